Context: an optimization exercise on an open-source flow, tuned for small area. The choices shown serve that exercise and are no tape-out recipe.
RTL that was checked went through simulation tests only; none was proved equivalent to the original.
The runs stand in the order in which they began. Some may have run side by side, so a run need not build on the results above it, and the first need not be the original design.
The series may have gaps, and a smaller design here may also do less where the tests do not look.
Function not checked in runs 1 and 3 to 7: the RTL went through the layout flow alone.
Power figures rest on the tool's default switching activity, not on a simulated workload.

## design.v

```verilog
module gamma_oscillator #(
    parameter [8:0] CYCLE_LEN = 9'd256   
)(
    input  wire       clk,
    input  wire       rst_n,
    output reg  [7:0] phase_out,     
    output reg        cycle_start    
);
    always @(posedge clk or negedge rst_n) begin
        if (!rst_n) begin
            phase_out   <= 8'd0;
            cycle_start <= 1'b0;
        end
        else begin
            if (phase_out == CYCLE_LEN - 1) begin
                phase_out   <= 8'd0;
                cycle_start <= 1'b1;   
            end
            else begin
                phase_out   <= phase_out + 8'd1;
                cycle_start <= 1'b0;
            end
        end
    end
endmodule
module theta_oscillator #(
    parameter [2:0] GAMMA_PER_THETA = 3'd7   
)(
    input  wire       clk,
    input  wire       rst_n,
    input  wire       gamma_tick,    
    output reg  [2:0] gamma_cnt,     
    output reg        theta_tick,    
    output wire       episode_last   
);
    assign episode_last = (gamma_cnt == GAMMA_PER_THETA);
    always @(posedge clk or negedge rst_n) begin
        if (!rst_n) begin
            gamma_cnt  <= 3'd0;
            theta_tick <= 1'b0;
        end
        else begin
            theta_tick <= 1'b0;   
            if (gamma_tick) begin
                if (gamma_cnt >= GAMMA_PER_THETA) begin
                    gamma_cnt  <= 3'd0;
                    theta_tick <= 1'b1;
                end
                else begin
                    gamma_cnt <= gamma_cnt + 3'd1;
                end
            end
        end
    end
endmodule
module episode_memory (
    input  wire       clk,
    input  wire       rst_n,
    input  wire       gamma_tick,        
    input  wire       theta_tick,        
    input  wire [2:0] current_winner,    
    output reg  [2:0] episode_winner,    
    output reg  [3:0] episode_strength,  
    output reg        ep_valid           
);
    reg [3:0] vote_0, vote_1, vote_2, vote_3, vote_4, vote_5;
    reg  [2:0] max_idx;
    reg  [3:0] max_val;
    always @(*) begin
        max_idx = 3'd0; max_val = vote_0;
        if (vote_1 > max_val) begin max_val = vote_1; max_idx = 3'd1; end
        if (vote_2 > max_val) begin max_val = vote_2; max_idx = 3'd2; end
        if (vote_3 > max_val) begin max_val = vote_3; max_idx = 3'd3; end
        if (vote_4 > max_val) begin max_val = vote_4; max_idx = 3'd4; end
        if (vote_5 > max_val) begin max_val = vote_5; max_idx = 3'd5; end
    end
    always @(posedge clk or negedge rst_n) begin
        if (!rst_n) begin
            vote_0 <= 4'd0; vote_1 <= 4'd0; vote_2 <= 4'd0;
            vote_3 <= 4'd0; vote_4 <= 4'd0; vote_5 <= 4'd0;
            episode_winner   <= 3'd0;
            episode_strength <= 4'd0;
            ep_valid         <= 1'b0;
        end
        else if (theta_tick) begin
            episode_winner   <= max_idx;
            episode_strength <= max_val;
            ep_valid         <= 1'b1;
            vote_0 <= 4'd0; vote_1 <= 4'd0; vote_2 <= 4'd0;
            vote_3 <= 4'd0; vote_4 <= 4'd0; vote_5 <= 4'd0;
        end
        else if (gamma_tick) begin
            case (current_winner)
                3'd0: if (vote_0 < 4'd15) vote_0 <= vote_0 + 4'd1;
                3'd1: if (vote_1 < 4'd15) vote_1 <= vote_1 + 4'd1;
                3'd2: if (vote_2 < 4'd15) vote_2 <= vote_2 + 4'd1;
                3'd3: if (vote_3 < 4'd15) vote_3 <= vote_3 + 4'd1;
                3'd4: if (vote_4 < 4'd15) vote_4 <= vote_4 + 4'd1;
                3'd5: if (vote_5 < 4'd15) vote_5 <= vote_5 + 4'd1;
                default: ;
            endcase
        end
    end
endmodule
module metacognition #(
    parameter [3:0] EXPLOIT_THR    = 4'd6,
    parameter [3:0] EXPLORE_THR    = 4'd5,
    parameter [1:0] CONF_EXP_THR   = 2'd2,
    parameter [7:0] ERR_HIGH_THR   = 8'd50,   
    parameter [7:0] ERR_FORCE_WIN  = 8'd5     
)(
    input  wire       clk,
    input  wire       rst_n,
    input  wire       theta_tick,
    input  wire [3:0] ep_strength,
    input  wire       ep_valid,
    input  wire [7:0] pred_err,
    input  wire       cyc_start,
    input  wire       input_mismatch,   
    output reg        exploit_mode,
    output wire       explore_mode,
    output reg [1:0]  confidence_level,
    output wire       err_explore     
);
    reg [7:0] err_high_cnt;
    always @(posedge clk or negedge rst_n) begin
        if (!rst_n) begin
            err_high_cnt <= 8'd0;
        end
        else if (cyc_start) begin
            if (pred_err > ERR_HIGH_THR) begin
                if (err_high_cnt < ERR_FORCE_WIN)
                    err_high_cnt <= err_high_cnt + 8'd1;
            end
            else begin
                err_high_cnt <= 8'd0;   
            end
        end
    end
    wire err_forced = (err_high_cnt >= ERR_FORCE_WIN);
    assign err_explore  = err_forced;
    assign explore_mode = err_forced ||
                          input_mismatch ||            
                          (ep_valid &&
                           (ep_strength   <= EXPLORE_THR) &&
                           (confidence_level <= CONF_EXP_THR));
    always @(posedge clk or negedge rst_n) begin
        if (!rst_n) begin
            exploit_mode     <= 1'b0;
            confidence_level <= 2'd0;
        end
        else if (theta_tick && ep_valid) begin
            if (ep_strength >= EXPLOIT_THR) begin
                confidence_level <= 2'd3;
                exploit_mode     <= 1'b1;
            end
            else if (ep_strength <= EXPLORE_THR) begin
                if (confidence_level == 2'd3)
                    confidence_level <= 2'd2;
                else
                    confidence_level <= 2'd1;
                exploit_mode <= 1'b0;
            end
            else begin
                confidence_level <= 2'd2;
                exploit_mode     <= 1'b0;
            end
        end
    end
endmodule
module delta_oscillator #(
    parameter [2:0] THETA_PER_DELTA = 3'd4   
)(
    input  wire       clk,
    input  wire       rst_n,
    input  wire       theta_tick,     
    output reg  [2:0] theta_cnt,      
    output reg        delta_tick,     
    output wire       topic_last      
);
    assign topic_last = (theta_cnt == THETA_PER_DELTA);
    always @(posedge clk or negedge rst_n) begin
        if (!rst_n) begin
            theta_cnt  <= 3'd0;
            delta_tick <= 1'b0;
        end
        else begin
            delta_tick <= 1'b0;
            if (theta_tick) begin
                if (theta_cnt >= THETA_PER_DELTA) begin
                    theta_cnt  <= 3'd0;
                    delta_tick <= 1'b1;   
                end
                else begin
                    theta_cnt <= theta_cnt + 3'd1;
                end
            end
        end
    end
endmodule
module topic_memory #(
    parameter [2:0] TOPIC_STAB_THR = 3'd3   
)(
    input  wire       clk,
    input  wire       rst_n,
    input  wire       theta_tick,
    input  wire       delta_tick,
    input  wire [2:0] ep_winner,
    output reg  [2:0] topic_winner,
    output reg  [2:0] topic_strength,
    output reg        topic_valid
);
    reg [2:0] tvote_0, tvote_1, tvote_2, tvote_3, tvote_4, tvote_5;
    reg [2:0] tmax_idx;
    reg [2:0] tmax_val;
    always @(*) begin
        tmax_idx = 3'd0; tmax_val = tvote_0;
        if (tvote_1 > tmax_val) begin tmax_val = tvote_1; tmax_idx = 3'd1; end
        if (tvote_2 > tmax_val) begin tmax_val = tvote_2; tmax_idx = 3'd2; end
        if (tvote_3 > tmax_val) begin tmax_val = tvote_3; tmax_idx = 3'd3; end
        if (tvote_4 > tmax_val) begin tmax_val = tvote_4; tmax_idx = 3'd4; end
        if (tvote_5 > tmax_val) begin tmax_val = tvote_5; tmax_idx = 3'd5; end
    end
    always @(posedge clk or negedge rst_n) begin
        if (!rst_n) begin
            tvote_0 <= 3'd0; tvote_1 <= 3'd0; tvote_2 <= 3'd0;
            tvote_3 <= 3'd0; tvote_4 <= 3'd0; tvote_5 <= 3'd0;
            topic_winner   <= 3'd0;
            topic_strength <= 3'd0;
            topic_valid    <= 1'b0;
        end
        else if (delta_tick) begin
            if (tmax_val >= TOPIC_STAB_THR) begin
                topic_winner   <= tmax_idx;
                topic_strength <= tmax_val;
            end
            topic_strength <= tmax_val;
            topic_valid    <= 1'b1;
            tvote_0 <= 3'd0; tvote_1 <= 3'd0; tvote_2 <= 3'd0;
            tvote_3 <= 3'd0; tvote_4 <= 3'd0; tvote_5 <= 3'd0;
        end
        else if (theta_tick) begin
            case (ep_winner)
                3'd0: if (tvote_0 < 3'd7) tvote_0 <= tvote_0 + 3'd1;
                3'd1: if (tvote_1 < 3'd7) tvote_1 <= tvote_1 + 3'd1;
                3'd2: if (tvote_2 < 3'd7) tvote_2 <= tvote_2 + 3'd1;
                3'd3: if (tvote_3 < 3'd7) tvote_3 <= tvote_3 + 3'd1;
                3'd4: if (tvote_4 < 3'd7) tvote_4 <= tvote_4 + 3'd1;
                3'd5: if (tvote_5 < 3'd7) tvote_5 <= tvote_5 + 3'd1;
                default: ;
            endcase
        end
    end
endmodule
module phase_neuron #(
    parameter [7:0] THRESHOLD  = 8'd64,    
    parameter [7:0] LEAK       = 8'd8,     
    parameter [7:0] CYCLE_LEN  = 8'd255    
)(
    input  wire       clk,
    input  wire       rst_n,
    input  wire [7:0] global_phase,     
    input  wire       cycle_start,      
    input  wire [7:0] input_current,    
    output reg        spike_out,        
    output reg  [7:0] phase_lock,       
    output reg        fired_this_cycle  
);
    reg [7:0] v_mem;         
    reg       has_fired;     
    reg [8:0] v_next;        
    always @(posedge clk or negedge rst_n) begin
        if (!rst_n) begin
            v_mem           <= 8'd0;
            spike_out       <= 1'b0;
            phase_lock      <= 8'd255;   
            fired_this_cycle<= 1'b0;
            has_fired       <= 1'b0;
            v_next          <= 9'd0;
        end
        else begin
            spike_out <= 1'b0;   
            if (cycle_start) begin
                v_mem            <= 8'd0;
                has_fired        <= 1'b0;
                fired_this_cycle <= 1'b0;
            end
            else if (!has_fired) begin
                v_next = {1'b0, v_mem} + {1'b0, input_current};
                v_mem  <= v_next[8] ? 8'd255 : v_next[7:0];
                if (v_next[8] || v_next[7:0] >= THRESHOLD) begin
                    spike_out        <= 1'b1;
                    phase_lock       <= global_phase;
                    fired_this_cycle <= 1'b1;
                    has_fired        <= 1'b1;
                    v_mem            <= 8'd0;
                end
            end
        end
    end
endmodule
module coincidence_detector #(
    parameter [7:0] PHASE_TOL  = 8'd20,
    parameter [7:0] CYCLE_LEN  = 8'd255
)(
    input  wire       clk,
    input  wire       rst_n,
    input  wire       fired_a,
    input  wire       fired_b,
    input  wire [7:0] phase_a,
    input  wire [7:0] phase_b,
    input  wire       cycle_start,
    output reg  [7:0] relevance,
    output reg        coincident
);
    wire [8:0] pa = {1'b0, phase_a};
    wire [8:0] pb = {1'b0, phase_b};
    wire [8:0] diff_raw = (pa >= pb) ? (pa - pb) : (pb - pa);
    wire [8:0] diff_wrap = 9'd256 - diff_raw;
    wire [7:0] phase_diff = (diff_raw <= diff_wrap) ?
                             diff_raw[7:0] : diff_wrap[7:0];
    wire [7:0] rel_score = 8'd255 - phase_diff;
    always @(posedge clk or negedge rst_n) begin
        if (!rst_n) begin
            relevance  <= 8'd0;
            coincident <= 1'b0;
        end
        else if (cycle_start) begin
            if (fired_a && fired_b) begin
                relevance  <= rel_score;
                coincident <= (phase_diff <= PHASE_TOL) ? 1'b1 : 1'b0;
            end
            else begin
                relevance  <= 8'd0;
                coincident <= 1'b0;
            end
        end
    end
endmodule
module seq2_predictor #(
    parameter [7:0] SLOT_A_INIT = 8'd5,
    parameter [7:0] SLOT_B_INIT = 8'd50,
    parameter [7:0] ETA         = 8'd8
)(
    input  wire       clk,
    input  wire       rst_n,
    input  wire       cycle_start,
    input  wire [7:0] actual_phase,
    input  wire       fired,
    output reg  [7:0] force_pred,    
    output reg        force_valid,   
    output reg  [7:0] slot_A,
    output reg  [7:0] slot_B,
    output reg        last_winner,
    output reg  [7:0] error_out
);
    wire [7:0] rawA = actual_phase - slot_A;
    wire [7:0] invA = 8'd255 - rawA + 8'd1;
    wire [7:0] dA   = (rawA <= invA) ? rawA : invA;
    wire [7:0] rawB = actual_phase - slot_B;
    wire [7:0] invB = 8'd255 - rawB + 8'd1;
    wire [7:0] dB   = (rawB <= invB) ? rawB : invB;
    wire is_A = (dA <= dB);
    wire winner_changed = fired && (last_winner != (is_A ? 1'b0 : 1'b1));
    wire [7:0] winner_dist = is_A ? dA : dB;
    wire [7:0] curr_slot   = is_A ? slot_A : slot_B;
    wire [7:0] raw_dir     = actual_phase - curr_slot;
    wire       dn_dir      = (raw_dir[7] == 1'b1) && (raw_dir != 8'd0);
    wire       up_dir      = (raw_dir[7] == 1'b0) && (raw_dir != 8'd0);
    wire [7:0] step        = (winner_dist[7:2] > 8'd1) ? winner_dist[7:2] : 8'd1;
    reg [8:0]  slot_up;
    always @(posedge clk or negedge rst_n) begin
        if (!rst_n) begin
            slot_A      <= SLOT_A_INIT;
            slot_B      <= SLOT_B_INIT;
            last_winner <= 1'b0;
            force_pred  <= SLOT_B_INIT;
            force_valid <= 1'b0;
            error_out   <= 8'd0;
        end
        else if (cycle_start && fired) begin
            if (winner_dist > 8'd2) begin
                if (is_A) begin
                    if (dn_dir)
                        slot_A <= (slot_A >= step) ? slot_A - step : 8'd0;
                    else if (up_dir) begin
                        slot_up = {1'b0, slot_A} + {1'b0, step};
                        slot_A <= (slot_up > 9'd255) ? 8'd255 : slot_up[7:0];
                    end
                end else begin
                    if (dn_dir)
                        slot_B <= (slot_B >= step) ? slot_B - step : 8'd0;
                    else if (up_dir) begin
                        slot_up = {1'b0, slot_B} + {1'b0, step};
                        slot_B <= (slot_up > 9'd255) ? 8'd255 : slot_up[7:0];
                    end
                end
            end
            if (winner_changed) begin
                force_pred  <= is_A ? slot_A : slot_B;
                force_valid <= 1'b1;
            end else begin
                force_valid <= 1'b0;
            end
            error_out   <= winner_dist;
            last_winner <= is_A ? 1'b0 : 1'b1;
        end
        else if (cycle_start) begin
            force_valid <= 1'b0;
        end
    end
endmodule
module phase_stdp #(
    parameter [7:0] W_INIT   = 8'd128,   
    parameter [7:0] W_MAX    = 8'd255,   
    parameter [7:0] W_MIN    = 8'd1,     
    parameter [7:0] ETA_LTP  = 8'd4,     
    parameter [7:0] ETA_LTD  = 8'd3,     
    parameter [7:0] WINDOW   = 8'd30     
)(
    input  wire       clk,
    input  wire       rst_n,
    input  wire       cycle_start,       
    input  wire [7:0] phase_pre,         
    input  wire [7:0] phase_post,        
    input  wire       fired_pre,         
    input  wire       fired_post,        
    input  wire [7:0] eta_boost,
    output reg  [7:0] weight,            
    output reg        ltp_event,         
    output reg        ltd_event          
);
    wire [7:0] raw_diff = phase_pre - phase_post;   
    wire [7:0] inv_diff   = 8'd255 - raw_diff + 8'd1;  
    wire [7:0] diff_abs   = (raw_diff <= inv_diff) ? raw_diff : inv_diff;
    wire pre_first  = (raw_diff[7] == 1'b1) && (raw_diff != 8'd0);
    wire post_first = (raw_diff[7] == 1'b0) && (raw_diff != 8'd0);
    wire [8:0] dyn_ltp = {1'b0, ETA_LTP} + {1'b0, eta_boost};
    wire [8:0] dyn_ltd = {1'b0, ETA_LTD} + {1'b0, eta_boost};
    wire [7:0] eff_ltp = (dyn_ltp > 9'd255) ? 8'd255 : dyn_ltp[7:0];
    wire [7:0] eff_ltd = (dyn_ltd > 9'd255) ? 8'd255 : dyn_ltd[7:0];
    reg [8:0] w_next;
    always @(posedge clk or negedge rst_n) begin
        if (!rst_n) begin
            weight    <= W_INIT;
            ltp_event <= 1'b0;
            ltd_event <= 1'b0;
        end
        else if (cycle_start) begin
            ltp_event <= 1'b0;
            ltd_event <= 1'b0;
            if (fired_pre && fired_post && (diff_abs <= WINDOW)) begin
                if (pre_first) begin
                    w_next = {1'b0, weight} + {1'b0, eff_ltp};
                    weight    <= (w_next > {1'b0, W_MAX}) ? W_MAX : w_next[7:0];
                    ltp_event <= 1'b1;
                end
                else if (post_first) begin
                    if (weight > eff_ltd + W_MIN)
                        weight <= weight - eff_ltd;
                    else
                        weight <= W_MIN;
                    ltd_event <= 1'b1;
                end
            end
        end
    end
endmodule
module predictive_phase #(
    parameter [7:0] W_INIT    = 8'd128,
    parameter [7:0] ETA_LTP   = 8'd4,
    parameter [7:0] ETA_LTD   = 8'd3,
    parameter [7:0] WINDOW    = 8'd128,
    parameter [7:0] PRED_GAIN = 8'd1
)(
    input  wire       clk,
    input  wire       rst_n,
    input  wire       cycle_start,
    input  wire [7:0] actual_phase,
    input  wire       fired_actual,
    input  wire [7:0] pred_phase_in,    
    input  wire       pred_valid,       
    input  wire [7:0] eta_boost_in,     
    input  wire [7:0] force_pred,       
    input  wire       force_valid,      
    output reg  [7:0] error_mag,
    output reg        error_sign,
    output reg        error_valid,
    output reg  [7:0] pred_phase_out,
    output wire [7:0] weight,
    output wire [7:0] eta_boost_out     
);
    reg [7:0] my_pred;
    wire [9:0] eff_wide = ({2'b0, my_pred} + {2'b0, my_pred} +
                           {2'b0, my_pred} + {2'b0, pred_phase_in});
    wire [7:0] effective_pred = pred_valid ? eff_wide[9:2] : my_pred;
    wire [7:0] raw_err  = actual_phase - effective_pred;
    wire [7:0] inv_err  = 8'd255 - raw_err + 8'd1;
    wire [7:0] err_abs  = (raw_err <= inv_err) ? raw_err : inv_err;
    wire       act_fast = (raw_err[7] == 1'b1) && (raw_err != 8'd0);
    assign eta_boost_out = err_abs >> 2;    
    wire ltp_ev, ltd_ev;
    wire pred_err_valid = (err_abs > 8'd2);
    phase_stdp #(
        .W_INIT(W_INIT),
        .ETA_LTP(ETA_LTP),
        .ETA_LTD(ETA_LTD),
        .WINDOW(WINDOW)
    ) syn (
        .clk(clk), .rst_n(rst_n),
        .cycle_start(cycle_start),
        .phase_pre (act_fast ? actual_phase : effective_pred),
        .phase_post(act_fast ? effective_pred : actual_phase),
        .fired_pre (fired_actual && pred_err_valid),
        .fired_post(fired_actual && pred_err_valid),
        .eta_boost(eta_boost_in),     
        .weight(weight),
        .ltp_event(ltp_ev),
        .ltd_event(ltd_ev)
    );
    wire [7:0] adapt_base = (err_abs[7:2] > 8'd1) ? err_abs[7:2] : 8'd1;
    wire [8:0] adapt_wide = {1'b0, adapt_base} + {1'b0, eta_boost_in[7:2]};
    wire [7:0] adapt_step = (adapt_wide > 9'd255) ? 8'd255 : adapt_wide[7:0];
    reg  [8:0] pred_next;
    always @(posedge clk or negedge rst_n) begin
        if (!rst_n) begin
            my_pred        <= 8'd128;
            pred_phase_out <= 8'd128;
            error_mag      <= 8'd0;
            error_sign     <= 1'b0;
            error_valid    <= 1'b0;
        end
        else if (cycle_start && fired_actual) begin
            error_mag   <= err_abs;
            error_sign  <= ~act_fast;
            error_valid <= pred_err_valid;
            if (force_valid) begin
                my_pred <= force_pred;
            end else if (pred_err_valid) begin
                if (act_fast) begin
                    if (my_pred >= adapt_step)
                        my_pred <= my_pred - adapt_step;
                    else
                        my_pred <= 8'd0;
                end else begin
                    pred_next = {1'b0, my_pred} + {1'b0, adapt_step};
                    my_pred <= (pred_next > 9'd255) ? 8'd255 : pred_next[7:0];
                end
            end else if (pred_valid) begin
                if (pred_phase_in > my_pred)
                    my_pred <= my_pred + 8'd1;
                else if (pred_phase_in < my_pred && my_pred > 8'd0)
                    my_pred <= my_pred - 8'd1;
            end
            pred_phase_out <= force_valid ? force_pred : my_pred;
        end
        else if (cycle_start) begin
            error_valid <= 1'b0;
        end
    end
endmodule
module pst_brain_v2 #(
    parameter [7:0] THRESHOLD    = 8'd200,
    parameter [7:0] PHASE_TOL    = 8'd15,
    parameter [7:0] ETA_LTP      = 8'd4,
    parameter [7:0] ETA_LTD      = 8'd2,
    parameter [2:0] W_SHIFT      = 3'd2,
    parameter [7:0] DECAY_PERIOD = 8'd2,
    parameter [7:0] ERR_WIN      = 8'd3,
    parameter [7:0] ERR_THR      = 8'd5,
    parameter [3:0] EP_BIAS      = 4'd4,    
    parameter [3:0] TOPIC_BIAS   = 4'd2,    
    parameter [7:0] SLOT_A_INIT  = 8'd0,
    parameter [7:0] SLOT_B_INIT  = 8'd213
)(
    input  wire        clk,
    input  wire        rst_n,
    input  wire [7:0]  cur0, cur1, cur2, cur3,
    output wire [7:0]  phase0, phase1, phase2, phase3,
    output wire [2:0]  winner,
    output wire [7:0]  winner_score,
    output wire [7:0]  winner_rel,
    output wire [7:0]  w_ab, w_ac, w_ad, w_bc, w_bd, w_cd,
    output wire [7:0]  seq_slot_A, seq_slot_B,
    output wire        seq_force_valid,
    output wire [7:0]  seq_force_pred,
    output wire [7:0]  pred_out,
    output wire [7:0]  pred_err,
    output wire        reward_out,   
    output wire [2:0]  gamma_cnt,
    output wire        theta_tick,
    output wire        episode_last,
    output wire [2:0]  ep_winner,
    output wire [3:0]  ep_strength,
    output wire        ep_valid,
    output wire        exploit_mode,
    output wire        explore_mode,
    output wire [1:0]  confidence_level,
    output wire [2:0]  theta_cnt,       
    output wire        delta_tick,      
    output wire [2:0]  topic_winner,
    output wire [2:0]  topic_strength,
    output wire        topic_valid,
    output wire        err_explore      
);
    wire [7:0] gphase;
    wire       cyc_start;
    gamma_oscillator #(.CYCLE_LEN(9'd256)) osc (
        .clk(clk), .rst_n(rst_n),
        .phase_out(gphase), .cycle_start(cyc_start)
    );
    theta_oscillator #(.GAMMA_PER_THETA(3'd7)) theta (
        .clk(clk), .rst_n(rst_n),
        .gamma_tick(cyc_start),
        .gamma_cnt(gamma_cnt),
        .theta_tick(theta_tick),
        .episode_last(episode_last)
    );
    episode_memory ep_mem (
        .clk(clk), .rst_n(rst_n),
        .gamma_tick(cyc_start),
        .theta_tick(theta_tick),
        .current_winner(winner_w),
        .episode_winner(ep_winner),
        .episode_strength(ep_strength),
        .ep_valid(ep_valid)
    );
    metacognition #(.EXPLOIT_THR(4'd6), .EXPLORE_THR(4'd5), .CONF_EXP_THR(2'd2),
                    .ERR_HIGH_THR(8'd50), .ERR_FORCE_WIN(8'd5)) meta (
        .clk(clk), .rst_n(rst_n),
        .theta_tick(theta_tick),
        .ep_strength(ep_strength),
        .ep_valid(ep_valid),
        .pred_err(pred_err_w),
        .cyc_start(cyc_start),
        .input_mismatch(input_mismatch),   
        .exploit_mode(exploit_mode),
        .explore_mode(explore_mode),
        .confidence_level(confidence_level),
        .err_explore(err_explore_w)
    );
    delta_oscillator #(.THETA_PER_DELTA(3'd4)) delta (
        .clk(clk), .rst_n(rst_n),
        .theta_tick(theta_tick),
        .theta_cnt(theta_cnt),
        .delta_tick(delta_tick),
        .topic_last()
    );
    topic_memory topic (
        .clk(clk), .rst_n(rst_n),
        .theta_tick(theta_tick),
        .delta_tick(delta_tick),
        .ep_winner(ep_winner),
        .topic_winner(topic_winner),
        .topic_strength(topic_strength),
        .topic_valid(topic_valid)
    );
    wire fired0, fired1, fired2, fired3;
    phase_neuron #(.THRESHOLD(THRESHOLD),.LEAK(8'd0)) n0 (
        .clk(clk),.rst_n(rst_n),.global_phase(gphase),.cycle_start(cyc_start),
        .input_current(cur0),.spike_out(),.phase_lock(phase0),.fired_this_cycle(fired0));
    phase_neuron #(.THRESHOLD(THRESHOLD),.LEAK(8'd0)) n1 (
        .clk(clk),.rst_n(rst_n),.global_phase(gphase),.cycle_start(cyc_start),
        .input_current(cur1),.spike_out(),.phase_lock(phase1),.fired_this_cycle(fired1));
    phase_neuron #(.THRESHOLD(THRESHOLD),.LEAK(8'd0)) n2 (
        .clk(clk),.rst_n(rst_n),.global_phase(gphase),.cycle_start(cyc_start),
        .input_current(cur2),.spike_out(),.phase_lock(phase2),.fired_this_cycle(fired2));
    phase_neuron #(.THRESHOLD(THRESHOLD),.LEAK(8'd0)) n3 (
        .clk(clk),.rst_n(rst_n),.global_phase(gphase),.cycle_start(cyc_start),
        .input_current(cur3),.spike_out(),.phase_lock(phase3),.fired_this_cycle(fired3));
    wire [7:0] rel_ab, rel_ac, rel_ad, rel_bc, rel_bd, rel_cd;
    wire       coin_ab, coin_ac, coin_ad, coin_bc, coin_bd, coin_cd;
    coincidence_detector #(.PHASE_TOL(PHASE_TOL)) cd_ab (
        .clk(clk),.rst_n(rst_n),.cycle_start(cyc_start),
        .fired_a(fired0),.fired_b(fired1),.phase_a(phase0),.phase_b(phase1),
        .relevance(rel_ab),.coincident(coin_ab));
    coincidence_detector #(.PHASE_TOL(PHASE_TOL)) cd_ac (
        .clk(clk),.rst_n(rst_n),.cycle_start(cyc_start),
        .fired_a(fired0),.fired_b(fired2),.phase_a(phase0),.phase_b(phase2),
        .relevance(rel_ac),.coincident(coin_ac));
    coincidence_detector #(.PHASE_TOL(PHASE_TOL)) cd_ad (
        .clk(clk),.rst_n(rst_n),.cycle_start(cyc_start),
        .fired_a(fired0),.fired_b(fired3),.phase_a(phase0),.phase_b(phase3),
        .relevance(rel_ad),.coincident(coin_ad));
    coincidence_detector #(.PHASE_TOL(PHASE_TOL)) cd_bc (
        .clk(clk),.rst_n(rst_n),.cycle_start(cyc_start),
        .fired_a(fired1),.fired_b(fired2),.phase_a(phase1),.phase_b(phase2),
        .relevance(rel_bc),.coincident(coin_bc));
    coincidence_detector #(.PHASE_TOL(PHASE_TOL)) cd_bd (
        .clk(clk),.rst_n(rst_n),.cycle_start(cyc_start),
        .fired_a(fired1),.fired_b(fired3),.phase_a(phase1),.phase_b(phase3),
        .relevance(rel_bd),.coincident(coin_bd));
    coincidence_detector #(.PHASE_TOL(PHASE_TOL)) cd_cd (
        .clk(clk),.rst_n(rst_n),.cycle_start(cyc_start),
        .fired_a(fired2),.fired_b(fired3),.phase_a(phase2),.phase_b(phase3),
        .relevance(rel_cd),.coincident(coin_cd));
    wire [7:0] stdp_ab, stdp_ac, stdp_ad, stdp_bc, stdp_bd, stdp_cd;
    wire [2:0] winner_w;
    wire en_ab = (winner_w == 3'd0);
    wire en_ac = (winner_w == 3'd1);
    wire en_ad = (winner_w == 3'd2);
    wire en_bc = (winner_w == 3'd3);
    wire en_bd = (winner_w == 3'd4);
    wire en_cd = (winner_w == 3'd5);
    wire prot_any = topic_valid && !explore_mode;
    wire prot_ab = prot_any;
    wire prot_ac = prot_any;
    wire prot_ad = prot_any;
    wire prot_bc = prot_any;
    wire prot_bd = prot_any;
    wire prot_cd = prot_any;
    stdp_gated #(.W_INIT(8'd128),.ETA_LTP(ETA_LTP),.ETA_LTD(ETA_LTD),.DECAY_PERIOD(DECAY_PERIOD)) s_ab (
        .clk(clk),.rst_n(rst_n),.cycle_start(cyc_start),.enable(en_ab),.reward(internal_reward),.protect(prot_ab),
        .phase_pre(phase0),.fired_pre(fired0),
        .phase_post(phase1),.fired_post(fired1),
        .weight(stdp_ab));
    stdp_gated #(.W_INIT(8'd128),.ETA_LTP(ETA_LTP),.ETA_LTD(ETA_LTD),.DECAY_PERIOD(DECAY_PERIOD)) s_ac (
        .clk(clk),.rst_n(rst_n),.cycle_start(cyc_start),.enable(en_ac),.reward(internal_reward),.protect(prot_ac),
        .phase_pre(phase0),.fired_pre(fired0),
        .phase_post(phase2),.fired_post(fired2),
        .weight(stdp_ac));
    stdp_gated #(.W_INIT(8'd128),.ETA_LTP(ETA_LTP),.ETA_LTD(ETA_LTD),.DECAY_PERIOD(DECAY_PERIOD)) s_ad (
        .clk(clk),.rst_n(rst_n),.cycle_start(cyc_start),.enable(en_ad),.reward(internal_reward),.protect(prot_ad),
        .phase_pre(phase0),.fired_pre(fired0),
        .phase_post(phase3),.fired_post(fired3),
        .weight(stdp_ad));
    stdp_gated #(.W_INIT(8'd128),.ETA_LTP(ETA_LTP),.ETA_LTD(ETA_LTD),.DECAY_PERIOD(DECAY_PERIOD)) s_bc (
        .clk(clk),.rst_n(rst_n),.cycle_start(cyc_start),.enable(en_bc),.reward(internal_reward),.protect(prot_bc),
        .phase_pre(phase1),.fired_pre(fired1),
        .phase_post(phase2),.fired_post(fired2),
        .weight(stdp_bc));
    stdp_gated #(.W_INIT(8'd128),.ETA_LTP(ETA_LTP),.ETA_LTD(ETA_LTD),.DECAY_PERIOD(DECAY_PERIOD)) s_bd (
        .clk(clk),.rst_n(rst_n),.cycle_start(cyc_start),.enable(en_bd),.reward(internal_reward),.protect(prot_bd),
        .phase_pre(phase1),.fired_pre(fired1),
        .phase_post(phase3),.fired_post(fired3),
        .weight(stdp_bd));
    stdp_gated #(.W_INIT(8'd128),.ETA_LTP(ETA_LTP),.ETA_LTD(ETA_LTD),.DECAY_PERIOD(DECAY_PERIOD)) s_cd (
        .clk(clk),.rst_n(rst_n),.cycle_start(cyc_start),.enable(en_cd),.reward(internal_reward),.protect(prot_cd),
        .phase_pre(phase2),.fired_pre(fired2),
        .phase_post(phase3),.fired_post(fired3),
        .weight(stdp_cd));
    assign w_ab = stdp_ab; assign w_ac = stdp_ac; assign w_ad = stdp_ad;
    assign w_bc = stdp_bc; assign w_bd = stdp_bd; assign w_cd = stdp_cd;
    wire ctx_gate = force_valid_w | explore_mode | input_mismatch_ctx;
    wire [7:0] ep_b_ab    = (ep_valid    && (ep_winner    == 3'd0)) ? {4'd0, EP_BIAS}    : 8'd0;
    wire [7:0] ep_b_ac    = (ep_valid    && (ep_winner    == 3'd1)) ? {4'd0, EP_BIAS}    : 8'd0;
    wire [7:0] ep_b_ad    = (ep_valid    && (ep_winner    == 3'd2)) ? {4'd0, EP_BIAS}    : 8'd0;
    wire [7:0] ep_b_bc    = (ep_valid    && (ep_winner    == 3'd3)) ? {4'd0, EP_BIAS}    : 8'd0;
    wire [7:0] ep_b_bd    = (ep_valid    && (ep_winner    == 3'd4)) ? {4'd0, EP_BIAS}    : 8'd0;
    wire [7:0] ep_b_cd    = (ep_valid    && (ep_winner    == 3'd5)) ? {4'd0, EP_BIAS}    : 8'd0;
    wire [7:0] top_b_ab   = (topic_valid && (topic_winner == 3'd0)) ? {5'd0, TOPIC_BIAS} : 8'd0;
    wire [7:0] top_b_ac   = (topic_valid && (topic_winner == 3'd1)) ? {5'd0, TOPIC_BIAS} : 8'd0;
    wire [7:0] top_b_ad   = (topic_valid && (topic_winner == 3'd2)) ? {5'd0, TOPIC_BIAS} : 8'd0;
    wire [7:0] top_b_bc   = (topic_valid && (topic_winner == 3'd3)) ? {5'd0, TOPIC_BIAS} : 8'd0;
    wire [7:0] top_b_bd   = (topic_valid && (topic_winner == 3'd4)) ? {5'd0, TOPIC_BIAS} : 8'd0;
    wire [7:0] top_b_cd   = (topic_valid && (topic_winner == 3'd5)) ? {5'd0, TOPIC_BIAS} : 8'd0;
    wire [7:0] score_ab = rel_ab[7:1]
                        + (ctx_gate    ? 8'd0 : stdp_ab[7:2])    
                        + (explore_mode? 8'd0 : ep_b_ab)         
                        + (explore_mode? 8'd0 : top_b_ab);       
    wire [7:0] score_ac = rel_ac[7:1]
                        + (ctx_gate    ? 8'd0 : stdp_ac[7:2])
                        + (explore_mode? 8'd0 : ep_b_ac)
                        + (explore_mode? 8'd0 : top_b_ac);
    wire [7:0] score_ad = rel_ad[7:1]
                        + (ctx_gate    ? 8'd0 : stdp_ad[7:2])
                        + (explore_mode? 8'd0 : ep_b_ad)
                        + (explore_mode? 8'd0 : top_b_ad);
    wire [7:0] score_bc = rel_bc[7:1]
                        + (ctx_gate    ? 8'd0 : stdp_bc[7:2])
                        + (explore_mode? 8'd0 : ep_b_bc)
                        + (explore_mode? 8'd0 : top_b_bc);
    wire [7:0] score_bd = rel_bd[7:1]
                        + (ctx_gate    ? 8'd0 : stdp_bd[7:2])
                        + (explore_mode? 8'd0 : ep_b_bd)
                        + (explore_mode? 8'd0 : top_b_bd);
    wire [7:0] score_cd = rel_cd[7:1]
                        + (ctx_gate    ? 8'd0 : stdp_cd[7:2])
                        + (explore_mode? 8'd0 : ep_b_cd)
                        + (explore_mode? 8'd0 : top_b_cd);
    reg [2:0] w_comb;
    reg [7:0] ws_comb;   
    reg [7:0] wr_comb;   
    always @(*) begin
        w_comb=3'd0; ws_comb=score_ab; wr_comb=rel_ab;
        if (score_ac>ws_comb) begin w_comb=3'd1; ws_comb=score_ac; wr_comb=rel_ac; end
        if (score_ad>ws_comb) begin w_comb=3'd2; ws_comb=score_ad; wr_comb=rel_ad; end
        if (score_bc>ws_comb) begin w_comb=3'd3; ws_comb=score_bc; wr_comb=rel_bc; end
        if (score_bd>ws_comb) begin w_comb=3'd4; ws_comb=score_bd; wr_comb=rel_bd; end
        if (score_cd>ws_comb) begin w_comb=3'd5; ws_comb=score_cd; wr_comb=rel_cd; end
    end
    reg [7:0] wa_comb;   
    always @(*) begin
        wa_comb = 8'd0;
        if (w_comb != 3'd0 && rel_ab > wa_comb) wa_comb = rel_ab;
        if (w_comb != 3'd1 && rel_ac > wa_comb) wa_comb = rel_ac;
        if (w_comb != 3'd2 && rel_ad > wa_comb) wa_comb = rel_ad;
        if (w_comb != 3'd3 && rel_bc > wa_comb) wa_comb = rel_bc;
        if (w_comb != 3'd4 && rel_bd > wa_comb) wa_comb = rel_bd;
        if (w_comb != 3'd5 && rel_cd > wa_comb) wa_comb = rel_cd;
    end
    reg [2:0]  winner_r;
    reg [7:0]  winner_score_r, winner_rel_r, winner_alt_rel_r;
    always @(posedge clk or negedge rst_n) begin
        if (!rst_n) begin winner_r<=0; winner_score_r<=0; winner_rel_r<=0; winner_alt_rel_r<=0; end
        else if (cyc_start) begin
            winner_r       <= w_comb;
            winner_score_r <= ws_comb;
            winner_rel_r   <= wr_comb;
            winner_alt_rel_r <= wa_comb;
        end
    end
    assign winner_w     = winner_r;
    assign winner       = winner_r;
    assign winner_score = winner_score_r;
    assign winner_rel   = winner_rel_r;
    localparam [7:0] MISMATCH_DIF   = 8'd20;   
    localparam [7:0] STABLE_WIN     = 8'd10;   
    reg [2:0] prev_winner_r;
    reg [7:0] stable_cnt;
    always @(posedge clk or negedge rst_n) begin
        if (!rst_n) begin
            prev_winner_r <= 3'd0;
            stable_cnt    <= 8'd0;
        end
        else if (cyc_start) begin
            if (winner_r == prev_winner_r) begin
                if (stable_cnt < 8'd255) stable_cnt <= stable_cnt + 8'd1;
            end
            else begin
                stable_cnt <= 8'd0;   
            end
            prev_winner_r <= winner_r;
        end
    end
    wire winner_stable = (stable_cnt >= STABLE_WIN);
    wire input_mismatch = !winner_stable &&
                          (winner_alt_rel_r > winner_rel_r + MISMATCH_DIF);
    localparam [7:0] MISMATCH_CTX = 8'd40;
    wire input_mismatch_ctx = (winner_alt_rel_r > winner_rel_r + MISMATCH_CTX);
    reg [7:0] win_idx_mapped;
    always @(*) begin
        case (winner_r)
            3'd0: win_idx_mapped = 8'd0;
            3'd1: win_idx_mapped = 8'd43;
            3'd2: win_idx_mapped = 8'd85;
            3'd3: win_idx_mapped = 8'd128;
            3'd4: win_idx_mapped = 8'd170;
            3'd5: win_idx_mapped = 8'd213;
            default: win_idx_mapped = 8'd0;
        endcase
    end
    wire [7:0] force_pred_w, seq_err_w;
    wire       force_valid_w, seq_lw_w;
    reg win_fired_a_r, win_fired_b_r;
    always @(*) begin
        case (winner_r)
            3'd0: begin win_fired_a_r=fired0; win_fired_b_r=fired1; end
            3'd1: begin win_fired_a_r=fired0; win_fired_b_r=fired2; end
            3'd2: begin win_fired_a_r=fired0; win_fired_b_r=fired3; end
            3'd3: begin win_fired_a_r=fired1; win_fired_b_r=fired2; end
            3'd4: begin win_fired_a_r=fired1; win_fired_b_r=fired3; end
            3'd5: begin win_fired_a_r=fired2; win_fired_b_r=fired3; end
            default: begin win_fired_a_r=1'b0; win_fired_b_r=1'b0; end
        endcase
    end
    wire win_fired = win_fired_a_r | win_fired_b_r;
    seq2_predictor #(
        .SLOT_A_INIT(SLOT_A_INIT),
        .SLOT_B_INIT(SLOT_B_INIT),
        .ETA(8'd8)
    ) seq2 (
        .clk(clk), .rst_n(rst_n), .cycle_start(cyc_start),
        .actual_phase(win_idx_mapped),
        .fired(win_fired),
        .force_pred(force_pred_w),
        .force_valid(force_valid_w),
        .slot_A(seq_slot_A), .slot_B(seq_slot_B),
        .last_winner(seq_lw_w), .error_out(seq_err_w)
    );
    assign seq_force_valid = force_valid_w;
    assign seq_force_pred  = force_pred_w;
    wire pred_err_sign, pred_err_valid;
    wire [7:0] pred_boost_out;
    predictive_phase #(
        .W_INIT(8'd128),
        .ETA_LTP(ETA_LTP),
        .ETA_LTD(ETA_LTD),
        .WINDOW(8'd128)
    ) pred (
        .clk(clk), .rst_n(rst_n), .cycle_start(cyc_start),
        .actual_phase(win_idx_mapped),
        .fired_actual(win_fired),
        .pred_phase_in(8'd0),
        .pred_valid(1'b0),
        .eta_boost_in(8'd0),
        .force_pred(force_pred_w),
        .force_valid(force_valid_w),
        .error_mag(pred_err),
        .error_sign(pred_err_sign),
        .error_valid(pred_err_valid),
        .pred_phase_out(pred_out),
        .weight(),
        .eta_boost_out(pred_boost_out)
    );
    assign err_explore = err_explore_w;
    wire        pred_err_internal;
    wire [7:0]  pred_err_w;
    wire        err_explore_w;        
    assign pred_err_internal = pred_err;
    assign pred_err_w        = pred_err;
    reg [7:0] err_zero_cnt;    
    reg       internal_reward;
    always @(posedge clk or negedge rst_n) begin
        if (!rst_n) begin
            err_zero_cnt   <= 8'd0;
            internal_reward <= 1'b0;
        end
        else if (cyc_start) begin
            if (pred_err_w < ERR_THR) begin
                err_zero_cnt <= (err_zero_cnt < ERR_WIN) ? err_zero_cnt + 8'd1 : ERR_WIN;
                internal_reward <= (err_zero_cnt >= ERR_WIN - 8'd1) ? 1'b1 : 1'b0;
            end
            else begin
                err_zero_cnt   <= 8'd0;
                internal_reward <= 1'b0;
            end
        end
    end
    assign reward_out = internal_reward;
endmodule
module stdp_gated #(
    parameter [7:0] W_INIT       = 8'd128,
    parameter [7:0] W_MAX        = 8'd190,
    parameter [7:0] W_MIN        = 8'd80,
    parameter [7:0] ETA_LTP      = 8'd4,
    parameter [7:0] ETA_LTD      = 8'd2,
    parameter [7:0] WINDOW       = 8'd30,
    parameter [7:0] DECAY_PERIOD = 8'd2
)(
    input  wire       clk,
    input  wire       rst_n,
    input  wire       cycle_start,
    input  wire       enable,
    input  wire       reward,       
    input  wire       protect,      
    input  wire [7:0] phase_pre,
    input  wire       fired_pre,
    input  wire [7:0] phase_post,
    input  wire       fired_post,
    output reg  [7:0] weight
);
    wire [7:0] raw_diff = phase_pre - phase_post;
    wire [7:0] inv_diff = 8'd255 - raw_diff + 8'd1;
    wire [7:0] diff_abs = (raw_diff <= inv_diff) ? raw_diff : inv_diff;
    wire pre_first  = (raw_diff[7] == 1'b1) && (raw_diff != 8'd0);
    wire post_first = (raw_diff[7] == 1'b0) && (raw_diff != 8'd0);
    wire [7:0] eff_ltp = reward ? ((ETA_LTP << 1 > 8'd255) ? 8'd255 : ETA_LTP << 1)
                                : ETA_LTP;
    reg [7:0] decay_cnt;
    reg [8:0] w_next;
    always @(posedge clk or negedge rst_n) begin
        if (!rst_n) begin
            weight    <= W_INIT;
            decay_cnt <= 8'd0;
        end
        else if (cycle_start) begin
            if (decay_cnt >= DECAY_PERIOD - 1) begin
                decay_cnt <= 8'd0;
                if (!protect && weight > W_MIN) weight <= weight - 8'd1;
            end
            else begin
                decay_cnt <= decay_cnt + 8'd1;
                if (enable && fired_pre && fired_post && (diff_abs <= WINDOW)) begin
                    if (pre_first) begin
                        w_next = {1'b0, weight} + {1'b0, eff_ltp};
                        weight <= (w_next > {1'b0, W_MAX}) ? W_MAX : w_next[7:0];
                    end
                    else if (post_first && !protect) begin
                        if (weight > ETA_LTD + W_MIN)
                            weight <= weight - ETA_LTD;
                        else
                            weight <= W_MIN;
                    end
                end
            end
        end
    end
endmodule
```

## run.sh

```bash
#!/bin/bash
# synth_recipe.tcl (not shown) runs the flow's synth.tcl, then flattens the netlist and writes it again
# the make line also repeats each setting of config.mk as NAME=value (left out here)
make -C /OpenROAD-flow-scripts/flow DESIGN_CONFIG=/design/flow/config.mk WORK_HOME=/design/flow/orfs CLKGATE_MAP_FILE= SYNTH_SCRIPT=/design/flow/synth_recipe.tcl finish
```

## config.mk

```make
export PLATFORM = sky130hd
export DESIGN_NAME = pst_brain_v2
export DESIGN_NICKNAME = pst_brain_v2
export VERILOG_FILES = /design/flow/design.v
export SDC_FILE = /design/flow/constraint.sdc
export NUM_CORES = 4
export LEC_CHECK = 0
export CAP_MARGIN = 20
export CORE_MARGIN = 2
export CORE_UTILIZATION = 40
export SLEW_MARGIN = 20
```

## constraint.sdc

```tcl
create_clock -name core_clock -period 40.0 [get_ports {clk}]
set_input_delay 8.0000 -clock core_clock [delete_from_list [all_inputs] [get_ports {clk}]]
set_output_delay 8.0000 -clock core_clock [all_outputs]
set_load 0.01 [all_outputs]
```

==> metrics.cfg, run 1 <==
[detailed_routing]
wl_per_cell_um=20.3
drt_iter0_markers=2774
drc=0
dr.pass1.iters=6
vias_per_cell=5.68
routed_wirelength_mm=127
antenna_left=0
vias=35500

[global_route]
grt_antenna_before_repair=3
grt_pass1_wl_mm=199
grt_max_degree=113
grt.total_usage_pct=24.6
grt_pass1_vias=34200
grt_overflow_total=0

[setup_path]
endpoint_kind=register
cp.required_ns=40.57
r2r_cells=121
rr_endpoint=winner_alt_rel_r[1]
critPathSlowestCell=a311oi_1
reg2reg_from=winner_rel_r[4]
start_kind=register
crit_arrival_ns=27.03
slowest_delay_ns=0.91
crit_type=register to register
crit_fanout=32
r2r_slack_ns=13.54

[cells_and_area]
area_delta_synth_final_pct=12.9
fin_nets=5534
drive_gt1_share_pct=6.52
fin_util_pct=45.5

[timing]
rsz0062_at_grt=no
tightest_slew_ns=1.10
fin_skew_ns=0.0295
tns_ns=0
finalCritPeriodShare_pct=66.2
slew_viol_final=0
setup_violations=0
fin_ws_ns=13.54
hold_violations=0
period_needed_ns=26.46
fmax_mhz=37.8
slew-limit-headroom_pct=26.1

[hold_path]
holdPathEnd=n1.v_mem[5]
whs_path_depth=2
hold_path_class=register to register
hold_path_startpoint=n1.v_mem[5]

[yosys]
ys_types=93
ys_ff_latch=398
yosys-top-cells-area=dfrtp_1, ha_1, a21oi_1
yosys-top-cells-count=ha_1, nor2_1, a21oi_1, inv_1, dfrtp_1
syn-num-nets=5415
synth_seq_area_share_pct=25.4
synthCells=4795
yosys.area.top_type=dfrtp_1
ys_warn_count=13
synth_edf_count=0
syn_avg_cell_area_um2=8.24
netlist_area_mm2=0.0395
yosysMostFrequentCell=ha_1
synth.top_cell.area_share_pct=22.0
async_reset_ff_share_pct=100
synth_ff_type=dfrtp_1

[place]
numPortBuffers=203
globalplace.congestion=0.964
hpwlAfterDp_mm=97.6
pre_cts_slack_ns=14.07

[power]
internal_power_w=0.000752
clockPowerShare_pct=45.3
power.share.sequential_pct=38.6
pwr-share-comb_pct=16.1
peakVddDrop_mv=0.0296
leakage_nw=21.2
switchingPower_w=0.000307
switching_share_pct=29.0
power_per_cell_area_mw_per_mm2=23.7

[clock_tree]
path_clk_slew_ns=0.06
clock-root-buffer=clkbuf_16
post_cts_resized=0
cts_buffers=50
h-tree-depth=2
hold_buffers=0
cts_tree=built
cts_setup_buffers=0
numClockSinks=398
clkLatencyLatePin_ns=0.66
cts_buffer_depth=3

[floorplanning]
fp.coreArea_mm2=0.0981
dieWidth_um=318
start_util_pct=40.3
rows=115
die_h_um=318
die_area_mm2=0.101
io_pins=204

[run_status]
status=complete, no violations

[run]
drv_cap=0

[worst max-delay path, delay by kind of cell (launching register included)]
family	cells	cell delay, ns
buf+inv	12	2.33
flops	1	0.47
mux	4	1.31
fa+ha+maj	15	4.46
simple gates	31	5.56
compound gates	58	11.98
xor+xnor	1	0.13
[how the worst max path moves through the flow]
stage,from,depth (start not counted),slack [ns],to
5_1_grt,winner_rel_r[4],124,10.97,winner_alt_rel_r[0]
6_report,winner_rel_r[4],121,13.54,winner_alt_rel_r[1]
2_1_floorplan,winner_rel_r[4],131,17.66,winner_alt_rel_r[0]
4_1_cts,winner_rel_r[4],122,14.03,winner_alt_rel_r[1]
3_3_place_gp,winner_rel_r[4],122,14.71,winner_alt_rel_r[0]
3_5_place_dp,winner_rel_r[4],122,14.07,winner_alt_rel_r[1]
[cells in the final DEF, fill, tap and decap left out, drive strengths merged, types with 59 or more instances in the layout]
cell           instances
nand4                 59
mux2                  83
o21bai                73
ha                   536
clkdlybuf4s50        202
nor2                 466
nand3                123
dfrtp                348
mux2i                 93
xor2                  87
nor2b                 83
nor3                  91
inv                  413
nand2                307
clkbuf                71
a21o                 119
a21oi                456
xnor2                176
o21ai                317
[power groups by stage]
stage	registers [W]	logic, W	clock network (W)
6_report	0.000409	0.000170	0.000480
5_1_grt	0.000409	0.000188	0.000506
4_1_cts	0.000409	0.000170	0.000493
3_5_place_dp	0.000416	0.000169	0
3_3_place_gp	0.000416	0.000168	0
2_1_floorplan	0.000414	0.000113	0
[per-stage QoR]
stage          cells  total power (W)  cell area [µm²]  hold slack [ns]
6_report        6246          0.00106            44600            0.471
2_1_floorplan   4795         0.000528            39500            0.443
4_1_cts         6242          0.00107            44600            0.474
3_5_place_dp    6149         0.000585            42900            0.462
5_1_grt         6242          0.00110            44600            0.498
3_3_place_gp    6149         0.000584            42900            0.455
[final cells by class]
type | instances | area [µm²]
clock inverter | 22 | 229
multi-input combinational | 3812 | 27400
tap | 1287 | 1610
fill | 9859 | 53500
timing repair buffer | 242 | 2330
antenna | 4 | 10.0
inverter | 410 | 1540
sequential | 398 | 10000
clock buffer | 71 | 1490
[cell families (layout without fill, tap and decap cells)]
family / count (synthesis) / after routing / synth area share [%]
AO/OA/AOI/OAI: 1384 / 1384 / 21.9
XOR/XNOR: 263 / 263 / 5.83
AND/OR/NAND/NOR: 1400 / 1400 / 16.9
other: 0 / 4 / 0
multiplexers: 176 / 176 / 4.76
buffers and inverters: 585 / 745 / 5.59
adder cells (fa/ha/maj): 589 / 589 / 19.6
flip-flops: 398 / 398 / 25.4
[routing by layer]
metal  part of all wire [%]  track usage, %  vias up
li1                       -               -    17300
met1                     45            32.8    17100
met2                     46            40.3      873
met3                    6.7            4.89      160
met4                    2.5            7.13        0
met5                      0               0        -
==> inputs of run 2 (changes only) <==
==> design.v (replaced) <==
module pst_brain_v2 (
    input  wire        clk,
    input  wire        rst_n,
    input  wire [7:0]  cur0, cur1, cur2, cur3,
    output wire [7:0]  phase0, phase1, phase2, phase3,
    output wire [2:0]  winner,
    output wire [7:0]  winner_score,
    output wire [7:0]  winner_rel,
    output wire [7:0]  w_ab, w_ac, w_ad, w_bc, w_bd, w_cd,
    output wire [7:0]  seq_slot_A, seq_slot_B,
    output wire        seq_force_valid,
    output wire [7:0]  seq_force_pred,
    output wire [7:0]  pred_out,
    output wire [7:0]  pred_err,
    output wire        reward_out,
    output wire [2:0]  gamma_cnt,
    output wire        theta_tick,
    output wire        episode_last,
    output wire [2:0]  ep_winner,
    output wire [3:0]  ep_strength,
    output wire        ep_valid,
    output wire        exploit_mode,
    output wire        explore_mode,
    output wire [1:0]  confidence_level,
    output wire [2:0]  theta_cnt,
    output wire        delta_tick,
    output wire [2:0]  topic_winner,
    output wire [2:0]  topic_strength,
    output wire        topic_valid,
    output wire        err_explore
);
    integer i;
    function [8:0] addc;
        input [7:0] a;
        input [7:0] b;
        input       ci;
        integer k;
        reg c;
        begin
            c = ci;
            for (k = 0; k < 8; k = k + 1) begin
                addc[k] = a[k] ^ b[k] ^ c;
                c = (a[k] & b[k]) | (c & (a[k] ^ b[k]));
            end
            addc[8] = c;
        end
    endfunction
    function gt8;
        input [7:0] a;
        input [7:0] b;
        integer k;
        reg g;
        begin
            g = 1'b0;
            for (k = 0; k < 8; k = k + 1)
                g = a[k] ? (~b[k] | g) : (~b[k] & g);
            gt8 = g;
        end
    endfunction
    function [7:0] decr;
        input [7:0] r;
        input       dec;
        integer k;
        reg b;
        begin
            b = dec;
            for (k = 0; k < 8; k = k + 1) begin
                decr[k] = r[k] ^ b;
                b = b & ~r[k];
            end
        end
    endfunction
    function [7:0] cdist;
        input [7:0] r;
        integer k;
        reg c;
        reg [7:0] x;
        begin
            x = r ^ {8{r[7]}};
            c = r[7];
            for (k = 0; k < 8; k = k + 1) begin
                cdist[k] = x[k] ^ c;
                c = c & x[k];
            end
        end
    endfunction
    function [7:0] crel;
        input [7:0] r;
        begin
            crel = decr(r ^ {8{~r[7]}}, r[7]);
        end
    endfunction
    reg [7:0] gph;
    reg       cs;
    always @(posedge clk or negedge rst_n) begin
        if (!rst_n) begin
            gph <= 8'd0;
            cs  <= 1'b0;
        end else begin
            gph <= gph + 8'd1;
            cs  <= &gph;
        end
    end
    reg [2:0] gcnt;
    reg       tht;
    reg [2:0] tcnt;
    reg       dlt;
    always @(posedge clk or negedge rst_n) begin
        if (!rst_n) begin
            gcnt <= 3'd0;
            tht  <= 1'b0;
            tcnt <= 3'd0;
            dlt  <= 1'b0;
        end else begin
            tht <= cs & (&gcnt);
            if (cs) gcnt <= gcnt + 3'd1;
            dlt <= tht & tcnt[2];
            if (tht) tcnt <= tcnt[2] ? 3'd0 : tcnt + 3'd1;
        end
    end
    assign gamma_cnt    = gcnt;
    assign theta_tick   = tht;
    assign episode_last = &gcnt;
    assign theta_cnt    = tcnt;
    assign delta_tick   = dlt;
    wire [31:0] cur_all = {cur3, cur2, cur1, cur0};
    reg  [31:0] rem;
    reg  [31:0] ph;
    reg  [3:0]  fired;
    reg  [35:0] nd;
    always @(*) begin
        for (i = 0; i < 4; i = i + 1)
            nd[9*i +: 9] = addc(rem[8*i +: 8], ~cur_all[8*i +: 8], 1'b1);
    end
    always @(posedge clk or negedge rst_n) begin
        if (!rst_n) begin
            rem   <= {4{8'd199}};
            ph    <= {32{1'b1}};
            fired <= 4'd0;
        end else begin
            for (i = 0; i < 4; i = i + 1) begin
                rem[8*i +: 8] <= cs ? 8'd199 : nd[9*i +: 8];
                fired[i]      <= ~cs & (fired[i] | ~nd[9*i+8]);
                if (~cs & ~fired[i] & ~nd[9*i+8]) ph[8*i +: 8] <= gph;
            end
        end
    end
    assign phase0 = ph[7:0];
    assign phase1 = ph[15:8];
    assign phase2 = ph[23:16];
    assign phase3 = ph[31:24];
    reg [31:0] sp;
    reg [3:0]  sf;
    always @(posedge clk) begin
        if (cs) sp <= ph;
    end
    always @(posedge clk or negedge rst_n) begin
        if (!rst_n)  sf <= 4'd0;
        else if (cs) sf <= fired;
    end
    reg  [2:0] winner_r;
    reg  [7:0] wscore_r, wrel_r;
    reg        mm20_r, mm40_r, eq_r;
    reg  [3:0] stab;
    reg  [47:0] w;
    reg        dph;
    reg  [7:0] sA, sB, fpred, my_pred, pout, perr;
    reg        lw, fvalid;
    reg  [1:0] ezc;
    reg        reward;
    reg  [2:0] ehc;
    reg        exploit_r;
    reg  [1:0] conf;
    reg  [2:0] epw;
    reg  [3:0] eps;
    reg        epv;
    reg  [2:0] tw, ts;
    reg        tv;
    wire err_forced = (ehc >= 3'd5);
    wire in_mm      = ~(stab >= 4'd10) & mm20_r;
    wire explore    = err_forced | in_mm | (epv & (eps <= 4'd5) & (conf <= 2'd2));
    wire ctx_gate   = fvalid | explore | mm40_r;
    wire [2:0] si    = gph[2:0];
    wire       sact  = (&gph[7:4]) & ~(si[2] & si[1]);
    wire       spass = gph[3];
    reg [7:0] spa, spb;
    reg       sfa, sfb;
    reg [5:0] sw;
    always @(*) begin
        case (si)
            3'd0:    begin spa = sp[7:0];   sfa = sf[0]; spb = sp[15:8];  sfb = sf[1]; sw = w[7:2];   end
            3'd1:    begin spa = sp[7:0];   sfa = sf[0]; spb = sp[23:16]; sfb = sf[2]; sw = w[15:10]; end
            3'd2:    begin spa = sp[7:0];   sfa = sf[0]; spb = sp[31:24]; sfb = sf[3]; sw = w[23:18]; end
            3'd3:    begin spa = sp[15:8];  sfa = sf[1]; spb = sp[23:16]; sfb = sf[2]; sw = w[31:26]; end
            3'd4:    begin spa = sp[15:8];  sfa = sf[1]; spb = sp[31:24]; sfb = sf[3]; sw = w[39:34]; end
            default: begin spa = sp[23:16]; sfa = sf[2]; spb = sp[31:24]; sfb = sf[3]; sw = w[47:42]; end
        endcase
    end
    wire [8:0] sdiff = addc(spa, ~spb, 1'b1);
    wire [7:0] srel  = (sfa & sfb) ? crel(sdiff[7:0]) : 8'd0;
    wire       sb2   = ~explore & epv & (epw == si);
    wire       sb1   = ~explore & tv  & (tw  == si);
    wire [8:0] ssum1 = addc({1'b0, srel[7:1]}, {2'b0, (ctx_gate ? 6'd0 : sw)}, 1'b0);
    wire [8:0] sscore = addc(ssum1[7:0], {5'b0, sb2, sb1, 1'b0}, 1'b0);
    reg  [7:0] bs, brel;
    reg  [2:0] bi;
    reg        a20, a40;
    wire [8:0] brel20 = addc(brel, 8'd20, 1'b0);
    wire [8:0] brel40 = addc(brel, 8'd40, 1'b0);
    wire       sne    = (si != bi);
    wire       h20    = sne & gt8(srel, brel20[7:0]);
    wire       h40    = sne & gt8(srel, brel40[7:0]);
    wire       sfirst = (si == 3'd0);
    always @(posedge clk) begin
        if (sact & ~spass & (sfirst | gt8(sscore[7:0], bs))) begin
            bs   <= sscore[7:0];
            bi   <= si;
            brel <= srel;
        end
        if (sact & spass) begin
            a20 <= (~sfirst & a20) | h20;
            a40 <= (~sfirst & a40) | h40;
        end
    end
    always @(posedge clk or negedge rst_n) begin
        if (!rst_n) begin
            winner_r <= 3'd0;
            wscore_r <= 8'd0;
            wrel_r   <= 8'd0;
            mm20_r   <= 1'b0;
            mm40_r   <= 1'b0;
            eq_r     <= 1'b1;
            stab     <= 4'd0;
        end else if (cs) begin
            winner_r <= bi;
            wscore_r <= bs;
            wrel_r   <= brel;
            mm20_r   <= a20;
            mm40_r   <= a40;
            eq_r     <= (bi == winner_r);
            if (eq_r) stab <= (stab >= 4'd10) ? 4'd10 : stab + 4'd1;
            else      stab <= 4'd0;
        end
    end
    assign winner       = winner_r;
    assign winner_score = wscore_r;
    assign winner_rel   = wrel_r;
    reg [7:0] lpa, lpb, act;
    reg       lfa, lfb;
    reg [7:0] wsel;
    always @(*) begin
        case (winner_r)
            3'd0:    begin lpa = ph[7:0];   lfa = fired[0]; lpb = ph[15:8];  lfb = fired[1]; act = 8'd0;   wsel = w[7:0];   end
            3'd1:    begin lpa = ph[7:0];   lfa = fired[0]; lpb = ph[23:16]; lfb = fired[2]; act = 8'd43;  wsel = w[15:8];  end
            3'd2:    begin lpa = ph[7:0];   lfa = fired[0]; lpb = ph[31:24]; lfb = fired[3]; act = 8'd85;  wsel = w[23:16]; end
            3'd3:    begin lpa = ph[15:8];  lfa = fired[1]; lpb = ph[23:16]; lfb = fired[2]; act = 8'd128; wsel = w[31:24]; end
            3'd4:    begin lpa = ph[15:8];  lfa = fired[1]; lpb = ph[31:24]; lfb = fired[3]; act = 8'd170; wsel = w[39:32]; end
            default: begin lpa = ph[23:16]; lfa = fired[2]; lpb = ph[31:24]; lfb = fired[3]; act = 8'd213; wsel = w[47:40]; end
        endcase
    end
    wire       wf     = lfa | lfb;
    wire [8:0] ldiff  = addc(lpa, ~lpb, 1'b1);
    wire [7:0] lr     = ldiff[7:0];
    wire       lclose = lr[7] ? gt8(lr, 8'd225) : ~gt8(lr, 8'd30);
    wire       prot    = tv & ~explore;
    wire [8:0] ltp     = addc(wsel, {4'b0, reward, ~reward, 2'b0}, 1'b0);
    wire [7:0] ltpc    = gt8(ltp[7:0], 8'd190) ? 8'd190 : ltp[7:0];
    wire [8:0] ltdm    = addc(wsel, 8'hFD, 1'b1);
    wire [7:0] ltd     = gt8(wsel, 8'd82) ? ltdm[7:0] : 8'd80;
    wire       dolearn = lfa & lfb & lclose & (lr[7] | ((|lr) & ~prot));
    wire [7:0] lval    = lr[7] ? ltpc : ltd;
    always @(posedge clk or negedge rst_n) begin
        if (!rst_n) begin
            w   <= {6{8'd128}};
            dph <= 1'b0;
        end else if (cs) begin
            dph <= ~dph;
            for (i = 0; i < 6; i = i + 1) begin
                if (~dph & dolearn & (winner_r == i))
                    w[8*i +: 8] <= lval;
                else
                    w[8*i +: 8] <= decr(w[8*i +: 8], dph & ~prot & gt8(w[8*i +: 8], 8'd80));
            end
        end
    end
    assign w_ab = w[7:0];   assign w_ac = w[15:8];  assign w_ad = w[23:16];
    assign w_bc = w[31:24]; assign w_bd = w[39:32]; assign w_cd = w[47:40];
    wire [8:0] rawA  = addc(act, ~sA, 1'b1);
    wire [8:0] rawB  = addc(act, ~sB, 1'b1);
    wire [7:0] dA    = cdist(rawA[7:0]);
    wire [7:0] dB    = cdist(rawB[7:0]);
    wire       isA   = ~gt8(dA, dB);
    wire [7:0] sd    = isA ? dA : dB;
    wire       sdn   = isA ? rawA[7] : rawB[7];
    wire [7:0] scur  = isA ? sA : sB;
    wire [7:0] sstep = {2'b0, sd[7:3], sd[2] | ~(|sd[7:3])};
    wire [8:0] sres  = addc(scur, sstep ^ {8{sdn}}, sdn);
    wire [7:0] snext = (sdn ^ sres[8]) ? {8{~sdn}} : sres[7:0];
    wire       smove = (|sd[7:2]) | (&sd[1:0]);
    always @(posedge clk or negedge rst_n) begin
        if (!rst_n) begin
            sA     <= 8'd0;
            sB     <= 8'd213;
            lw     <= 1'b0;
            fpred  <= 8'd213;
            fvalid <= 1'b0;
        end else if (cs) begin
            if (wf) begin
                if (smove) begin
                    if (isA) sA <= snext;
                    else     sB <= snext;
                end
                if (lw == isA) fpred <= scur;
                fvalid <= (lw == isA);
                lw     <= ~isA;
            end else begin
                fvalid <= 1'b0;
            end
        end
    end
    assign seq_slot_A      = sA;
    assign seq_slot_B      = sB;
    assign seq_force_valid = fvalid;
    assign seq_force_pred  = fpred;
    wire [8:0] rawP  = addc(act, ~my_pred, 1'b1);
    wire       pdn   = rawP[7];
    wire [7:0] eP    = cdist(rawP[7:0]);
    wire [7:0] pstep = {2'b0, eP[7:3], eP[2] | ~(|eP[7:3])};
    wire [8:0] pres  = addc(my_pred, pstep ^ {8{pdn}}, pdn);
    wire [7:0] pnext = (pdn ^ pres[8]) ? {8{~pdn}} : pres[7:0];
    wire       pmove = (|eP[7:2]) | (&eP[1:0]);
    always @(posedge clk or negedge rst_n) begin
        if (!rst_n) begin
            my_pred <= 8'd128;
            pout    <= 8'd128;
            perr    <= 8'd0;
        end else if (cs & wf) begin
            perr <= eP;
            if (fvalid)     my_pred <= fpred;
            else if (pmove) my_pred <= pnext;
            pout <= fvalid ? fpred : my_pred;
        end
    end
    assign pred_out = pout;
    assign pred_err = perr;
    always @(posedge clk or negedge rst_n) begin
        if (!rst_n) begin
            ezc    <= 2'd0;
            reward <= 1'b0;
            ehc    <= 3'd0;
        end else if (cs) begin
            if (perr < 8'd5) begin
                ezc    <= (ezc == 2'd3) ? 2'd3 : ezc + 2'd1;
                reward <= ezc[1];
            end else begin
                ezc    <= 2'd0;
                reward <= 1'b0;
            end
            if (perr > 8'd50) begin
                if (ehc < 3'd5) ehc <= ehc + 3'd1;
            end else begin
                ehc <= 3'd0;
            end
        end
    end
    assign reward_out  = reward;
    assign err_explore = err_forced;
    always @(posedge clk or negedge rst_n) begin
        if (!rst_n) begin
            exploit_r <= 1'b0;
            conf      <= 2'd0;
        end else if (tht && epv) begin
            if (eps >= 4'd6) begin
                conf      <= 2'd3;
                exploit_r <= 1'b1;
            end else begin
                conf      <= (conf == 2'd3) ? 2'd2 : 2'd1;
                exploit_r <= 1'b0;
            end
        end
    end
    assign exploit_mode     = exploit_r;
    assign explore_mode     = explore;
    assign confidence_level = conf;
    reg [23:0] ev;
    reg [2:0]  emi;
    reg [3:0]  emv;
    always @(*) begin
        emi = 3'd0; emv = ev[3:0];
        for (i = 1; i < 6; i = i + 1)
            if (gt8({4'b0, ev[4*i +: 4]}, {4'b0, emv})) begin emi = i; emv = ev[4*i +: 4]; end
    end
    always @(posedge clk or negedge rst_n) begin
        if (!rst_n) begin
            ev  <= 24'd0;
            epw <= 3'd0;
            eps <= 4'd0;
            epv <= 1'b0;
        end else if (tht) begin
            epw <= emi;
            eps <= emv;
            epv <= 1'b1;
            ev  <= 24'd0;
        end else if (cs) begin
            for (i = 0; i < 6; i = i + 1)
                if (winner_r == i) ev[4*i +: 4] <= ev[4*i +: 4] + 4'd1;
        end
    end
    assign ep_winner   = epw;
    assign ep_strength = eps;
    assign ep_valid    = epv;
    reg [17:0] tvt;
    reg [2:0]  tmi, tmv;
    always @(*) begin
        tmi = 3'd0; tmv = tvt[2:0];
        for (i = 1; i < 6; i = i + 1)
            if (gt8({5'b0, tvt[3*i +: 3]}, {5'b0, tmv})) begin tmi = i; tmv = tvt[3*i +: 3]; end
    end
    always @(posedge clk or negedge rst_n) begin
        if (!rst_n) begin
            tvt <= 18'd0;
            tw  <= 3'd0;
            ts  <= 3'd0;
            tv  <= 1'b0;
        end else if (dlt) begin
            if (tmv >= 3'd3) tw <= tmi;
            ts  <= tmv;
            tv  <= 1'b1;
            tvt <= 18'd0;
        end else if (tht) begin
            for (i = 0; i < 6; i = i + 1)
                if (epw == i) tvt[3*i +: 3] <= tvt[3*i +: 3] + 3'd1;
        end
    end
    assign topic_winner   = tw;
    assign topic_strength = ts;
    assign topic_valid    = tv;
endmodule
==> metrics.cfg, run 2 <==
[yosys]
yosys-top-cells-area=dfrtp_1, dfstp_2, edfxtp_1
async_reset_ff_share_pct=84.1  ; -16 points
synth_ff_type=dfrtp_1
yosys-top-cells-count=dfrtp_1, inv_1, nand2_1, nor2_1, o21ai_0
ys_warn_count=1  ; -12
synth_edf_count=53  ; +53
yosys.area.top_type=dfrtp_1
syn-num-nets=2352  ; -57%
synth_seq_area_share_pct=40.4  ; +15 points
syn_avg_cell_area_um2=10.2  ; +23%
synthCells=2115  ; -56%
synth.top_cell.area_share_pct=24.3  ; +2.3 points
ys_ff_latch=333  ; -16%
netlist_area_mm2=0.0215  ; -46%
ys_types=100  ; +7.5%
yosysMostFrequentCell=dfrtp_1

[clock_tree]
clkLatencyLatePin_ns=0.58  ; -0.08 ns
numClockSinks=333  ; -16%
path_clk_slew_ns=0.06  ; about the same
h-tree-depth=2  ; unchanged
cts_setup_buffers=0  ; unchanged
cts_tree=built
cts_buffer_depth=3  ; unchanged
post_cts_resized=0  ; unchanged
cts_buffers=41  ; -18%
clock-root-buffer=clkbuf_16
hold_buffers=0  ; unchanged

[timing]
holdWs_ns=0.478  ; +0.00710 ns
slew-limit-headroom_pct=30.3  ; +4.2 points
hold_violations=0  ; unchanged
fmax_mhz=87.4  ; +130%
rsz0062_at_grt=no
fin_ws_ns=28.56  ; +15.02 ns
tns_ns=0  ; unchanged
finalCritPeriodShare_pct=28.6  ; -38 points
period_needed_ns=11.44  ; -15.02 ns
slew_viol_final=0  ; unchanged
fin_skew_ns=0.0221  ; -0.00736 ns
setup_violations=0  ; unchanged
tightest_slew_ns=1.05  ; -0.0549 ns

[place]
hpwlAfterDp_mm=45.1  ; -54%
dpl.cell_count=2935  ; -52%
numPortBuffers=203  ; unchanged
placed_cell_area_mm2=0.0242  ; -44%
globalplace.congestion=0.888  ; -7.9%
pre_cts_slack_ns=27.86  ; +13.78 ns

[hold_path]
hold_path_class=register to register

[detailed_routing]
drc=0  ; unchanged
drt_iter0_markers=963  ; -65%
antenna_left=0  ; unchanged
routed_wirelength_mm=61.4  ; -52%
vias=16500  ; -53%
dr.pass1.iters=5  ; -1
vias_per_cell=5.49  ; -3.4%
wl_per_cell_um=20.4  ; +0.51%

[setup_path]
critPathSlowestCell=a2111oi_2
r2r_cells=38  ; -69%
critPathBufInv=8  ; -4
crit_fanout=16  ; -50%
crit_top_cell=fa_1
endpoint_kind=register
critPathCapture=brel[0]
cp.required_ns=40.25  ; -0.32 ns
r2r_slack_ns=28.56  ; +15.02 ns
crit_type=register to register
start_kind=register
crit_family=adder cells
reg2reg_from=gph[1]
slowest_delay_ns=0.70  ; -0.21 ns
rr_endpoint=brel[0]
crit_cells=38  ; -69%
crit_start=gph[1]
crit_arrival_ns=11.70  ; -15.33 ns

[floorplanning]
rows=84  ; -27%
die_area_mm2=0.0556  ; -45%
die_h_um=236  ; -26%
start_util_pct=40.7  ; +0.40 points
io_pins=204  ; unchanged
fp.coreArea_mm2=0.0529  ; -46%
dieWidth_um=236  ; -26%

[cells_and_area]
final_cell_mix=dfrtp_1, inv_1, clkdlybuf4s50_1
drive_gt1_share_pct=12.8  ; +6.3 points
largest_register=w
area_delta_synth_final_pct=19.1
final_common_cell=dfrtp_1
stdcell_area_mm2=0.0256  ; -43%
n_antenna_cell=0  ; -4
fin_cells=3011  ; -52%
largest_register_ffs=48
fin_nets=2527  ; -54%
n_fill_cell=4852  ; -51%

[global_route]
grt_pass1_vias=16900  ; -51%
grt_overflow_total=0  ; unchanged
grt.total_usage_pct=22.2  ; -2.4 points
grt_pass1_wl_mm=97.5  ; -51%
grt_max_degree=169  ; +50%
grt_antenna_before_repair=1  ; -2

[run_status]
status=complete, no violations

[power]
peakVddDrop_mv=0.0260  ; -12%
power_per_cell_area_mw_per_mm2=37.2  ; +57%
leakage_nw=10.8  ; -49%

[run]
drv_cap=0  ; unchanged

[run 2: cell count changes in the layout (fill, tap and decap cells not counted), moves of 125 or more]
cell	before	now
dfrtp_1	346	205
xnor2_1	175	50
inv_1	407	203
ha_1	536	126
nor2_1	464	161
a21oi_1	452	88
o21ai_0	293	134
[run 2: how the worst min path moves through the flow]
stage,startpoint,to,slack (ns),cells past startpoint
after floorplan,brel[0],wrel_r[0],0.47,1
after global placement,pout[1],pout[1],0.47,2
after detailed placement,exploit_r,exploit_r,0.47,2
after CTS,pout[1],pout[1],0.49,2
after global routing,exploit_r,exploit_r,0.51,2
final,pout[1],pout[1],0.48,2
[run 2: tightest hold or removal path, cell delays in order, from the launching register on]
cell	delay (ns)
dfrtp_1	0.34
nand2_1	0.05
o21ai_0	0.06
[run 2: cell families (layout without fill, tap and decap cells)]
family / after synthesis / in the layout / synth area share [%]
compound gates: 482 / 482 / 15.5
xor+xnor: 101 / 101 / 4.11
fa+ha+maj: 224 / 224 / 15.5
buf+inv: 302 / 510 / 5.52
flops: 333 / 333 / 40.4
mux: 155 / 155 / 7.90
simple gates: 518 / 518 / 11.1
[run 2: per-stage QoR]
| stage | utilization [%] | power [W] |
|---|---|---|
| after global placement | 45.8 | 0.000568 |
| final | 48.4 | 0.000953 |
| after CTS | 48.4 | 0.000966 |
| after detailed placement | 45.8 | 0.000575 |
| after global routing | 48.4 | 0.00100 |
| after floorplan | - | 0.000499 |
[run 2: cell type report]
cell class	count	area (µm²)	area share [%]
timing repair buffer	229	2240	8.76
sequential	333	8690	34.0
tap	688	861	3.36
inverter	205	769	3.00
clock inverter	11	178	0.694
clock buffer	65	1200	4.67
multi-input combinational	1480	11700	45.6
[run 2: metal layers]
layer / vias up / GRT usage, % / wire, µm
met2: 436 / 37.5 / 29700
li1: 7754 / - / -
met5: - / 0 / 0
met1: 8225 / 28.2 / 26000
met3: 104 / 5.15 / 3970
met4: 0 / 6.81 / 1650
[run 2: report_power, final]
part	leakage, nW	switching, W	internal, W	total (W)
clock network	0.673	0.000152	0.000232	0.000384
registers	4.02	0.0000202	0.000382	0.000402
logic	6.12	0.0000942	0.0000725	0.000167
==> inputs of run 3 (changes only) <==
--- a/design.v
+++ b/design.v
@@ -165,2 +165,6 @@
     reg  [47:0] w;
+    reg  [23:0] ev;
+    reg  [17:0] tvt;
+    reg  [53:0] evn;
+    reg  [53:0] tvn;
     reg        dph;
@@ -182,5 +186,8 @@
     wire ctx_gate   = fvalid | explore | mm40_r;
-    wire [2:0] si    = gph[2:0];
-    wire       sact  = (&gph[7:4]) & ~(si[2] & si[1]);
+    reg  [7:0] bs, wa;
+    reg  [2:0] bi;
+    wire       sact  = (&gph[7:4]) & ~(gph[2] & gph[1]);
     wire       spass = gph[3];
+    wire [2:0] si    = sact ? gph[2:0] : bi;
+    wire       sfirst = (gph[2:0] == 3'd0);
     reg [7:0] spa, spb;
@@ -188,2 +195,4 @@
     reg [5:0] sw;
+    reg [3:0] sev;
+    reg [2:0] stv;
     always @(*) begin
@@ -197,2 +206,10 @@
         endcase
+        case (gph[2:0])
+            3'd0:    begin sev = ev[3:0];   stv = tvt[2:0];   end
+            3'd1:    begin sev = ev[7:4];   stv = tvt[5:3];   end
+            3'd2:    begin sev = ev[11:8];  stv = tvt[8:6];   end
+            3'd3:    begin sev = ev[15:12]; stv = tvt[11:9];  end
+            3'd4:    begin sev = ev[19:16]; stv = tvt[14:12]; end
+            default: begin sev = ev[23:20]; stv = tvt[17:15]; end
+        endcase
     end
@@ -204,22 +221,29 @@
     wire [8:0] sscore = addc(ssum1[7:0], {5'b0, sb2, sb1, 1'b0}, 1'b0);
-    reg  [7:0] bs, brel;
-    reg  [2:0] bi;
-    reg        a20, a40;
-    wire [8:0] brel20 = addc(brel, 8'd20, 1'b0);
-    wire [8:0] brel40 = addc(brel, 8'd40, 1'b0);
-    wire       sne    = (si != bi);
-    wire       h20    = sne & gt8(srel, brel20[7:0]);
-    wire       h40    = sne & gt8(srel, brel40[7:0]);
-    wire       sfirst = (si == 3'd0);
+    wire       sne   = (gph[2:0] != bi);
+    wire [8:0] sevp  = addc({4'b0, sev}, 8'd0, (winner_r == gph[2:0]));
+    wire [8:0] stvp  = addc({5'b0, stv}, 8'd0, (epw == gph[2:0]));
+    reg  [3:0] emv;
+    reg  [2:0] emi, tmi, tmv;
     always @(posedge clk) begin
-        if (sact & ~spass & (sfirst | gt8(sscore[7:0], bs))) begin
-            bs   <= sscore[7:0];
-            bi   <= si;
-            brel <= srel;
+        if (sact & ~spass) begin
+            if (sfirst | gt8(sscore[7:0], bs)) begin
+                bs <= sscore[7:0];
+                bi <= si;
+            end
+            if (sfirst | gt8({4'b0, sevp[3:0]}, {4'b0, emv})) begin
+                emv <= sevp[3:0];
+                emi <= gph[2:0];
+            end
+            if (sfirst | gt8({5'b0, stvp[2:0]}, {5'b0, tmv})) begin
+                tmv <= stvp[2:0];
+                tmi <= gph[2:0];
+            end
         end
         if (sact & spass) begin
-            a20 <= (~sfirst & a20) | h20;
-            a40 <= (~sfirst & a40) | h40;
+            if (sne & (sfirst | gt8(srel, wa))) wa <= srel;
+            else if (sfirst)                    wa <= 8'd0;
         end
     end
+    wire [8:0] srel20 = addc(srel, 8'd20, 1'b0);
+    wire [8:0] srel40 = addc(srel, 8'd40, 1'b0);
     always @(posedge clk or negedge rst_n) begin
@@ -235,6 +259,6 @@
             winner_r <= bi;
-            wscore_r <= bs;
-            wrel_r   <= brel;
-            mm20_r   <= a20;
-            mm40_r   <= a40;
+            wscore_r <= sscore[7:0];
+            wrel_r   <= srel;
+            mm20_r   <= gt8(wa, srel20[7:0]);
+            mm40_r   <= gt8(wa, srel40[7:0]);
             eq_r     <= (bi == winner_r);
@@ -275,9 +299,9 @@
             dph <= 1'b0;
-        end else if (cs) begin
-            dph <= ~dph;
+        end else begin
+            dph <= dph ^ cs;
             for (i = 0; i < 6; i = i + 1) begin
-                if (~dph & dolearn & (winner_r == i))
+                if (cs & ~dph & dolearn & (winner_r == i))
                     w[8*i +: 8] <= lval;
                 else
-                    w[8*i +: 8] <= decr(w[8*i +: 8], dph & ~prot & gt8(w[8*i +: 8], 8'd80));
+                    w[8*i +: 8] <= decr(w[8*i +: 8], cs & dph & ~prot & gt8(w[8*i +: 8], 8'd80));
             end
@@ -384,9 +408,7 @@
     assign confidence_level = conf;
-    reg [23:0] ev;
-    reg [2:0]  emi;
-    reg [3:0]  emv;
     always @(*) begin
-        emi = 3'd0; emv = ev[3:0];
-        for (i = 1; i < 6; i = i + 1)
-            if (gt8({4'b0, ev[4*i +: 4]}, {4'b0, emv})) begin emi = i; emv = ev[4*i +: 4]; end
+        for (i = 0; i < 6; i = i + 1) begin
+            evn[9*i +: 9] = addc({4'b0, ev[4*i +: 4]}, 8'd0, cs & (winner_r == i));
+            tvn[9*i +: 9] = addc({5'b0, tvt[3*i +: 3]}, 8'd0, tht & (epw == i));
+        end
     end
@@ -398,10 +420,10 @@
             epv <= 1'b0;
-        end else if (tht) begin
-            epw <= emi;
-            eps <= emv;
-            epv <= 1'b1;
-            ev  <= 24'd0;
-        end else if (cs) begin
+        end else begin
+            if (tht) begin
+                epw <= emi;
+                eps <= emv;
+                epv <= 1'b1;
+            end
             for (i = 0; i < 6; i = i + 1)
-                if (winner_r == i) ev[4*i +: 4] <= ev[4*i +: 4] + 4'd1;
+                ev[4*i +: 4] <= evn[9*i +: 4] & {4{~tht}};
         end
@@ -411,9 +433,2 @@
     assign ep_valid    = epv;
-    reg [17:0] tvt;
-    reg [2:0]  tmi, tmv;
-    always @(*) begin
-        tmi = 3'd0; tmv = tvt[2:0];
-        for (i = 1; i < 6; i = i + 1)
-            if (gt8({5'b0, tvt[3*i +: 3]}, {5'b0, tmv})) begin tmi = i; tmv = tvt[3*i +: 3]; end
-    end
     always @(posedge clk or negedge rst_n) begin
@@ -424,10 +439,10 @@
             tv  <= 1'b0;
-        end else if (dlt) begin
-            if (tmv >= 3'd3) tw <= tmi;
-            ts  <= tmv;
-            tv  <= 1'b1;
-            tvt <= 18'd0;
-        end else if (tht) begin
+        end else begin
+            if (dlt) begin
+                if (tmv >= 3'd3) tw <= tmi;
+                ts  <= tmv;
+                tv  <= 1'b1;
+            end
             for (i = 0; i < 6; i = i + 1)
-                if (epw == i) tvt[3*i +: 3] <= tvt[3*i +: 3] + 3'd1;
+                tvt[3*i +: 3] <= tvn[9*i +: 3] & {3{~dlt}};
         end
--- a/config.mk
+++ b/config.mk
@@ -7,2 +7,3 @@
 export LEC_CHECK = 0
+export ABC_AREA = 1
 export CAP_MARGIN = 20
@@ -10,2 +11,3 @@
 export CORE_UTILIZATION = 40
+export CTS_BUF_LIST = sky130_fd_sc_hd__clkbuf_2
 export SLEW_MARGIN = 20
==> metrics.cfg, run 3 <==
[setup_path]
endpoint_kind=output pin
rr_endpoint=sA[6]
crit_fanout=4  ; -12
start_kind=register
r2r_slack_ns=28.86  ; +0.30 ns
crit_arrival_ns=3.27  ; -8.43 ns
critPathCapture=explore_mode
crit_type=register to output pin
r2r_cells=53  ; +39%
cp.required_ns=32.00  ; -8.25 ns
reg2reg_from=winner_r[1]
crit_start=stab[0]

[timing]
setup_violations=0  ; unchanged
fmax_mhz=88.7  ; +1.5%
hold_violations=0  ; unchanged
slew_viol_final=0  ; unchanged
rsz0062_at_grt=no
slew-limit-headroom_pct=29.8  ; -0.47 points
finalCritPeriodShare_pct=28.2  ; -0.43 points
period_needed_ns=11.27  ; -0.173 ns
tightest_slew_ns=1.05  ; +0.00324 ns
fin_skew_ns=0.124  ; +0.102 ns
tns_ns=0  ; unchanged

[cells_and_area]
fin_nets=2728  ; +8.0%
multi_input_area_mm2=0.00969  ; -17%
fin_util_pct=47.7  ; -0.76 points
stdcell_area_mm2=0.0239  ; -6.6%
largest_register=w
fin_cells=3222  ; +7.0%
final_common_cell=nand2_1
largest_register_ffs=48  ; unchanged
final_cell_mix=nand2_1, inv_1, dfrtp_1
n_fill_cell=4867  ; +0.31%
register_area_mm2=0.00902  ; +3.8%
drive_gt1_share_pct=12.3  ; -0.50 points
area_delta_synth_final_pct=17.6

[yosys]
yosysMostFrequentCell=nand2_1
synth-simple-area-share_pct=15.2  ; +4.0 points
synth_seq_area_share_pct=44.3  ; +3.9 points
synth_mux_area_share_pct=0.215  ; -7.7 points
syn_avg_cell_area_um2=9.20  ; -9.5%
synth_ff_type=dfrtp_1
synthCells=2210  ; +4.5%
netlist_area_mm2=0.0203  ; -5.4%
synthAdderAreaFrac_pct=16.9  ; +1.4 points
synth_top_family_by_area=adder cells
yosys-top-cells-area=dfrtp_1, edfxtp_1, ha_1
synth_edf_count=64  ; +21%
yosys-top-cells-count=nand2_1, inv_1, dfrtp_1, o21ai_0, ha_1
synth_compound_area_share_pct=11.9  ; -3.5 points
ys_warn_count=1  ; unchanged
yosys.area.top_type=dfrtp_1
ys_types=69  ; -31%
synth.top_cell.area_share_pct=25.7  ; +1.4 points
synthXorXnorAreaFrac_pct=3.44  ; -0.67 points
async_reset_ff_share_pct=81.4  ; -2.7 points
syn-num-nets=2472  ; +5.1%
ys_ff_latch=344  ; +3.3%

[global_route]
grt_pass1_vias=16500  ; -2.2%
grt_pass1_wl_mm=93.9  ; -3.7%
grt.total_usage_pct=23.1  ; +0.90 points
grt_antenna_before_repair=1  ; unchanged
grt_max_degree=94  ; -44%
grt_overflow_total=0  ; unchanged

[detailed_routing]
drt_iter0_markers=1127  ; +17%
drc=0  ; unchanged
vias_per_cell=5.06  ; -7.8%
dr.pass1.iters=6  ; +1
vias=16300  ; -1.3%
wl_per_cell_um=18.6  ; -8.7%
routed_wirelength_mm=59.9  ; -2.3%
antenna_left=0  ; unchanged

[run]
drv_cap=0  ; unchanged

[power]
peakVddDrop_mv=0.0175  ; -33%
power_per_cell_area_mw_per_mm2=34.5  ; -7.4%
leakage_nw=11.3  ; +4.7%

[floorplanning]
die_area_mm2=0.0527  ; -5.3%
die_h_um=229  ; -2.7%
start_util_pct=40.5  ; -0.14 points
fp.coreArea_mm2=0.0502  ; -5.1%
dieWidth_um=229  ; -2.7%
rows=82  ; -2.4%
io_pins=204  ; unchanged

[clock_tree]
clkLatencyLatePin_ns=1.12  ; +0.54 ns
numClockSinks=344  ; +3.3%
path_clk_slew_ns=0.10  ; +0.04 ns
cts_buffer_depth=3  ; unchanged
cts_buffers=96  ; +130%
cts_tree=built
hold_buffers=0  ; unchanged
clock-root-buffer=clkbuf_2
post_cts_resized=0  ; unchanged
h-tree-depth=3  ; +1
cts_setup_buffers=0  ; unchanged

[place]
numPortBuffers=203  ; unchanged
hpwlAfterDp_mm=44.6  ; -1.3%
placed_cell_area_mm2=0.0230  ; -5.0%
globalplace.congestion=0.919  ; +3.5%
dpl.cell_count=3040  ; +3.6%

[run_status]
status=complete, no violations

[hold_path]
hold_path_class=register to register
hold_path_startpoint=emi[0]

run 3: cell types whose count changed after synthesis, sizes merged, moves of 25 or more:
cell    change
nand2     +289
inv       +149
mux2       -81
o21ai      +76
mux2i      -67
xnor2      -28
a21oi      -27
nand3      +27
clkbuf     -25
ha         +25
nand2b     -25
run 3: cell families after synthesis:
group           count (synthesis)
simple gates                  728
buf+inv                       414
compound gates                413
flops                         344
fa+ha+maj                     228
xor+xnor                       79
mux                             4
run 3: worst min-delay path by stage:
stage                   end  slack, ns  cells after the start
CTS                  ev[19]       0.47                      1
detailed placement   epw[0]       0.44                      2
floorplan            epw[0]       0.43                      2
global placement     epw[2]       0.44                      2
global route        tvt[14]       0.50                      1
finish               epw[0]       0.46                      2
run 3: critical path, cell delays in order, from the launching register on:
cell             delay (ns)
dfrtp_1                0.38
inv_1                  0.08
ha_1                   0.20
o31ai_1                0.40
nand2_1                0.18
o311ai_1               0.13
buf_4                  0.22
clkdlybuf4s50_1        0.57
run 3: through the flow:
stage                     hold WS (ns)  worst slack [ns]  total power, W
after detailed placement         0.443             28.38        0.000568
after global placement           0.438             28.52        0.000562
after CTS                        0.473             28.58        0.000837
final                            0.459             28.73        0.000825
after floorplan                  0.430             29.11        0.000502
after global routing             0.501             28.07        0.000877
run 3: final cells by class:
class / count / share of cell area, %
diodes: 2 / 0.0209
clock buffers: 136 / 2.85
clock inverters: 44 / 0.900
inverters: 357 / 5.62
multi-input cells: 1452 / 40.5
flip-flops and latches: 344 / 37.7
well taps: 672 / 3.51
repair buffers: 215 / 8.89
run 3: layer usage:
metal | global-route usage [%] | part of all wire [%] | vias up
met5 | 0 | 0 | -
met4 | 9.86 | 3.4 | 0
met3 | 6.21 | 8.2 | 119
met2 | 35.6 | 45 | 564
met1 | 30.6 | 44 | 7830
li1 | - | - | 7783
run 3: power breakdown:
group          internal, W  switching [W]
logic            0.0000607      0.0000897
registers         0.000393      0.0000182
clock network     0.000101       0.000163
total             0.000554       0.000271
==> inputs of run 4 (changes only) <==
--- a/config.mk
+++ b/config.mk
@@ -11,3 +11,4 @@
 export CORE_UTILIZATION = 40
-export CTS_BUF_LIST = sky130_fd_sc_hd__clkbuf_2
+export CTS_BUF_LIST = sky130_fd_sc_hd__clkbuf_4
+export CTS_CLUSTER_SIZE = 30
 export SLEW_MARGIN = 20
==> metrics.cfg, run 4 <==
[setup_path]
endpoint_kind=register
crit_top_cell=inv_1
cp.required_ns=40.71  ; +8.71 ns
critPathSlowestCell=dfrtp_1
crit_fanout=21  ; +17
slowest_delay_ns=0.57  ; about the same
start_kind=register
crit_type=register to register
crit_arrival_ns=11.88  ; +8.61 ns

[yosys]
synth_ff_type=dfrtp_1
syn-num-nets=2472  ; unchanged
yosysMostFrequentCell=nand2_1
ys_ff_latch=344  ; unchanged
synthCells=2210  ; unchanged
ys_types=69  ; unchanged
yosys-top-cells-count=nand2_1, inv_1, dfrtp_1, o21ai_0, ha_1
syn_avg_cell_area_um2=9.20  ; unchanged
synth.top_cell.area_share_pct=25.7  ; unchanged
ys_warn_count=1  ; unchanged
yosys.area.top_type=dfrtp_1
synth_edf_count=64  ; unchanged
async_reset_ff_share_pct=81.4  ; unchanged
yosys-top-cells-area=dfrtp_1, edfxtp_1, ha_1
netlist_area_mm2=0.0203  ; unchanged
synth_seq_area_share_pct=44.3  ; unchanged

[global_route]
grt_pass1_vias=16500  ; -0.36%
grt_pass1_wl_mm=93.7  ; -0.16%
grt_max_degree=94  ; unchanged
grt.total_usage_pct=23.1  ; about the same
grt_antenna_before_repair=1  ; unchanged
grt_overflow_total=0  ; unchanged

[detailed_routing]
routed_wirelength_mm=59.9  ; about the same
vias=16300  ; +0.27%
wl_per_cell_um=18.6  ; about the same
drc=0  ; unchanged
antenna_left=0  ; unchanged
drt_iter0_markers=1057  ; -6.2%
dr.pass1.iters=5  ; -1
vias_per_cell=5.07  ; +0.24%

[clock_tree]
post_cts_resized=0  ; unchanged
clkLatencyLatePin_ns=0.87  ; -0.25 ns
cts_buffers=97  ; +1.0%
cts_buffer_depth=3  ; unchanged
hold_buffers=0  ; unchanged
cts_tree=built
h-tree-depth=3  ; unchanged
numClockSinks=344  ; unchanged
path_clk_slew_ns=0.07  ; -0.03 ns
clock-root-buffer=clkbuf_4
cts_setup_buffers=0  ; unchanged

[cells_and_area]
drive_gt1_share_pct=13.1  ; +0.81 points
largest_register_ffs=48  ; unchanged
final_cell_mix=nand2_1, inv_1, dfrtp_1
final_common_cell=nand2_1
largest_register=w
area_delta_synth_final_pct=19.7
fin_util_pct=48.5  ; +0.84 points
fin_nets=2729  ; +0.037%

[power]
clockPowerShare_pct=38.0  ; +6.1 points
switchingPower_w=0.000268  ; -1.0%
power_per_cell_area_mw_per_mm2=37.2  ; +7.9%
internal_power_w=0.000638  ; +15%
pwr-share-comb_pct=16.6  ; -1.6 points
peakVddDrop_mv=0.0191  ; +9.0%
switching_share_pct=29.6  ; -3.2 points
leakage_nw=11.4  ; +1.1%
power.share.sequential_pct=45.4  ; -4.4 points

[floorplanning]
dieWidth_um=229  ; unchanged
die_area_mm2=0.0527  ; unchanged
die_h_um=229  ; unchanged
start_util_pct=40.5  ; unchanged
rows=82  ; unchanged
io_pins=204  ; unchanged
fp.coreArea_mm2=0.0502  ; unchanged

[timing]
tns_ns=0  ; unchanged
slew-limit-headroom_pct=27.2  ; -2.6 points
finalCritPeriodShare_pct=27.9  ; -0.27 points
fin_skew_ns=0.0823  ; -0.0417 ns
period_needed_ns=11.16  ; -0.107 ns
slew_viol_final=0  ; unchanged
tightest_slew_ns=1.09  ; +0.0375 ns
setup_violations=0  ; unchanged
fmax_mhz=89.6  ; +0.96%
hold_violations=0  ; unchanged
rsz0062_at_grt=no

[place]
numPortBuffers=203  ; unchanged
globalplace.congestion=0.919  ; unchanged
hpwlAfterDp_mm=44.6  ; unchanged

[hold_path]
hold_path_class=register to register

[run_status]
status=complete, no violations

[run]
drv_cap=0  ; unchanged

==> run 4: cell types whose count changed in the layout (fill, tap and decap cells not counted) <==
| cell | delta |
|---|---|
| inv_2 | +1 |
| clkbuf_4 | +156 |
| clkinv_1 | -19 |
| inv_6 | -1 |
| clkbuf_2 | -136 |
| diode_2 | -1 |
| clkinv_4 | +1 |
==> run 4: layer usage <==
layer  track usage, %  vias up  part of all wire [%]
li1                 -     7776                     -
met1             30.6     7864                    44
met2             35.8      592                    45
met3             6.31      108                   8.3
met4             9.25        0                   3.0
met5                0        -                     0
==> run 4: final timing paths <==
check                                 start      to  slack [ns]  depth (start not counted)
worst min-delay path                 emi[0]  epw[0]        0.47                          2
max in group asynchronous             rst_n   w[36]       30.55                          3
worst max register to register  winner_r[2]   sA[6]       28.84                         52
min in group asynchronous             rst_n  rem[3]        7.19                          1
worst max-delay path            winner_r[2]   sA[6]       28.84                         52
worst min register to register       emi[0]  epw[0]        0.47                          2
==> run 4: per-stage QoR <==
step / total power [W] / setup WS, ns / hold WS, ns / std cells / cell area (µm²)
final: 0.000906 / 28.84 / 0.470 / 3223 / 24300
after global routing: 0.000959 / 28.08 / 0.495 / 3223 / 24300
after CTS: 0.000919 / 28.84 / 0.464 / 3222 / 24300
after detailed placement: 0.000568 / 28.38 / 0.443 / 3040 / 23000
after global placement: 0.000562 / 28.52 / 0.438 / 3040 / 23000
after floorplan: 0.000502 / 29.11 / 0.430 / 2210 / 20300
==> run 4: worst max-delay path: cells and delay by family (launching register included) <==
family	cells	cell delay (ns)
adder cells (fa/ha/maj)	20	5.23
AND/OR/NAND/NOR	10	2.22
AO/OA/AOI/OAI	7	1.46
buffers and inverters	13	1.17
flip-flops	1	0.57
XOR/XNOR	2	0.31
==> run 4: power groups by stage <==
stage / sequential, W / clock, W / combinational, W
after detailed placement: 0.000418 / 0 / 0.000151
after CTS: 0.000412 / 0.000356 / 0.000152
after global routing: 0.000414 / 0.000374 / 0.000171
final: 0.000412 / 0.000344 / 0.000150
after global placement: 0.000417 / 0 / 0.000145
after floorplan: 0.000412 / 0 / 0.0000900
==> run 4: final cells by class <==
class	count	area, µm²
inverters	357	1340
fillers	4805	25800
flip-flops and latches	344	9020
clock inverters	26	148
clock buffers	156	1170
well taps	672	841
repair buffers	215	2130
diodes	1	2.50
multi-input cells	1452	9690
==> run 4: logic make-up (layout without fill, tap and decap cells) <==
family                     Yosys count  after routing  synth area share, %
other                                0              1                    0
muxes                                4              4                0.215
AOI/OAI and AO/OA                  413            413                 11.9
adders and majority gates          228            228                 16.9
buffers and inverters              414            754                 8.04
DFF                                344            344                 44.3
and+or+nand+nor                    728            728                 15.2
xor gates and xnor gates            79             79                 3.44
==> inputs of run 5 (changes only) <==
--- a/config.mk
+++ b/config.mk
@@ -11,4 +11,5 @@
 export CORE_UTILIZATION = 40
-export CTS_BUF_LIST = sky130_fd_sc_hd__clkbuf_4
-export CTS_CLUSTER_SIZE = 30
+export CTS_BUF_LIST = sky130_fd_sc_hd__clkbuf_8
+export CTS_CLUSTER_DIAMETER = 80
+export CTS_CLUSTER_SIZE = 16
 export SLEW_MARGIN = 20
==> metrics.cfg, run 5 <==
[run_status]
status=complete, no violations

[yosys]
syn_avg_cell_area_um2=9.20  ; unchanged
synth_seq_area_share_pct=44.3  ; unchanged
yosysMostFrequentCell=nand2_1
ys_types=69  ; unchanged
synth_ff_type=dfrtp_1
synthCells=2210  ; unchanged
ys_warn_count=1  ; unchanged
yosys.area.top_type=dfrtp_1
yosys-top-cells-count=nand2_1, inv_1, dfrtp_1, o21ai_0, ha_1
netlist_area_mm2=0.0203  ; unchanged
synth_edf_count=64  ; unchanged
yosys-top-cells-area=dfrtp_1, edfxtp_1, ha_1
synth.top_cell.area_share_pct=25.7  ; unchanged
async_reset_ff_share_pct=81.4  ; unchanged
ys_ff_latch=344  ; unchanged
syn-num-nets=2472  ; unchanged

[timing]
setup_violations=0  ; unchanged
hold_violations=0  ; unchanged
slew-limit-headroom_pct=28.6  ; +1.4 points
tightest_slew_ns=1.07  ; -0.0208 ns
fin_skew_ns=0.0287  ; -0.0535 ns
period_needed_ns=11.19  ; +0.0272 ns
fmax_mhz=89.4  ; -0.24%
finalCritPeriodShare_pct=28.0  ; +0.068 points
tns_ns=0  ; unchanged
slew_viol_final=0  ; unchanged
rsz0062_at_grt=no

[run]
drv_cap=0  ; unchanged

[cells_and_area]
stdcell_area_mm2=0.0236  ; -3.2%
largest_register_ffs=48  ; unchanged
final_common_cell=nand2_1
fin_nets=2660  ; -2.5%
area_delta_synth_final_pct=15.9
largest_register=w
final_cell_mix=nand2_1, inv_1, dfrtp_1
drive_gt1_share_pct=8.55  ; -4.5 points

[floorplanning]
die_h_um=229  ; unchanged
fp.coreArea_mm2=0.0502  ; unchanged
rows=82  ; unchanged
dieWidth_um=229  ; unchanged
die_area_mm2=0.0527  ; unchanged
start_util_pct=40.5  ; unchanged
io_pins=204  ; unchanged

[clock_tree]
path_clk_slew_ns=0.11  ; +0.04 ns
clock-root-buffer=clkbuf_8
cts_setup_buffers=0  ; unchanged
clkLatencyLatePin_ns=0.65  ; -0.22 ns
h-tree-depth=1  ; -2
post_cts_resized=0  ; unchanged
numClockSinks=344  ; unchanged
hold_buffers=0  ; unchanged
cts_tree=built
cts_buffer_depth=3  ; unchanged
cts_buffers=28  ; -71%

[setup_path]
crit_top_cell=inv_1
endpoint_kind=register
r2r_cells=53  ; +1.9%
rr_endpoint=sA[6]
crit_type=register to register
critPathSlowestCell=dfrtp_1
r2r_slack_ns=28.81  ; -0.03 ns
crit_fanout=21  ; unchanged
cp.required_ns=40.55  ; -0.16 ns
start_kind=register
reg2reg_from=winner_r[1]
slowest_delay_ns=0.73  ; +0.16 ns
critPathCapture=sA[6]
crit_arrival_ns=11.74  ; -0.14 ns
crit_start=winner_r[1]

[detailed_routing]
vias=15900  ; -2.9%
drt_iter0_markers=1190  ; +13%
vias_per_cell=5.13  ; +1.2%
antenna_left=0  ; unchanged
wl_per_cell_um=19.1  ; +2.5%
drc=0  ; unchanged
dr.pass1.iters=7  ; +2
routed_wirelength_mm=59.0  ; -1.6%

[place]
placed_cell_area_mm2=0.0230  ; unchanged
hpwlAfterDp_mm=44.6  ; unchanged
numPortBuffers=203  ; unchanged
globalplace.congestion=0.919  ; unchanged

[power]
leakage_nw=11.0  ; -4.1%
power_per_cell_area_mw_per_mm2=32.5  ; -13%
peakVddDrop_mv=0.0228  ; +20%

[global_route]
grt_pass1_wl_mm=92.3  ; -1.5%
grt_pass1_vias=15800  ; -3.9%
grt_antenna_before_repair=1  ; unchanged
grt_max_degree=94  ; unchanged
grt_overflow_total=0  ; unchanged
grt.total_usage_pct=22.5  ; -0.62 points

[hold_path]
hold_path_class=register to register

-- run 5: cell counts after synthesis --
No cell type changed its count.
-- run 5: routing by layer --
metal	global-route usage [%]	routed length, µm	up-vias
met1	30.7	26300	7725
met5	0	0	-
met3	4.96	4330	75
met2	35.9	26800	514
li1	-	-	7551
met4	6.17	1510	0
-- run 5: kinds of logic (layout without fill, tap and decap cells) --
family | count (synthesis) | count (layout) | share of synthesized area (%)
flip-flops | 344 | 344 | 44.3
buffers and inverters | 414 | 624 | 8.04
multiplexers | 4 | 4 | 0.215
AND/OR/NAND/NOR | 728 | 728 | 15.2
AO/OA/AOI/OAI | 413 | 413 | 11.9
XOR/XNOR | 79 | 79 | 3.44
other | 0 | 1 | 0
adder cells (fa/ha/maj) | 228 | 228 | 16.9
-- run 5: worst min path at each step --
stage | start | end | cells after the start
finish | emi[0] | epw[0] | 2
detailed placement | emi[0] | epw[0] | 2
global placement | emi[2] | epw[2] | 2
global route | tvt[14] | tvt[14] | 1
CTS | emi[0] | epw[0] | 2
floorplan | emi[0] | epw[0] | 2
-- run 5: critical path, delay by kind of cell, from the launching register on --
kind	cells	cell delay, ns
AND/OR/NAND/NOR	10	1.92
adder cells (fa/ha/maj)	19	5.14
AO/OA/AOI/OAI	8	1.57
buffers and inverters	14	1.41
XOR/XNOR	2	0.31
flip-flops	1	0.73
-- run 5: final cells by class --
cell class	instances	area [µm²]
Multi-Input combinational cell	1452	9690
Tap cell	672	841
Timing Repair Buffer	215	2130
Sequential cell	344	9020
Clock inverter	24	158
Inverter	357	1340
Fill cell	4795	26600
Antenna cell	1	2.50
Clock buffer	28	385
-- run 5: power breakdown --
group	switching (W)	total, W	internal [W]
sequential	0.0000182	0.000411	0.000393
combinational	0.0000899	0.000151	0.0000608
clock	0.000130	0.000205	0.0000751
-- run 5: metrics by stage --
stage | total power, W | util [%] | setup slack [ns] | std cells | hold WS (ns)
after floorplan | 0.000502 | - | 29.11 | 2210 | 0.430
after global placement | 0.000562 | 45.9 | 28.52 | 3040 | 0.438
after detailed placement | 0.000568 | 45.9 | 28.38 | 3040 | 0.443
after CTS | 0.000776 | 47.0 | 28.81 | 3092 | 0.469
after global routing | 0.000811 | 47.0 | 28.00 | 3093 | 0.502
final | 0.000767 | 47.0 | 28.81 | 3093 | 0.467
==> inputs of run 6 (changes only) <==
--- a/design.v
+++ b/design.v
@@ -92,2 +92,24 @@
     endfunction
+    function [3:0] pop8;
+        input [7:0] b;
+        reg sa, ca, sb, cb, sc, cc, cd, se, ce, cf;
+        begin
+            {ca, sa} = b[0] + b[1] + b[2];
+            {cb, sb} = b[3] + b[4] + b[5];
+            {cc, sc} = b[6] + b[7] + sa;
+            {cd, pop8[0]} = sb + sc;
+            {ce, se} = ca + cb + cc;
+            {cf, pop8[1]} = se + cd;
+            {pop8[3], pop8[2]} = ce + cf;
+        end
+    endfunction
+    function [2:0] pop5;
+        input [4:0] b;
+        reg sa, ca, cb;
+        begin
+            {ca, sa} = b[0] + b[1] + b[2];
+            {cb, pop5[0]} = b[3] + b[4] + sa;
+            {pop5[2], pop5[1]} = ca + cb;
+        end
+    endfunction
     reg [7:0] gph;
@@ -165,6 +187,4 @@
     reg  [47:0] w;
-    reg  [23:0] ev;
-    reg  [17:0] tvt;
-    reg  [53:0] evn;
-    reg  [53:0] tvn;
+    reg  [20:0] ews;
+    reg  [11:0] tws;
     reg        dph;
@@ -195,4 +215,2 @@
     reg [5:0] sw;
-    reg [3:0] sev;
-    reg [2:0] stv;
     always @(*) begin
@@ -206,10 +224,2 @@
         endcase
-        case (gph[2:0])
-            3'd0:    begin sev = ev[3:0];   stv = tvt[2:0];   end
-            3'd1:    begin sev = ev[7:4];   stv = tvt[5:3];   end
-            3'd2:    begin sev = ev[11:8];  stv = tvt[8:6];   end
-            3'd3:    begin sev = ev[15:12]; stv = tvt[11:9];  end
-            3'd4:    begin sev = ev[19:16]; stv = tvt[14:12]; end
-            default: begin sev = ev[23:20]; stv = tvt[17:15]; end
-        endcase
     end
@@ -222,4 +232,8 @@
     wire       sne   = (gph[2:0] != bi);
-    wire [8:0] sevp  = addc({4'b0, sev}, 8'd0, (winner_r == gph[2:0]));
-    wire [8:0] stvp  = addc({5'b0, stv}, 8'd0, (epw == gph[2:0]));
+    wire [2:0] vc = gph[2:0];
+    wire [7:0] em = {winner_r == vc, ews[20:18] == vc, ews[17:15] == vc, ews[14:12] == vc,
+                     ews[11:9] == vc, ews[8:6] == vc, ews[5:3] == vc, ews[2:0] == vc};
+    wire [4:0] tm = {epw == vc, tws[11:9] == vc, tws[8:6] == vc, tws[5:3] == vc, tws[2:0] == vc};
+    wire [3:0] sevp = pop8(em);
+    wire [2:0] stvp = pop5(tm);
     reg  [3:0] emv;
@@ -232,8 +246,8 @@
             end
-            if (sfirst | gt8({4'b0, sevp[3:0]}, {4'b0, emv})) begin
-                emv <= sevp[3:0];
+            if (sfirst | gt8({4'b0, sevp}, {4'b0, emv})) begin
+                emv <= sevp;
                 emi <= gph[2:0];
             end
-            if (sfirst | gt8({5'b0, stvp[2:0]}, {5'b0, tmv})) begin
-                tmv <= stvp[2:0];
+            if (sfirst | gt8({5'b0, stvp}, {5'b0, tmv})) begin
+                tmv <= stvp;
                 tmi <= gph[2:0];
@@ -408,7 +422,4 @@
     assign confidence_level = conf;
-    always @(*) begin
-        for (i = 0; i < 6; i = i + 1) begin
-            evn[9*i +: 9] = addc({4'b0, ev[4*i +: 4]}, 8'd0, cs & (winner_r == i));
-            tvn[9*i +: 9] = addc({5'b0, tvt[3*i +: 3]}, 8'd0, tht & (epw == i));
-        end
+    always @(posedge clk) begin
+        if (cs) ews <= {ews[17:0], winner_r};
     end
@@ -416,3 +427,2 @@
         if (!rst_n) begin
-            ev  <= 24'd0;
             epw <= 3'd0;
@@ -420,10 +430,6 @@
             epv <= 1'b0;
-        end else begin
-            if (tht) begin
-                epw <= emi;
-                eps <= emv;
-                epv <= 1'b1;
-            end
-            for (i = 0; i < 6; i = i + 1)
-                ev[4*i +: 4] <= evn[9*i +: 4] & {4{~tht}};
+        end else if (tht) begin
+            epw <= emi;
+            eps <= emv;
+            epv <= 1'b1;
         end
@@ -433,5 +439,7 @@
     assign ep_valid    = epv;
+    always @(posedge clk) begin
+        if (tht) tws <= {tws[8:0], epw};
+    end
     always @(posedge clk or negedge rst_n) begin
         if (!rst_n) begin
-            tvt <= 18'd0;
             tw  <= 3'd0;
@@ -439,10 +447,6 @@
             tv  <= 1'b0;
-        end else begin
-            if (dlt) begin
-                if (tmv >= 3'd3) tw <= tmi;
-                ts  <= tmv;
-                tv  <= 1'b1;
-            end
-            for (i = 0; i < 6; i = i + 1)
-                tvt[3*i +: 3] <= tvn[9*i +: 3] & {3{~dlt}};
+        end else if (dlt) begin
+            if (tmv >= 3'd3) tw <= tmi;
+            ts  <= tmv;
+            tv  <= 1'b1;
         end
==> flow/run.sh (new file) <==
#!/bin/bash
# Own layout flow: the standard layout (standard.sh, unchanged synthesis),
# with two layout choices changed:
#  - the port buffers that buffer_ports inserts use the smallest buffer cell
#  - the clock tree is built from clkbuf_4 clusters without dummy loads
# Each tool's output is kept in a log file in the work folder.
set -euo pipefail
export BUFFER_PORTS_ARGS="-buffer_cell sky130_fd_sc_hd__buf_1"
export CTS_ARGS="-sink_clustering_enable -repair_clock_nets -sink_clustering_size 12 -sink_clustering_max_diameter 60 -buf_list \"sky130_fd_sc_hd__clkbuf_4 sky130_fd_sc_hd__clkbuf_8\" -root_buf sky130_fd_sc_hd__clkbuf_16 -tree_buf sky130_fd_sc_hd__clkbuf_8 -dont_use_dummy_load"
bash standard.sh synth > synth.log 2>&1
bash standard.sh > layout.log 2>&1
==> standard.sh (new file) <==
#!/bin/bash
# synth_recipe.tcl (not shown) runs the flow's synth.tcl, then flattens the netlist and writes it again
# the make line also repeats each setting of config.mk as NAME=value (left out here)
make -C /OpenROAD-flow-scripts/flow DESIGN_CONFIG=/design/flow/config.mk WORK_HOME=/design/flow/orfs CLKGATE_MAP_FILE= SYNTH_SCRIPT=/design/flow/synth_recipe.tcl "${@:-finish}"
--- a/config.mk
+++ b/config.mk
@@ -11,5 +11,2 @@
 export CORE_UTILIZATION = 40
-export CTS_BUF_LIST = sky130_fd_sc_hd__clkbuf_8
-export CTS_CLUSTER_DIAMETER = 80
-export CTS_CLUSTER_SIZE = 16
 export SLEW_MARGIN = 20
removed: run.sh
==> metrics.cfg, run 6 <==
[cells_and_area]
final_cell_mix=nand2_1, inv_1, o21ai_0
final_common_cell=nand2_1
largest_register=w
fin_util_pct=44.3  ; -2.6 points
largest_register_ffs=48  ; unchanged
n_antenna_cell=0  ; -1
area_delta_synth_final_pct=10.3
fin_nets=2499  ; -6.1%
stdcell_area_mm2=0.0216  ; -8.5%
drive_gt1_share_pct=8.75  ; +0.20 points

[place]
numPortBuffers=203  ; unchanged
hpwlAfterDp_mm=41.5  ; -6.9%
pre_cts_slack_ns=28.21  ; -0.175 ns
placed_cell_area_mm2=0.0210  ; -8.8%
globalplace.congestion=0.962  ; +4.6%

[clock_tree]
cts_setup_buffers=0  ; unchanged
h-tree-depth=2  ; +1
cts_tree=built
post_cts_resized=0  ; unchanged
hold_buffers=0  ; unchanged
path_clk_slew_ns=0.08  ; -0.03 ns
cts_buffer_depth=3  ; unchanged
clkLatencyLatePin_ns=0.55  ; -0.10 ns
cts_buffers=38  ; +36%
numClockSinks=335  ; -2.6%
clock-root-buffer=clkbuf_16

[yosys]
synth_ff_type=dfrtp_1
ys_warn_count=1  ; unchanged
yosysMostFrequentCell=nand2_1
synthCells=2058  ; -6.9%
ys_ff_latch=335  ; -2.6%
netlist_area_mm2=0.0196  ; -3.8%
synth.top_cell.area_share_pct=21.4  ; -4.3 points
yosys-top-cells-count=nand2_1, inv_1, o21ai_0, dfrtp_1, ha_1
synth_edf_count=97  ; +52%
yosys-top-cells-area=dfrtp_1, edfxtp_1, dfstp_2
ys_types=60  ; -13%
syn_avg_cell_area_um2=9.50  ; +3.3%
yosys.area.top_type=dfrtp_1
async_reset_ff_share_pct=71.0  ; -10 points
syn-num-nets=2292  ; -7.3%
synth_seq_area_share_pct=45.8  ; +1.5 points

[run]
drv_cap=0  ; unchanged

[power]
peakVddDrop_mv=0.0204  ; -10%
power_per_cell_area_mw_per_mm2=35.2  ; +8.1%
leakage_nw=9.62  ; -12%

[setup_path]
crit_top_cell=fa_1
crit_type=register to register
critPathSlowestCell=dfrtp_1
cp.required_ns=40.14  ; -0.41 ns
endpoint_kind=register
crit_arrival_ns=11.97  ; +0.23 ns
crit_fanout=20  ; -4.8%
slowest_delay_ns=0.97  ; +0.24 ns
start_kind=register

[global_route]
grt_overflow_total=0  ; unchanged
grt_pass1_vias=15000  ; -5.1%
grt_antenna_before_repair=0  ; -1
grt.total_usage_pct=22.0  ; -0.43 points
grt_max_degree=80  ; -15%
grt_pass1_wl_mm=86.2  ; -6.6%

[timing]
hold_violations=0  ; unchanged
finalCritPeriodShare_pct=29.6  ; +1.6 points
tightest_slew_ns=1.06  ; -0.00314 ns
slew-limit-headroom_pct=29.1  ; +0.54 points
slew_viol_final=0  ; unchanged
tns_ns=0  ; unchanged
period_needed_ns=11.82  ; +0.632 ns
fmax_mhz=84.6  ; -5.3%
holdWs_ns=0.455  ; -0.0120 ns
rsz0062_at_grt=no
fin_skew_ns=0.0753  ; +0.0466 ns
fin_ws_ns=28.18  ; -0.632 ns
setup_violations=0  ; unchanged

[floorplanning]
die_h_um=225  ; -1.9%
fp.coreArea_mm2=0.0486  ; -3.0%
rows=81  ; -1.2%
die_area_mm2=0.0507  ; -3.8%
dieWidth_um=225  ; -1.9%
start_util_pct=40.2  ; -0.34 points
io_pins=204  ; unchanged

[hold_path]
hold_path_class=register to register

[detailed_routing]
vias_per_cell=5.19  ; +1.2%
vias=15000  ; -5.6%
routed_wirelength_mm=54.6  ; -7.4%
dr.pass1.iters=5  ; -2
drc=0  ; unchanged
wl_per_cell_um=18.9  ; -0.72%
drt_iter0_markers=1135  ; -4.6%
antenna_left=0  ; unchanged

[run_status]
status=complete, no violations

run 6: power breakdown:
group / switching (W) / leakage, nW / internal (W)
sequential: 0.0000166 / 3.70 / 0.000388
combinational: 0.0000854 / 5.62 / 0.0000535
clock: 0.000119 / 0.299 / 0.0000962
total: 0.000221 / 9.62 / 0.000538
run 6: worst max-delay path, delay by kind of cell (launching register included):
family | cells | cell delay [ns]
DFF | 1 | 0.97
adders and majority gates | 16 | 5.30
buffers and inverters | 8 | 0.98
AOI/OAI and AO/OA | 4 | 1.15
xor gates and xnor gates | 3 | 0.77
and+or+nand+nor | 10 | 2.20
run 6: path summary, 6_finish.rpt:
check                      startpoint    endpoint  slack, ns  depth (start not counted)
max                            gph[2]       bs[2]      28.18                         41
min                            emi[0]      epw[0]       0.46                          2
max reg2reg                    gph[2]       bs[2]      28.18                         41
min reg2reg                    emi[0]      epw[0]       0.46                          2
max in group asynchronous       rst_n  my_pred[1]      30.26                          3
min in group asynchronous       rst_n      epw[0]       7.47                          1
run 6: metal layers:
metal  up-vias  share of wire, %  global-route usage [%]
met5         -                 0                       0
met4         0               3.3                    7.65
met3       111               7.0                    4.65
met2       501                48                    37.0
met1      7264                42                    28.2
li1       7097                 -                       -
run 6: cells by family (layout without fill, tap and decap cells):
| kind of cell | after synthesis | in the layout | synth area share [%] |
|---|---|---|---|
| DFF | 335 | 335 | 45.8 |
| AOI/OAI and AO/OA | 376 | 376 | 11.2 |
| adders and majority gates | 200 | 200 | 16.0 |
| and+or+nand+nor | 665 | 665 | 14.4 |
| buffers and inverters | 365 | 570 | 7.16 |
| xor gates and xnor gates | 107 | 107 | 4.91 |
| muxes | 10 | 10 | 0.531 |
run 6: metrics by stage:
stage | cells | power (W)
6_report | 2885 | 0.000759
5_1_grt | 2885 | 0.000806
4_1_cts | 2884 | 0.000771
3_5_place_dp | 2846 | 0.000553
3_3_place_gp | 2846 | 0.000548
2_1_floorplan | 2058 | 0.000497
run 6: layout make-up:
type	instances	area [µm²]
sequential	335	8960
tap	622	778
multi-input combinational	1358	9200
inverter	314	1180
clock buffer	38	579
timing repair buffer	218	878
fill	4679	27100
==> inputs of run 7 (changes only) <==
--- a/flow/run.sh
+++ b/flow/run.sh
@@ -8,3 +8,3 @@
 export BUFFER_PORTS_ARGS="-buffer_cell sky130_fd_sc_hd__buf_1"
-export CTS_ARGS="-sink_clustering_enable -repair_clock_nets -sink_clustering_size 12 -sink_clustering_max_diameter 60 -buf_list \"sky130_fd_sc_hd__clkbuf_4 sky130_fd_sc_hd__clkbuf_8\" -root_buf sky130_fd_sc_hd__clkbuf_16 -tree_buf sky130_fd_sc_hd__clkbuf_8 -dont_use_dummy_load"
+export CTS_ARGS="-sink_clustering_enable -repair_clock_nets -sink_clustering_size 12 -sink_clustering_max_diameter 60 -buf_list sky130_fd_sc_hd__clkbuf_8 -dont_use_dummy_load"
 bash standard.sh synth > synth.log 2>&1
==> metrics.cfg, run 7 <==
[timing]
slew_viol_final=0  ; unchanged
finalCritPeriodShare_pct=29.7  ; +0.16 points
fin_ws_ns=28.11  ; -0.0658 ns
tns_ns=0  ; unchanged
tightest_slew_ns=1.07  ; +0.00933 ns
fin_skew_ns=0.107  ; +0.0314 ns
fmax_mhz=84.1  ; -0.55%
period_needed_ns=11.89  ; +0.0658 ns
slew-limit-headroom_pct=28.5  ; -0.62 points
setup_violations=0  ; unchanged
rsz0062_at_grt=no
hold_violations=0  ; unchanged

[yosys]
async_reset_ff_share_pct=71.0  ; unchanged
ys_types=60  ; unchanged
synth.top_cell.area_share_pct=21.4  ; unchanged
syn-num-nets=2292  ; unchanged
yosys.area.top_type=dfrtp_1
netlist_area_mm2=0.0196  ; unchanged
ys_ff_latch=335  ; unchanged
synth_edf_count=97  ; unchanged
yosys-top-cells-area=dfrtp_1, edfxtp_1, dfstp_2
yosys-top-cells-count=nand2_1, inv_1, o21ai_0, dfrtp_1, ha_1
syn_avg_cell_area_um2=9.50  ; unchanged
synthCells=2058  ; unchanged
synth_ff_type=dfrtp_1
ys_warn_count=1  ; unchanged
synth_seq_area_share_pct=45.8  ; unchanged
yosysMostFrequentCell=nand2_1

[setup_path]
slowest_delay_ns=0.97  ; about the same
crit_fanout=20  ; unchanged
crit_arrival_ns=12.11  ; +0.14 ns
start_kind=register
critPathBufInv=8  ; unchanged
critPathSlowestCell=dfrtp_1
reg2reg_from=gph[2]
endpoint_kind=register
crit_top_cell=fa_1
crit_family=adder cells
crit_start=gph[2]
crit_type=register to register
cp.required_ns=40.22  ; +0.08 ns

[place]
pre_cts_slack_ns=28.21  ; unchanged
hpwlAfterDp_mm=41.5  ; unchanged
globalplace.congestion=0.962  ; unchanged
numPortBuffers=203  ; unchanged

[clock_tree]
clkLatencyLatePin_ns=0.65  ; +0.10 ns
hold_buffers=0  ; unchanged
cts_buffers=38  ; unchanged
post_cts_resized=0  ; unchanged
clock-root-buffer=clkbuf_8
cts_setup_buffers=0  ; unchanged
path_clk_slew_ns=0.09  ; about the same
numClockSinks=335  ; unchanged
h-tree-depth=2  ; unchanged
cts_tree=built
cts_buffer_depth=3  ; unchanged

[run_status]
status=complete, no violations

[detailed_routing]
wl_per_cell_um=19.0  ; +0.13%
vias_per_cell=5.20  ; +0.13%
dr.pass1.iters=5  ; unchanged
vias=15000  ; +0.13%
antenna_left=0  ; unchanged
routed_wirelength_mm=54.7  ; +0.13%
drc=0  ; unchanged
drt_iter0_markers=1131  ; -0.35%

[floorplanning]
fp.coreArea_mm2=0.0486  ; unchanged
die_area_mm2=0.0507  ; unchanged
start_util_pct=40.2  ; unchanged
rows=81  ; unchanged
io_pins=204  ; unchanged
die_h_um=225  ; unchanged
dieWidth_um=225  ; unchanged

[cells_and_area]
largest_register=w
final_cell_mix=nand2_1, inv_1, o21ai_0
drive_gt1_share_pct=8.75  ; unchanged
final_common_cell=nand2_1
largest_register_ffs=48  ; unchanged
fin_util_pct=44.2  ; -0.12 points
n_antenna_cell=0  ; unchanged
area_delta_synth_final_pct=10.0
fin_nets=2499  ; unchanged

[power]
leakage_nw=9.59  ; -0.27%
switchingPower_w=0.000221  ; about the same
peakVddDrop_mv=0.0204  ; -0.11%
pwr-share-comb_pct=18.6  ; +0.3 points
power.share.sequential_pct=54.2  ; +0.9 points
clockPowerShare_pct=27.2  ; -1.2 points
switching_share_pct=29.6  ; +0.47 points
power_per_cell_area_mw_per_mm2=34.7  ; -1.2%
internal_power_w=0.000526  ; -2.1%

[hold_path]
hold_path_startpoint=emi[0]
hold_path_class=register to register

[global_route]
grt_antenna_before_repair=0  ; unchanged
grt.total_usage_pct=22.1  ; +0.040 points
grt_max_degree=80  ; unchanged
grt_pass1_wl_mm=86.3  ; about the same
grt_overflow_total=0  ; unchanged
grt_pass1_vias=15000  ; -0.086%

[run]
drv_cap=0  ; unchanged

-- run 7: cell type report --
type	count	area, µm²
fillers	4690	27100
multi-input cells	1358	9200
flip-flops and latches	335	8960
inverters	314	1180
repair buffers	218	878
well taps	622	778
clock buffers	38	523
-- run 7: path summary, 6_finish.rpt --
| path | endpoint | slack, ns | cells after the start |
|---|---|---|---|
| max reg2reg | bs[2] | 28.11 | 41 |
| min in group asynchronous | epw[0] | 7.37 | 1 |
| max in group asynchronous | my_pred[1] | 30.32 | 3 |
| min | epw[0] | 0.46 | 2 |
| max | bs[2] | 28.11 | 41 |
| min reg2reg | epw[0] | 0.46 | 2 |
-- run 7: cell families after synthesis --
| logic type | after synthesis | share of synthesized area (%) |
|---|---|---|
| AO/OA/AOI/OAI | 376 | 11.2 |
| XOR/XNOR | 107 | 4.91 |
| adder cells (fa/ha/maj) | 200 | 16.0 |
| buffers and inverters | 365 | 7.16 |
| flip-flops | 335 | 45.8 |
| multiplexers | 10 | 0.531 |
| AND/OR/NAND/NOR | 665 | 14.4 |
-- run 7: per-stage QoR --
step,cell area [µm²],std cells,total power [W],hold WS [ns]
2_1_floorplan,19600,2058,0.000497,0.426
3_3_place_gp,21000,2846,0.000548,0.430
3_5_place_dp,21000,2846,0.000553,0.438
4_1_cts,21500,2884,0.000758,0.457
5_1_grt,21500,2885,0.000793,0.459
6_report,21500,2885,0.000748,0.456
-- run 7: metal layers --
| metal | up-vias | routed length [µm] | track usage [%] |
|---|---|---|---|
| li1 | 7099 | - | - |
| met1 | 7299 | 23000 | 28.2 |
| met2 | 487 | 26300 | 37.2 |
| met3 | 107 | 3680 | 4.80 |
| met4 | 0 | 1700 | 7.14 |
| met5 | - | 0 | 0 |
-- run 7: tightest hold or removal path, cell delays in order, from the launching register on --
cell and delay [ns]:
edfxtp_1 0.32, nand2_1 0.05, nand2_1 0.05
-- run 7: power by group through the flow --
stage / registers [W] / logic, W / clock network [W]
5_1_grt: 0.000408 / 0.000162 / 0.000223
2_1_floorplan: 0.000407 / 0.0000902 / 0
3_5_place_dp: 0.000412 / 0.000141 / 0
4_1_cts: 0.000405 / 0.000142 / 0.000210
6_report: 0.000405 / 0.000139 / 0.000204
3_3_place_gp: 0.000411 / 0.000137 / 0
==> inputs of run 8 (changes only) <==
--- a/design.v
+++ b/design.v
@@ -260,4 +260,7 @@
     end
-    wire [8:0] srel20 = addc(srel, 8'd20, 1'b0);
-    wire [8:0] srel40 = addc(srel, 8'd40, 1'b0);
+    wire [8:0] wad    = addc(wa, ~srel, 1'b1);
+    wire       d20    = gt8(wad[7:0], 8'd20);
+    wire       d40    = gt8(wad[7:0], 8'd40);
+    wire       mm20   = gt8(srel, 8'd235) ? (wad[8] | d20) : (wad[8] & d20);
+    wire       mm40   = gt8(srel, 8'd215) ? (wad[8] | d40) : (wad[8] & d40);
     always @(posedge clk or negedge rst_n) begin
@@ -275,4 +278,4 @@
             wrel_r   <= srel;
-            mm20_r   <= gt8(wa, srel20[7:0]);
-            mm40_r   <= gt8(wa, srel40[7:0]);
+            mm20_r   <= mm20;
+            mm40_r   <= mm40;
             eq_r     <= (bi == winner_r);
@@ -423,3 +426,3 @@
     always @(posedge clk) begin
-        if (cs) ews <= {ews[17:0], winner_r};
+        ews <= {ews[17:0], (cs ? winner_r : ews[20:18])};
     end
--- a/flow/run.sh
+++ b/flow/run.sh
@@ -4,3 +4,3 @@
 #  - the port buffers that buffer_ports inserts use the smallest buffer cell
-#  - the clock tree is built from clkbuf_4 clusters without dummy loads
+#  - the clock tree is built from clkbuf_8 clusters without dummy loads
 # Each tool's output is kept in a log file in the work folder.
==> metrics.cfg, run 8 <==
[global_route]
grt_overflow_total=0  ; unchanged
grt_util_met1_pct=28.6  ; +0.39 points
grt.total_usage_pct=22.4  ; +0.37 points
top_usage_layer=met2
grtUsageMet3_pct=5.40  ; +0.60 points
grt_pass1_vias=15000  ; -0.26%
grt_pass1_wl_mm=86.6  ; +0.43%
met2_usage_pct=36.8  ; -0.47 points
grt_max_degree=78  ; -2.5%
grt_antenna_before_repair=0  ; unchanged

[timing]
fin_skew_ns=0.0780  ; -0.0287 ns
tightest_slew_ns=1.04  ; -0.0291 ns
fin_ws_ns=28.19  ; +0.0757 ns
finalCritPeriodShare_pct=29.5  ; -0.19 points
hold_violations=0  ; unchanged
fmax_mhz=84.7  ; +0.64%
tns_ns=0  ; unchanged
period_needed_ns=11.81  ; -0.0757 ns
slew-limit-headroom_pct=30.4  ; +1.9 points
slew_viol_final=0  ; unchanged
rsz0062_at_grt=no
setup_violations=0  ; unchanged

[cells_and_area]
final_cell_mix=nand2_1, inv_1, buf_1
largest_register=w
drive_gt1_share_pct=9.11  ; +0.36 points
largest_register_ffs=48  ; unchanged
fin_cells=2884  ; -0.035%
n_antenna_cell=0  ; unchanged
stdcell_area_mm2=0.0215  ; -0.22%
area_delta_synth_final_pct=9.68
fin_nets=2499  ; unchanged
final_common_cell=nand2_1

[setup_path]
crit_arrival_ns=12.29  ; +0.18 ns
cp.required_ns=40.48  ; +0.26 ns
critPathSlowestCell=a21oi_1
crit_top_cell=fa_1
crit_fanout=16  ; -20%
crit_type=register to register
r2r_cells=41  ; unchanged
endpoint_kind=register
slowest_delay_ns=0.87  ; -0.10 ns
start_kind=register
r2r_slack_ns=28.19  ; +0.08 ns

[yosys]
ys_warn_count=1  ; unchanged
synthCells=2063  ; +0.24%
syn-num-nets=2298  ; +0.26%
netlist_area_mm2=0.0196  ; +0.10%
yosys-top-cells-area=dfrtp_1, edfxtp_1, dfstp_2
synth_edf_count=76  ; -22%
synth_ff_type=dfrtp_1
synth.top_cell.area_share_pct=21.3  ; -0.022 points
yosys.area.top_type=dfrtp_1
async_reset_ff_share_pct=71.0  ; unchanged
ys_types=59  ; -1.7%
syn_avg_cell_area_um2=9.49  ; -0.14%
synth_seq_area_share_pct=44.7  ; -1.1 points
yosysMostFrequentCell=nand2_1
yosys-top-cells-count=nand2_1, inv_1, o21ai_0, dfrtp_1, nor2_1
ys_ff_latch=335  ; unchanged

[detailed_routing]
vias_per_cell=5.14  ; -1.1%
wl_per_cell_um=19.3  ; +2.1%
drt_iter0_markers=985  ; -13%
vias=14800  ; -1.1%
antenna_left=0  ; unchanged
drc=0  ; unchanged
dr.pass1.iters=5  ; unchanged
routed_wirelength_mm=55.8  ; +2.1%

[place]
numPortBuffers=203  ; unchanged
placed_cell_area_mm2=0.0209  ; -0.31%
pre_cts_slack_ns=28.10  ; -0.112 ns
dpl.cell_count=2845  ; -0.035%
globalplace.congestion=0.913  ; -5.1%
hpwlAfterDp_mm=42.8  ; +3.0%

[clock_tree]
cts_buffers=39  ; +2.6%
post_cts_resized=0  ; unchanged
clock-root-buffer=clkbuf_8
hold_buffers=0  ; unchanged
path_clk_slew_ns=0.08  ; about the same
numClockSinks=335  ; unchanged
clkLatencyLatePin_ns=0.62  ; -0.03 ns
cts_buffer_depth=3  ; unchanged
cts_tree=built
cts_setup_buffers=0  ; unchanged
h-tree-depth=2  ; unchanged

[power]
clockPowerShare_pct=27.8  ; +0.6 points
power.share.sequential_pct=54.6  ; +0.4 points
pwr-share-comb_pct=17.7  ; -0.9 points
switchingPower_w=0.000215  ; -2.9%
finalPower_w=0.000738  ; -1.3%
switching_share_pct=29.1  ; -0.50 points
power_per_cell_area_mw_per_mm2=34.4  ; -1.0%
leakage_nw=9.56  ; -0.32%
internal_power_w=0.000523  ; -0.55%
peakVddDrop_mv=0.0237  ; +16%

[floorplanning]
dieWidth_um=225  ; about the same
fp.coreArea_mm2=0.0486  ; unchanged
io_pins=204  ; unchanged
start_util_pct=40.2  ; +0.041 points
rows=81  ; unchanged
die_area_mm2=0.0507  ; +0.10%
die_h_um=225  ; about the same

[run_status]
status=complete, no violations

[hold_path]
whs_path_depth=0  ; -2
hold_path_class=register to register

[run]
drv_cap=0  ; unchanged

## run 8: area by class of cell
type	instances	area [µm²]
Tap cell	622	778
Inverter	301	1130
Sequential cell	335	8750
Timing Repair Buffer	215	860
Fill cell	4782	27200
Multi-Input combinational cell	1372	9410
Clock buffer	39	537
## run 8: cell families (layout without fill, tap and decap cells)
logic type | count (synthesis) | count (layout) | share of synthesized area, %
AO/OA/AOI/OAI | 366 | 366 | 10.9
AND/OR/NAND/NOR | 695 | 695 | 15.7
buffers and inverters | 356 | 555 | 7.26
multiplexers | 3 | 3 | 0.173
flip-flops | 335 | 335 | 44.7
adder cells (fa/ha/maj) | 201 | 201 | 16.3
XOR/XNOR | 107 | 107 | 4.96
## run 8: path summary, 6_finish.rpt
path | start | end
setup / recovery | winner_r[0] | my_pred[5]
hold / removal | ews[7] | ews[10]
setup reg to reg | winner_r[0] | my_pred[5]
hold reg to reg | ews[7] | ews[10]
max in group asynchronous | rst_n | tv
min in group asynchronous | rst_n | my_pred[1]
## run 8: routing by layer
metal,part of all wire [%],vias to the layer above
li1,-,7075
met1,42,7204
met2,47,422
met3,6.9,124
met4,3.9,0
met5,0,-
## run 8: critical path: cells and delay by family, from the launching register on
family | cells | cell delay [ns]
adders and majority gates | 19 | 6.29
DFF | 1 | 0.84
AOI/OAI and AO/OA | 5 | 1.41
and+or+nand+nor | 9 | 1.87
buffers and inverters | 6 | 0.96
xor gates and xnor gates | 2 | 0.34
## run 8: power groups by stage
stage / clock [W] / combinational, W / sequential (W)
after floorplan: 0 / 0.0000874 / 0.000404
after global routing: 0.000226 / 0.000153 / 0.000406
after detailed placement: 0 / 0.000133 / 0.000410
after CTS: 0.000214 / 0.000135 / 0.000403
final: 0.000205 / 0.000131 / 0.000403
after global placement: 0 / 0.000128 / 0.000408
## run 8: stage by stage
stage / hold WS, ns / util, %
after floorplan: 0.349 / -
after global placement: 0.352 / 43.0
after detailed placement: 0.355 / 43.0
after CTS: 0.344 / 44.1
after global routing: 0.342 / 44.1
final: 0.343 / 44.1
==> inputs of run 9 (changes only) <==
--- a/flow/run.sh
+++ b/flow/run.sh
@@ -8,3 +8,3 @@
 export BUFFER_PORTS_ARGS="-buffer_cell sky130_fd_sc_hd__buf_1"
-export CTS_ARGS="-sink_clustering_enable -repair_clock_nets -sink_clustering_size 12 -sink_clustering_max_diameter 60 -buf_list sky130_fd_sc_hd__clkbuf_8 -dont_use_dummy_load"
+export CTS_ARGS="-sink_clustering_enable -repair_clock_nets -sink_clustering_size 16 -sink_clustering_max_diameter 70 -buf_list sky130_fd_sc_hd__clkbuf_8 -dont_use_dummy_load"
 bash standard.sh synth > synth.log 2>&1
==> metrics.cfg, run 9 <==
[yosys]
synth_ff_type=dfrtp_1
syn_avg_cell_area_um2=9.49  ; unchanged
synth_seq_area_share_pct=44.7  ; unchanged
yosysMostFrequentCell=nand2_1
yosys.area.top_type=dfrtp_1
synth_compound_area_share_pct=10.9  ; unchanged
yosys-top-cells-area=dfrtp_1, edfxtp_1, dfstp_2
async_reset_ff_share_pct=71.0  ; unchanged
netlist_area_mm2=0.0196  ; unchanged
ys_warn_count=1  ; unchanged
synthXorXnorAreaFrac_pct=4.96  ; unchanged
synthAdderAreaFrac_pct=16.3  ; unchanged
synth-simple-area-share_pct=15.7  ; unchanged
synth_mux_area_share_pct=0.173  ; unchanged
synthCells=2063  ; unchanged
synth_edf_count=76  ; unchanged
ys_ff_latch=335  ; unchanged
synth.top_cell.area_share_pct=21.3  ; unchanged
yosys-top-cells-count=nand2_1, inv_1, o21ai_0, dfrtp_1, nor2_1
synth_top_family_by_area=adder cells
syn-num-nets=2298  ; unchanged
ys_types=59  ; unchanged

[detailed_routing]
antenna_left=0  ; unchanged
routed_wirelength_mm=55.5  ; -0.53%
dr.pass1.iters=5  ; unchanged
vias=14800  ; -0.12%
vias_per_cell=5.15  ; +0.23%
drc=0  ; unchanged
drt_iter0_markers=1040  ; +5.6%
wl_per_cell_um=19.3  ; -0.18%

[timing]
rsz0062_at_grt=no
slew_viol_final=0  ; unchanged
fin_skew_ns=0.0680  ; -0.0100 ns
fmax_mhz=85.1  ; +0.53%
setup_violations=0  ; unchanged
tightest_slew_ns=1.04  ; -0.00614 ns
finalCritPeriodShare_pct=29.4  ; -0.16 points
tns_ns=0  ; unchanged
hold_violations=0  ; unchanged
slew-limit-headroom_pct=30.9  ; +0.41 points
period_needed_ns=11.75  ; -0.0621 ns

[power]
peakVddDrop_mv=0.0242  ; +2.2%
pwr-share-comb_pct=18.4  ; +0.7 points
power_per_cell_area_mw_per_mm2=33.3  ; -3.2%
internal_power_w=0.000501  ; -4.3%
clockPowerShare_pct=24.9  ; -2.9 points
finalPower_w=0.000710  ; -3.9%
switching_share_pct=29.5  ; +0.33 points
power.share.sequential_pct=56.7  ; +2.1 points
switchingPower_w=0.000209  ; -2.8%
leakage_nw=9.49  ; -0.75%

[hold_path]
holdPathEnd=ews[9]
hold_path_startpoint=ews[6]
hold_path_class=register to register
whs_path_depth=0  ; unchanged

[setup_path]
crit_arrival_ns=12.31  ; +0.02 ns
rr_endpoint=my_pred[6]
critPathSlowestCell=a21oi_1
reg2reg_from=winner_r[0]
endpoint_kind=register
cp.required_ns=40.56  ; +0.08 ns
slowest_delay_ns=0.86  ; about the same
r2r_slack_ns=28.25  ; +0.06 ns
r2r_cells=41  ; unchanged
crit_fanout=16  ; unchanged
crit_type=register to register
crit_top_cell=fa_1
start_kind=register

[cells_and_area]
fin_nets=2489  ; -0.40%
largest_register=w
drive_gt1_share_pct=8.70  ; -0.40 points
final_common_cell=nand2_1
largest_register_ffs=48  ; unchanged
n_antenna_cell=0  ; unchanged
final_cell_mix=nand2_1, inv_1, buf_1
area_delta_synth_final_pct=8.97

[clock_tree]
numClockSinks=335  ; unchanged
cts_setup_buffers=0  ; unchanged
cts_buffer_depth=3  ; unchanged
path_clk_slew_ns=0.10  ; +0.02 ns
post_cts_resized=0  ; unchanged
cts_buffers=29  ; -26%
clock-root-buffer=clkbuf_8
h-tree-depth=1  ; -1
clkLatencyLatePin_ns=0.65  ; +0.03 ns
hold_buffers=0  ; unchanged
cts_tree=built

[floorplanning]
die_h_um=225  ; unchanged
die_area_mm2=0.0507  ; unchanged
io_pins=204  ; unchanged
fp.coreArea_mm2=0.0486  ; unchanged
start_util_pct=40.2  ; unchanged
dieWidth_um=225  ; unchanged
rows=81  ; unchanged

[global_route]
grt_overflow_total=0  ; unchanged
grt_antenna_before_repair=1  ; +1
grt_pass1_wl_mm=86.2  ; -0.46%
grt.total_usage_pct=22.1  ; -0.31 points
grt_max_degree=78  ; unchanged
grt_pass1_vias=14800  ; -1.1%

[place]
hpwlAfterDp_mm=42.8  ; unchanged
globalplace.congestion=0.913  ; unchanged
numPortBuffers=203  ; unchanged

[run_status]
status=complete, no violations

[run]
drv_cap=0  ; unchanged

==> run 9: cell counts after synthesis <==
No cell type changed its count.
==> run 9: final cells by class <==
cell class                      instances  area [µm²]
Fill cell                            4765       27300
Timing Repair Buffer                  215         860
Tap cell                              622         778
Inverter                              301        1130
Clock buffer                           29         399
Multi-Input combinational cell       1372        9410
Sequential cell                       335        8750
==> run 9: metal layers <==
layer / part of all wire [%] / GRT usage (%)
met1: 42 / 28.6
met2: 48 / 37.3
met3: 6.7 / 4.51
met4: 3.1 / 6.86
met5: 0.023 / 0
==> run 9: metrics by stage <==
stage | hold WS (ns) | utilization, % | setup slack (ns) | instance area [µm²] | std cells
2_1_floorplan | 0.349 | - | 29.11 | 19600 | 2063
3_5_place_dp | 0.355 | 43.0 | 28.10 | 20900 | 2845
3_3_place_gp | 0.352 | 43.0 | 28.34 | 20900 | 2845
6_report | 0.364 | 43.9 | 28.25 | 21300 | 2874
4_1_cts | 0.365 | 43.8 | 28.11 | 21300 | 2874
5_1_grt | 0.377 | 43.9 | 27.42 | 21300 | 2874
==> run 9: cells by family (layout without fill, tap and decap cells) <==
kind of cell / after synthesis / count (layout)
mux: 3 / 3
xor+xnor: 107 / 107
compound gates: 366 / 366
simple gates: 695 / 695
fa+ha+maj: 201 / 201
flops: 335 / 335
buf+inv: 356 / 545
==> run 9: critical path, delay by kind of cell, from the launching register on <==
| family | cells | cell delay, ns |
|---|---|---|
| buf+inv | 6 | 0.95 |
| simple gates | 9 | 1.96 |
| xor+xnor | 2 | 0.34 |
| fa+ha+maj | 19 | 6.29 |
| compound gates | 5 | 1.30 |
| flops | 1 | 0.84 |
==> run 9: how the worst max path moves through the flow <==
stage	startpoint	to	slack, ns	cells after the start
after global placement	winner_r[0]	my_pred[6]	28.34	41
after global routing	winner_r[0]	my_pred[1]	27.42	41
after detailed placement	winner_r[0]	my_pred[1]	28.10	41
final	winner_r[0]	my_pred[6]	28.25	41
after floorplan	cur1[0]	ph[13]	29.11	14
after CTS	winner_r[0]	my_pred[6]	28.11	41
==> run 9: power groups by stage <==
stage / sequential [W] / combinational, W / clock [W]
6_report: 0.000402 / 0.000131 / 0.000176
5_1_grt: 0.000406 / 0.000152 / 0.000195
4_1_cts: 0.000403 / 0.000135 / 0.000183
3_5_place_dp: 0.000410 / 0.000133 / 0
3_3_place_gp: 0.000408 / 0.000128 / 0
2_1_floorplan: 0.000404 / 0.0000874 / 0
==> inputs of run 10 (changes only) <==
--- a/flow/run.sh
+++ b/flow/run.sh
@@ -8,3 +8,3 @@
 export BUFFER_PORTS_ARGS="-buffer_cell sky130_fd_sc_hd__buf_1"
-export CTS_ARGS="-sink_clustering_enable -repair_clock_nets -sink_clustering_size 16 -sink_clustering_max_diameter 70 -buf_list sky130_fd_sc_hd__clkbuf_8 -dont_use_dummy_load"
+export CTS_ARGS="-sink_clustering_enable -repair_clock_nets -sink_clustering_size 30 -sink_clustering_max_diameter 100 -buf_list sky130_fd_sc_hd__clkbuf_16 -dont_use_dummy_load"
 bash standard.sh synth > synth.log 2>&1
--- a/config.mk
+++ b/config.mk
@@ -10,3 +10,3 @@
 export CORE_MARGIN = 2
-export CORE_UTILIZATION = 40
+export CORE_UTILIZATION = 60
 export SLEW_MARGIN = 20
==> metrics.cfg, run 10 <==
[setup_path]
crit_arrival_ns=11.87  ; -0.44 ns
crit_start=winner_r[0]
cp.required_ns=40.45  ; -0.11 ns
r2r_cells=42  ; +2.4%
crit_family=adder cells
r2r_slack_ns=28.58  ; +0.33 ns
start_kind=register
reg2reg_from=winner_r[0]
slowest_delay_ns=0.84  ; -0.02 ns
rr_endpoint=my_pred[2]
crit_type=register to register
endpoint_kind=register
crit_top_cell=fa_1
crit_fanout=16  ; unchanged
critPathSlowestCell=dfrtp_1
critPathBufInv=7  ; +1

[place]
numPortBuffers=203  ; unchanged
pre_cts_slack_ns=28.54  ; +0.440 ns
globalplace.congestion=0.945  ; +3.5%
hpwlAfterDp_mm=39.2  ; -8.3%
placed_cell_area_mm2=0.0207  ; -1.1%

[cells_and_area]
n_fill_cell=2758  ; -42%
largest_register_ffs=48  ; unchanged
largest_register=w
stdcell_area_mm2=0.0211  ; -1.2%
final_common_cell=nand2_1
drive_gt1_share_pct=8.09  ; -0.62 points
area_delta_synth_final_pct=7.68
fin_nets=2475  ; -0.56%
n_antenna_cell=0  ; unchanged
final_cell_mix=nand2_1, inv_1, buf_1

[timing]
period_needed_ns=11.42  ; -0.333 ns
tns_ns=0  ; unchanged
fin_skew_ns=0.0406  ; -0.0274 ns
hold_violations=0  ; unchanged
finalCritPeriodShare_pct=28.5  ; -0.83 points
setup_violations=0  ; unchanged
fin_ws_ns=28.58  ; +0.333 ns
tightest_slew_ns=1.04  ; +0.000942 ns
fmax_mhz=87.6  ; +2.9%
rsz0062_at_grt=no
slew-limit-headroom_pct=30.8  ; -0.063 points
slew_viol_final=0  ; unchanged

[yosys]
synth_edf_count=76  ; unchanged
netlist_area_mm2=0.0196  ; unchanged
synth_ff_type=dfrtp_1
yosys-top-cells-area=dfrtp_1, edfxtp_1, dfstp_2
synth_seq_area_share_pct=44.7  ; unchanged
ys_warn_count=1  ; unchanged
syn-num-nets=2298  ; unchanged
synth.top_cell.area_share_pct=21.3  ; unchanged
yosys.area.top_type=dfrtp_1
syn_avg_cell_area_um2=9.49  ; unchanged
yosysMostFrequentCell=nand2_1
yosys-top-cells-count=nand2_1, inv_1, o21ai_0, dfrtp_1, nor2_1
ys_ff_latch=335  ; unchanged
synthCells=2063  ; unchanged
async_reset_ff_share_pct=71.0  ; unchanged
ys_types=59  ; unchanged

[hold_path]
hold_path_class=register to register
whs_path_depth=0  ; unchanged
hold_path_startpoint=ews[16]
holdPathEnd=ews[19]

[clock_tree]
cts_setup_buffers=0  ; unchanged
clkLatencyLatePin_ns=0.53  ; -0.12 ns
path_clk_slew_ns=0.12  ; +0.02 ns
clock-root-buffer=clkbuf_16
h-tree-depth=1  ; unchanged
hold_buffers=0  ; unchanged
post_cts_resized=0  ; unchanged
cts_buffer_depth=3  ; unchanged
cts_buffers=15  ; -48%
cts_tree=built
numClockSinks=335  ; unchanged

[power]
peakVddDrop_mv=0.0329  ; +36%
leakage_nw=9.47  ; -0.23%
power_per_cell_area_mw_per_mm2=33.7  ; +1.2%

[floorplanning]
fp.coreArea_mm2=0.0324  ; -33%
dieWidth_um=185  ; -18%
die_area_mm2=0.0341  ; -33%
start_util_pct=60.5  ; +20 points
rows=66  ; -19%
io_pins=204  ; unchanged
die_h_um=185  ; -18%

[global_route]
grt_overflow_total=0  ; unchanged
grt.total_usage_pct=30.5  ; +8.4 points
grt_pass1_vias=14500  ; -2.4%
grt_pass1_wl_mm=80.6  ; -6.6%
grt_antenna_before_repair=0  ; -1
grt_max_degree=80  ; +2.6%

[run_status]
status=complete, no violations

[detailed_routing]
vias_per_cell=5.55  ; +7.8%
drc=0  ; unchanged
dr.pass1.iters=5  ; unchanged
routed_wirelength_mm=51.4  ; -7.5%
wl_per_cell_um=19.2  ; -0.78%
antenna_left=0  ; unchanged
vias=14900  ; +0.49%
drt_iter0_markers=1130  ; +8.7%

[run]
drv_cap=0  ; unchanged

==> run 10: cell counts after synthesis <==
Identical to the previous run, type by type.
==> run 10: power breakdown <==
part | internal [W] | switching [W]
clock | 0.0000683 | 0.000107
sequential | 0.000385 | 0.0000155
combinational | 0.0000520 | 0.0000828
==> run 10: layout make-up <==
cell class	instances	area [µm²]	share of cell area, %
Timing Repair Buffer	215	860	4.08
Sequential cell	335	8750	41.5
Multi-Input combinational cell	1372	9410	44.6
Tap cell	442	553	2.62
Inverter	301	1130	5.36
Clock buffer	15	375	1.78
==> run 10: worst max path at each step <==
stage               depth (start not counted)         end
floorplan                                  14      ph[13]
global placement                           41  my_pred[2]
detailed placement                         14      ph[28]
CTS                                        42  my_pred[4]
global route                               54       sA[1]
finish                                     42  my_pred[2]
==> run 10: kinds of logic (layout without fill, tap and decap cells) <==
| family | after synthesis | count (layout) | synth area share, % |
|---|---|---|---|
| and+or+nand+nor | 695 | 695 | 15.7 |
| AOI/OAI and AO/OA | 366 | 366 | 10.9 |
| buffers and inverters | 356 | 531 | 7.26 |
| DFF | 335 | 335 | 44.7 |
| adders and majority gates | 201 | 201 | 16.3 |
| xor gates and xnor gates | 107 | 107 | 4.96 |
| muxes | 3 | 3 | 0.173 |
==> run 10: worst reg2reg max path: cells and delay by family, from the launching register on <==
kind	cells	cell delay, ns
adders and majority gates	19	6.22
AOI/OAI and AO/OA	5	0.99
and+or+nand+nor	9	2.00
DFF	1	0.84
xor gates and xnor gates	2	0.32
buffers and inverters	7	1.01
==> run 10: layer usage <==
| layer | track usage (%) | wire, µm | part of all wire (%) | up-vias |
|---|---|---|---|---|
| met1 | 44.3 | 23200 | 45 | 7272 |
| met3 | 4.05 | 3180 | 6.2 | 76 |
| met5 | 0 | 0 | 0 | - |
| met4 | 7.81 | 1220 | 2.4 | 0 |
| li1 | - | - | - | 7040 |
| met2 | 48.9 | 23800 | 46 | 492 |
==> run 10: through the flow <==
stage / hold slack (ns) / power (W) / util (%) / std cells
final: 0.353 / 0.000710 / 65.1 / 2680
after CTS: 0.356 / 0.000716 / 65.1 / 2679
after floorplan: 0.349 / 0.000491 / - / 2063
after detailed placement: 0.354 / 0.000542 / 63.9 / 2664
after global routing: 0.362 / 0.000749 / 65.1 / 2680
after global placement: 0.352 / 0.000536 / 63.9 / 2663
==> inputs of run 11 (changes only) <==
--- a/design.v
+++ b/design.v
@@ -189,3 +189,3 @@
     reg  [11:0] tws;
-    reg        dph;
+    wire       dph = gcnt[0];           
     reg  [7:0] sA, sB, fpred, my_pred, pout, perr;
@@ -193,5 +193,3 @@
     reg  [1:0] ezc;
-    reg        reward;
     reg  [2:0] ehc;
-    reg        exploit_r;
     reg  [1:0] conf;
@@ -199,5 +197,5 @@
     reg  [3:0] eps;
-    reg        epv;
     reg  [2:0] tw, ts;
-    reg        tv;
+    wire epv = |eps;
+    wire tv  = |ts;
     wire err_forced = (ehc >= 3'd5);
@@ -306,3 +304,3 @@
     wire       prot    = tv & ~explore;
-    wire [8:0] ltp     = addc(wsel, {4'b0, reward, ~reward, 2'b0}, 1'b0);
+    wire [8:0] ltp     = addc(wsel, {4'b0, reward_out, ~reward_out, 2'b0}, 1'b0);
     wire [7:0] ltpc    = gt8(ltp[7:0], 8'd190) ? 8'd190 : ltp[7:0];
@@ -315,5 +313,3 @@
             w   <= {6{8'd128}};
-            dph <= 1'b0;
         end else begin
-            dph <= dph ^ cs;
             for (i = 0; i < 6; i = i + 1) begin
@@ -389,3 +385,2 @@
             ezc    <= 2'd0;
-            reward <= 1'b0;
             ehc    <= 3'd0;
@@ -394,6 +389,4 @@
                 ezc    <= (ezc == 2'd3) ? 2'd3 : ezc + 2'd1;
-                reward <= ezc[1];
             end else begin
                 ezc    <= 2'd0;
-                reward <= 1'b0;
             end
@@ -406,3 +399,3 @@
     end
-    assign reward_out  = reward;
+    assign reward_out  = &ezc;
     assign err_explore = err_forced;
@@ -410,3 +403,2 @@
         if (!rst_n) begin
-            exploit_r <= 1'b0;
             conf      <= 2'd0;
@@ -415,6 +407,4 @@
                 conf      <= 2'd3;
-                exploit_r <= 1'b1;
             end else begin
                 conf      <= (conf == 2'd3) ? 2'd2 : 2'd1;
-                exploit_r <= 1'b0;
             end
@@ -422,3 +412,3 @@
     end
-    assign exploit_mode     = exploit_r;
+    assign exploit_mode     = &conf;
     assign explore_mode     = explore;
@@ -432,3 +422,2 @@
             eps <= 4'd0;
-            epv <= 1'b0;
         end else if (tht) begin
@@ -436,3 +425,2 @@
             eps <= emv;
-            epv <= 1'b1;
         end
@@ -449,3 +437,2 @@
             ts  <= 3'd0;
-            tv  <= 1'b0;
         end else if (dlt) begin
@@ -453,3 +440,2 @@
             ts  <= tmv;
-            tv  <= 1'b1;
         end
--- a/flow/run.sh
+++ b/flow/run.sh
@@ -8,3 +8,3 @@
 export BUFFER_PORTS_ARGS="-buffer_cell sky130_fd_sc_hd__buf_1"
-export CTS_ARGS="-sink_clustering_enable -repair_clock_nets -sink_clustering_size 30 -sink_clustering_max_diameter 100 -buf_list sky130_fd_sc_hd__clkbuf_16 -dont_use_dummy_load"
+export CTS_ARGS="-sink_clustering_enable -repair_clock_nets -sink_clustering_size 16 -sink_clustering_max_diameter 70 -buf_list sky130_fd_sc_hd__clkbuf_8 -dont_use_dummy_load"
 bash standard.sh synth > synth.log 2>&1
--- a/config.mk
+++ b/config.mk
@@ -10,3 +10,3 @@
 export CORE_MARGIN = 2
-export CORE_UTILIZATION = 60
+export CORE_UTILIZATION = 40
 export SLEW_MARGIN = 20
==> metrics.cfg, run 11 <==
[timing]
hold_violations=0  ; unchanged
slew_viol_final=0  ; unchanged
slew-limit-headroom_pct=32.1  ; +1.3 points
rsz0062_at_grt=no
fin_skew_ns=0.116  ; +0.0749 ns
fmax_mhz=90.3  ; +3.1%
period_needed_ns=11.08  ; -0.342 ns
setup_violations=0  ; unchanged
tns_ns=0  ; unchanged
fin_ws_ns=28.92  ; +0.342 ns
tightest_slew_ns=1.02  ; -0.0188 ns
finalCritPeriodShare_pct=27.7  ; -0.85 points

[global_route]
grt_pass1_wl_mm=84.6  ; +5.0%
met2_usage_pct=36.3  ; -13 points
top_usage_layer=met2
grt_overflow_total=0  ; unchanged
grt.total_usage_pct=21.7  ; -8.8 points
grtUsageMet3_pct=4.17  ; +0.12 points
grt_max_degree=75  ; -6.3%
grt_util_met1_pct=28.5  ; -16 points
grt_pass1_vias=14800  ; +2.0%
grt_antenna_before_repair=0  ; unchanged

[setup_path]
critPathSlowestCell=dfrtp_1
crit_top_cell=fa_1
cp.required_ns=40.51  ; +0.06 ns
crit_family=adder cells
start_kind=register
crit_type=register to register
crit_fanout=24  ; +8
crit_arrival_ns=11.59  ; -0.28 ns
endpoint_kind=register
critPathBufInv=12  ; +5
slowest_delay_ns=0.73  ; -0.11 ns

[cells_and_area]
drive_gt1_share_pct=9.86  ; +1.8 points
fin_nets=2446  ; -1.2%
largest_register_ffs=48  ; unchanged
area_delta_synth_final_pct=9.40
n_antenna_cell=0  ; unchanged
stdcell_area_mm2=0.0211  ; +0.11%
final_common_cell=nand2_1
final_cell_mix=nand2_1, inv_1, buf_1
largest_register=w

[floorplanning]
start_util_pct=40.5  ; -20 points
rows=80  ; +21%
io_pins=204  ; unchanged
dieWidth_um=224  ; +21%
die_h_um=224  ; +21%
die_area_mm2=0.0500  ; +47%
fp.coreArea_mm2=0.0476  ; +47%

[yosys]
ys_types=61  ; +3.4%
synth_edf_count=76  ; unchanged
ys_ff_latch=330  ; -1.5%
netlist_area_mm2=0.0193  ; -1.5%
async_reset_ff_share_pct=70.6  ; -0.44 points
yosysMostFrequentCell=nand2_1
synth.top_cell.area_share_pct=21.0  ; -0.33 points
synth_ff_type=dfrtp_1
syn-num-nets=2252  ; -2.0%
synth_seq_area_share_pct=44.7  ; about the same
yosys-top-cells-count=nand2_1, inv_1, o21ai_0, dfrtp_1, ha_1
ys_warn_count=1  ; unchanged
yosys-top-cells-area=dfrtp_1, edfxtp_1, dfstp_2
yosys.area.top_type=dfrtp_1
syn_avg_cell_area_um2=9.55  ; +0.69%
synthCells=2019  ; -2.1%

[clock_tree]
cts_buffers=31  ; +16
clock-root-buffer=clkbuf_8
h-tree-depth=1  ; unchanged
cts_setup_buffers=0  ; unchanged
clkLatencyLatePin_ns=0.68  ; +0.15 ns
numClockSinks=330  ; -1.5%
path_clk_slew_ns=0.10  ; -0.02 ns
post_cts_resized=0  ; unchanged
cts_tree=built
cts_buffer_depth=3  ; unchanged
hold_buffers=0  ; unchanged

[place]
pre_cts_slack_ns=28.86  ; +0.320 ns
globalplace.congestion=0.924  ; -2.2%
numPortBuffers=203  ; unchanged
hpwlAfterDp_mm=41.7  ; +6.2%
placed_cell_area_mm2=0.0207  ; -0.12%

[detailed_routing]
dr.pass1.iters=5  ; unchanged
vias_per_cell=5.17  ; -6.9%
vias=14600  ; -1.9%
wl_per_cell_um=19.1  ; -0.44%
drt_iter0_markers=1000  ; -12%
routed_wirelength_mm=53.9  ; +5.0%
drc=0  ; unchanged
antenna_left=0  ; unchanged

[hold_path]
hold_path_class=register to register

[power]
leakage_nw=9.30  ; -1.8%
power_per_cell_area_mw_per_mm2=33.7  ; +0.13%
peakVddDrop_mv=0.0244  ; -26%

[run]
drv_cap=0  ; unchanged

[run_status]
status=complete, no violations

-- run 11: cell types whose count changed in the layout (fill, tap and decap cells not counted), sizes merged, moves of 9 or more --
cell,change
o21ai,+28
or2,-22
nor2,-10
nand3,-11
xnor2,-9
o22ai,-10
clkbuf,+16
nand2,-41
inv,+23
-- run 11: worst paths after layout --
kind / start / to / slack [ns] / cells past startpoint
worst max register to register: winner_r[2] / sB[4] / 28.92 / 52
min in group asynchronous: rst_n / wscore_r[4] / 7.27 / 1
worst min-delay path: ews[2] / ews[5] / 0.30 / 0
max in group asynchronous: rst_n / ehc[0] / 30.48 / 3
worst max-delay path: winner_r[2] / sB[4] / 28.92 / 52
worst min register to register: ews[2] / ews[5] / 0.30 / 0
-- run 11: logic make-up (layout without fill, tap and decap cells) --
logic type	after synthesis	count (layout)	share of synthesized area (%)
compound gates	391	391	11.9
flops	330	330	44.7
simple gates	609	609	14.2
buf+inv	376	568	7.52
xor+xnor	105	105	4.85
fa+ha+maj	199	199	16.4
mux	9	9	0.486
-- run 11: area by class of cell --
class                      count  area (µm²)
clock buffer                  31         427
fill                        4667       26500
inverter                     324        1220
multi-input combinational   1313        9220
sequential                   330        8630
tap                          615         769
timing repair buffer         213         838
-- run 11: worst reg2reg max path: cells and delay by family (launching register included) --
family	cells	cell delay, ns
xor+xnor	2	0.30
flops	1	0.73
fa+ha+maj	18	4.84
compound gates	10	1.76
buf+inv	12	1.18
simple gates	10	2.11
-- run 11: through the flow --
| step | utilization (%) | hold slack [ns] | std cells | total power (W) |
|---|---|---|---|---|
| after floorplan | - | 0.349 | 2019 | 0.000489 |
| after global placement | 43.4 | 0.352 | 2794 | 0.000534 |
| after detailed placement | 43.4 | 0.354 | 2794 | 0.000539 |
| after global routing | 44.3 | 0.304 | 2826 | 0.000755 |
| after CTS | 44.3 | 0.291 | 2825 | 0.000722 |
| final | 44.3 | 0.295 | 2826 | 0.000712 |
-- run 11: routing by layer --
metal,vias up,part of all wire (%),routed length (µm)
met5,-,0,0
met4,0,3.5,1890
met3,97,6.4,3450
li1,6938,-,-
met1,7150,43,23200
met2,416,47,25400
-- run 11: where the power goes --
| part | leakage [nW] | switching (W) | internal (W) | total, W |
|---|---|---|---|---|
| clock network | 0.223 | 0.000111 | 0.0000684 | 0.000179 |
| registers | 3.68 | 0.0000174 | 0.000380 | 0.000397 |
| logic | 5.40 | 0.0000829 | 0.0000520 | 0.000135 |
| total | 9.30 | 0.000211 | 0.000500 | 0.000712 |
==> inputs of run 12 (changes only) <==
--- a/flow/run.sh
+++ b/flow/run.sh
@@ -8,3 +8,3 @@
 export BUFFER_PORTS_ARGS="-buffer_cell sky130_fd_sc_hd__buf_1"
-export CTS_ARGS="-sink_clustering_enable -repair_clock_nets -sink_clustering_size 16 -sink_clustering_max_diameter 70 -buf_list sky130_fd_sc_hd__clkbuf_8 -dont_use_dummy_load"
+export CTS_ARGS="-sink_clustering_enable -repair_clock_nets -sink_clustering_size 10 -sink_clustering_max_diameter 50 -buf_list sky130_fd_sc_hd__clkbuf_4 -root_buf sky130_fd_sc_hd__clkbuf_16 -tree_buf sky130_fd_sc_hd__clkbuf_8 -sink_clustering_buffer sky130_fd_sc_hd__clkbuf_4 -dont_use_dummy_load"
 bash standard.sh synth > synth.log 2>&1
==> metrics.cfg, run 12 <==
[hold_path]
hold_path_class=register to register

[cells_and_area]
largest_register=w
area_delta_synth_final_pct=9.47  ; about the same
largest_register_ffs=48  ; unchanged
n_antenna_cell=0  ; unchanged
drive_gt1_share_pct=10.5  ; +0.65 points
fin_nets=2462  ; +0.65%
final_common_cell=nand2_1
final_cell_mix=nand2_1, inv_1, buf_1
stdcell_area_mm2=0.0211  ; about the same

[setup_path]
crit_type=register to register
cp.required_ns=40.45  ; -0.06 ns
crit_family=adder cells
crit_fanout=24  ; unchanged
critPathBufInv=12  ; unchanged
endpoint_kind=register
crit_arrival_ns=11.47  ; -0.12 ns
crit_top_cell=fa_1
slowest_delay_ns=0.72  ; about the same
start_kind=register
critPathSlowestCell=dfrtp_1

[yosys]
synthCells=2019  ; unchanged
yosys-top-cells-count=nand2_1, inv_1, o21ai_0, dfrtp_1, ha_1
yosysMostFrequentCell=nand2_1
syn_avg_cell_area_um2=9.55  ; unchanged
ys_ff_latch=330  ; unchanged
synth_top_family_by_area=adder cells
synth.top_cell.area_share_pct=21.0  ; unchanged
yosys.area.top_type=dfrtp_1
syn-num-nets=2252  ; unchanged
synthAdderAreaFrac_pct=16.4  ; unchanged
synth_edf_count=76  ; unchanged
netlist_area_mm2=0.0193  ; unchanged
ys_warn_count=1  ; unchanged
yosys-top-cells-area=dfrtp_1, edfxtp_1, dfstp_2
async_reset_ff_share_pct=70.6  ; unchanged
synthXorXnorAreaFrac_pct=4.85  ; unchanged
synth-simple-area-share_pct=14.2  ; unchanged
synth_ff_type=dfrtp_1
ys_types=61  ; unchanged
synth_mux_area_share_pct=0.486  ; unchanged
synth_compound_area_share_pct=11.9  ; unchanged
synth_seq_area_share_pct=44.7  ; unchanged

[place]
placed_cell_area_mm2=0.0207  ; unchanged
pre_cts_slack_ns=28.86  ; unchanged
hpwlAfterDp_mm=41.7  ; unchanged
globalplace.congestion=0.924  ; unchanged
numPortBuffers=203  ; unchanged

[detailed_routing]
routed_wirelength_mm=54.3  ; +0.76%
drt_iter0_markers=928  ; -7.2%
wl_per_cell_um=19.1  ; +0.20%
drc=0  ; unchanged
vias=14700  ; +0.48%
antenna_left=0  ; unchanged
vias_per_cell=5.16  ; about the same
dr.pass1.iters=5  ; unchanged

[floorplanning]
fp.coreArea_mm2=0.0476  ; unchanged
start_util_pct=40.5  ; unchanged
dieWidth_um=224  ; unchanged
die_area_mm2=0.0500  ; unchanged
die_h_um=224  ; unchanged
rows=80  ; unchanged
io_pins=204  ; unchanged

[clock_tree]
cts_buffers=47  ; +52%
path_clk_slew_ns=0.11  ; about the same
numClockSinks=330  ; unchanged
clock-root-buffer=clkbuf_16
cts_setup_buffers=0  ; unchanged
cts_tree=built
hold_buffers=0  ; unchanged
cts_buffer_depth=3  ; unchanged
clkLatencyLatePin_ns=0.57  ; -0.11 ns
h-tree-depth=2  ; +1
post_cts_resized=0  ; unchanged

[timing]
tightest_slew_ns=1.04  ; +0.0201 ns
slew_viol_final=0  ; unchanged
slew-limit-headroom_pct=30.7  ; -1.3 points
fmax_mhz=90.7  ; +0.47%
tns_ns=0  ; unchanged
holdWs_ns=0.314  ; +0.0186 ns
rsz0062_at_grt=no
setup_violations=0  ; unchanged
fin_ws_ns=28.98  ; +0.0522 ns
period_needed_ns=11.02  ; -0.0522 ns
finalCritPeriodShare_pct=27.6  ; -0.13 points
fin_skew_ns=0.0868  ; -0.0288 ns
hold_violations=0  ; unchanged

[power]
leakage_nw=9.33  ; +0.34%
finalPower_w=0.000720  ; +1.2%
peakVddDrop_mv=0.0183  ; -25%
power_per_cell_area_mw_per_mm2=34.1  ; +1.2%

[run]
drv_cap=0  ; unchanged

[global_route]
grt.total_usage_pct=22.1  ; +0.33 points
grt_pass1_vias=15000  ; +1.5%
grt_antenna_before_repair=0  ; unchanged
grt_max_degree=75  ; unchanged
grt_overflow_total=0  ; unchanged
grt_pass1_wl_mm=85.4  ; +0.99%

[run_status]
status=complete, no violations

==> run 12: stage by stage <==
step	cells	utilization, %
global route	2842	44.3
detailed placement	2794	43.4
CTS	2841	44.3
finish	2842	44.3
floorplan	2019	-
global placement	2794	43.4
==> run 12: cell type report <==
| cell class | instances | area (µm²) |
|---|---|---|
| clock buffer | 47 | 440 |
| fill | 4695 | 26500 |
| inverter | 324 | 1220 |
| multi-input combinational | 1313 | 9220 |
| sequential | 330 | 8630 |
| tap | 615 | 769 |
| timing repair buffer | 213 | 838 |
==> run 12: kinds of logic after synthesis <==
logic type               count (synthesis)
multiplexers                             9
AO/OA/AOI/OAI                          391
adder cells (fa/ha/maj)                199
XOR/XNOR                               105
buffers and inverters                  376
AND/OR/NAND/NOR                        609
flip-flops                             330
==> run 12: final timing paths <==
| path | startpoint | to | slack [ns] | depth (start not counted) |
|---|---|---|---|---|
| worst max register to register | winner_r[2] | sB[4] | 28.98 | 52 |
| min in group asynchronous | rst_n | wscore_r[4] | 7.39 | 1 |
| worst min register to register | ews[8] | ews[11] | 0.31 | 0 |
| max in group asynchronous | rst_n | perr[5] | 30.39 | 3 |
| worst min-delay path | ews[8] | ews[11] | 0.31 | 0 |
| worst max-delay path | winner_r[2] | sB[4] | 28.98 | 52 |
==> run 12: layer usage <==
metal | routed length (µm) | up-vias | global-route usage [%]
met5 | 0 | - | 0
met4 | 1940 | 0 | 8.58
met3 | 3840 | 111 | 4.46
met2 | 25600 | 475 | 36.4
met1 | 23000 | 7094 | 28.6
li1 | - | 6991 | -
==> run 12: report_power, final <==
part	switching, W	internal (W)	total, W
registers	0.0000174	0.000380	0.000397
clock network	0.000117	0.0000714	0.000188
logic	0.0000826	0.0000520	0.000135
total	0.000217	0.000503	0.000720
==> inputs of run 13 (changes only) <==
--- a/design.v
+++ b/design.v
@@ -304,8 +304,6 @@
     wire       prot    = tv & ~explore;
-    wire [8:0] ltp     = addc(wsel, {4'b0, reward_out, ~reward_out, 2'b0}, 1'b0);
-    wire [7:0] ltpc    = gt8(ltp[7:0], 8'd190) ? 8'd190 : ltp[7:0];
-    wire [8:0] ltdm    = addc(wsel, 8'hFD, 1'b1);
-    wire [7:0] ltd     = gt8(wsel, 8'd82) ? ltdm[7:0] : 8'd80;
+    wire [8:0] lsum    = addc(wsel, lr[7] ? {4'b0, reward_out, ~reward_out, 2'b0} : 8'hFE, 1'b0);
+    wire [7:0] lval    = lr[7] ? (gt8(lsum[7:0], 8'd190) ? 8'd190 : lsum[7:0])
+                               : (gt8(lsum[7:0], 8'd80)  ? lsum[7:0] : 8'd80);
     wire       dolearn = lfa & lfb & lclose & (lr[7] | ((|lr) & ~prot));
-    wire [7:0] lval    = lr[7] ? ltpc : ltd;
     always @(posedge clk or negedge rst_n) begin
--- a/flow/run.sh
+++ b/flow/run.sh
@@ -8,3 +8,3 @@
 export BUFFER_PORTS_ARGS="-buffer_cell sky130_fd_sc_hd__buf_1"
-export CTS_ARGS="-sink_clustering_enable -repair_clock_nets -sink_clustering_size 10 -sink_clustering_max_diameter 50 -buf_list sky130_fd_sc_hd__clkbuf_4 -root_buf sky130_fd_sc_hd__clkbuf_16 -tree_buf sky130_fd_sc_hd__clkbuf_8 -sink_clustering_buffer sky130_fd_sc_hd__clkbuf_4 -dont_use_dummy_load"
+export CTS_ARGS="-sink_clustering_enable -repair_clock_nets -sink_clustering_size 16 -sink_clustering_max_diameter 70 -buf_list sky130_fd_sc_hd__clkbuf_8 -dont_use_dummy_load"
 bash standard.sh synth > synth.log 2>&1
--- a/config.mk
+++ b/config.mk
@@ -10,3 +10,3 @@
 export CORE_MARGIN = 2
-export CORE_UTILIZATION = 40
+export CORE_UTILIZATION = 35
 export SLEW_MARGIN = 20
==> metrics.cfg, run 13 <==
[timing]
slew-limit-headroom_pct=33.1  ; +2.4 points
setup_violations=0  ; unchanged
rsz0062_at_grt=no
period_needed_ns=11.28  ; +0.256 ns
finalCritPeriodShare_pct=28.2  ; +0.64 points
fin_skew_ns=0.0600  ; -0.0268 ns
hold_violations=0  ; unchanged
slew_viol_final=0  ; unchanged
tns_ns=0  ; unchanged
fmax_mhz=88.7  ; -2.3%
holdWs_ns=0.351  ; +0.0375 ns
tightest_slew_ns=1.00  ; -0.0360 ns

[global_route]
grt_overflow_total=0  ; unchanged
grt_pass1_vias=14400  ; -3.6%
grt.total_usage_pct=19.4  ; -2.7 points
grt_antenna_before_repair=0  ; unchanged
grt_max_degree=73  ; -2.7%
grt_pass1_wl_mm=84.7  ; -0.90%

[yosys]
yosys-top-cells-count=nand2_1, inv_1, o21ai_0, dfrtp_1, nor2_1
yosys.area.top_type=dfrtp_1
async_reset_ff_share_pct=70.6  ; unchanged
yosysMostFrequentCell=nand2_1
ys_warn_count=1  ; unchanged
synth.top_cell.area_share_pct=21.4  ; +0.38 points
synth_edf_count=76  ; unchanged
synth_seq_area_share_pct=45.5  ; +0.80 points
syn_avg_cell_area_um2=9.55  ; about the same
netlist_area_mm2=0.0189  ; -1.8%
ys_ff_latch=330  ; unchanged
yosys-top-cells-area=dfrtp_1, edfxtp_1, fa_1
synthCells=1985  ; -1.7%
syn-num-nets=2214  ; -1.7%
ys_types=58  ; -4.9%
synth_ff_type=dfrtp_1

[floorplanning]
io_pins=204  ; unchanged
dieWidth_um=237  ; +5.8%
start_util_pct=35.3  ; -5.2 points
rows=85  ; +6.3%
die_area_mm2=0.0560  ; +12%
fp.coreArea_mm2=0.0537  ; +13%
die_h_um=237  ; +5.8%

[setup_path]
rr_endpoint=sB[4]
critPathCapture=sB[4]
crit_fanout=23  ; -4.2%
crit_arrival_ns=11.82  ; +0.35 ns
reg2reg_from=winner_r[0]
cp.required_ns=40.54  ; +0.09 ns
r2r_slack_ns=28.72  ; -0.26 ns
crit_start=winner_r[0]
critPathSlowestCell=dfrtp_1
crit_top_cell=fa_1
endpoint_kind=register
slowest_delay_ns=0.74  ; +0.02 ns
crit_type=register to register
start_kind=register
r2r_cells=48  ; -7.7%

[detailed_routing]
routed_wirelength_mm=54.2  ; -0.22%
antenna_left=0  ; unchanged
drt_iter0_markers=1076  ; +16%
dr.pass1.iters=5  ; unchanged
vias=14400  ; -2.1%
drc=0  ; unchanged
wl_per_cell_um=18.9  ; -1.3%
vias_per_cell=5.00  ; -3.2%

[clock_tree]
numClockSinks=330  ; unchanged
cts_buffer_depth=3  ; unchanged
post_cts_resized=0  ; unchanged
hold_buffers=0  ; unchanged
clock-root-buffer=clkbuf_8
h-tree-depth=1  ; -1
path_clk_slew_ns=0.10  ; about the same
cts_buffers=28  ; -40%
clkLatencyLatePin_ns=0.64  ; +0.07 ns
cts_tree=built
cts_setup_buffers=0  ; unchanged

[power]
power_per_cell_area_mw_per_mm2=34.8  ; +1.9%
finalPower_w=0.000724  ; +0.53%
peakVddDrop_mv=0.0257  ; +40%
leakage_nw=9.06  ; -2.9%

[cells_and_area]
largest_register=w
final_common_cell=nand2_1
fin_nets=2408  ; -2.2%
stdcell_area_mm2=0.0208  ; -1.3%
area_delta_synth_final_pct=9.96
n_antenna_cell=0  ; unchanged
drive_gt1_share_pct=8.08  ; -2.4 points
largest_register_ffs=48  ; unchanged
final_cell_mix=nand2_1, inv_1, buf_1

[place]
placed_cell_area_mm2=0.0204  ; -1.0%
globalplace.congestion=0.931  ; +0.80%
hpwlAfterDp_mm=42.1  ; +1.2%
numPortBuffers=203  ; unchanged

[hold_path]
hold_path_startpoint=ews[7]
hold_path_class=register to register

[run_status]
status=complete, no violations

[run]
drv_cap=0  ; unchanged

-- run 13: cell types whose count changed after synthesis, sizes merged, moves of 4 or more --
cell,change
a21oi,+7
nand2,-4
inv,-12
o221ai,-5
xor2,-7
o22ai,+9
nor2,-4
fa,+4
ha,-8
xnor2,+8
o21ai,-27
nand3,+7
-- run 13: worst max-delay path, delay by kind of cell, from the launching register on --
kind	cells	cell delay [ns]
buffers and inverters	7	0.62
AND/OR/NAND/NOR	12	2.63
flip-flops	1	0.74
XOR/XNOR	2	0.17
adder cells (fa/ha/maj)	20	5.51
AO/OA/AOI/OAI	7	1.52
-- run 13: worst min path at each step --
stage,end,depth (start not counted),slack [ns]
after floorplan,ews[10],0,0.35
after global placement,ews[9],0,0.35
after detailed placement,ews[17],0,0.36
after CTS,ews[10],0,0.36
after global routing,ews[10],0,0.37
final,ews[10],0,0.35
-- run 13: power by group --
group	leakage [nW]	switching [W]	internal, W	total, W
registers	3.68	0.0000173	0.000380	0.000397
clock network	0.201	0.000110	0.0000622	0.000172
logic	5.18	0.0000991	0.0000560	0.000155
total	9.06	0.000226	0.000498	0.000724
-- run 13: kinds of logic (layout without fill, tap and decap cells) --
| kind of cell | after synthesis | count (layout) | synth area share, % |
|---|---|---|---|
| simple gates | 605 | 605 | 13.5 |
| compound gates | 378 | 378 | 11.6 |
| buf+inv | 362 | 554 | 7.36 |
| flops | 330 | 330 | 45.5 |
| fa+ha+maj | 195 | 195 | 16.6 |
| xor+xnor | 106 | 106 | 4.90 |
| mux | 9 | 9 | 0.495 |
-- run 13: layout make-up --
type                       instances  area (µm²)
clock buffer                      28         385
fill                            5421       32900
inverter                         312        1170
multi-input combinational       1293        8940
sequential                       330        8620
tap                              696         871
timing repair buffer             214         848
-- run 13: metal layers --
layer	routed length (µm)	up-vias	track usage (%)	part of all wire (%)
li1	-	6855	-	-
met4	1380	0	5.22	2.6
met5	0	-	0	0
met3	3600	86	3.70	6.6
met1	23000	6993	25.4	42
met2	26200	429	32.8	48
-- run 13: through the flow --
| step | util (%) | setup slack (ns) | instances |
|---|---|---|---|
| 6_report | 38.8 | 28.72 | 2873 |
| 5_1_grt | 38.8 | 27.82 | 2873 |
| 4_1_cts | 38.8 | 28.73 | 2873 |
| 3_5_place_dp | 38.1 | 28.63 | 2845 |
| 3_3_place_gp | 38.1 | 28.71 | 2845 |
| 2_1_floorplan | - | 29.11 | 1985 |
==> inputs of run 14 (changes only) <==
--- a/design.v
+++ b/design.v
@@ -92,24 +92,2 @@
     endfunction
-    function [3:0] pop8;
-        input [7:0] b;
-        reg sa, ca, sb, cb, sc, cc, cd, se, ce, cf;
-        begin
-            {ca, sa} = b[0] + b[1] + b[2];
-            {cb, sb} = b[3] + b[4] + b[5];
-            {cc, sc} = b[6] + b[7] + sa;
-            {cd, pop8[0]} = sb + sc;
-            {ce, se} = ca + cb + cc;
-            {cf, pop8[1]} = se + cd;
-            {pop8[3], pop8[2]} = ce + cf;
-        end
-    endfunction
-    function [2:0] pop5;
-        input [4:0] b;
-        reg sa, ca, cb;
-        begin
-            {ca, sa} = b[0] + b[1] + b[2];
-            {cb, pop5[0]} = b[3] + b[4] + sa;
-            {pop5[2], pop5[1]} = ca + cb;
-        end
-    endfunction
     reg [7:0] gph;
@@ -231,7 +209,2 @@
     wire [2:0] vc = gph[2:0];
-    wire [7:0] em = {winner_r == vc, ews[20:18] == vc, ews[17:15] == vc, ews[14:12] == vc,
-                     ews[11:9] == vc, ews[8:6] == vc, ews[5:3] == vc, ews[2:0] == vc};
-    wire [4:0] tm = {epw == vc, tws[11:9] == vc, tws[8:6] == vc, tws[5:3] == vc, tws[2:0] == vc};
-    wire [3:0] sevp = pop8(em);
-    wire [2:0] stvp = pop5(tm);
     reg  [3:0] emv;
@@ -244,10 +217,2 @@
             end
-            if (sfirst | gt8({4'b0, sevp}, {4'b0, emv})) begin
-                emv <= sevp;
-                emi <= gph[2:0];
-            end
-            if (sfirst | gt8({5'b0, stvp}, {5'b0, tmv})) begin
-                tmv <= stvp;
-                tmi <= gph[2:0];
-            end
         end
@@ -258,2 +223,21 @@
     end
+    wire       ewin  = (gph[7:6] == 2'b10) & ~(gph[5] & gph[4]);
+    wire       twin  = (gph[7:6] == 2'b11) & ~(gph[5] & gph[4]);
+    wire [2:0] ec    = gph[5:3];
+    wire       vlast = (gph[2:0] == 3'd7);
+    wire       vtail = twin ? (tws[11:9] == ec) : (ews[20:18] == ec);
+    reg  [2:0] ecnt;
+    wire [8:0] etot  = addc({5'b0, ecnt}, 8'd0, twin ? (epw == ec) : (winner_r == ec));
+    always @(posedge clk) begin
+        if (gph[2:0] == 3'd0)                     ecnt <= {2'b0, vtail};
+        else if (ewin ? ~vlast : ~gph[2])         ecnt <= ecnt + {2'b0, vtail};
+        if (ewin & vlast & ((ec == 3'd0) | gt8({4'b0, etot[3:0]}, {4'b0, emv}))) begin
+            emv <= etot[3:0];
+            emi <= ec;
+        end
+        if (twin & vlast & ((ec == 3'd0) | gt8({5'b0, etot[2:0]}, {5'b0, tmv}))) begin
+            tmv <= etot[2:0];
+            tmi <= ec;
+        end
+    end
     wire [8:0] wad    = addc(wa, ~srel, 1'b1);
@@ -429,3 +413,3 @@
     always @(posedge clk) begin
-        if (tht) tws <= {tws[8:0], epw};
+        if (tht | twin) tws <= {tws[8:0], (tht ? epw : tws[11:9])};
     end
--- a/config.mk
+++ b/config.mk
@@ -10,3 +10,3 @@
 export CORE_MARGIN = 2
-export CORE_UTILIZATION = 35
+export CORE_UTILIZATION = 28
 export SLEW_MARGIN = 20
==> metrics.cfg, run 14 <==
[run_status]
status=complete, no violations

[clock_tree]
numClockSinks=333  ; +0.91%
cts_buffer_depth=3  ; unchanged
post_cts_resized=0  ; unchanged
clock-root-buffer=clkbuf_8
cts_setup_buffers=0  ; unchanged
h-tree-depth=1  ; unchanged
cts_tree=built
cts_buffers=29  ; +3.6%
path_clk_slew_ns=0.10  ; about the same
hold_buffers=0  ; unchanged
clkLatencyLatePin_ns=0.66  ; +0.02 ns

[yosys]
ys_warn_count=1  ; unchanged
async_reset_ff_share_pct=70.0  ; -0.64 points
synthAdderAreaFrac_pct=16.3  ; -0.32 points
yosys.area.top_type=dfrtp_1
synth_seq_area_share_pct=46.2  ; +0.72 points
synth_ff_type=dfrtp_1
synth-simple-area-share_pct=13.8  ; +0.32 points
synth_top_family_by_area=adder cells
synth_compound_area_share_pct=11.5  ; -0.15 points
syn-num-nets=2185  ; -1.3%
synth_mux_area_share_pct=1.46  ; +0.96 points
yosys-top-cells-area=dfrtp_1, edfxtp_1, dfstp_2
netlist_area_mm2=0.0188  ; -0.77%
yosysMostFrequentCell=nand2_1
synthCells=1960  ; -1.3%
synthXorXnorAreaFrac_pct=3.53  ; -1.4 points
ys_types=64  ; +10%
syn_avg_cell_area_um2=9.59  ; +0.50%
ys_ff_latch=333  ; +0.91%
synth.top_cell.area_share_pct=21.6  ; +0.17 points
yosys-top-cells-count=nand2_1, inv_1, o21ai_0, dfrtp_1
synth_edf_count=77  ; +1.3%

[global_route]
grt_max_degree=69  ; -5.5%
grt_overflow_total=0  ; unchanged
grt_pass1_wl_mm=85.7  ; +1.3%
grt_pass1_vias=13900  ; -3.8%
grt_antenna_before_repair=0  ; unchanged
grt.total_usage_pct=16.0  ; -3.3 points

[cells_and_area]
largest_register=w
final_cell_mix=nand2_1, inv_1, o21ai_0
largest_register_ffs=48  ; unchanged
area_delta_synth_final_pct=11.4
n_antenna_cell=0  ; unchanged
drive_gt1_share_pct=7.93  ; -0.16 points
fin_nets=2384  ; -1.0%
final_common_cell=nand2_1

[detailed_routing]
drt_iter0_markers=1174  ; +9.1%
drc=0  ; unchanged
routed_wirelength_mm=56.2  ; +3.7%
antenna_left=0  ; unchanged
wl_per_cell_um=18.5  ; -1.7%
dr.pass1.iters=6  ; +1
vias=14200  ; -1.2%
vias_per_cell=4.68  ; -6.4%

[power]
power_per_cell_area_mw_per_mm2=34.7  ; about the same
finalPower_w=0.000728  ; +0.50%
peakVddDrop_mv=0.0257  ; about the same
leakage_nw=9.08  ; +0.29%

[place]
globalplace.congestion=0.943  ; +1.2%
numPortBuffers=203  ; unchanged
hpwlAfterDp_mm=43.8  ; +4.0%

[setup_path]
crit_type=register to register
r2r_slack_ns=28.92  ; +0.20 ns
critPathSlowestCell=nor2_2
r2r_cells=51  ; +6.3%
crit_top_cell=fa_1
endpoint_kind=register
reg2reg_from=winner_r[2]
slowest_delay_ns=0.65  ; -0.09 ns
rr_endpoint=sA[3]
start_kind=register
crit_fanout=24  ; +4.3%
crit_arrival_ns=11.59  ; -0.23 ns
cp.required_ns=40.51  ; -0.03 ns

[floorplanning]
start_util_pct=28.1  ; -7.1 points
rows=95  ; +12%
die_h_um=263  ; +11%
die_area_mm2=0.0692  ; +24%
fp.coreArea_mm2=0.0668  ; +24%
dieWidth_um=263  ; +11%
io_pins=204  ; unchanged

[timing]
slew-limit-headroom_pct=28.8  ; -4.3 points
rsz0062_at_grt=no
finalCritPeriodShare_pct=27.7  ; -0.49 points
tns_ns=0  ; unchanged
hold_violations=0  ; unchanged
period_needed_ns=11.08  ; -0.195 ns
holdWs_ns=0.335  ; -0.0168 ns
fmax_mhz=90.2  ; +1.8%
fin_skew_ns=0.0695  ; +0.00943 ns
setup_violations=0  ; unchanged
tightest_slew_ns=1.06  ; +0.0527 ns
slew_viol_final=0  ; unchanged

[hold_path]
holdPathEnd=ews[8]
hold_path_startpoint=ews[5]
hold_path_class=register to register
whs_path_depth=0  ; unchanged

[run]
drv_cap=0  ; unchanged

[run 14: changes by cell type after synthesis, sizes merged, moves of 9 or more]
| cell | delta |
|---|---|
| buf | -10 |
| xor2 | -21 |
| mux2i | +18 |
| o21ai | +9 |
| a221oi | -12 |
| xnor2 | -11 |
[run 14: worst max path at each step]
stage          cells past startpoint   startpoint      to  slack (ns)
6_report                          51  winner_r[2]   sA[3]       28.92
5_1_grt                           54  winner_r[2]   sA[4]       28.20
4_1_cts                           51  winner_r[2]   sA[3]       28.92
3_5_place_dp                      14      cur1[0]  ph[15]       28.72
3_3_place_gp                       4        rst_n   sA[0]       28.82
2_1_floorplan                     14      cur1[0]  ph[13]       29.11
[run 14: power by group]
part	total [W]	internal, W	switching, W	leakage (nW)
logic	0.000150	0.0000541	0.0000958	5.14
clock network	0.000177	0.0000643	0.000113	0.209
registers	0.000401	0.000383	0.0000178	3.73
total	0.000728	0.000502	0.000226	9.08
[run 14: worst max-delay path, delay by kind of cell, from the launching register on]
family                   cells  cell delay, ns
flip-flops                   1            0.61
XOR/XNOR                     2            0.39
AND/OR/NAND/NOR             12            2.20
buffers and inverters       11            1.22
AO/OA/AOI/OAI                7            1.23
adder cells (fa/ha/maj)     19            5.30
[run 14: cell families (layout without fill, tap and decap cells)]
group	Yosys count	in the layout
compound gates	376	376
xor+xnor	74	74
fa+ha+maj	192	192
buf+inv	353	550
flops	333	333
mux	27	27
simple gates	605	605
[run 14: layer usage]
layer	global-route usage, %	up-vias	share of wire [%]	routed length [µm]
met1	20.9	6853	44	24600
met3	4.66	115	7.8	4390
met2	25.3	429	44	24900
li1	-	6788	-	-
met5	0	-	0	0
met4	5.78	0	4.1	2300
[run 14: final cells by class]
cell class              count  area [µm²]
flip-flops and latches    333        8700
repair buffers            214         848
multi-input cells        1274        8760
inverters                 307        1150
clock buffers              29         399
well taps                 873        1090
fillers                  7129       45900
[run 14: stage by stage]
stage	util, %	instances	area (µm²)	setup slack, ns
floorplan	-	1960	18800	29.11
CTS	31.4	3030	20900	28.92
global placement	30.8	3001	20500	28.82
detailed placement	30.8	3001	20500	28.72
finish	31.4	3030	20900	28.92
global route	31.4	3030	20900	28.20
==> inputs of run 15 (changes only) <==
--- a/config.mk
+++ b/config.mk
@@ -10,3 +10,3 @@
 export CORE_MARGIN = 2
-export CORE_UTILIZATION = 28
+export CORE_UTILIZATION = 35
 export SLEW_MARGIN = 20
==> metrics.cfg, run 15 <==
[run_status]
status=complete, no violations

[yosys]
ys_ff_latch=333  ; unchanged
synth.top_cell.area_share_pct=21.6  ; unchanged
netlist_area_mm2=0.0188  ; unchanged
ys_warn_count=1  ; unchanged
ys_types=64  ; unchanged
yosys-top-cells-count=nand2_1, inv_1, o21ai_0, dfrtp_1
async_reset_ff_share_pct=70.0  ; unchanged
synthCells=1960  ; unchanged
yosysMostFrequentCell=nand2_1
yosys-top-cells-area=dfrtp_1, edfxtp_1, dfstp_2
synth_edf_count=77  ; unchanged
synth_ff_type=dfrtp_1
syn-num-nets=2185  ; unchanged
synth_seq_area_share_pct=46.2  ; unchanged
yosys.area.top_type=dfrtp_1
syn_avg_cell_area_um2=9.59  ; unchanged

[timing]
tightest_slew_ns=1.04  ; -0.0195 ns
slew_viol_final=0  ; unchanged
fin_ws_ns=28.71  ; -0.210 ns
tns_ns=0  ; unchanged
fmax_mhz=88.5  ; -1.9%
hold_violations=0  ; unchanged
fin_skew_ns=0.100  ; +0.0306 ns
rsz0062_at_grt=no
setup_violations=0  ; unchanged
period_needed_ns=11.29  ; +0.210 ns
slew-limit-headroom_pct=30.2  ; +1.3 points
finalCritPeriodShare_pct=28.2  ; +0.52 points

[cells_and_area]
n_fill_cell=5322  ; -25%
multi_input_area_mm2=0.00877  ; +0.11%
largest_register=w
fin_util_pct=39.2  ; +7.8 points
register_area_mm2=0.00870  ; unchanged
area_delta_synth_final_pct=10.2
largest_register_ffs=48  ; unchanged
fin_nets=2382  ; -0.084%
final_common_cell=nand2_1
drive_gt1_share_pct=7.94  ; about the same
final_cell_mix=nand2_1, inv_1, o21ai_0

[global_route]
grt_pass1_vias=14400  ; +4.0%
grt_overflow_total=0  ; unchanged
grt_max_degree=70  ; +1.4%
grt.total_usage_pct=19.9  ; +3.8 points
grt_pass1_wl_mm=86.3  ; +0.60%
grt_antenna_before_repair=0  ; unchanged

[hold_path]
hold_path_class=register to register
whs_path_depth=0  ; unchanged
hold_path_startpoint=ews[3]
holdPathEnd=ews[6]

[setup_path]
slowest_delay_ns=0.55  ; -0.10 ns
cp.required_ns=40.56  ; +0.05 ns
crit_type=register to register
rr_endpoint=sA[2]
critPathSlowestCell=dfrtp_1
reg2reg_from=winner_r[0]
crit_fanout=24  ; unchanged
start_kind=register
r2r_cells=51  ; unchanged
endpoint_kind=register
crit_top_cell=fa_1
r2r_slack_ns=28.71  ; -0.21 ns
crit_arrival_ns=11.85  ; +0.26 ns

[clock_tree]
path_clk_slew_ns=0.11  ; about the same
clkLatencyLatePin_ns=0.67  ; about the same
numClockSinks=333  ; unchanged
h-tree-depth=1  ; unchanged
cts_buffer_depth=3  ; unchanged
post_cts_resized=0  ; unchanged
cts_setup_buffers=0  ; unchanged
cts_tree=built
clock-root-buffer=clkbuf_8
hold_buffers=0  ; unchanged
cts_buffers=30  ; +3.4%

[run]
drv_cap=0  ; unchanged

[power]
finalPower_w=0.000731  ; +0.46%
power_per_cell_area_mw_per_mm2=35.3  ; +1.6%
peakVddDrop_mv=0.0248  ; -3.4%
leakage_nw=9.08  ; -0.10%

[detailed_routing]
dr.pass1.iters=5  ; -1
drc=0  ; unchanged
vias=14500  ; +2.1%
antenna_left=0  ; unchanged
drt_iter0_markers=1001  ; -15%
vias_per_cell=5.09  ; +8.8%
routed_wirelength_mm=55.5  ; -1.2%
wl_per_cell_um=19.5  ; +5.2%

[place]
pre_cts_slack_ns=28.69  ; -0.0313 ns
hpwlAfterDp_mm=43.1  ; -1.7%
numPortBuffers=203  ; unchanged
globalplace.congestion=0.934  ; -0.91%

[floorplanning]
dieWidth_um=236  ; -10%
die_h_um=236  ; -10%
fp.coreArea_mm2=0.0529  ; -21%
start_util_pct=35.6  ; +7.4 points
io_pins=204  ; unchanged
die_area_mm2=0.0556  ; -20%
rows=84  ; -12%

run 15: cell counts after synthesis:
Identical to the previous run, type by type.
run 15: worst max path at each step:
stage | slack [ns] | endpoint | startpoint
2_1_floorplan | 29.11 | ph[13] | cur1[0]
3_3_place_gp | 28.88 | ph[8] | cur1[0]
3_5_place_dp | 28.69 | my_pred[0] | winner_r[2]
4_1_cts | 28.58 | my_pred[0] | winner_r[2]
5_1_grt | 27.86 | sB[5] | winner_r[0]
6_report | 28.71 | sA[2] | winner_r[0]
run 15: cells by family (layout without fill, tap and decap cells):
family | Yosys count | count (layout) | share of synthesized area [%]
other | 0 | 1 | 0
XOR/XNOR | 74 | 74 | 3.53
AND/OR/NAND/NOR | 605 | 605 | 13.8
flip-flops | 333 | 333 | 46.2
multiplexers | 27 | 27 | 1.46
buffers and inverters | 353 | 548 | 7.19
adder cells (fa/ha/maj) | 192 | 192 | 16.3
AO/OA/AOI/OAI | 376 | 376 | 11.5
run 15: per-stage QoR:
stage | cells | hold WS [ns] | cell area, µm²
CTS | 2843 | 0.313 | 20700
floorplan | 1960 | 0.310 | 18800
finish | 2844 | 0.309 | 20700
global placement | 2813 | 0.310 | 20300
global route | 2843 | 0.322 | 20700
detailed placement | 2813 | 0.312 | 20300
run 15: final cells by class:
class / instances / area share, %
Clock buffer: 30 / 1.99
Multi-Input combinational cell: 1274 / 42.3
Tap cell: 688 / 4.15
Timing Repair Buffer: 211 / 3.99
Inverter: 307 / 5.56
Sequential cell: 333 / 42.0
Antenna cell: 1 / 0.0121
run 15: critical path: cells and delay by family (launching register included):
family          cells  cell delay, ns
simple gates       12            2.50
xor+xnor            2            0.38
buf+inv            10            0.76
flops               1            0.55
compound gates      7            1.45
fa+ha+maj          20            5.53
run 15: routing by layer:
| layer | track usage (%) | routed length, µm | vias to the layer above |
|---|---|---|---|
| met3 | 4.12 | 3880 | 114 |
| met4 | 6.81 | 2120 | 0 |
| met1 | 26.4 | 23800 | 7091 |
| met2 | 32.4 | 25600 | 491 |
| met5 | 0 | 0 | - |
| li1 | - | - | 6786 |
run 15: power breakdown:
part	internal [W]	switching, W	leakage, nW
registers	0.000383	0.0000176	3.73
clock network	0.0000664	0.000114	0.216
logic	0.0000538	0.0000963	5.13
==> inputs of run 16 (changes only) <==
--- a/design.v
+++ b/design.v
@@ -306,14 +306,22 @@
     assign w_bc = w[31:24]; assign w_bd = w[39:32]; assign w_cd = w[47:40];
-    wire [8:0] rawA  = addc(act, ~sA, 1'b1);
-    wire [8:0] rawB  = addc(act, ~sB, 1'b1);
-    wire [7:0] dA    = cdist(rawA[7:0]);
-    wire [7:0] dB    = cdist(rawB[7:0]);
-    wire       isA   = ~gt8(dA, dB);
-    wire [7:0] sd    = isA ? dA : dB;
-    wire       sdn   = isA ? rawA[7] : rawB[7];
+    reg  [7:0] dAr, snr;
+    reg        isA, smr;
+    wire       u100 = (gph == 8'd253);
+    wire       u101 = (gph == 8'd254);
+    wire       u102 = &gph;
     wire [7:0] scur  = isA ? sA : sB;
-    wire [7:0] sstep = {2'b0, sd[7:3], sd[2] | ~(|sd[7:3])};
-    wire [8:0] sres  = addc(scur, sstep ^ {8{sdn}}, sdn);
-    wire [7:0] snext = (sdn ^ sres[8]) ? {8{~sdn}} : sres[7:0];
-    wire       smove = (|sd[7:2]) | (&sd[1:0]);
+    wire [7:0] ux    = u100 ? sA : u101 ? sB : u102 ? scur : my_pred;
+    wire [8:0] uraw  = addc(act, ~ux, 1'b1);
+    wire [7:0] ud    = cdist(uraw[7:0]);
+    wire       udn   = uraw[7];
+    wire [7:0] ustep = {2'b0, ud[7:3], ud[2] | ~(|ud[7:3])};
+    wire [8:0] ures  = addc(ux, ustep ^ {8{udn}}, udn);
+    wire [7:0] unext = (udn ^ ures[8]) ? {8{~udn}} : ures[7:0];
+    wire       umove = (|ud[7:2]) | (&ud[1:0]);
+    always @(posedge clk) begin
+        dAr <= ud;
+        if (u101) isA <= ~gt8(dAr, ud);
+        snr <= unext;
+        smr <= umove;
+    end
     always @(posedge clk or negedge rst_n) begin
@@ -327,5 +335,5 @@
             if (wf) begin
-                if (smove) begin
-                    if (isA) sA <= snext;
-                    else     sB <= snext;
+                if (smr) begin
+                    if (isA) sA <= snr;
+                    else     sB <= snr;
                 end
@@ -343,9 +351,2 @@
     assign seq_force_pred  = fpred;
-    wire [8:0] rawP  = addc(act, ~my_pred, 1'b1);
-    wire       pdn   = rawP[7];
-    wire [7:0] eP    = cdist(rawP[7:0]);
-    wire [7:0] pstep = {2'b0, eP[7:3], eP[2] | ~(|eP[7:3])};
-    wire [8:0] pres  = addc(my_pred, pstep ^ {8{pdn}}, pdn);
-    wire [7:0] pnext = (pdn ^ pres[8]) ? {8{~pdn}} : pres[7:0];
-    wire       pmove = (|eP[7:2]) | (&eP[1:0]);
     always @(posedge clk or negedge rst_n) begin
@@ -356,5 +357,5 @@
         end else if (cs & wf) begin
-            perr <= eP;
+            perr <= ud;
             if (fvalid)     my_pred <= fpred;
-            else if (pmove) my_pred <= pnext;
+            else if (umove) my_pred <= unext;
             pout <= fvalid ? fpred : my_pred;
==> metrics.cfg, run 16 <==
[clock_tree]
numClockSinks=351  ; +5.4%
h-tree-depth=1  ; unchanged
clock-root-buffer=clkbuf_8
path_clk_slew_ns=0.11  ; about the same
cts_tree=built
hold_buffers=0  ; unchanged
cts_buffers=31  ; +3.3%
cts_buffer_depth=3  ; unchanged
post_cts_resized=0  ; unchanged
clkLatencyLatePin_ns=0.67  ; about the same
cts_setup_buffers=0  ; unchanged

[power]
internal_power_w=0.000526  ; +4.5%
switchingPower_w=0.000238  ; +4.6%
peakVddDrop_mv=0.0241  ; -2.8%
power.share.sequential_pct=54.6  ; -0.2 points
pwr-share-comb_pct=21.0  ; +0.5 points
power_per_cell_area_mw_per_mm2=37.4  ; +6.1%
clockPowerShare_pct=24.4  ; -0.3 points
switching_share_pct=31.2  ; about the same
leakage_nw=8.75  ; -3.6%

[yosys]
async_reset_ff_share_pct=66.4  ; -3.6 points
synth_seq_area_share_pct=49.0  ; +2.8 points
syn_avg_cell_area_um2=9.73  ; +1.4%
netlist_area_mm2=0.0185  ; -1.7%
yosysMostFrequentCell=nand2_1
ys_types=63  ; -1.6%
synth_ff_type=dfrtp_1
yosys.area.top_type=dfrtp_1
ys_ff_latch=351  ; +5.4%
yosys-top-cells-area=dfrtp_1, edfxtp_1, dfstp_2
synthCells=1900  ; -3.1%
syn-num-nets=2092  ; -4.3%
synth_edf_count=78  ; +1.3%
synth.top_cell.area_share_pct=21.9  ; +0.37 points
ys_warn_count=1  ; unchanged
yosys-top-cells-count=nand2_1, inv_1, o21ai_0, dfrtp_1, nor2_1

[place]
numPortBuffers=203  ; unchanged
hpwlAfterDp_mm=41.3  ; -4.2%
placed_cell_area_mm2=0.0200  ; -1.6%
globalplace.congestion=0.913  ; -2.3%

[setup_path]
crit_fanout=12  ; -50%
crit_top_cell=inv_1
slowest_delay_ns=0.46  ; -0.09 ns
crit_start=gph[0]
reg2reg_from=gph[0]
crit_type=register to register
r2r_cells=49  ; -3.9%
r2r_slack_ns=28.87  ; +0.16 ns
start_kind=register
cp.required_ns=40.59  ; +0.03 ns
critPathSlowestCell=dfrtp_1
crit_arrival_ns=11.72  ; -0.13 ns
rr_endpoint=my_pred[2]
endpoint_kind=register

[detailed_routing]
drc=0  ; unchanged
vias_per_cell=5.13  ; +0.67%
vias=14300  ; -1.5%
wl_per_cell_um=19.4  ; -0.59%
dr.pass1.iters=7  ; +2
antenna_left=0  ; unchanged
drt_iter0_markers=1083  ; +8.2%
routed_wirelength_mm=54.0  ; -2.7%

[timing]
tns_ns=0  ; unchanged
fmax_mhz=89.8  ; +1.4%
rsz0062_at_grt=no
slew-limit-headroom_pct=39.4  ; +9.2 points
fin_skew_ns=0.0595  ; -0.0406 ns
setup_violations=0  ; unchanged
tightest_slew_ns=0.905  ; -0.132 ns
slew_viol_final=0  ; unchanged
hold_violations=0  ; unchanged
finalCritPeriodShare_pct=27.8  ; -0.40 points
period_needed_ns=11.13  ; -0.161 ns

[cells_and_area]
n_fill_cell=5234  ; -1.7%
multi_input_area_mm2=0.00811  ; -7.6%
fin_nets=2288  ; -3.9%
final_common_cell=nand2_1
stdcell_area_mm2=0.0204  ; -1.5%
area_delta_synth_final_pct=10.4
largest_register=w
largest_register_ffs=48  ; unchanged
drive_gt1_share_pct=9.65  ; +1.7 points
register_area_mm2=0.00907  ; +4.3%
final_cell_mix=nand2_1, inv_1, o21ai_0

[floorplanning]
rows=84  ; unchanged
die_area_mm2=0.0547  ; -1.6%
die_h_um=234  ; -0.82%
fp.coreArea_mm2=0.0524  ; -0.80%
io_pins=204  ; unchanged
start_util_pct=35.3  ; -0.31 points
dieWidth_um=234  ; -0.82%

[hold_path]
whs_path_depth=0  ; unchanged
hold_path_startpoint=ews[16]
holdPathEnd=ews[19]
hold_path_class=register to register

[global_route]
grt_pass1_wl_mm=83.4  ; -3.3%
grt_pass1_vias=14100  ; -2.3%
grt.total_usage_pct=19.9  ; about the same
grt_antenna_before_repair=1  ; +1
grt_overflow_total=0  ; unchanged
grt_max_degree=82  ; +17%

[run]
drv_cap=0  ; unchanged

[run_status]
status=complete, no violations

run 16: changes by cell type after synthesis, sizes merged, moves of 11 or more:
cell | previous run | this run
dfxtp | 23 | 40
fa | 88 | 71
ha | 103 | 87
inv | 305 | 294
mux2i | 24 | 8
nand2 | 385 | 366
xnor2 | 23 | 10
xor2 | 51 | 39
run 16: critical path: cells and delay by family (launching register included):
kind	cells	cell delay [ns]
compound gates	6	1.30
xor+xnor	1	0.22
fa+ha+maj	21	5.71
buf+inv	14	1.68
flops	1	0.46
simple gates	7	1.61
run 16: routing by layer:
layer	global-route usage (%)	up-vias	wire length (µm)
li1	-	6647	-
met2	32.8	455	25600
met3	4.46	82	4300
met4	5.08	0	1240
met5	0	-	0
met1	26.4	7082	22800
run 16: logic make-up after synthesis:
kind of cell | synth area share [%]
AOI/OAI and AO/OA | 12.6
xor gates and xnor gates | 2.32
adders and majority gates | 13.6
buffers and inverters | 7.18
DFF | 49.0
muxes | 0.616
and+or+nand+nor | 14.6
run 16: final cells by class:
| type | instances | area share [%] |
|---|---|---|
| Sequential cell | 351 | 44.4 |
| Antenna cell | 1 | 0.0123 |
| Clock buffer | 31 | 2.09 |
| Inverter | 298 | 5.52 |
| Timing Repair Buffer | 210 | 4.03 |
| Tap cell | 688 | 4.22 |
| Multi-Input combinational cell | 1204 | 39.7 |
run 16: how the worst max path moves through the flow:
stage	depth (start not counted)	slack, ns	to
floorplan	14	29.11	ph[13]
finish	49	28.87	my_pred[2]
detailed placement	14	28.68	ph[14]
global route	51	28.16	my_pred[2]
global placement	14	28.83	ph[9]
CTS	49	29.00	my_pred[2]
run 16: power groups by stage:
stage,clock (W),combinational (W),sequential [W]
2_1_floorplan,0,0.0000990,0.000420
3_3_place_gp,0,0.000152,0.000424
3_5_place_dp,0,0.000159,0.000425
4_1_cts,0.000194,0.000161,0.000418
5_1_grt,0.000207,0.000184,0.000420
6_report,0.000187,0.000160,0.000417
run 16: stage by stage:
stage          utilization [%]  hold WS (ns)  setup slack (ns)  total power [W]  std cells
2_1_floorplan                -         0.310             29.11         0.000519       1900
3_3_place_gp              38.1         0.311             28.83         0.000576       2751
3_5_place_dp              38.1         0.313             28.68         0.000584       2751
4_1_cts                   38.9         0.332             29.00         0.000772       2782
5_1_grt                   38.9         0.335             28.16         0.000811       2783
6_report                  38.9         0.329             28.87         0.000764       2783
==> inputs of run 17 (changes only) <==
--- a/design.v
+++ b/design.v
@@ -134,2 +134,10 @@
     end
+    reg  [3:0]  fired_d;
+    reg  [31:0] ph_d;
+    always @(*) begin
+        for (i = 0; i < 4; i = i + 1) begin
+            fired_d[i]     = ~cs & (fired[i] | ~nd[9*i+8]);
+            ph_d[8*i +: 8] = (~cs & ~fired[i] & ~nd[9*i+8]) ? gph : ph[8*i +: 8];
+        end
+    end
     always @(posedge clk or negedge rst_n) begin
@@ -142,5 +150,5 @@
                 rem[8*i +: 8] <= cs ? 8'd199 : nd[9*i +: 8];
-                fired[i]      <= ~cs & (fired[i] | ~nd[9*i+8]);
-                if (~cs & ~fired[i] & ~nd[9*i+8]) ph[8*i +: 8] <= gph;
             end
+            fired <= fired_d;
+            ph    <= ph_d;
         end
@@ -154,3 +162,3 @@
     always @(posedge clk) begin
-        if (cs) sp <= ph;
+        if (&gph) sp <= ph_d;
     end
@@ -158,3 +166,3 @@
         if (!rst_n)  sf <= 4'd0;
-        else if (cs) sf <= fired;
+        else if (&gph) sf <= fired_d;
     end
@@ -186,3 +194,3 @@
     wire       spass = gph[3];
-    wire [2:0] si    = sact ? gph[2:0] : bi;
+    wire [2:0] si    = sact ? gph[2:0] : cs ? winner_r : bi;
     wire       sfirst = (gph[2:0] == 3'd0);
@@ -247,2 +255,9 @@
     wire       mm40   = gt8(srel, 8'd215) ? (wad[8] | d40) : (wad[8] & d40);
+    reg  [7:0] brel;
+    reg        bm20, bm40;
+    always @(posedge clk) begin
+        brel <= srel;
+        bm20 <= mm20;
+        bm40 <= mm40;
+    end
     always @(posedge clk or negedge rst_n) begin
@@ -258,6 +273,6 @@
             winner_r <= bi;
-            wscore_r <= sscore[7:0];
-            wrel_r   <= srel;
-            mm20_r   <= mm20;
-            mm40_r   <= mm40;
+            wscore_r <= bs;
+            wrel_r   <= brel;
+            mm20_r   <= bm20;
+            mm40_r   <= bm40;
             eq_r     <= (bi == winner_r);
@@ -270,18 +285,29 @@
     assign winner_rel   = wrel_r;
-    reg [7:0] lpa, lpb, act;
-    reg       lfa, lfb;
-    reg [7:0] wsel;
+    reg [7:0] act;
+    always @(*) begin
+        case (winner_r)
+            3'd0:    act = 8'd0;
+            3'd1:    act = 8'd43;
+            3'd2:    act = 8'd85;
+            3'd3:    act = 8'd128;
+            3'd4:    act = 8'd170;
+            default: act = 8'd213;
+        endcase
+    end
+    wire       lfa    = sfa;
+    wire       lfb    = sfb;
+    wire       wf     = sfa | sfb;
+    wire [7:0] lr     = sdiff[7:0];
+    reg  [1:0] wsel_lo;
     always @(*) begin
         case (winner_r)
-            3'd0:    begin lpa = ph[7:0];   lfa = fired[0]; lpb = ph[15:8];  lfb = fired[1]; act = 8'd0;   wsel = w[7:0];   end
-            3'd1:    begin lpa = ph[7:0];   lfa = fired[0]; lpb = ph[23:16]; lfb = fired[2]; act = 8'd43;  wsel = w[15:8];  end
-            3'd2:    begin lpa = ph[7:0];   lfa = fired[0]; lpb = ph[31:24]; lfb = fired[3]; act = 8'd85;  wsel = w[23:16]; end
-            3'd3:    begin lpa = ph[15:8];  lfa = fired[1]; lpb = ph[23:16]; lfb = fired[2]; act = 8'd128; wsel = w[31:24]; end
-            3'd4:    begin lpa = ph[15:8];  lfa = fired[1]; lpb = ph[31:24]; lfb = fired[3]; act = 8'd170; wsel = w[39:32]; end
-            default: begin lpa = ph[23:16]; lfa = fired[2]; lpb = ph[31:24]; lfb = fired[3]; act = 8'd213; wsel = w[47:40]; end
+            3'd0:    wsel_lo = w[1:0];
+            3'd1:    wsel_lo = w[9:8];
+            3'd2:    wsel_lo = w[17:16];
+            3'd3:    wsel_lo = w[25:24];
+            3'd4:    wsel_lo = w[33:32];
+            default: wsel_lo = w[41:40];
         endcase
     end
-    wire       wf     = lfa | lfb;
-    wire [8:0] ldiff  = addc(lpa, ~lpb, 1'b1);
-    wire [7:0] lr     = ldiff[7:0];
+    wire [7:0] wsel   = {sw, wsel_lo};
     wire       lclose = lr[7] ? gt8(lr, 8'd225) : ~gt8(lr, 8'd30);
==> metrics.cfg, run 17 <==
[yosys]
ys_warn_count=1  ; unchanged
yosys.area.top_type=dfrtp_1
yosys-top-cells-count=nand2_1, inv_1, o21ai_0, dfrtp_1, nor2_1
synthCells=1891  ; -0.47%
synthAdderAreaFrac_pct=13.1  ; -0.49 points
syn-num-nets=2077  ; -0.72%
async_reset_ff_share_pct=64.5  ; -1.8 points
synth_seq_area_share_pct=50.9  ; +1.9 points
synth_top_family_by_area=simple AND/OR/NAND/NOR gates
netlist_area_mm2=0.0182  ; -1.6%
yosys-top-cells-area=dfrtp_1, edfxtp_1, dfstp_2
synth_compound_area_share_pct=11.1  ; -1.5 points
synth.top_cell.area_share_pct=22.3  ; +0.36 points
synthXorXnorAreaFrac_pct=2.17  ; -0.15 points
synth_edf_count=78  ; unchanged
yosysMostFrequentCell=nand2_1
synth_mux_area_share_pct=0.241  ; -0.38 points
ys_types=64  ; +1.6%
syn_avg_cell_area_um2=9.62  ; -1.1%
synth-simple-area-share_pct=14.9  ; +0.28 points
ys_ff_latch=361  ; +2.8%
synth_ff_type=dfrtp_1

[timing]
fmax_mhz=88.3  ; -1.6%
hold_violations=0  ; unchanged
period_needed_ns=11.32  ; +0.186 ns
tightest_slew_ns=1.05  ; +0.146 ns
rsz0062_at_grt=no
tns_ns=0  ; unchanged
finalCritPeriodShare_pct=28.3  ; +0.47 points
setup_violations=0  ; unchanged
fin_skew_ns=0.0706  ; +0.0111 ns
slew-limit-headroom_pct=29.7  ; -9.7 points
slew_viol_final=0  ; unchanged

[setup_path]
reg2reg_from=gph[4]
slowest_delay_ns=0.58  ; +0.12 ns
crit_arrival_ns=11.90  ; +0.18 ns
endpoint_kind=register
start_kind=register
crit_fanout=13  ; +1
crit_start=gph[4]
critPathSlowestCell=dfrtp_1
crit_type=register to register
cp.required_ns=40.58  ; about the same
crit_top_cell=inv_1

[floorplanning]
io_pins=204  ; unchanged
fp.coreArea_mm2=0.0513  ; -2.2%
die_area_mm2=0.0538  ; -1.6%
die_h_um=232  ; -0.80%
dieWidth_um=232  ; -0.80%
rows=83  ; -1.2%
start_util_pct=35.5  ; +0.20 points

[cells_and_area]
fin_nets=2270  ; -0.79%
largest_register=w
final_cell_mix=nand2_1, inv_1, o21ai_0
n_fill_cell=5201  ; -0.63%
final_common_cell=nand2_1
fin_util_pct=39.1  ; +0.15 points
largest_register_ffs=48  ; unchanged
drive_gt1_share_pct=8.74  ; -0.91 points
area_delta_synth_final_pct=10.2

[place]
numPortBuffers=203  ; unchanged
globalplace.congestion=0.902  ; -1.2%
hpwlAfterDp_mm=37.6  ; -8.8%

[global_route]
grt.total_usage_pct=18.3  ; -1.5 points
grt_max_degree=164  ; +100%
grt_antenna_before_repair=1  ; unchanged
grt_pass1_vias=13200  ; -6.3%
grt_pass1_wl_mm=76.4  ; -8.4%
grt_overflow_total=0  ; unchanged

[detailed_routing]
drc=0  ; unchanged
drt_iter0_markers=941  ; -13%
dr.pass1.iters=5  ; -2
antenna_left=0  ; unchanged
vias_per_cell=4.88  ; -4.8%
wl_per_cell_um=17.9  ; -7.7%
vias=13500  ; -5.5%
routed_wirelength_mm=49.5  ; -8.4%

[run]
drv_cap=0  ; unchanged

[run_status]
status=complete, no violations

[hold_path]
hold_path_startpoint=ews[8]
hold_path_class=register to register

[power]
peakVddDrop_mv=0.0196  ; -19%
leakage_nw=8.74  ; -0.11%
power_per_cell_area_mw_per_mm2=34.8  ; -7.1%

[clock_tree]
post_cts_resized=0  ; unchanged
cts_tree=built
cts_buffers=30  ; -3.2%
hold_buffers=0  ; unchanged
cts_setup_buffers=0  ; unchanged
clkLatencyLatePin_ns=0.65  ; -0.02 ns
clock-root-buffer=clkbuf_8
numClockSinks=361  ; +2.8%
cts_buffer_depth=3  ; unchanged
path_clk_slew_ns=0.11  ; about the same
h-tree-depth=1  ; unchanged

-- run 17: changes by cell type in the layout (fill, tap and decap cells not counted), moves of 9 or more --
| cell | previous run | this run |
|---|---|---|
| nand2_1 | 336 | 420 |
| xor2_1 | 39 | 30 |
| dfxtp_1 | 40 | 50 |
| o22ai_1 | 34 | 15 |
| a21oi_1 | 53 | 34 |
| nand3_1 | 52 | 34 |
| o221ai_1 | 15 | 6 |
| a221oi_1 | 12 | 3 |
| nor2_2 | 17 | 4 |
-- run 17: power breakdown --
part / switching (W) / total (W) / internal [W]
Combinational: 0.0000516 / 0.0000859 / 0.0000342
Clock: 0.000120 / 0.000187 / 0.0000666
Sequential: 0.0000125 / 0.000424 / 0.000412
-- run 17: final timing paths --
path	slack [ns]	end	cells after the start
worst max-delay path	28.68	my_pred[4]	55
worst min-delay path	0.32	ews[11]	0
worst max register to register	28.68	my_pred[4]	55
worst min register to register	0.32	ews[11]	0
max in group asynchronous	30.86	sA[7]	3
min in group asynchronous	7.54	rem[3]	2
-- run 17: cell families after synthesis --
group | Yosys count
simple gates | 634
fa+ha+maj | 152
flops | 361
buf+inv | 349
xor+xnor | 45
mux | 4
compound gates | 346
-- run 17: per-layer routing --
| layer | global-route usage, % | wire length (µm) |
|---|---|---|
| met4 | 5.49 | 1350 |
| met1 | 25.2 | 22400 |
| met3 | 3.19 | 2710 |
| met5 | 0 | 0 |
| met2 | 29.6 | 23000 |
-- run 17: final cells by class --
| cell class | instances | area [µm²] | area share (%) |
|---|---|---|---|
| Timing Repair Buffer | 209 | 823 | 4.11 |
| Clock buffer | 30 | 413 | 2.06 |
| Sequential cell | 361 | 9260 | 46.2 |
| Tap cell | 680 | 851 | 4.25 |
| Inverter | 301 | 1130 | 5.64 |
| Antenna cell | 1 | 2.50 | 0.0125 |
| Multi-Input combinational cell | 1181 | 7560 | 37.7 |
-- run 17: critical path: cells and delay by family, from the launching register on --
kind	cells	cell delay (ns)
AO/OA/AOI/OAI	7	1.79
XOR/XNOR	2	0.39
adder cells (fa/ha/maj)	20	5.23
buffers and inverters	15	1.06
flip-flops	1	0.58
AND/OR/NAND/NOR	11	2.21
-- run 17: through the flow --
| stage | instances | power (W) | cell area (µm²) | worst slack (ns) | hold WS (ns) |
|---|---|---|---|---|---|
| detailed placement | 2732 | 0.000519 | 19600 | 28.51 | 0.312 |
| CTS | 2762 | 0.000708 | 20000 | 28.66 | 0.325 |
| global route | 2763 | 0.000737 | 20000 | 27.71 | 0.321 |
| global placement | 2732 | 0.000515 | 19600 | 28.57 | 0.310 |
| floorplan | 1891 | 0.000484 | 18200 | 28.95 | 0.310 |
| finish | 2763 | 0.000697 | 20000 | 28.68 | 0.325 |
==> inputs of run 18 (changes only) <==
--- a/flow/run.sh
+++ b/flow/run.sh
@@ -8,3 +8,3 @@
 export BUFFER_PORTS_ARGS="-buffer_cell sky130_fd_sc_hd__buf_1"
-export CTS_ARGS="-sink_clustering_enable -repair_clock_nets -sink_clustering_size 16 -sink_clustering_max_diameter 70 -buf_list sky130_fd_sc_hd__clkbuf_8 -dont_use_dummy_load"
+export CTS_ARGS="-sink_clustering_enable -repair_clock_nets -sink_clustering_size 24 -sink_clustering_max_diameter 80 -buf_list sky130_fd_sc_hd__clkbuf_16 -dont_use_dummy_load"
 bash standard.sh synth > synth.log 2>&1
==> metrics.cfg, run 18 <==
[yosys]
ys_warn_count=1  ; unchanged
yosys-top-cells-area=dfrtp_1, edfxtp_1, dfstp_2
async_reset_ff_share_pct=64.5  ; unchanged
synthCells=1891  ; unchanged
netlist_area_mm2=0.0182  ; unchanged
syn-num-nets=2077  ; unchanged
yosys.area.top_type=dfrtp_1
yosys-top-cells-count=nand2_1, inv_1, o21ai_0, dfrtp_1, nor2_1
synth.top_cell.area_share_pct=22.3  ; unchanged
synth_edf_count=78  ; unchanged
synth_ff_type=dfrtp_1
ys_types=64  ; unchanged
yosysMostFrequentCell=nand2_1
syn_avg_cell_area_um2=9.62  ; unchanged
synth_seq_area_share_pct=50.9  ; unchanged
ys_ff_latch=361  ; unchanged

[global_route]
grtUsageMet3_pct=3.12  ; -0.074 points
grt_max_degree=164  ; unchanged
grt_pass1_vias=13200  ; +0.12%
grt_antenna_before_repair=0  ; -1
top_usage_layer=met2
grt_pass1_wl_mm=76.7  ; +0.37%
grt_overflow_total=0  ; unchanged
grt_util_met1_pct=25.3  ; +0.18 points
met2_usage_pct=29.6  ; about the same
grt.total_usage_pct=18.4  ; +0.051 points

[hold_path]
hold_path_startpoint=ews[14]
hold_path_class=register to register

[floorplanning]
die_h_um=232  ; unchanged
fp.coreArea_mm2=0.0513  ; unchanged
rows=83  ; unchanged
dieWidth_um=232  ; unchanged
io_pins=204  ; unchanged
start_util_pct=35.5  ; unchanged
die_area_mm2=0.0538  ; unchanged

[place]
hpwlAfterDp_mm=37.6  ; unchanged
numPortBuffers=203  ; unchanged
globalplace.congestion=0.902  ; unchanged

[timing]
hold_violations=0  ; unchanged
finalCritPeriodShare_pct=28.3  ; about the same
tns_ns=0  ; unchanged
fin_skew_ns=0.0421  ; -0.0286 ns
period_needed_ns=11.32  ; +0.00100 ns
rsz0062_at_grt=no
tightest_slew_ns=1.06  ; +0.00490 ns
slew_viol_final=0  ; unchanged
holdWs_ns=0.312  ; -0.0122 ns
fmax_mhz=88.3  ; about the same
slew-limit-headroom_pct=29.3  ; -0.33 points
setup_violations=0  ; unchanged

[setup_path]
crit_arrival_ns=11.83  ; -0.07 ns
critPathSlowestCell=dfrtp_1
slowest_delay_ns=0.58  ; about the same
cp.required_ns=40.51  ; -0.07 ns
reg2reg_from=gph[4]
endpoint_kind=register
crit_fanout=13  ; unchanged
crit_start=gph[4]
start_kind=register
crit_type=register to register
crit_top_cell=inv_1

[clock_tree]
cts_buffers=26  ; -13%
post_cts_resized=0  ; unchanged
hold_buffers=0  ; unchanged
clkLatencyLatePin_ns=0.58  ; -0.07 ns
path_clk_slew_ns=0.10  ; about the same
clock-root-buffer=clkbuf_16
cts_tree=built
cts_setup_buffers=0  ; unchanged
cts_buffer_depth=3  ; unchanged
h-tree-depth=1  ; unchanged
numClockSinks=361  ; unchanged

[power]
power_per_cell_area_mw_per_mm2=36.9  ; +6.3%
switching_share_pct=25.1  ; -1.3 points
pwr-share-comb_pct=11.5  ; -0.8 points
leakage_nw=8.84  ; +1.2%
internal_power_w=0.000561  ; +9.4%
switchingPower_w=0.000188  ; +2.3%
peakVddDrop_mv=0.0291  ; +48%
clockPowerShare_pct=31.9  ; +5.1 points
power.share.sequential_pct=56.7  ; -4.2 points

[detailed_routing]
routed_wirelength_mm=49.3  ; -0.26%
drt_iter0_markers=934  ; -0.74%
vias=13500  ; +0.022%
vias_per_cell=4.89  ; +0.20%
drc=0  ; unchanged
wl_per_cell_um=17.9  ; about the same
dr.pass1.iters=5  ; unchanged
antenna_left=0  ; unchanged

[cells_and_area]
fin_nets=2266  ; -0.18%
largest_register_ffs=48  ; unchanged
drive_gt1_share_pct=8.57  ; -0.18 points
fin_util_pct=39.5  ; +0.46 points
largest_register=w
n_antenna_cell=0  ; -1
final_common_cell=nand2_1
final_cell_mix=nand2_1, inv_1, o21ai_0
area_delta_synth_final_pct=11.5

[run]
drv_cap=0  ; unchanged

[run_status]
status=complete, no violations

==> run 18: power by group through the flow <==
stage                     clock, W  sequential (W)  combinational (W)
final                     0.000239        0.000424          0.0000858
after global routing      0.000262        0.000428           0.000102
after CTS                 0.000247        0.000425          0.0000886
after detailed placement         0        0.000432          0.0000869
after global placement           0        0.000431          0.0000836
after floorplan                  0        0.000430          0.0000535
==> run 18: stage by stage <==
stage | total power (W) | setup slack [ns] | instance area (µm²) | instances
3_5_place_dp | 0.000519 | 28.51 | 19600 | 2732
5_1_grt | 0.000792 | 27.71 | 20300 | 2758
4_1_cts | 0.000761 | 28.65 | 20300 | 2758
2_1_floorplan | 0.000484 | 28.95 | 18200 | 1891
3_3_place_gp | 0.000515 | 28.57 | 19600 | 2732
6_report | 0.000749 | 28.68 | 20300 | 2758
==> run 18: worst paths after layout <==
check	end	cells past startpoint	slack, ns
worst max-delay path	my_pred[6]	55	28.68
worst min-delay path	ews[17]	0	0.31
worst max register to register	my_pred[6]	55	28.68
worst min register to register	ews[17]	0	0.31
max in group asynchronous	lw	3	30.76
min in group asynchronous	rem[3]	2	7.59
==> run 18: worst max-delay path, delay by kind of cell (launching register included) <==
family / cells / cell delay [ns]
fa+ha+maj: 20 / 5.21
buf+inv: 15 / 1.05
flops: 1 / 0.58
xor+xnor: 2 / 0.39
simple gates: 11 / 2.23
compound gates: 7 / 1.79
==> run 18: area by class of cell <==
| class | instances | area [µm²] |
|---|---|---|
| sequential | 361 | 9260 |
| tap | 680 | 851 |
| timing repair buffer | 209 | 823 |
| fill | 5166 | 31000 |
| clock buffer | 26 | 651 |
| multi-input combinational | 1181 | 7560 |
| inverter | 301 | 1130 |
==> run 18: layer usage <==
layer	vias to the layer above	wire length [µm]
met2	376	22900
li1	6481	-
met1	6561	22300
met4	0	1320
met3	71	2840
met5	-	0
==> run 18: logic make-up (layout without fill, tap and decap cells) <==
group | Yosys count | after routing | share of synthesized area (%)
adders and majority gates | 152 | 152 | 13.1
muxes | 4 | 4 | 0.241
DFF | 361 | 361 | 50.9
xor gates and xnor gates | 45 | 45 | 2.17
AOI/OAI and AO/OA | 346 | 346 | 11.1
buffers and inverters | 349 | 536 | 7.54
and+or+nand+nor | 634 | 634 | 14.9
==> inputs of run 19 (changes only) <==
--- a/design.v
+++ b/design.v
@@ -190,3 +190,4 @@
     wire ctx_gate   = fvalid | explore | mm40_r;
-    reg  [7:0] bs, wa;
+    reg  [7:0] bs, brel;
+    reg        a20, a40;
     reg  [2:0] bi;
@@ -215,2 +216,7 @@
     wire [8:0] sscore = addc(ssum1[7:0], {5'b0, sb2, sb1, 1'b0}, 1'b0);
+    wire [8:0] wad   = addc(srel, ~brel, 1'b1);
+    wire       d20   = gt8(wad[7:0], 8'd20);
+    wire       d40   = gt8(wad[7:0], 8'd40);
+    wire       mm20  = gt8(brel, 8'd235) ? (wad[8] | d20) : (wad[8] & d20);
+    wire       mm40  = gt8(brel, 8'd215) ? (wad[8] | d40) : (wad[8] & d40);
     wire       sne   = (gph[2:0] != bi);
@@ -226,5 +232,6 @@
         end
+        if (gph == 8'd246) brel <= srel;
         if (sact & spass) begin
-            if (sne & (sfirst | gt8(srel, wa))) wa <= srel;
-            else if (sfirst)                    wa <= 8'd0;
+            a20 <= (~sfirst & a20) | (sne & mm20);
+            a40 <= (~sfirst & a40) | (sne & mm40);
         end
@@ -250,14 +257,2 @@
     end
-    wire [8:0] wad    = addc(wa, ~srel, 1'b1);
-    wire       d20    = gt8(wad[7:0], 8'd20);
-    wire       d40    = gt8(wad[7:0], 8'd40);
-    wire       mm20   = gt8(srel, 8'd235) ? (wad[8] | d20) : (wad[8] & d20);
-    wire       mm40   = gt8(srel, 8'd215) ? (wad[8] | d40) : (wad[8] & d40);
-    reg  [7:0] brel;
-    reg        bm20, bm40;
-    always @(posedge clk) begin
-        brel <= srel;
-        bm20 <= mm20;
-        bm40 <= mm40;
-    end
     always @(posedge clk or negedge rst_n) begin
@@ -275,4 +270,4 @@
             wrel_r   <= brel;
-            mm20_r   <= bm20;
-            mm40_r   <= bm40;
+            mm20_r   <= a20;
+            mm40_r   <= a40;
             eq_r     <= (bi == winner_r);
@@ -326,3 +321,3 @@
                 else
-                    w[8*i +: 8] <= decr(w[8*i +: 8], cs & dph & ~prot & gt8(w[8*i +: 8], 8'd80));
+                    w[8*i +: 8] <= decr(w[8*i +: 8], cs & dph & ~prot & (w[8*i +: 8] != 8'd80));
             end
--- a/flow/run.sh
+++ b/flow/run.sh
@@ -8,3 +8,3 @@
 export BUFFER_PORTS_ARGS="-buffer_cell sky130_fd_sc_hd__buf_1"
-export CTS_ARGS="-sink_clustering_enable -repair_clock_nets -sink_clustering_size 24 -sink_clustering_max_diameter 80 -buf_list sky130_fd_sc_hd__clkbuf_16 -dont_use_dummy_load"
+export CTS_ARGS="-sink_clustering_enable -repair_clock_nets -sink_clustering_size 16 -sink_clustering_max_diameter 70 -buf_list sky130_fd_sc_hd__clkbuf_8 -dont_use_dummy_load"
 bash standard.sh synth > synth.log 2>&1
==> metrics.cfg, run 19 <==
[run_status]
status=complete, no violations

[clock_tree]
cts_setup_buffers=0  ; unchanged
clock-root-buffer=clkbuf_8
clkLatencyLatePin_ns=0.64  ; +0.06 ns
post_cts_resized=0  ; unchanged
h-tree-depth=1  ; unchanged
cts_tree=built
hold_buffers=0  ; unchanged
cts_buffers=30  ; +15%
cts_buffer_depth=3  ; unchanged
numClockSinks=353  ; -2.2%
path_clk_slew_ns=0.10  ; about the same

[cells_and_area]
area_delta_synth_final_pct=10.1
fin_cells=2809  ; +1.8%
largest_register_ffs=48  ; unchanged
largest_register=w
n_fill_cell=5120  ; -0.89%
fin_nets=2317  ; +2.3%
final_common_cell=nand2_1
drive_gt1_share_pct=9.11  ; +0.55 points
final_cell_mix=nand2_1, inv_1, buf_1
n_antenna_cell=0  ; unchanged

[yosys]
synth_ff_type=dfrtp_1
async_reset_ff_share_pct=66.0  ; +1.5 points
synth.top_cell.area_share_pct=22.1  ; -0.21 points
syn-num-nets=2122  ; +2.2%
ys_types=64  ; unchanged
yosys.area.top_type=dfrtp_1
synthCells=1936  ; +2.4%
ys_warn_count=1  ; unchanged
netlist_area_mm2=0.0184  ; +0.96%
yosys-top-cells-area=dfrtp_1, edfxtp_1, dfstp_2
ys_ff_latch=353  ; -2.2%
synth_seq_area_share_pct=49.7  ; -1.2 points
synth_edf_count=80  ; +2.6%
synth_top_family_by_area=simple AND/OR/NAND/NOR gates
synthAdderAreaFrac_pct=13.0  ; -0.13 points
yosys-top-cells-count=nand2_1, inv_1, dfrtp_1, o21ai_0, nor2_1
yosysMostFrequentCell=nand2_1
synth_compound_area_share_pct=9.48  ; -1.6 points
synth-simple-area-share_pct=17.5  ; +2.6 points
syn_avg_cell_area_um2=9.49  ; -1.4%
synthXorXnorAreaFrac_pct=2.14  ; -0.027 points
synth_mux_area_share_pct=0.354  ; +0.11 points

[detailed_routing]
drt_iter0_markers=1023  ; +9.5%
wl_per_cell_um=18.3  ; +2.4%
drc=0  ; unchanged
vias_per_cell=4.90  ; +0.11%
routed_wirelength_mm=51.4  ; +4.3%
antenna_left=0  ; unchanged
vias=13800  ; +2.0%
dr.pass1.iters=5  ; unchanged

[setup_path]
reg2reg_from=gph[0]
crit_family=adder cells
endpoint_kind=register
start_kind=register
crit_type=register to register
crit_start=gph[0]
crit_cells=60  ; +9.1%
slowest_delay_ns=0.57  ; about the same
crit_arrival_ns=12.05  ; +0.22 ns
critPathBufInv=20  ; +5
critPathSlowestCell=and2_1
crit_top_cell=inv_1
cp.required_ns=40.49  ; -0.02 ns
crit_fanout=14  ; +1
r2r_cells=60  ; +9.1%

[timing]
slew_viol_final=0  ; unchanged
period_needed_ns=11.56  ; +0.240 ns
finalCritPeriodShare_pct=28.9  ; +0.60 points
hold_violations=0  ; unchanged
slew-limit-headroom_pct=45.1  ; +16 points
fin_skew_ns=0.0650  ; +0.0229 ns
rsz0062_at_grt=no
holdWs_ns=0.328  ; +0.0153 ns
fin_ws_ns=28.44  ; -0.240 ns
setup_violations=0  ; unchanged
tns_ns=0  ; unchanged
fmax_mhz=86.5  ; -2.1%
tightest_slew_ns=0.821  ; -0.236 ns

[power]
finalPower_w=0.000681  ; -9.1%
peakVddDrop_mv=0.0235  ; -19%
leakage_nw=9.52  ; +7.7%
power_per_cell_area_mw_per_mm2=33.7  ; -8.9%

[floorplanning]
die_h_um=233  ; +0.47%
io_pins=204  ; unchanged
die_area_mm2=0.0543  ; +0.95%
rows=83  ; unchanged
dieWidth_um=233  ; +0.47%
start_util_pct=35.6  ; +0.13 points
fp.coreArea_mm2=0.0516  ; +0.61%

[place]
hpwlAfterDp_mm=39.4  ; +4.8%
numPortBuffers=203  ; unchanged
globalplace.congestion=0.880  ; -2.4%
pre_cts_slack_ns=28.49  ; -0.0227 ns
dpl.cell_count=2779  ; +1.7%

[run]
drv_cap=0  ; unchanged

[global_route]
grt_pass1_wl_mm=79.3  ; +3.4%
grt.total_usage_pct=19.0  ; +0.61 points
grt_max_degree=74  ; -55%
grt_overflow_total=0  ; unchanged
grt_pass1_vias=13800  ; +4.4%
grt_antenna_before_repair=0  ; unchanged

[hold_path]
whs_path_depth=0  ; unchanged
hold_path_class=register to register
hold_path_startpoint=ews[14]

run 19: cell count changes after synthesis, moves of 7 or more:
cell,before,now
o21ai_0,204,131
nand2_1,420,475
inv_1,286,313
o21ai_1,12,25
a21oi_1,34,44
dfxtp_1,50,40
o21ai_2,3,13
nand3_1,34,43
nand3_2,2,11
xnor2_1,15,7
nor2_8,1,8
or2_2,15,8
run 19: where the power goes:
| group | total (W) | switching (W) | internal (W) |
|---|---|---|---|
| combinational | 0.0000856 | 0.0000512 | 0.0000344 |
| clock | 0.000182 | 0.000116 | 0.0000665 |
| sequential | 0.000413 | 0.00000993 | 0.000403 |
run 19: layout make-up:
class	instances	area [µm²]	area share (%)
Tap cell	680	851	4.21
Clock buffer	30	413	2.04
Multi-Input combinational cell	1214	7810	38.6
Inverter	322	1210	5.99
Sequential cell	353	9120	45.1
Timing Repair Buffer	210	822	4.06
run 19: through the flow:
stage	area, µm²	utilization [%]
floorplan	18400	-
global placement	19800	38.4
detailed placement	19800	38.4
CTS	20200	39.2
global route	20200	39.2
finish	20200	39.2
run 19: logic make-up after synthesis:
family | after synthesis
xor+xnor | 44
mux | 6
flops | 353
fa+ha+maj | 152
compound gates | 298
buf+inv | 369
simple gates | 714
run 19: final timing paths:
check	end	slack, ns
max	my_pred[2]	28.44
min	ews[17]	0.33
max reg2reg	my_pred[2]	28.44
min reg2reg	ews[17]	0.33
max in group asynchronous	my_pred[2]	30.51
min in group asynchronous	rem[11]	7.41
run 19: routing by layer:
| layer | up-vias | wire (µm) | global-route usage, % |
|---|---|---|---|
| li1 | 6562 | - | - |
| met1 | 6702 | 21800 | 24.3 |
| met2 | 387 | 24600 | 32.0 |
| met4 | 0 | 1820 | 6.15 |
| met5 | - | 0 | 0 |
| met3 | 103 | 3270 | 3.96 |
==> inputs of run 20 (changes only) <==
--- a/flow/run.sh
+++ b/flow/run.sh
@@ -8,3 +8,3 @@
 export BUFFER_PORTS_ARGS="-buffer_cell sky130_fd_sc_hd__buf_1"
-export CTS_ARGS="-sink_clustering_enable -repair_clock_nets -sink_clustering_size 16 -sink_clustering_max_diameter 70 -buf_list sky130_fd_sc_hd__clkbuf_8 -dont_use_dummy_load"
+export CTS_ARGS="-sink_clustering_enable -repair_clock_nets -sink_clustering_size 22 -sink_clustering_max_diameter 60 -buf_list sky130_fd_sc_hd__clkbuf_8 -dont_use_dummy_load"
 bash standard.sh synth > synth.log 2>&1
==> metrics.cfg, run 20 <==
[setup_path]
r2r_cells=58  ; -3.3%
r2r_slack_ns=28.49  ; +0.05 ns
start_kind=register
crit_fanout=14  ; unchanged
crit_arrival_ns=12.02  ; -0.03 ns
cp.required_ns=40.51  ; +0.02 ns
endpoint_kind=register
crit_top_cell=inv_1
slowest_delay_ns=0.57  ; about the same
critPathSlowestCell=and2_1
rr_endpoint=my_pred[1]
crit_type=register to register
reg2reg_from=gph[0]

[cells_and_area]
largest_register_ffs=48  ; unchanged
fin_cells=2815  ; +0.21%
stdcell_area_mm2=0.0203  ; +0.41%
final_common_cell=nand2_1
drive_gt1_share_pct=9.37  ; +0.26 points
largest_register=w
final_cell_mix=nand2_1, inv_1, buf_1
fin_util_pct=39.4  ; +0.16 points
area_delta_synth_final_pct=10.6
n_antenna_cell=0  ; unchanged
fin_nets=2323  ; +0.26%

[timing]
tightest_slew_ns=0.813  ; -0.00718 ns
tns_ns=0  ; unchanged
fin_skew_ns=0.126  ; +0.0610 ns
fin_ws_ns=28.49  ; +0.0505 ns
rsz0062_at_grt=no
fmax_mhz=86.9  ; +0.44%
slew_viol_final=0  ; unchanged
period_needed_ns=11.51  ; -0.0505 ns
hold_violations=0  ; unchanged
slew-limit-headroom_pct=45.6  ; +0.48 points
setup_violations=0  ; unchanged
finalCritPeriodShare_pct=28.8  ; -0.13 points

[global_route]
grt_overflow_total=0  ; unchanged
met2_usage_pct=32.0  ; about the same
grt.total_usage_pct=19.2  ; +0.19 points
grt_pass1_wl_mm=79.5  ; +0.20%
grt_util_met1_pct=24.1  ; -0.19 points
top_usage_layer=met2
grt_antenna_before_repair=0  ; unchanged
grt_pass1_vias=13800  ; +0.058%
grt_max_degree=74  ; unchanged
grtUsageMet3_pct=4.60  ; +0.65 points

[yosys]
syn_avg_cell_area_um2=9.49  ; unchanged
synth_ff_type=dfrtp_1
synthCells=1936  ; unchanged
synth_compound_area_share_pct=9.48  ; unchanged
synth.top_cell.area_share_pct=22.1  ; unchanged
yosysMostFrequentCell=nand2_1
synth_seq_area_share_pct=49.7  ; unchanged
syn-num-nets=2122  ; unchanged
ys_types=64  ; unchanged
ys_ff_latch=353  ; unchanged
synth_mux_area_share_pct=0.354  ; unchanged
ys_warn_count=1  ; unchanged
yosys.area.top_type=dfrtp_1
synthXorXnorAreaFrac_pct=2.14  ; unchanged
yosys-top-cells-count=nand2_1, inv_1, dfrtp_1, o21ai_0, nor2_1
synthAdderAreaFrac_pct=13.0  ; unchanged
synth_top_family_by_area=simple AND/OR/NAND/NOR gates
async_reset_ff_share_pct=66.0  ; unchanged
netlist_area_mm2=0.0184  ; unchanged
synth_edf_count=80  ; unchanged
yosys-top-cells-area=dfrtp_1, edfxtp_1, dfstp_2
synth-simple-area-share_pct=17.5  ; unchanged

[run]
drv_cap=0  ; unchanged

[place]
placed_cell_area_mm2=0.0198  ; unchanged
hpwlAfterDp_mm=39.4  ; unchanged
numPortBuffers=203  ; unchanged
globalplace.congestion=0.880  ; unchanged
pre_cts_slack_ns=28.49  ; unchanged
dpl.cell_count=2779  ; unchanged

[detailed_routing]
antenna_left=0  ; unchanged
routed_wirelength_mm=51.6  ; +0.34%
wl_per_cell_um=18.3  ; +0.13%
vias_per_cell=4.89  ; about the same
vias=13800  ; +0.15%
drc=0  ; unchanged
drt_iter0_markers=993  ; -2.9%
dr.pass1.iters=5  ; unchanged

[hold_path]
holdPathEnd=ews[4]
hold_path_class=register to register
hold_path_startpoint=ews[1]
whs_path_depth=0  ; unchanged

[clock_tree]
path_clk_slew_ns=0.12  ; +0.02 ns
cts_setup_buffers=0  ; unchanged
numClockSinks=353  ; unchanged
post_cts_resized=0  ; unchanged
cts_buffers=36  ; +20%
h-tree-depth=2  ; +1
hold_buffers=0  ; unchanged
cts_buffer_depth=3  ; unchanged
clock-root-buffer=clkbuf_8
clkLatencyLatePin_ns=0.65  ; about the same
cts_tree=built

[power]
peakVddDrop_mv=0.0164  ; -30%
leakage_nw=9.57  ; +0.45%
power_per_cell_area_mw_per_mm2=34.4  ; +2.3%

[run_status]
status=complete, no violations

[floorplanning]
fp.coreArea_mm2=0.0516  ; unchanged
io_pins=204  ; unchanged
rows=83  ; unchanged
die_area_mm2=0.0543  ; unchanged
start_util_pct=35.6  ; unchanged
dieWidth_um=233  ; unchanged
die_h_um=233  ; unchanged

run 20: cell counts after synthesis:
Identical to the previous run, type by type.
run 20: kinds of logic (layout without fill, tap and decap cells):
logic type      Yosys count  count (layout)
compound gates          298             298
flops                   353             353
mux                       6               6
xor+xnor                 44              44
fa+ha+maj               152             152
buf+inv                 369             568
simple gates            714             714
run 20: cell type report:
type | instances | area, µm²
clock buffers | 36 | 495
fillers | 5127 | 31300
inverters | 322 | 1210
multi-input cells | 1214 | 7810
flip-flops and latches | 353 | 9120
well taps | 680 | 851
repair buffers | 210 | 822
run 20: through the flow:
step | total power (W) | hold WS, ns
2_1_floorplan | 0.000474 | 0.310
3_3_place_gp | 0.000503 | 0.313
5_1_grt | 0.000740 | 0.247
4_1_cts | 0.000711 | 0.234
3_5_place_dp | 0.000507 | 0.313
6_report | 0.000699 | 0.259
run 20: worst max-delay path by stage:
stage                 start         end  slack, ns  depth (start not counted)
global route         gph[0]  my_pred[2]      27.52                         60
global placement    cur1[0]      sp[14]      28.55                         13
floorplan           cur0[0]       sp[0]      28.95                         13
finish               gph[0]  my_pred[1]      28.49                         58
CTS                  gph[0]  my_pred[2]      28.50                         60
detailed placement  cur1[0]       sp[8]      28.49                         13
run 20: worst max-delay path: cells and delay by family, from the launching register on:
kind                     cells  cell delay [ns]
adder cells (fa/ha/maj)     21             5.44
AO/OA/AOI/OAI                6             1.15
flip-flops                   1             0.47
AND/OR/NAND/NOR              9             1.76
XOR/XNOR                     2             0.45
buffers and inverters       20             2.12
run 20: report_power, final:
| group | switching, W | leakage [nW] | internal, W |
|---|---|---|---|
| combinational | 0.0000513 | 5.40 | 0.0000343 |
| sequential | 0.00000996 | 3.91 | 0.000403 |
| clock | 0.000120 | 0.259 | 0.0000804 |
run 20: metal layers:
metal,part of all wire (%),up-vias
li1,-,6567
met1,42,6710
met2,48,395
met3,6.4,102
met4,3.7,0
met5,0,-
==> inputs of run 21 (changes only) <==
--- a/design.v
+++ b/design.v
@@ -321,3 +321,3 @@
                 else
-                    w[8*i +: 8] <= decr(w[8*i +: 8], cs & dph & ~prot & (w[8*i +: 8] != 8'd80));
+                    w[8*i +: 8] <= decr(w[8*i +: 8], cs & dph & ~prot & gt8(w[8*i +: 8], 8'd80));
             end
--- a/flow/run.sh
+++ b/flow/run.sh
@@ -8,3 +8,3 @@
 export BUFFER_PORTS_ARGS="-buffer_cell sky130_fd_sc_hd__buf_1"
-export CTS_ARGS="-sink_clustering_enable -repair_clock_nets -sink_clustering_size 22 -sink_clustering_max_diameter 60 -buf_list sky130_fd_sc_hd__clkbuf_8 -dont_use_dummy_load"
+export CTS_ARGS="-sink_clustering_enable -repair_clock_nets -sink_clustering_size 16 -sink_clustering_max_diameter 70 -buf_list sky130_fd_sc_hd__clkbuf_8 -dont_use_dummy_load"
 bash standard.sh synth > synth.log 2>&1
==> metrics.cfg, run 21 <==
[yosys]
yosys-top-cells-count=nand2_1, inv_1, o21ai_0, dfrtp_1, nor2_1
async_reset_ff_share_pct=66.0  ; unchanged
synth_ff_type=dfrtp_1
ys_warn_count=1  ; unchanged
yosys-top-cells-area=dfrtp_1, edfxtp_1, dfstp_2
yosys.area.top_type=dfrtp_1
syn_avg_cell_area_um2=9.56  ; +0.76%
synth_seq_area_share_pct=50.4  ; +0.69 points
synthCells=1895  ; -2.1%
syn-num-nets=2081  ; -1.9%
ys_ff_latch=353  ; unchanged
ys_types=57  ; -11%
synth.top_cell.area_share_pct=22.4  ; +0.31 points
synth_edf_count=80  ; unchanged
yosysMostFrequentCell=nand2_1
netlist_area_mm2=0.0181  ; -1.4%

[detailed_routing]
drc=0  ; unchanged
drt_iter0_markers=911  ; -8.3%
met2_length_mm=22.5  ; -8.7%
vias_per_cell=4.82  ; -1.5%
wl_met1_mm=22.0  ; +0.80%
vias=13400  ; -3.1%
dr.pass1.iters=5  ; unchanged
wl_met3_mm=2.75  ; -17%
routed_wirelength_mm=49.0  ; -5.0%
wl_per_cell_um=17.7  ; -3.4%
top_layer_used=met4
antenna_left=0  ; unchanged

[global_route]
grt_antenna_before_repair=2  ; +2
grt.total_usage_pct=18.3  ; -0.86 points
grt_max_degree=67  ; -9.5%
grt_pass1_wl_mm=76.0  ; -4.3%
grt_pass1_vias=13400  ; -3.2%
grt_overflow_total=0  ; unchanged

[clock_tree]
cts_tree=built
post_cts_resized=0  ; unchanged
clock-root-buffer=clkbuf_8
h-tree-depth=1  ; -1
clkLatencyLatePin_ns=0.63  ; -0.02 ns
hold_buffers=0  ; unchanged
cts_buffer_depth=3  ; unchanged
numClockSinks=353  ; unchanged
cts_buffers=29  ; -19%
path_clk_slew_ns=0.10  ; -0.02 ns
cts_setup_buffers=0  ; unchanged

[timing]
tns_ns=0  ; unchanged
hold_violations=0  ; unchanged
slew_viol_final=0  ; unchanged
slew-limit-headroom_pct=42.2  ; -3.4 points
fmax_mhz=89.9  ; +3.4%
holdWs_ns=0.335  ; +0.0762 ns
tightest_slew_ns=0.867  ; +0.0535 ns
finalCritPeriodShare_pct=27.8  ; -0.96 points
setup_violations=0  ; unchanged
rsz0062_at_grt=no
fin_skew_ns=0.0515  ; -0.0745 ns
period_needed_ns=11.13  ; -0.383 ns

[cells_and_area]
drive_gt1_share_pct=7.81  ; -1.6 points
stdcell_area_mm2=0.0199  ; -2.0%
fin_util_pct=38.9  ; -0.49 points
final_cell_mix=nand2_1, inv_1, buf_1
fin_nets=2276  ; -2.0%
largest_register_ffs=48  ; unchanged
final_common_cell=nand2_1
area_delta_synth_final_pct=9.84
largest_register=w

[place]
hpwlAfterDp_mm=37.9  ; -3.8%
placed_cell_area_mm2=0.0195  ; -1.6%
globalplace.congestion=0.917  ; +4.1%
numPortBuffers=203  ; unchanged

[floorplanning]
die_h_um=232  ; -0.68%
start_util_pct=35.4  ; -0.20 points
dieWidth_um=232  ; -0.68%
fp.coreArea_mm2=0.0512  ; -0.80%
io_pins=204  ; unchanged
die_area_mm2=0.0536  ; -1.3%
rows=83  ; unchanged

[run_status]
status=complete, no violations

[setup_path]
endpoint_kind=register
critPathSlowestCell=dfrtp_1
crit_type=register to register
slowest_delay_ns=0.48  ; -0.09 ns
crit_top_cell=inv_1
critPathBufInv=15  ; -25%
cp.required_ns=40.54  ; +0.03 ns
crit_family=adder cells
crit_arrival_ns=11.67  ; -0.35 ns
crit_fanout=13  ; -1
start_kind=register

[power]
power_per_cell_area_mw_per_mm2=34.0  ; -1.4%
peakVddDrop_mv=0.0200  ; +22%
leakage_nw=9.10  ; -4.8%

[hold_path]
hold_path_class=register to register

[run]
drv_cap=0  ; unchanged

run 21: cell types whose count changed in the layout (fill, tap and decap cells not counted), moves of 6 or more:
cell,delta
a221oi_1,+10
a22o_1,-6
clkbuf_8,-7
nand2_1,-45
nand2_2,-7
nand3_1,-6
nor2_1,+6
nor2_8,-7
nor4_1,-6
o21ai_0,+38
o21ai_1,-7
o21ai_2,-11
run 21: worst paths after layout:
kind                         from          to  slack, ns  cells after the start
max                        gph[0]  my_pred[0]      28.87                     52
min reg2reg                ews[0]      ews[3]       0.34                      0
max in group asynchronous   rst_n     rem[27]      30.44                      3
min in group asynchronous   rst_n       tw[0]       7.52                      1
max reg2reg                gph[0]  my_pred[0]      28.87                     52
min                        ews[0]      ews[3]       0.34                      0
run 21: logic make-up after synthesis:
| logic type | Yosys count | share of synthesized area [%] |
|---|---|---|
| fa+ha+maj | 152 | 13.2 |
| flops | 353 | 50.4 |
| xor+xnor | 42 | 2.03 |
| simple gates | 641 | 15.1 |
| buf+inv | 374 | 8.41 |
| mux | 8 | 0.470 |
| compound gates | 325 | 10.4 |
run 21: where the power goes:
part / internal [W] / switching, W
Sequential: 0.000403 / 0.0000103
Clock: 0.0000645 / 0.000113
Combinational: 0.0000344 / 0.0000505
Total: 0.000502 / 0.000174
run 21: metal layers:
| metal | vias up | GRT usage [%] |
|---|---|---|
| met1 | 6471 | 24.8 |
| met3 | 87 | 3.01 |
| met5 | - | 0 |
| li1 | 6454 | - |
| met4 | 0 | 7.34 |
| met2 | 339 | 29.3 |
run 21: cell type report:
type	count	area (µm²)
sequential	353	9120
inverter	329	1240
timing repair buffer	209	811
antenna	1	2.50
tap	680	851
clock buffer	29	399
fill	5143	31300
multi-input combinational	1168	7470
run 21: worst register-to-register path: cells and delay by family (launching register included):
kind                     cells  cell delay (ns)
adder cells (fa/ha/maj)     21             5.39
flip-flops                   1             0.48
XOR/XNOR                     2             0.39
buffers and inverters       15             1.40
AO/OA/AOI/OAI                8             1.72
AND/OR/NAND/NOR              6             1.64
run 21: metrics by stage:
stage	instances	power, W	setup WS (ns)
6_report	2769	0.000676	28.87
3_5_place_dp	2739	0.000507	28.44
4_1_cts	2768	0.000688	28.96
3_3_place_gp	2739	0.000502	28.59
2_1_floorplan	1895	0.000474	28.95
5_1_grt	2769	0.000716	28.11
==> inputs of run 22 (changes only) <==
--- a/flow/run.sh
+++ b/flow/run.sh
@@ -8,3 +8,3 @@
 export BUFFER_PORTS_ARGS="-buffer_cell sky130_fd_sc_hd__buf_1"
-export CTS_ARGS="-sink_clustering_enable -repair_clock_nets -sink_clustering_size 16 -sink_clustering_max_diameter 70 -buf_list sky130_fd_sc_hd__clkbuf_8 -dont_use_dummy_load"
+export CTS_ARGS="-sink_clustering_enable -repair_clock_nets -sink_clustering_size 18 -sink_clustering_max_diameter 75 -buf_list sky130_fd_sc_hd__clkbuf_8 -dont_use_dummy_load"
 bash standard.sh synth > synth.log 2>&1
==> metrics.cfg, run 22 <==
[run_status]
status=complete, no violations

[clock_tree]
cts_buffer_depth=3  ; unchanged
path_clk_slew_ns=0.12  ; +0.02 ns
clkLatencyLatePin_ns=0.64  ; about the same
h-tree-depth=1  ; unchanged
hold_buffers=0  ; unchanged
cts_buffers=26  ; -10%
cts_setup_buffers=0  ; unchanged
clock-root-buffer=clkbuf_8
numClockSinks=353  ; unchanged
cts_tree=built
post_cts_resized=0  ; unchanged

[timing]
fmax_mhz=89.6  ; -0.26%
setup_violations=0  ; unchanged
fin_ws_ns=28.84  ; -0.0295 ns
finalCritPeriodShare_pct=27.9  ; +0.074 points
slew-limit-headroom_pct=41.9  ; -0.32 points
tightest_slew_ns=0.872  ; +0.00482 ns
hold_violations=0  ; unchanged
rsz0062_at_grt=no
slew_viol_final=0  ; unchanged
period_needed_ns=11.16  ; +0.0295 ns
fin_skew_ns=0.0827  ; +0.0312 ns
tns_ns=0  ; unchanged

[power]
pwr-share-comb_pct=12.7  ; about the same
power.share.sequential_pct=61.9  ; +0.7 points
internal_power_w=0.000496  ; -1.2%
peakVddDrop_mv=0.0209  ; +4.8%
switching_share_pct=25.7  ; about the same
leakage_nw=9.08  ; -0.24%
clockPowerShare_pct=25.4  ; -0.9 points
power_per_cell_area_mw_per_mm2=33.6  ; -1.0%
switchingPower_w=0.000172  ; -1.1%

[detailed_routing]
vias=13400  ; +0.16%
dr.pass1.iters=5  ; unchanged
drc=0  ; unchanged
routed_wirelength_mm=48.9  ; -0.16%
vias_per_cell=4.83  ; +0.27%
drt_iter0_markers=985  ; +8.1%
antenna_left=0  ; unchanged
wl_per_cell_um=17.7  ; about the same

[yosys]
ys_ff_latch=353  ; unchanged
netlist_area_mm2=0.0181  ; unchanged
ys_warn_count=1  ; unchanged
synth_edf_count=80  ; unchanged
syn-num-nets=2081  ; unchanged
async_reset_ff_share_pct=66.0  ; unchanged
synthCells=1895  ; unchanged
yosysMostFrequentCell=nand2_1
yosys-top-cells-area=dfrtp_1, edfxtp_1, dfstp_2
ys_types=57  ; unchanged
yosys-top-cells-count=nand2_1, inv_1, o21ai_0, dfrtp_1, nor2_1
synth_seq_area_share_pct=50.4  ; unchanged
synth_ff_type=dfrtp_1
syn_avg_cell_area_um2=9.56  ; unchanged
yosys.area.top_type=dfrtp_1
synth.top_cell.area_share_pct=22.4  ; unchanged

[floorplanning]
die_h_um=232  ; unchanged
die_area_mm2=0.0536  ; unchanged
io_pins=204  ; unchanged
rows=83  ; unchanged
dieWidth_um=232  ; unchanged
start_util_pct=35.4  ; unchanged
fp.coreArea_mm2=0.0512  ; unchanged

[setup_path]
reg2reg_from=gph[1]
crit_top_cell=inv_1
r2r_cells=52  ; unchanged
crit_fanout=13  ; unchanged
crit_type=register to register
rr_endpoint=my_pred[0]
cp.required_ns=40.51  ; -0.03 ns
slowest_delay_ns=0.48  ; about the same
crit_start=gph[1]
r2r_slack_ns=28.84  ; -0.03 ns
critPathSlowestCell=dfrtp_1
crit_arrival_ns=11.67  ; about the same
start_kind=register
endpoint_kind=register

[cells_and_area]
drive_gt1_share_pct=7.67  ; -0.13 points
area_delta_synth_final_pct=9.61
fin_nets=2273  ; -0.13%
fin_cells=2766  ; -0.11%
final_cell_mix=nand2_1, inv_1, buf_1
n_fill_cell=5152  ; +0.17%
final_common_cell=nand2_1
largest_register_ffs=48  ; unchanged
multi_input_area_mm2=0.00747  ; unchanged
register_area_mm2=0.00912  ; unchanged
largest_register=w

[place]
numPortBuffers=203  ; unchanged
dpl.cell_count=2739  ; unchanged
hpwlAfterDp_mm=37.9  ; unchanged
globalplace.congestion=0.917  ; unchanged
pre_cts_slack_ns=28.44  ; unchanged

[global_route]
grt_antenna_before_repair=2  ; unchanged
grt_pass1_wl_mm=75.9  ; -0.15%
grt.total_usage_pct=18.3  ; -0.021 points
grt_pass1_vias=13400  ; +0.015%
grt_max_degree=67  ; unchanged
grt_overflow_total=0  ; unchanged

[hold_path]
hold_path_class=register to register
whs_path_depth=0  ; unchanged
holdPathEnd=ews[4]
hold_path_startpoint=ews[1]

[run]
drv_cap=0  ; unchanged

run 22: worst max-delay path, delay by kind of cell, from the launching register on:
family,cells,cell delay [ns]
adders and majority gates,21,5.38
AOI/OAI and AO/OA,8,1.71
and+or+nand+nor,6,1.64
buffers and inverters,15,1.41
DFF,1,0.48
xor gates and xnor gates,2,0.38
run 22: power by group through the flow:
stage / Sequential [W] / Combinational [W] / Clock (W)
after global routing: 0.000416 / 0.000101 / 0.000190
after floorplan: 0.000421 / 0.0000533 / 0
after CTS: 0.000414 / 0.0000877 / 0.000178
after global placement: 0.000420 / 0.0000821 / 0
after detailed placement: 0.000421 / 0.0000861 / 0
final: 0.000413 / 0.0000848 / 0.000169
run 22: kinds of logic (layout without fill, tap and decap cells):
family | Yosys count | in the layout | synth area share (%)
AOI/OAI and AO/OA | 325 | 325 | 10.4
buffers and inverters | 374 | 564 | 8.41
xor gates and xnor gates | 42 | 42 | 2.03
adders and majority gates | 152 | 152 | 13.2
muxes | 8 | 8 | 0.470
and+or+nand+nor | 641 | 641 | 15.1
DFF | 353 | 353 | 50.4
other | 0 | 1 | 0
run 22: worst max-delay path by stage:
stage | to | slack, ns | cells past startpoint
after detailed placement | sp[16] | 28.44 | 13
final | my_pred[0] | 28.84 | 52
after floorplan | sp[0] | 28.95 | 13
after global placement | sp[15] | 28.59 | 13
after global routing | my_pred[6] | 28.04 | 54
after CTS | my_pred[0] | 28.91 | 52
run 22: layout make-up:
class                           instances  area share [%]
Sequential cell                       353            45.9
Tap cell                              680            4.28
Antenna cell                            1          0.0126
Inverter                              329            6.23
Clock buffer                           26            1.80
Multi-Input combinational cell       1168            37.6
Timing Repair Buffer                  209            4.08
run 22: layer usage:
layer  vias to the layer above  global-route usage [%]  share of wire [%]
met3                        80                    2.89                5.3
met5                         -                       0                  0
met1                      6515                    24.7                 45
met4                         0                    7.34                3.6
met2                       330                    29.4                 46
li1                       6447                       -                  -
run 22: through the flow:
| stage | area (µm²) | hold WS, ns | total power [W] | utilization, % |
|---|---|---|---|---|
| 2_1_floorplan | 18100 | 0.310 | 0.000474 | - |
| 3_3_place_gp | 19500 | 0.312 | 0.000502 | 38.1 |
| 3_5_place_dp | 19500 | 0.312 | 0.000507 | 38.1 |
| 4_1_cts | 19900 | 0.322 | 0.000680 | 38.8 |
| 5_1_grt | 19900 | 0.338 | 0.000708 | 38.8 |
| 6_report | 19900 | 0.328 | 0.000667 | 38.8 |
==> inputs of run 23 (changes only) <==
--- a/flow/run.sh
+++ b/flow/run.sh
@@ -8,3 +8,3 @@
 export BUFFER_PORTS_ARGS="-buffer_cell sky130_fd_sc_hd__buf_1"
-export CTS_ARGS="-sink_clustering_enable -repair_clock_nets -sink_clustering_size 18 -sink_clustering_max_diameter 75 -buf_list sky130_fd_sc_hd__clkbuf_8 -dont_use_dummy_load"
+export CTS_ARGS="-sink_clustering_enable -repair_clock_nets -sink_clustering_size 16 -sink_clustering_max_diameter 70 -buf_list \"sky130_fd_sc_hd__clkbuf_4 sky130_fd_sc_hd__clkbuf_8\" -dont_use_dummy_load"
 bash standard.sh synth > synth.log 2>&1
==> metrics.cfg, run 23 <==
[run_status]
status=complete, no violations

[timing]
slew-limit-headroom_pct=42.2  ; +0.32 points
fin_skew_ns=0.0515  ; -0.0312 ns
slew_viol_final=0  ; unchanged
tightest_slew_ns=0.867  ; -0.00482 ns
setup_violations=0  ; unchanged
finalCritPeriodShare_pct=27.8  ; -0.074 points
rsz0062_at_grt=no
tns_ns=0  ; unchanged
hold_violations=0  ; unchanged
period_needed_ns=11.13  ; -0.0295 ns
fmax_mhz=89.9  ; +0.26%

[floorplanning]
rows=83  ; unchanged
die_h_um=232  ; unchanged
die_area_mm2=0.0536  ; unchanged
fp.coreArea_mm2=0.0512  ; unchanged
dieWidth_um=232  ; unchanged
start_util_pct=35.4  ; unchanged
io_pins=204  ; unchanged

[hold_path]
hold_path_startpoint=ews[0]
hold_path_class=register to register

[yosys]
ys_warn_count=1  ; unchanged
syn_avg_cell_area_um2=9.56  ; unchanged
synth_seq_area_share_pct=50.4  ; unchanged
synth_edf_count=80  ; unchanged
syn-num-nets=2081  ; unchanged
yosys-top-cells-count=nand2_1, inv_1, o21ai_0, dfrtp_1, nor2_1
yosysMostFrequentCell=nand2_1
netlist_area_mm2=0.0181  ; unchanged
yosys.area.top_type=dfrtp_1
ys_ff_latch=353  ; unchanged
synthCells=1895  ; unchanged
async_reset_ff_share_pct=66.0  ; unchanged
ys_types=57  ; unchanged
synth_ff_type=dfrtp_1
synth.top_cell.area_share_pct=22.4  ; unchanged
yosys-top-cells-area=dfrtp_1, edfxtp_1, dfstp_2

[global_route]
grt_max_degree=67  ; unchanged
grt_overflow_total=0  ; unchanged
grt_pass1_wl_mm=76.0  ; +0.15%
grt.total_usage_pct=18.3  ; +0.021 points
grt_pass1_vias=13400  ; -0.015%
grt_antenna_before_repair=2  ; unchanged

[clock_tree]
clkLatencyLatePin_ns=0.63  ; about the same
post_cts_resized=0  ; unchanged
cts_setup_buffers=0  ; unchanged
path_clk_slew_ns=0.10  ; -0.02 ns
numClockSinks=353  ; unchanged
cts_buffer_depth=3  ; unchanged
hold_buffers=0  ; unchanged
cts_buffers=29  ; +12%
cts_tree=built
clock-root-buffer=clkbuf_8
h-tree-depth=1  ; unchanged

[detailed_routing]
dr.pass1.iters=5  ; unchanged
drc=0  ; unchanged
vias_per_cell=4.82  ; -0.27%
antenna_left=0  ; unchanged
routed_wirelength_mm=49.0  ; +0.16%
drt_iter0_markers=911  ; -7.5%
wl_per_cell_um=17.7  ; about the same
vias=13400  ; -0.16%

[power]
power_per_cell_area_mw_per_mm2=34.0  ; +1.0%
leakage_nw=9.10  ; +0.24%
peakVddDrop_mv=0.0200  ; -4.6%

[cells_and_area]
final_common_cell=nand2_1
fin_util_pct=38.9  ; +0.081 points
largest_register_ffs=48  ; unchanged
multi_input_area_mm2=0.00747  ; unchanged
fin_nets=2276  ; +0.13%
n_fill_cell=5143  ; -0.17%
largest_register=w
final_cell_mix=nand2_1, inv_1, buf_1
register_area_mm2=0.00912  ; unchanged
drive_gt1_share_pct=7.81  ; +0.13 points
area_delta_synth_final_pct=9.84

[setup_path]
start_kind=register
crit_fanout=13  ; unchanged
slowest_delay_ns=0.48  ; about the same
crit_arrival_ns=11.67  ; about the same
crit_type=register to register
crit_top_cell=inv_1
endpoint_kind=register
reg2reg_from=gph[0]
crit_start=gph[0]
critPathSlowestCell=dfrtp_1
cp.required_ns=40.54  ; +0.03 ns

[place]
globalplace.congestion=0.917  ; unchanged
hpwlAfterDp_mm=37.9  ; unchanged
numPortBuffers=203  ; unchanged

[run]
drv_cap=0  ; unchanged

## run 23: cell types whose count changed in the layout (fill, tap and decap cells not counted)
cell / delta
clkbuf_8: +3
## run 23: path summary, 6_finish.rpt
check | endpoint | slack (ns) | cells past startpoint
min | ews[3] | 0.34 | 0
max in group asynchronous | rem[27] | 30.44 | 3
min in group asynchronous | tw[0] | 7.52 | 1
max reg2reg | my_pred[0] | 28.87 | 52
min reg2reg | ews[3] | 0.34 | 0
max | my_pred[0] | 28.87 | 52
## run 23: final cells by class
cell class	count	area share (%)
diodes	1	0.0126
clock buffers	29	2.01
inverters	329	6.22
multi-input cells	1168	37.6
flip-flops and latches	353	45.9
well taps	680	4.28
repair buffers	209	4.07
## run 23: logic make-up after synthesis
| logic type | after synthesis | share of synthesized area, % |
|---|---|---|
| compound gates | 325 | 10.4 |
| simple gates | 641 | 15.1 |
| mux | 8 | 0.470 |
| fa+ha+maj | 152 | 13.2 |
| flops | 353 | 50.4 |
| buf+inv | 374 | 8.41 |
| xor+xnor | 42 | 2.03 |
## run 23: stage by stage
stage	cells	area (µm²)	worst slack (ns)	hold slack, ns	power, W
after floorplan	1895	18100	28.95	0.310	0.000474
after CTS	2768	19900	28.96	0.338	0.000688
after detailed placement	2739	19500	28.44	0.312	0.000507
after global routing	2769	19900	28.11	0.342	0.000716
after global placement	2739	19500	28.59	0.312	0.000502
final	2769	19900	28.87	0.335	0.000676
## run 23: layer usage
metal / part of all wire, % / track usage (%) / up-vias / wire length [µm]
li1: - / - / 6454 / -
met1: 45 / 24.8 / 6471 / 22000
met2: 46 / 29.3 / 339 / 22500
met3: 5.6 / 3.01 / 87 / 2750
met4: 3.7 / 7.34 / 0 / 1820
met5: 0 / 0 / - / 0
## run 23: worst max-delay path: cells and delay by family, from the launching register on
family / cells / cell delay [ns]
buffers and inverters: 15 / 1.40
adders and majority gates: 21 / 5.39
AOI/OAI and AO/OA: 8 / 1.72
xor gates and xnor gates: 2 / 0.38
and+or+nand+nor: 6 / 1.64
DFF: 1 / 0.48
## run 23: where the power goes
group / internal, W / total, W / switching [W] / leakage [nW]
Sequential: 0.000403 / 0.000413 / 0.0000103 / 3.93
Clock: 0.0000645 / 0.000178 / 0.000113 / 0.209
Combinational: 0.0000344 / 0.0000849 / 0.0000505 / 4.97
Total: 0.000502 / 0.000676 / 0.000174 / 9.10

==> port drivers added, routing unchanged <==
In the flow no input, the clock included, has a driving cell. The finished layouts below were timed again as built, in two steps.
Step 1 (the two cells are an assumption about what drives the block):
set clk [get_ports {clk}]
set_driving_cell -lib_cell sky130_fd_sc_hd__clkbuf_16 $clk
set_driving_cell -lib_cell sky130_fd_sc_hd__buf_2 [delete_from_list [all_inputs] $clk]
Step 2 adds t to the input delays and takes it off the output delays; t is the mean of the earliest and latest rising clock arrival at the registers after step 1. Input paths then give back, and output paths get back, about the clock's delay inside the block.
Three values: ideal, step 1, step 2; two values: the first two.
| run | t (ns) | setup WS [ns] | worst hold slack (ns) | latest minus earliest clock arrival (ns) | pins driven straight from the clock port |
|---|---|---|---|---|---|
| run 1 | 0.716 | 13.535 / 13.535 / 13.535 | 0.471 / 0.471 / 0.471 | 0.032 / 0.031 | 1 |
| run 2 | 0.628 | 28.557 / 28.557 / 28.216 | 0.478 / 0.478 / 0.478 | 0.022 / 0.022 | 1 |
| run 3 | 1.115 | 28.729 / 28.675 / 28.465 | 0.459 / 0.459 / 0.459 | 0.124 / 0.124 | 1 |
| run 4 | 0.891 | 28.836 / 28.836 / 28.426 | 0.470 / 0.470 / 0.470 | 0.085 / 0.085 | 1 |
| run 5 | 0.696 | 28.809 / 28.809 / 28.426 | 0.467 / 0.467 / 0.467 | 0.029 / 0.029 | 1 |
| run 6 | 0.571 | 28.177 / 28.177 / 28.177 | 0.455 / 0.455 / 0.455 | 0.077 / 0.076 | 1 |
| run 7 | 0.644 | 28.112 / 28.112 / 28.112 | 0.456 / 0.456 / 0.456 | 0.107 / 0.107 | 1 |
| run 8 | 0.632 | 28.187 / 28.187 / 28.187 | 0.343 / 0.343 / 0.343 | 0.078 / 0.078 | 1 |
| run 9 | 0.673 | 28.249 / 28.249 / 28.249 | 0.364 / 0.364 / 0.364 | 0.068 / 0.068 | 1 |
| run 10 | 0.569 | 28.583 / 28.583 / 28.557 | 0.353 / 0.353 / 0.353 | 0.041 / 0.041 | 1 |
| run 11 | 0.672 | 28.924 / 28.924 / 28.883 | 0.295 / 0.295 / 0.295 | 0.116 / 0.117 | 1 |
| run 12 | 0.582 | 28.976 / 28.976 / 28.898 | 0.314 / 0.314 / 0.314 | 0.087 / 0.087 | 1 |
| run 13 | 0.661 | 28.721 / 28.721 / 28.708 | 0.351 / 0.351 / 0.351 | 0.060 / 0.060 | 1 |
| run 14 | 0.681 | 28.916 / 28.916 / 28.751 | 0.335 / 0.335 / 0.335 | 0.070 / 0.070 | 1 |
| run 15 | 0.680 | 28.706 / 28.706 / 28.706 | 0.309 / 0.309 / 0.309 | 0.100 / 0.100 | 1 |
| run 16 | 0.696 | 28.867 / 28.867 / 28.745 | 0.329 / 0.329 / 0.329 | 0.059 / 0.060 | 1 |
| run 17 | 0.673 | 28.681 / 28.681 / 28.503 | 0.325 / 0.325 / 0.325 | 0.072 / 0.073 | 1 |
| run 18 | 0.609 | 28.680 / 28.680 / 28.493 | 0.312 / 0.312 / 0.312 | 0.050 / 0.050 | 1 |
| run 19 | 0.662 | 28.440 / 28.440 / 28.440 | 0.328 / 0.328 / 0.328 | 0.065 / 0.066 | 1 |
| run 20 | 0.638 | 28.490 / 28.490 / 28.490 | 0.259 / 0.259 / 0.259 | 0.127 / 0.127 | 1 |
| run 21 | 0.649 | 28.873 / 28.873 / 28.498 | 0.335 / 0.335 / 0.335 | 0.051 / 0.051 | 1 |
| run 22 | 0.649 | 28.843 / 28.843 / 28.529 | 0.328 / 0.328 / 0.328 | 0.083 / 0.082 | 1 |
| run 23 | 0.649 | 28.873 / 28.873 / 28.498 | 0.335 / 0.335 / 0.335 | 0.051 / 0.051 | 1 |
After both steps every run listed still meets setup and hold. For run 4, which loses most, drivers alone change the setup slack by 0.000 ns; drivers and shift together by -0.410 ns.
